From an optimization exercise on the open Yosys and OpenROAD flow, aimed at small area; shortcuts taken in it are not production practice.
At most, simulation tests tie the RTL to the original design; equivalence was not proved.
Runs are listed by start time; runs that overlapped did not see each other's results, and the first one shown may already differ from the original design.
The series may have gaps, and a smaller design here may also do less where the tests do not look.
For runs 2 and 3, only the layout was checked, not whether the RTL still works.
Power figures rest on the tool's default switching activity, not on a simulated workload.

==> flow/design.v <==
module krv_core (
	input  wire clk,
	input  wire rstn,
	output wire wfi,
	input  wire kplic_int,
	input  wire [63:0] mtime,
	input  wire core_timer_int,
	output wire instr_itcm_access,
	output wire [31:0] instr_itcm_addr,
	input  wire [31:0] instr_itcm_read_data,
	input  wire instr_itcm_read_data_valid,
	output wire data_dtcm_access,
	input  wire data_dtcm_ready,
	output wire data_dtcm_rd0_wr1,
	output wire [3:0] data_dtcm_byte_strobe,
	output wire [31:0] data_dtcm_write_data,
	output wire [31:0] data_dtcm_addr,
	input  wire [31:0] data_dtcm_read_data,
	input  wire data_dtcm_read_data_valid,
	output wire IAXI_access,
	output wire [31:0] IAXI_addr,
	input  wire [31:0] IAXI_read_data,
	input  wire IAXI_read_data_valid,
	output wire DAXI_access,
	output wire DAXI_rd0_wr1,
	output wire [3:0] DAXI_byte_strobe,
	output wire [31:0] DAXI_write_data,
	output wire [31:0] DAXI_addr,
	input  wire DAXI_trans_buffer_full,
	input  wire [31:0] DAXI_read_data,
	input  wire DAXI_read_data_valid
);
core u_core (
	.cpu_clk			(clk),
	.cpu_rstn			(rstn),
	.boot_addr			(32'h0000_0000),
	.pg_resetn			(1'b1),
	.wfi				(wfi),
	.kplic_int			(kplic_int),
	.mtime				(mtime),
	.core_timer_int			(core_timer_int),
	.instr_itcm_access		(instr_itcm_access),
	.instr_itcm_addr		(instr_itcm_addr),
	.instr_itcm_read_data		(instr_itcm_read_data),
	.instr_itcm_read_data_valid	(instr_itcm_read_data_valid),
	.itcm_auto_load			(1'b0),
	.data_dtcm_access		(data_dtcm_access),
	.data_dtcm_ready		(data_dtcm_ready),
	.data_dtcm_rd0_wr1		(data_dtcm_rd0_wr1),
	.data_dtcm_byte_strobe		(data_dtcm_byte_strobe),
	.data_dtcm_write_data		(data_dtcm_write_data),
	.data_dtcm_addr			(data_dtcm_addr),
	.data_dtcm_read_data		(data_dtcm_read_data),
	.data_dtcm_read_data_valid	(data_dtcm_read_data_valid),
	.IAXI_access			(IAXI_access),
	.IAXI_addr			(IAXI_addr),
	.IAXI_read_data			(IAXI_read_data),
	.IAXI_read_data_valid		(IAXI_read_data_valid),
	.DAXI_access			(DAXI_access),
	.DAXI_rd0_wr1			(DAXI_rd0_wr1),
	.DAXI_byte_strobe		(DAXI_byte_strobe),
	.DAXI_write_data		(DAXI_write_data),
	.DAXI_addr			(DAXI_addr),
	.DAXI_trans_buffer_full		(DAXI_trans_buffer_full),
	.DAXI_read_data			(DAXI_read_data),
	.DAXI_read_data_valid		(DAXI_read_data_valid)
);
endmodule
module core (
	input  wire cpu_clk,						 
	input  wire cpu_rstn,						 
	input  wire [32 - 1 : 0] boot_addr,			 
	input  wire pg_resetn,						 
	output wire wfi,						 
	input  wire kplic_int,						 
	input wire [63:0] mtime,
	input wire core_timer_int,					 
	output wire instr_itcm_access,					 
	output wire [32 - 1 : 0] instr_itcm_addr,		 
	input  wire [32 - 1 : 0] instr_itcm_read_data,		 
	input  wire instr_itcm_read_data_valid,				 
	input  wire itcm_auto_load,					 
	output wire data_dtcm_access,	      				 
	input  wire data_dtcm_ready,					 
	output wire data_dtcm_rd0_wr1,					 
	output wire [3:0] data_dtcm_byte_strobe,			 
	output wire [32 - 1 : 0]  data_dtcm_write_data,	 
	output wire [32 - 1 : 0] data_dtcm_addr,		 
	input  wire [32 - 1 : 0] data_dtcm_read_data,		 
	input  wire data_dtcm_read_data_valid,				 
	output wire IAXI_access,					 
	output wire [32 - 1 : 0] IAXI_addr,			 
	input  wire [32 - 1 : 0] IAXI_read_data,		 
	input  wire IAXI_read_data_valid,				 
	output wire DAXI_access,					 
	output wire DAXI_rd0_wr1,					 
	output wire [3:0] DAXI_byte_strobe,				 
	output wire [32 - 1 : 0]  DAXI_write_data,		 
	output wire [32 - 1 : 0] DAXI_addr,			 
	input  wire DAXI_trans_buffer_full,				 
	input  wire [32 - 1 : 0] DAXI_read_data,		 
	input  wire DAXI_read_data_valid				 
);
wire 					jal_dec;
wire 					jalr_dec;
wire [5 - 1 : 0] 		rd_dec;
wire 					ret_ex;
wire 					jalr_ex;
wire 					fence_dec;
wire 					predict_taken_dec;
wire 					predict_taken_ex;
wire 					predict0_taken_dec;
wire 					predict0_taken_ex;
wire 					predict1_taken_dec;
wire 					predict1_taken_ex;
wire 					predict3_taken_dec;
wire 					predict3_taken_ex;
wire 					is_loop_dec;
wire 					is_loop_ex;
wire 					flush_dec;
wire 					ret_stack_pre_rd;
wire 					ret_stack_pre_rd_ex;
wire 					peek_ret_dec;
wire					ret_stack_ren_dec;
wire					ret_stack_ren_ex;
wire[32 - 1 : 0] 		ret_addr_dec;
wire[32 - 1 : 0] 		ret_addr_ex;
wire [32 - 1 : 0] 		pc_dec;
wire [32 - 1 : 0] 		pc_plus4_dec;
wire [5:0] 			rd_ex;
wire signed [32 - 1 : 0]  	src_data1_ex;	
wire signed [32 - 1 : 0]  	src_data2_ex;	
wire signed [32 - 1 : 0] 	imm_ex;
wire signed [32 - 1 : 0] 	imm_dec;
wire					alu_add_ex  ;
wire					alu_sub_ex  ;
wire					alu_com_ex  ;
wire					alu_ucom_ex ;
wire					alu_and_ex  ;
wire					alu_or_ex   ;
wire					alu_xor_ex  ;
wire					alu_sll_ex  ;
wire					alu_srl_ex  ;
wire					alu_sra_ex  ;
wire					alu_mul_ex  ;
wire					alu_mulh_ex  ;
wire					alu_mulhsu_ex  ;
wire					alu_mulhu_ex  ;
wire					alu_rem_ex  ;
wire					alu_remu_ex  ;
wire					alu_div_ex  ;
wire					alu_divu_ex  ;
wire 					beq_ex;
wire 					bne_ex;
wire 					blt_ex;
wire 					bge_ex;
wire 					bltu_ex;
wire 					bgeu_ex;
wire 					branch_taken_ex;
wire 					branch_ex;
wire 					branch_dec;
wire [32 - 1 : 0]		alu_result_ex;				
wire 					load_ex;
wire 					store_ex;
wire 					mem_H_ex;
wire 					mem_B_ex;
wire 					mem_U_ex;
wire [32 - 1 : 0] 		store_data_ex;
wire 					only_src2_used_ex;	
wire [32 - 1 : 0] 		pc_ex;
wire [32 - 1 : 0] 		pc_plus4_ex;
wire [32 - 1 : 0]		mem_addr_ex;
wire [32 - 1 : 0]		data_mem;				
wire [5:0] 			rd_mem;
wire [32 - 1 : 0]		alu_result_mem;		
wire 					load_mem;
wire 					store_mem;
wire 					mem_H_mem;
wire 					mem_B_mem;
wire 					mem_U_mem;
wire [32 - 1 : 0]		store_data_mem;
wire [32 - 1 : 0]		mem_addr_mem;
wire 					mem_wb_data_valid;
wire 					load_wait_data;
wire [5:0] 			rd_wb;
wire signed [32 - 1 : 0]	wr_data_wb;					
wire 					wr_valid_wb;
wire [32 - 1 : 0]		alu_result_wb;				
wire 					alu_result_valid_wb;
wire 					load_wb;	
wire [32 - 1 : 0] 		load_data_wb;
wire 					load_data_valid_wb;
 wire [11:0] 				mcsr_addr;
 wire 					mcsr_rd;
 wire 					mcsr_wr;
 wire 					valid_mcsr_rd;
 wire 					valid_mcsr_wr;
 wire 					mcsr_set;
 wire 					mcsr_clr;
 wire 					meip;		
 wire 					mtip;		
 wire 					meie;		
 wire 					mtie;		
 wire [32 - 1 : 0] 		mepc;		
 wire [32 - 1 : 0] 		dpc;		
 wire [32 - 1 : 0] 		mcause;	
 wire [32 - 1 : 0] 		mtval;	
 wire [32 - 1 : 0] 		mcsr_write_data;
 wire [32 - 1 : 0] 		mcsr_read_data;
 wire 					dtcm_en;
 wire [32 - 1 : 0] 		dtcm_start_addr;
wire 					mis_predict;
wire 					flush_ret_stack;
wire [32 - 1 : 0] 		pc;
wire 					pc_misaligned;
wire 					load_x0;
wire 					csr_illegal_access;
wire [32 - 1 : 0] 		fault_pc;	 
wire 					trap;
wire 					exception_met;
wire 					ecall;
wire 					instr_illegal;
wire 					ebreak;
wire  [32 - 1 : 0] 		vector_addr;
wire 					mret;
wire 					mepc_sel;
wire 					mcause_sel;
wire 					mtval_sel;
wire [32 - 1 : 0] 		illegal_instr;
wire 					valid_interrupt;
wire 					mstatus_mie;
wire [1:0] 				mtvec_mode;
wire [31:0] 				mtvec_base;
wire [32 - 1 : 0] 		instr_dec	;
wire 					instr_read_data_valid;	
wire [32 - 1 : 0] 		instr_read_data;
wire 					if_valid;
wire 					dec_valid;
wire 					ex_valid;
wire 					dec_ready;
wire 					ex_ready;
wire 					mem_ready;
wire 					wb_ready;
wire 					comb_rstn;
reset_comb u_reset_comb (
	.cpu_rstn	(cpu_rstn),
	.pg_resetn	(pg_resetn),
	.comb_rstn	(comb_rstn)
);
imem_ctrl u_imem_ctrl(
.cpu_clk			(cpu_clk),		
.cpu_rstn			(comb_rstn),		
.pc				(pc),	
.instr_read_data		(instr_read_data),
.instr_read_data_valid		(instr_read_data_valid),
.instr_itcm_access		(instr_itcm_access),	
.instr_itcm_addr		(instr_itcm_addr),
.instr_itcm_read_data		(instr_itcm_read_data),
.instr_itcm_read_data_valid	(instr_itcm_read_data_valid),
.itcm_auto_load			(itcm_auto_load),
.IAXI_access			(IAXI_access),	
.IAXI_addr			(IAXI_addr),
.IAXI_read_data			(IAXI_read_data),
.IAXI_read_data_valid		(IAXI_read_data_valid)
);
fetch u_fetch(
.cpu_clk		(cpu_clk),		
.cpu_rstn		(comb_rstn),		
.boot_addr		(boot_addr),
.pc			(pc),	
.instr_read_data	(instr_read_data),
.instr_read_data_valid	(instr_read_data_valid),	
.ret_stack_pre_rd	(ret_stack_pre_rd),
.ret_stack_pre_rd_ex	(ret_stack_pre_rd_ex),
.predict_taken_dec	(predict_taken_dec),
.predict0_taken_dec	(predict0_taken_dec),
.predict1_taken_dec	(predict1_taken_dec),
.predict3_taken_dec	(predict3_taken_dec),
.is_loop_dec		(is_loop_dec),
.peek_ret_dec		(peek_ret_dec),
.ret_stack_ren_dec	(ret_stack_ren_dec),
.ret_addr_dec		(ret_addr_dec),
.flush_dec		(flush_dec),
.pc_dec			(pc_dec),
.pc_plus4_dec		(pc_plus4_dec),
.if_valid		(if_valid ),		
.dec_ready		(dec_ready),		
.instr_dec		(instr_dec ),	
.jal_dec		(jal_dec), 
.jalr_dec		(jalr_dec), 
.rd_dec			(rd_dec), 
.jalr_ex		(jalr_ex), 
.ret_ex			(ret_ex), 
.fence_dec		(fence_dec),
.mis_predict		(mis_predict),
.flush_ret_stack	(flush_ret_stack),
.pc_ex			(pc_ex),
.pc_plus4_ex		(pc_plus4_ex),
.predict_taken_ex	(predict_taken_ex),
.predict0_taken_ex	(predict0_taken_ex),
.predict1_taken_ex	(predict1_taken_ex),
.predict3_taken_ex	(predict3_taken_ex),
.is_loop_ex		(is_loop_ex),
.ret_stack_ren_ex	(ret_stack_ren_ex),
.ret_addr_ex		(ret_addr_ex),
.branch_taken_ex	(branch_taken_ex),
.branch_ex		(branch_ex),
.branch_dec		(branch_dec),
.src_data1_ex		(src_data1_ex ),
.src_data2_ex		(src_data2_ex ),
.imm_ex			(imm_ex),
.imm_dec		(imm_dec),
.mret			(mret),
.pc_misaligned 		(pc_misaligned),
.fault_pc		(fault_pc),
.trap			(trap),
.vector_addr		(vector_addr),
.mepc			(mepc)
);
dec u_dec (
.cpu_clk		(cpu_clk ),	
.cpu_rstn		(comb_rstn ),	
.if_valid		(if_valid ),		
.dec_ready		(dec_ready),		
.instr_dec		(instr_dec ),
.ret_stack_pre_rd	(ret_stack_pre_rd),
.ret_stack_pre_rd_ex	(ret_stack_pre_rd_ex),
.predict_taken_dec	(predict_taken_dec),
.predict0_taken_dec	(predict0_taken_dec),
.predict1_taken_dec	(predict1_taken_dec),
.predict3_taken_dec	(predict3_taken_dec),
.is_loop_dec		(is_loop_dec),
.peek_ret_dec		(peek_ret_dec),
.ret_stack_ren_dec	(ret_stack_ren_dec),
.ret_addr_dec		(ret_addr_dec),
.flush_dec		(flush_dec),
.pc_dec			(pc_dec),
.pc_plus4_dec		(pc_plus4_dec),
.jal_dec		(jal_dec), 
.jalr_dec		(jalr_dec), 
.rd_dec			(rd_dec), 
.jalr_ex		(jalr_ex), 
.ret_ex			(ret_ex), 
.fence_dec		(fence_dec),
.dec_valid		(dec_valid ),		
.ex_ready		(ex_ready),		
.alu_result_ex		(alu_result_ex),
.only_src2_used_ex 	(only_src2_used_ex),
.src_data1_ex		(src_data1_ex ),
.src_data2_ex		(src_data2_ex ),
.alu_add_ex  		(alu_add_ex ),
.alu_sub_ex  		(alu_sub_ex ),
.alu_com_ex  		(alu_com_ex ),
.alu_ucom_ex 		(alu_ucom_ex ),
.alu_and_ex  		(alu_and_ex ),
.alu_or_ex   		(alu_or_ex ),
.alu_xor_ex  		(alu_xor_ex ),
.alu_sll_ex  		(alu_sll_ex ),
.alu_srl_ex  		(alu_srl_ex ),
.alu_sra_ex  		(alu_sra_ex ),
.alu_mul_ex  		(alu_mul_ex ),
.alu_mulh_ex  		(alu_mulh_ex ),
.alu_mulhsu_ex  	(alu_mulhsu_ex ),
.alu_mulhu_ex  		(alu_mulhu_ex ),
.alu_rem_ex  		(alu_rem_ex ),
.alu_remu_ex  		(alu_remu_ex ),
.alu_div_ex  		(alu_div_ex ),
.alu_divu_ex  		(alu_divu_ex ),
.beq_ex			(beq_ex),
.bne_ex			(bne_ex),
.blt_ex			(blt_ex),
.bge_ex			(bge_ex),
.bltu_ex		(bltu_ex),
.bgeu_ex		(bgeu_ex),
.mis_predict		(mis_predict),
.flush_ret_stack	(flush_ret_stack),
.load_ex		(load_ex),
.store_ex		(store_ex),
.mem_H_ex		(mem_H_ex),
.mem_B_ex		(mem_B_ex),
.mem_U_ex		(mem_U_ex),
.store_data_ex		(store_data_ex),
.branch_ex		(branch_ex),
.branch_dec		(branch_dec),
.predict_taken_ex	(predict_taken_ex),
.predict0_taken_ex	(predict0_taken_ex),
.predict1_taken_ex	(predict1_taken_ex),
.predict3_taken_ex	(predict3_taken_ex),
.is_loop_ex		(is_loop_ex),
.ret_stack_ren_ex	(ret_stack_ren_ex),
.ret_addr_ex		(ret_addr_ex),
.pc_ex			(pc_ex),
.pc_plus4_ex		(pc_plus4_ex),
.rd_ex			(rd_ex ), 
.imm_ex			(imm_ex),
.imm_dec		(imm_dec),
.data_mem		(data_mem),
.rd_mem			(rd_mem ),	
.mem_wb_data_valid	(mem_wb_data_valid),
.load_wait_data		(load_wait_data),
.rd_wb			(rd_wb ),	
.wr_valid_wb		(wr_valid_wb ),	
.wr_data_wb		(wr_data_wb),
.mcsr_addr		(mcsr_addr),
.mcsr_rd		(mcsr_rd),
.mcsr_wr		(mcsr_wr),
.valid_mcsr_rd		(valid_mcsr_rd),
.valid_mcsr_wr		(valid_mcsr_wr),
.mcsr_set		(mcsr_set),
.mcsr_clr		(mcsr_clr),
.mcsr_write_data	(mcsr_write_data),
.mcsr_read_data		(mcsr_read_data),
.valid_interrupt	(valid_interrupt),
.exception_met		(exception_met),
.ecall			(ecall),
.ebreak			(ebreak),
.instr_illegal		(instr_illegal),
.load_x0		(load_x0),
.mret			(mret),
.wfi			(wfi)
);
alu u_alu (
.cpu_clk		(cpu_clk ),				
.cpu_rstn		(comb_rstn),				
.alu_result_ex		(alu_result_ex),
.only_src2_used_ex 	(only_src2_used_ex),
.dec_valid		(dec_valid ),		
.ex_ready		(ex_ready),		
.src_data1_ex		(src_data1_ex ),
.src_data2_ex		(src_data2_ex ),	
.alu_add_ex		(alu_add_ex ),				
.alu_sub_ex		(alu_sub_ex ),				
.alu_com_ex		(alu_com_ex ),				
.alu_ucom_ex		(alu_ucom_ex ),				
.alu_and_ex		(alu_and_ex ),				
.alu_or_ex		(alu_or_ex ),				
.alu_xor_ex		(alu_xor_ex ),				
.alu_sll_ex		(alu_sll_ex ),				
.alu_srl_ex		(alu_srl_ex ),				
.alu_sra_ex		(alu_sra_ex ),				
.alu_mul_ex  		(alu_mul_ex ),
.alu_mulh_ex  		(alu_mulh_ex ),
.alu_mulhsu_ex  	(alu_mulhsu_ex ),
.alu_mulhu_ex  		(alu_mulhu_ex ),
.alu_rem_ex  		(alu_rem_ex ),
.alu_remu_ex  		(alu_remu_ex ),
.alu_div_ex  		(alu_div_ex ),
.alu_divu_ex  		(alu_divu_ex ),
.beq_ex			(beq_ex),
.bne_ex			(bne_ex),
.blt_ex			(blt_ex),
.bge_ex			(bge_ex),
.bltu_ex		(bltu_ex),
.bgeu_ex		(bgeu_ex),
.branch_taken_ex	(branch_taken_ex),
.rd_ex			(rd_ex ),			
.load_ex		(load_ex),
.store_ex		(store_ex),
.mem_H_ex		(mem_H_ex),
.mem_B_ex		(mem_B_ex),
.mem_U_ex		(mem_U_ex),
.store_data_ex		(store_data_ex),
.alu_result_mem		(alu_result_mem ),				
.ex_valid		(ex_valid ),				
.mem_ready		(mem_ready),		
.rd_mem			(rd_mem),				
.load_mem		(load_mem),
.store_mem		(store_mem),
.mem_H_mem		(mem_H_mem),
.mem_B_mem		(mem_B_mem),
.mem_U_mem		(mem_U_mem),
.store_data_mem		(store_data_mem),
.mem_addr_mem		(mem_addr_mem)
);
dmem_ctrl u_dmem_ctrl (
.cpu_clk			(cpu_clk ),				
.cpu_rstn			(comb_rstn),				
.load_ex			(load_ex),
.store_ex			(store_ex),
.load_mem			(load_mem),
.store_mem			(store_mem),
.mem_H_mem			(mem_H_mem),
.mem_B_mem			(mem_B_mem),
.mem_U_mem			(mem_U_mem),
.store_data_mem			(store_data_mem),
.mem_addr_mem			(mem_addr_mem),
.alu_result_mem			(alu_result_mem ),		
.ex_valid			(ex_valid ),				
.mem_ready			(mem_ready),		
.data_mem			(data_mem),
.mem_wb_data_valid		(mem_wb_data_valid),
.load_wait_data			(load_wait_data),
.rd_mem				(rd_mem),		
.wb_ready			(wb_ready),		
.load_wb 			(load_wb),			
.alu_result_wb			(alu_result_wb ),				
.alu_result_valid_wb		(alu_result_valid_wb ),				
.load_data_wb			(load_data_wb ),				
.load_data_valid_wb		(load_data_valid_wb ),				
.rd_wb				(rd_wb ),	
.dtcm_en			(dtcm_en),
.dtcm_start_addr		(dtcm_start_addr),
.data_dtcm_access		(data_dtcm_access),
.data_dtcm_ready		(data_dtcm_ready),
.data_dtcm_rd0_wr1		(data_dtcm_rd0_wr1),	
.data_dtcm_byte_strobe		(data_dtcm_byte_strobe),
.data_dtcm_write_data		(data_dtcm_write_data),
.data_dtcm_addr			(data_dtcm_addr),
.data_dtcm_read_data		(data_dtcm_read_data),
.data_dtcm_read_data_valid	(data_dtcm_read_data_valid),
.DAXI_access			(DAXI_access),
.DAXI_rd0_wr1			(DAXI_rd0_wr1),	
.DAXI_byte_strobe		(DAXI_byte_strobe),
.DAXI_write_data		(DAXI_write_data),
.DAXI_addr			(DAXI_addr),
.DAXI_trans_buffer_full		(DAXI_trans_buffer_full),
.DAXI_read_data			(DAXI_read_data),
.DAXI_read_data_valid		(DAXI_read_data_valid)
);
wb_ctrl u_wb_ctrl (
.cpu_clk			(cpu_clk ),				
.cpu_rstn			(comb_rstn),				
.wb_ready			(wb_ready),		
.load_wb 			(load_wb),			
.alu_result_wb			(alu_result_wb ),				
.alu_result_valid_wb		(alu_result_valid_wb ),				
.load_data_wb			(load_data_wb ),				
.load_data_valid_wb		(load_data_valid_wb ),	
.wr_valid_wb			(wr_valid_wb ),	
.wr_data_wb			(wr_data_wb)
);
mcsr u_mcsr(
.cpu_clk		(cpu_clk),		
.cpu_rstn		(comb_rstn),	
.instr_dec		(instr_dec ),	
.csr_addr		(mcsr_addr),
.mcsr_rd		(mcsr_rd),
.mcsr_wr		(mcsr_wr),
.valid_mcsr_rd		(valid_mcsr_rd),
.valid_mcsr_wr		(valid_mcsr_wr),
.mcsr_set		(mcsr_set),
.mcsr_clr		(mcsr_clr),
.write_data		(mcsr_write_data),
.read_data		(mcsr_read_data),
.valid_interrupt	(valid_interrupt),
.mret			(mret),
.meip			(meip),		
.mtip			(mtip),		
.mepc			(mepc),	
.mcause			(mcause),	
.mtval			(mtval),	
.mepc_sel		(mepc_sel),
.mcause_sel		(mcause_sel),
.mtval_sel		(mtval_sel),
.csr_illegal_access	(csr_illegal_access),
.illegal_instr		(illegal_instr ),	
.mstatus_mie		(mstatus_mie),
.meie			(meie),
.mtie			(mtie),
.mtvec_mode		(mtvec_mode),
.mtvec_base		(mtvec_base),
.dtcm_en		(dtcm_en),
.dtcm_start_addr	(dtcm_start_addr),
.mtime			(mtime)
);
trap_ctrl u_trap_ctrl (
.cpu_clk		(cpu_clk),		
.cpu_rstn		(comb_rstn),	
.pc_misaligned 		(pc_misaligned),
.pc			(pc),	
.fault_pc		(fault_pc),
.load_x0		(load_x0),
.csr_illegal_access	(csr_illegal_access),
.illegal_instr		(illegal_instr ),	
.kplic_int		(kplic_int),
.timer_int		(core_timer_int),
.valid_mcsr_rd		(valid_mcsr_rd),
.valid_mcsr_wr		(valid_mcsr_wr),
.mcsr_set		(mcsr_set),
.mcsr_clr		(mcsr_clr),
.write_data		(mcsr_write_data),
.mepc_sel		(mepc_sel),
.mcause_sel		(mcause_sel),
.mtval_sel		(mtval_sel),
.mstatus_mie		(mstatus_mie),
.meie			(meie),
.mtie			(mtie),
.mtvec_mode		(mtvec_mode),
.mtvec_base		(mtvec_base),
.valid_interrupt	(valid_interrupt),
.meip			(meip),				
.mtip			(mtip),		
.mepc			(mepc),
.mcause			(mcause),	
.mtval			(mtval),	
.trap			(trap),
.exception_met		(exception_met),
.ecall			(ecall),
.instr_illegal		(instr_illegal),
.vector_addr		(vector_addr)
);
endmodule
module reset_comb (
input wire cpu_rstn,				 
input wire pg_resetn,				 
output wire comb_rstn				 
);
assign comb_rstn = cpu_rstn && pg_resetn;
endmodule
module imem_ctrl (
input wire cpu_clk,					 
input wire cpu_rstn,					 
input wire [32 - 1 : 0] pc,			 
output wire [32 - 1 : 0] instr_read_data,  	 
output wire instr_read_data_valid,			 
output wire instr_itcm_access,				 
output wire [32 - 1 : 0] instr_itcm_addr,	 
input wire [32 - 1 : 0] instr_itcm_read_data,	 
input wire instr_itcm_read_data_valid,			 
input wire itcm_auto_load,			 
output wire IAXI_access,				 
output wire [32 - 1 : 0] IAXI_addr,		 
input wire [32 - 1 : 0] IAXI_read_data,	 
input wire IAXI_read_data_valid				 
);
wire addr_itcm;
assign addr_itcm =(pc >= 32'h0000_0000) && (pc < 32'h0000_0000 + 32'h0000_4000);
wire addr_AXI;
assign addr_AXI = ~(addr_itcm);
reg addr_AXI_r;
always @ (posedge cpu_clk or negedge cpu_rstn)
begin
	if(!cpu_rstn)
	begin
		addr_AXI_r <= 1'b0;
	end
	else
	begin
		addr_AXI_r <= addr_AXI;
	end
end
assign instr_itcm_access = addr_itcm;
assign instr_itcm_addr = pc;
assign IAXI_access = addr_AXI_r;
assign IAXI_addr = pc;
assign instr_read_data = ({32{(addr_itcm & instr_itcm_read_data_valid)}} & instr_itcm_read_data)
			|({32{(!itcm_auto_load & addr_AXI_r &  IAXI_read_data_valid)}} & IAXI_read_data);
assign instr_read_data_valid = (addr_itcm && instr_itcm_read_data_valid) || (!itcm_auto_load && addr_AXI_r && IAXI_read_data_valid);
endmodule
module fetch (
input wire cpu_clk,					 
input wire cpu_rstn,					 
input wire [32 - 1 : 0] boot_addr,		 
input wire jal_dec, 					 
input wire jalr_dec, 					 
input wire jalr_ex, 					 
input wire [5 - 1 : 0] rd_dec,			 
input wire ret_ex, 					 
input wire fence_dec,					 
input wire flush_dec,					 
output reg predict_taken_dec,				 
output reg predict0_taken_dec,				 
output reg predict1_taken_dec,				 
output reg predict3_taken_dec,				 
output wire ret_stack_pre_rd,				 
output reg ret_stack_ren_dec, 				 
output reg[32 - 1 : 0] ret_addr_dec,		 
output reg peek_ret_dec,				 
output reg is_loop_dec,					 
output reg [32 - 1 : 0] pc_dec,		 
output reg [32 - 1 : 0] pc_plus4_dec,		 
input wire dec_ready, 					 
output reg if_valid,					 
output reg [32 - 1 : 0] instr_dec,		 
input wire signed [32 - 1 : 0] src_data1_ex,	 
input wire signed [32 - 1 : 0] src_data2_ex,	 
input wire signed [32 - 1 : 0] imm_ex,		 
input wire signed [32 - 1 : 0] imm_dec,	 
input wire is_loop_ex,					 
input wire ret_stack_ren_ex,
input wire[32 - 1 : 0] ret_addr_ex,		 
input wire ret_stack_pre_rd_ex,				 
input wire predict_taken_ex,				 
input wire predict0_taken_ex,				 
input wire predict1_taken_ex,				 
input wire predict3_taken_ex,				 
input wire [32 - 1 : 0] pc_ex,			 
input wire [32 - 1 : 0] pc_plus4_ex,		 
output wire mis_predict,				 
output wire flush_ret_stack,				 
input wire branch_dec,
input wire branch_ex,
input wire branch_taken_ex,				 
output reg [32 - 1 : 0] pc,	
input wire instr_read_data_valid,			 
input wire [32 - 1 : 0] instr_read_data, 	 
input wire mret,					 
output wire pc_misaligned,				 
output wire [32 - 1 : 0] fault_pc,		 
input wire trap,					 
input wire  [32 - 1 : 0] vector_addr,		 
input wire [32 - 1 : 0] mepc,			 
);
wire if_bubble;
wire flush_if_r = 1'b0;
wire jal_dec_r = 1'b0;
wire jalr_ex_r = 1'b0;
wire branch_taken_ex_r = 1'b0;
wire predict_taken_ex_r = 1'b0;
wire mret_r = 1'b0;
wire fence_dec_r = 1'b0;
wire [32 - 1 : 0] imm_dec_f = imm_dec;
wire predict_taken;
wire is_loop;
wire [32 - 1 : 0] predict_target_pc;
wire[32 - 1 : 0] branch_target_pc = pc_ex + imm_ex;
wire[32 - 1 : 0] branch_pc_ex = pc_ex; 
wire jump = jal_dec || jalr_ex || ((jal_dec_r || jalr_ex_r) && !instr_read_data_valid);
wire stack_empty;
wire ret_stack_ren = !stack_empty && peek_ret && (!flush_if);
wire [32 - 1 : 0] ret_addr;
wire[32 - 1 : 0] jalr_target_pc = src_data1_ex + imm_ex;
wire[32 - 1 : 0] jal_target_pc = pc_dec + imm_dec_f;
wire [32 - 1 : 0] pc_plus4 = pc + 4;	
reg [32 - 1 : 0] next_pc;
branch_predict u_branch_predict(
.cpu_clk		(cpu_clk		),						
.cpu_rstn		(cpu_rstn		),						
.next_pc		(next_pc		),
.pc			(pc			),
.predict_taken		(predict_taken		),
.predict0_taken		(predict0_taken		),
.predict1_taken		(predict1_taken		),
.predict3_taken		(predict3_taken		),
.is_loop		(is_loop		),
.predict_target_pc	(predict_target_pc	),
.predict0_taken_ex	(predict0_taken_ex	),
.predict1_taken_ex	(predict1_taken_ex	),
.predict3_taken_ex	(predict3_taken_ex	),
.is_loop_dec		(is_loop_dec		),
.is_loop_ex		(is_loop_ex		),
.branch_ex		(branch_ex		),
.jal_dec		(jal_dec		),
.jalr_ex		(jalr_ex		),
.branch_pc_ex		(branch_pc_ex		),
.src_data1_ex		(src_data1_ex		),
.src_data2_ex		(src_data2_ex		),
.branch_target_pc	(branch_target_pc	),
.branch_taken_ex	(branch_taken_ex	)
);
wire mis_predict_taken 	   = (predict_taken_ex && !branch_taken_ex) || (predict_taken_ex_r && !branch_taken_ex_r && !instr_read_data_valid);
wire mis_predict_not_taken = (!predict_taken_ex && branch_taken_ex) || (!predict_taken_ex_r && branch_taken_ex_r && !instr_read_data_valid);
assign mis_predict = mis_predict_taken || mis_predict_not_taken;
wire peek_ret = (instr_read_data == 32'h00008067 );
wire ret_stack_wen = (jal_dec || (!peek_ret_dec && jalr_dec)) && (rd_dec==5'h1) && (!flush_dec);
assign ret_stack_pre_rd =  peek_ret && branch_dec && (!predict_taken_dec);
wire ret_stack_mis_pre_rd = mis_predict_not_taken && ret_stack_pre_rd_ex;
wire peek_ret_err = ret_stack_ren_ex && (!ret_ex);
wire ret_addr_err = (ret_stack_ren_ex && ret_ex) && (ret_addr_ex != jalr_target_pc);
assign flush_ret_stack = ret_addr_err || peek_ret_err;
ret_stack u_ret_stack
(
.cpu_clk		(cpu_clk	),					
.cpu_rstn		(cpu_rstn	),		
.ret_stack_wen		(ret_stack_wen	),
.pc_dec			(pc_dec		),
.ret_stack_mis_pre_rd	(ret_stack_mis_pre_rd),
.ret_stack_ren		(ret_stack_ren	),
.stack_empty		(stack_empty	),
.flush_ret_stack	(flush_ret_stack),
.ret_addr		(ret_addr	)
);
wire keep_pc = fence_dec || (fence_dec_r && !instr_read_data_valid) || !dec_ready || !instr_read_data_valid;
always @*
begin
	if(trap)
	begin
		next_pc = vector_addr;
	end
	else if(mis_predict_taken)
	begin
		next_pc = pc_plus4_ex;
	end
	else if(mis_predict_not_taken)
	begin
		next_pc = branch_target_pc;
	end
	else if(flush_ret_stack || jalr_ex || (jalr_ex_r && !instr_read_data_valid))
	begin
		next_pc = jalr_target_pc;
	end
	else if( jal_dec || (jal_dec_r && !instr_read_data_valid))
	begin
		next_pc = jal_target_pc;
	end
	else if(ret_stack_ren)
	begin
		next_pc = ret_addr;
	end	
	else if(mret || (mret_r))
	begin
		next_pc = mepc;
	end
	else if (keep_pc)
	begin
		next_pc = pc;
	end
	else if(predict_taken)
	begin
		next_pc = predict_target_pc;
	end
	else
	begin
		next_pc = pc_plus4;
	end
end
always @ (posedge cpu_clk or negedge cpu_rstn)
begin
	if (~cpu_rstn)
	begin
		pc <= boot_addr;
	end
	else
	begin
		pc <= next_pc;
	end
end
wire if_stall = 1'b0;
assign if_bubble = !instr_read_data_valid || if_stall;
wire flush_if = fence_dec || fence_dec_r || (jal_dec && dec_ready) || jal_dec_r || jalr_ex || jalr_ex_r || mis_predict || flush_ret_stack || trap | mret || mret_r
;
always @ (posedge cpu_clk or negedge cpu_rstn)
begin
	if (~cpu_rstn)
	begin
		instr_dec <= {32{1'b0}};
		pc_dec <= boot_addr;
		pc_plus4_dec <= boot_addr;
		if_valid <= 1'b0;
		predict_taken_dec <= 1'b0;
		predict0_taken_dec <= 1'b0;
		predict1_taken_dec <= 1'b0;
		predict3_taken_dec <= 1'b0;
		is_loop_dec <= 1'b0;
		peek_ret_dec <= 1'b0;
		ret_stack_ren_dec <= 1'b0;
		ret_addr_dec <= {32{1'b0}};
	end
	else
	begin
		if(flush_if || (flush_if_r && !instr_read_data_valid))
		begin
			instr_dec <= {32{1'b0}};
			if_valid <= 1'b0;
			predict_taken_dec <= 1'b0;
			predict0_taken_dec <= 1'b0;
			predict1_taken_dec <= 1'b0;
			predict3_taken_dec <= 1'b0;
			is_loop_dec <= 1'b0;
			peek_ret_dec <= 1'b0;
			ret_stack_ren_dec <= 1'b0;
			ret_addr_dec <= {32{1'b0}};
		end
		else if(dec_ready)
		begin
			if_valid <= 1'b1;
			if(if_bubble || jump)
			begin
				instr_dec <= {32{1'b0}};
				predict_taken_dec <= 1'b0;
				predict0_taken_dec <= 1'b0;
				predict1_taken_dec <= 1'b0;
				predict3_taken_dec <= 1'b0;
				is_loop_dec <= 1'b0;
				peek_ret_dec <= 1'b0;
				ret_stack_ren_dec <= 1'b0;
				ret_addr_dec <= {32{1'b0}};
			end
			else
			begin
				instr_dec <= instr_read_data;
				pc_dec <= pc;
				pc_plus4_dec <= pc_plus4;
				predict_taken_dec <= predict_taken;
				predict0_taken_dec <= predict0_taken;
				predict1_taken_dec <= predict1_taken;
				predict3_taken_dec <= predict3_taken;
				is_loop_dec <= is_loop;
				peek_ret_dec <= peek_ret;
				ret_addr_dec <= ret_addr;
				ret_stack_ren_dec <= ret_stack_ren;
			end
		end
	end
end
assign pc_misaligned = (|pc[1:0]);
assign fault_pc = pc_misaligned ? pc : {32{1'b0}};
wire [31:0] mis_predict_taken_cnt;
en_cnt u_mis_predict_taken_cnt (.clk(cpu_clk), .rstn(cpu_rstn), .en(mis_predict_taken && dec_ready), .cnt (mis_predict_taken_cnt));
wire [31:0] mis_predict_not_taken_cnt;
en_cnt u_mis_predict_not_taken_cnt (.clk(cpu_clk), .rstn(cpu_rstn), .en(mis_predict_not_taken && dec_ready), .cnt (mis_predict_not_taken_cnt));
wire [31:0] jal_dec_cnt;
en_cnt u_jal_dec_cnt (.clk(cpu_clk), .rstn(cpu_rstn), .en(jal_dec), .cnt (jal_dec_cnt));
wire [31:0] jalr_ex_cnt;
en_cnt u_jalr_ex_cnt (.clk(cpu_clk), .rstn(cpu_rstn), .en(jalr_ex), .cnt (jalr_ex_cnt));
endmodule
module branch_predict (
	input cpu_clk,						
	input cpu_rstn,				
	input [32 - 1 : 0] next_pc,
	input [32 - 1 : 0] pc,
	output predict_taken,
	output predict0_taken,
	output predict1_taken,
	output predict3_taken,
	output is_loop,
	output [32 - 1 : 0] predict_target_pc,
	input predict0_taken_ex,
	input predict1_taken_ex,
	input predict3_taken_ex,
	input [32 - 1 : 0] branch_target_pc,
	input branch_ex,
	input jal_dec,
	input jalr_ex,
	input [32 - 1 : 0] branch_pc_ex,
	input [32 - 1 : 0] src_data1_ex,
	input [32 - 1 : 0] src_data2_ex,
	input is_loop_dec,
	input is_loop_ex,
	input branch_taken_ex
);
parameter ENTRY_NUM = 16;
parameter PR_ADDR_WIDTH = $clog2(ENTRY_NUM);
wire [PR_ADDR_WIDTH - 1 : 0] bht_raddr = next_pc[PR_ADDR_WIDTH + 1 : 2];
wire [PR_ADDR_WIDTH - 1 : 0] bht_waddr = branch_pc_ex[PR_ADDR_WIDTH + 1 : 2];
wire [32 - 1 : 0] bht_w_pc = branch_pc_ex;
wire bht_wen = branch_ex;
reg [ENTRY_NUM - 1 : 0] bht_item_valid;
reg [ENTRY_NUM - 1 : 0] bht_item_is_loop;
reg bht_read_item_valid;
reg is_loop_rec;
reg[15:0] predict0_credit[ENTRY_NUM - 1 : 0];
reg[15:0] predict1_credit[ENTRY_NUM - 1 : 0];
reg[15:0] predict3_credit[ENTRY_NUM - 1 : 0];
reg[15:0] predict0_rd_credit;
reg[15:0] predict1_rd_credit;
reg[15:0] predict3_rd_credit;
always @ (posedge cpu_clk or negedge cpu_rstn)
begin
	if(!cpu_rstn)
	begin
		bht_item_valid <= {ENTRY_NUM{1'b0}};	
		bht_item_is_loop <= {ENTRY_NUM{1'b0}};
		bht_read_item_valid <= 1'b0;
		is_loop_rec <= 1'b0;
		predict0_rd_credit <= 16'h0;
		predict1_rd_credit <= 16'h0;
		predict3_rd_credit <= 16'h0;
	end
	else
	begin
		bht_read_item_valid <= bht_item_valid[bht_raddr];
		is_loop_rec <= bht_item_is_loop[bht_raddr];
		predict0_rd_credit <= predict0_credit[bht_raddr];
		predict1_rd_credit <= predict1_credit[bht_raddr];
		predict3_rd_credit <= predict3_credit[bht_raddr];
		if(bht_wen)
		begin
			bht_item_valid[bht_waddr] <= 1'b1;
			bht_item_is_loop[bht_waddr] <= is_loop_ex;
		end
	end
end
integer i;
wire predict0_credit_full = (predict0_credit[bht_waddr] == 16'hffff);
wire predict1_credit_full = (predict1_credit[bht_waddr] == 16'hffff);
wire predict3_credit_full = (predict3_credit[bht_waddr] == 16'hffff);
wire predict0_score = predict0_taken_ex ~^ branch_taken_ex;
wire predict1_score = predict1_taken_ex ~^ branch_taken_ex;
wire predict3_score = predict3_taken_ex ~^ branch_taken_ex;
always @ (posedge cpu_clk or negedge cpu_rstn)
begin
	if(!cpu_rstn)
	begin
		for(i=0; i<ENTRY_NUM; i=i+1)
		begin
			predict0_credit[i] <= 16'h0;
			predict1_credit[i] <= 16'h0;
			predict3_credit[i] <= 16'h0;
		end
	end
	else
	begin
		if(bht_wen)
		begin
			if(predict0_score && (!predict0_credit_full) && (!is_loop_ex))
			predict0_credit[bht_waddr] <= predict0_credit[bht_waddr] + 16'h1;
			if(predict1_score && (!predict1_credit_full) && (!is_loop_ex))
			predict1_credit[bht_waddr] <= predict1_credit[bht_waddr] + 16'h1;
			if(predict3_score && (!predict3_credit_full) && (!is_loop_ex))
			predict3_credit[bht_waddr] <= predict3_credit[bht_waddr] + 16'h1;
		end
	end
end
reg[32 - 1 : 0] bht [ENTRY_NUM - 1 : 0];
reg[32 - 1 : 0] bht_r_pc;
always @ (posedge cpu_clk)
begin
	bht_r_pc <= bht[bht_raddr];
	if(bht_wen)
	begin
		bht[bht_waddr] <= bht_w_pc;
	end
end
wire hit = bht_read_item_valid ? (pc == bht_r_pc) : 1'b0;
wire predict1_rd_data;
predictor_m2n2 u_predict0(
.cpu_clk		(cpu_clk		),
.cpu_rstn		(cpu_rstn		),
.branch_ex		(branch_ex		),
.is_loop_ex		(is_loop_ex		),
.branch_taken_ex	(branch_taken_ex	),
.next_pc		(next_pc		),
.branch_pc_ex		(branch_pc_ex		),
.predictor		(predict0_rd_data	)
);
wire [PR_ADDR_WIDTH - 1 : 0] predict1_raddr = next_pc[PR_ADDR_WIDTH + 1 : 2];
wire [PR_ADDR_WIDTH - 1 : 0] predict1_waddr = branch_pc_ex[PR_ADDR_WIDTH + 1 : 2];
wire predict1_wen = branch_ex;
basic_predictor_2b #(.entry_num(ENTRY_NUM),.addr_width(PR_ADDR_WIDTH)) u_predict1 (
.cpu_clk		(cpu_clk),
.cpu_rstn		(cpu_rstn),
.predictor_raddr 	(predict1_raddr),
.predictor_waddr 	(predict1_waddr),
.predictor_wen	 	(predict1_wen),
.branch_taken_ex 	(branch_taken_ex),
.predictor_rd_data	(predict1_rd_data)
);
wire predict2_rd_data;
wire is_loop_det;
loop_predictor u_predict2(
.cpu_clk		(cpu_clk),
.cpu_rstn		(cpu_rstn),
.pc_ex			(branch_pc_ex),
.branch_ex		(branch_ex),
.branch_taken_ex	(branch_taken_ex),
.jal_dec		(jal_dec),
.jalr_ex		(jalr_ex),
.pc			(pc),
.is_loop_dec		(is_loop_dec),
.is_loop_ex		(is_loop_ex),
.src_data1_ex		(src_data1_ex),
.src_data2_ex		(src_data2_ex),
.is_loop		(is_loop_det),
.loop_predict_taken	(predict2_rd_data)
);
assign is_loop = is_loop_det;
wire [PR_ADDR_WIDTH - 1 : 0] predict3_raddr = next_pc[PR_ADDR_WIDTH + 1 : 2];
wire [PR_ADDR_WIDTH - 1 : 0] predict3_waddr = branch_pc_ex[PR_ADDR_WIDTH + 1 : 2];
wire predict3_wen = branch_ex;
wire predict3_rd_data;
wire predict3_rd_valid;
predictor_rec #(.entry_num(ENTRY_NUM),.addr_width(PR_ADDR_WIDTH),.rec_num(8)) u_predict3 (
.cpu_clk		(cpu_clk),
.cpu_rstn		(cpu_rstn),
.predictor_raddr 	(predict3_raddr),
.predictor_waddr 	(predict3_waddr),
.predictor_wen	 	(predict3_wen),
.branch_taken_ex 	(branch_taken_ex),
.rec_entry_valid	(predict3_rd_valid),
.predictor_rd_data	(predict3_rd_data)
);
wire predictor;
wire predict0_win = (predict0_rd_credit > predict1_rd_credit) && (predict0_rd_credit > predict3_rd_credit);
wire predict1_win = (predict1_rd_credit >= predict3_rd_credit) && (predict1_rd_credit >= predict0_rd_credit);
wire predict3_win = (predict3_rd_credit > predict0_rd_credit) && (predict3_rd_credit > predict1_rd_credit);
assign predictor = is_loop_det? predict2_rd_data : (predict1_win ? predict1_rd_data : (predict3_win? predict3_rd_data : predict0_rd_data));
assign predict0_taken = hit && predict0_rd_data;
assign predict1_taken = hit && predict1_rd_data;
assign predict3_taken = hit && predict3_rd_data;
assign predict_taken = hit && predictor;
wire [PR_ADDR_WIDTH - 1 : 0] btt_raddr = next_pc[PR_ADDR_WIDTH + 1 : 2];
wire [PR_ADDR_WIDTH - 1 : 0] btt_waddr = branch_pc_ex[PR_ADDR_WIDTH + 1 : 2];
wire [32 - 1 : 0] btt_w_pc = branch_target_pc;
wire btt_wen = branch_ex;
reg[32 - 1 : 0] btt [ENTRY_NUM - 1 : 0];
reg[32 - 1 : 0] btt_r_pc;
always @ (posedge cpu_clk)
begin
	btt_r_pc <= btt[btt_raddr];
	if(btt_wen)
	begin
		btt[btt_waddr] <= btt_w_pc;
	end
end
assign predict_target_pc = btt_r_pc;
endmodule
module predictor_m2n2(
input     			cpu_clk,
input     			cpu_rstn,
input      			branch_ex,
input      			is_loop_ex,
input     			branch_taken_ex,
input [32 - 1 : 0] 	next_pc,
input [32 - 1 : 0] 	branch_pc_ex,
output 				predictor
);
parameter ENTRY_NUM = 16;
parameter PR_ADDR_WIDTH = $clog2(ENTRY_NUM);
wire no_loop_branch_ex = branch_ex && !is_loop_ex;
reg [1 :0] global_history;
always @ (posedge cpu_clk or negedge cpu_rstn)
begin
	if(!cpu_rstn)
	begin
		global_history <= 2'b00;
	end
	else 
	begin
		if(no_loop_branch_ex)
		begin
			global_history <= {global_history[0],branch_taken_ex};
		end
	end
end
wire select_bank0 = (~(|global_history));
wire select_bank1 = ((~global_history[1]) && global_history[0] );
wire select_bank2 = ((global_history[1]) && (~global_history[0]));
wire select_bank3 = (&global_history);
wire [PR_ADDR_WIDTH - 1 : 0] predictor_raddr = next_pc[PR_ADDR_WIDTH + 1 : 2];
wire [PR_ADDR_WIDTH - 1 : 0] predictor_waddr = branch_pc_ex[PR_ADDR_WIDTH + 1 : 2];
wire predictor_bank0_wen = no_loop_branch_ex && select_bank0;
wire predictor_bank0_rd_data;
basic_predictor_2b #(.entry_num(ENTRY_NUM),.addr_width(PR_ADDR_WIDTH)) u_predictor_bank0 (
.cpu_clk		(cpu_clk),
.cpu_rstn		(cpu_rstn),
.predictor_raddr 	(predictor_raddr),
.predictor_waddr 	(predictor_waddr),
.predictor_wen	 	(predictor_bank0_wen),
.branch_taken_ex 	(branch_taken_ex),
.predictor_rd_data	(predictor_bank0_rd_data)
);
wire predictor_bank1_wen = no_loop_branch_ex && select_bank1;
wire predictor_bank1_rd_data;
basic_predictor_2b #(.entry_num(ENTRY_NUM),.addr_width(PR_ADDR_WIDTH)) u_predictor_bank1 (
.cpu_clk		(cpu_clk),
.cpu_rstn		(cpu_rstn),
.predictor_raddr 	(predictor_raddr),
.predictor_waddr 	(predictor_waddr),
.predictor_wen	 	(predictor_bank1_wen),
.branch_taken_ex 	(branch_taken_ex),
.predictor_rd_data	(predictor_bank1_rd_data)
);
wire predictor_bank2_wen = no_loop_branch_ex && select_bank2;
wire predictor_bank2_rd_data;
basic_predictor_2b #(.entry_num(ENTRY_NUM),.addr_width(PR_ADDR_WIDTH)) u_predictor_bank2 (
.cpu_clk		(cpu_clk),
.cpu_rstn		(cpu_rstn),
.predictor_raddr 	(predictor_raddr),
.predictor_waddr 	(predictor_waddr),
.predictor_wen	 	(predictor_bank2_wen),
.branch_taken_ex 	(branch_taken_ex),
.predictor_rd_data	(predictor_bank2_rd_data)
);
wire predictor_bank3_wen = no_loop_branch_ex && select_bank3;
wire predictor_bank3_rd_data;
basic_predictor_2b #(.entry_num(ENTRY_NUM),.addr_width(PR_ADDR_WIDTH)) u_predictor_bank3 (
.cpu_clk		(cpu_clk),
.cpu_rstn		(cpu_rstn),
.predictor_raddr 	(predictor_raddr),
.predictor_waddr 	(predictor_waddr),
.predictor_wen	 	(predictor_bank3_wen),
.branch_taken_ex 	(branch_taken_ex),
.predictor_rd_data	(predictor_bank3_rd_data)
);
assign predictor =  	(select_bank0 & predictor_bank0_rd_data) |
			(select_bank1 & predictor_bank1_rd_data) |
			(select_bank2 & predictor_bank2_rd_data) |
			(select_bank3 & predictor_bank3_rd_data) ;
endmodule
module basic_predictor_2b #
(
parameter entry_num = 256,
parameter addr_width = $clog2(entry_num)
)
(
input cpu_clk,					
input cpu_rstn,		
input wire [addr_width - 1 : 0] predictor_raddr,
input wire [addr_width - 1 : 0] predictor_waddr,
input wire predictor_wen,
input wire branch_taken_ex,
output wire predictor_rd_data
);
reg[1:0] predictor[entry_num - 1 : 0];
reg[1:0] predictor_rd_data_i;
assign predictor_rd_data = predictor_rd_data_i[1];
wire[1:0] predictor_f5 = predictor[245];
integer i;
always @ (posedge cpu_clk or negedge cpu_rstn)
begin
	if(!cpu_rstn)
	begin
		for(i=0; i<entry_num; i=i+1)
		predictor[i] <= 2'b01;	
	end
	else
	begin
		predictor_rd_data_i <= predictor[predictor_raddr];	
		if(predictor_wen)
		begin
			case(predictor[predictor_waddr])
			2'b00: begin
				if(branch_taken_ex)
				predictor[predictor_waddr] <= 2'b01;
				else
				predictor[predictor_waddr] <= 2'b00;
			end
			2'b01: begin
				if(branch_taken_ex)
				predictor[predictor_waddr] <= 2'b10;
				else
				predictor[predictor_waddr] <= 2'b00;
			end
			2'b10: begin
				if(branch_taken_ex)
				predictor[predictor_waddr] <= 2'b11;
				else
				predictor[predictor_waddr] <= 2'b01;
			end
			2'b11: begin
				if(branch_taken_ex)
				predictor[predictor_waddr] <= 2'b11;
				else
				predictor[predictor_waddr] <= 2'b10;
			end
			endcase
		end
	end
end
endmodule
module predictor_rec #
(
parameter entry_num = 256,
parameter addr_width = $clog2(entry_num),
parameter rec_num = 8
)
(
input cpu_clk,					
input cpu_rstn,		
input wire [addr_width - 1 : 0] predictor_raddr,
input wire [addr_width - 1 : 0] predictor_waddr,
input wire predictor_wen,
input wire branch_taken_ex,
output reg rec_entry_valid,
output wire predictor_rd_data
);
reg[3:0] rec_cnt[entry_num - 1 : 0];
reg entry_valid[entry_num - 1 : 0];
integer j;
always @ (posedge cpu_clk or negedge cpu_rstn)
begin
	if(!cpu_rstn)
	begin
		for(j=0; j<entry_num; j=j+1)
		entry_valid[j] <= 1'b0;
	end
	else
	begin
		for(j=0; j<entry_num; j=j+1)
		begin
			if(rec_cnt[j] == (rec_num - 1))
			begin
				entry_valid[j] <= 1'b1;
			end
		end
	end
end
reg [3:0] select_rec;
integer k;
always @ (posedge cpu_clk or negedge cpu_rstn)
begin
	if(!cpu_rstn)
	begin
		select_rec <= 4'h0;
		for(k=0; k<entry_num; k=k+1)
		rec_cnt[k] <= 4'h0;
	end
	else
	begin
		select_rec <= rec_cnt[predictor_raddr];
		if(predictor_wen)
		begin
			if(rec_cnt[predictor_waddr] == (rec_num - 1))
			rec_cnt[predictor_waddr] <= 4'h0;
			else
			rec_cnt[predictor_waddr] <= rec_cnt[predictor_waddr] + 4'h1;
		end
	end
end
reg[rec_num - 1 : 0] rec_rd_data;
reg[rec_num - 1 : 0] rec[entry_num - 1 : 0];
integer i;
wire [rec_num - 1 : 0] rec_wloc_rec = rec[predictor_waddr];
wire [3:0] wr_rec = rec_cnt[predictor_waddr];
always @ (posedge cpu_clk or negedge cpu_rstn)
begin
	if(!cpu_rstn)
	begin
		rec_rd_data <= {rec_num{1'b0}};
		rec_entry_valid <= 1'b0;
		for(i=0; i<entry_num; i=i+1)
		rec[i] <= {rec_num{1'b0}};	
	end
	else
	begin
		rec_entry_valid <= entry_valid[predictor_raddr];
		rec_rd_data <= rec[predictor_raddr];	
		if(predictor_wen)
		begin
			rec[predictor_waddr][wr_rec] <= branch_taken_ex;
		end
	end
end
assign predictor_rd_data = rec_rd_data[select_rec];
endmodule
module loop_predictor(
input wire cpu_clk,
input wire cpu_rstn,
input wire[32 - 1 : 0] pc_ex,
input wire branch_ex,
input wire branch_taken_ex,
input wire jal_dec,
input wire jalr_ex,
input wire[32 - 1 : 0] pc,
input wire is_loop_dec,
input wire is_loop_ex,
input wire[32 - 1 : 0] src_data1_ex,
input wire[32 - 1 : 0] src_data2_ex,
output wire is_loop,
output wire loop_predict_taken
);
reg[32 - 1 : 0] loop_pc;
always @ (posedge cpu_clk or negedge cpu_rstn)
begin
	if(!cpu_rstn)
	begin
		loop_pc <= {32{1'b0}};
	end
	else 
	begin
		if(jal_dec || jalr_ex)
		loop_pc <= {32{1'b0}};
		else if(branch_ex)
		loop_pc <= pc_ex;
	end
end
assign is_loop = (pc == loop_pc);
reg[32 - 1 : 0] loop_src_data1;
reg[32 - 1 : 0] loop_src_data2;
always @ (posedge cpu_clk or negedge cpu_rstn)
begin
	if(!cpu_rstn)
	begin
		loop_src_data1 <= {32{1'b0}};
		loop_src_data2 <= {32{1'b0}};
	end
	else 
	begin
		if(branch_taken_ex)
		begin
			loop_src_data1 <= src_data1_ex;
			loop_src_data2 <= src_data2_ex;
		end
		else if(branch_ex && !is_loop_dec && !is_loop)
		begin
			loop_src_data1 <= src_data1_ex;
			loop_src_data2 <= src_data2_ex;
		end
	end
end
wire [32 - 1 : 0] branch_src_data1_ex = {32{branch_ex & is_loop_ex}} & src_data1_ex;
wire [32 - 1 : 0] branch_src_data2_ex = {32{branch_ex & is_loop_ex}} & src_data2_ex;
wire [32 - 1 : 0] src_data1_incr = is_loop_ex ? ((branch_src_data1_ex > loop_src_data1) ?  (branch_src_data1_ex - loop_src_data1) : (loop_src_data1 - branch_src_data1_ex)) : 0;
wire [32 - 1 : 0] src_data2_incr = is_loop_ex ? ((branch_src_data2_ex > loop_src_data2) ?  (branch_src_data2_ex - loop_src_data2) : (loop_src_data2 - branch_src_data2_ex)) : 0;
wire [32 - 1 : 0] loop_incr_i = src_data1_incr | src_data2_incr;
reg [32 - 1 : 0] loop_incr;
always @ (posedge cpu_clk or negedge cpu_rstn)
begin
	if(!cpu_rstn)
	begin
		loop_incr <= {32{1'b0}};
	end
	else 
	begin
		if(branch_ex && is_loop_ex)
		begin
			loop_incr <= loop_incr_i;
		end
	end
end
wire [32 - 1 : 0] loop_gap = is_loop ? ((loop_src_data1 > loop_src_data2 ) ? (loop_src_data1 - loop_src_data2) : (loop_src_data2 - loop_src_data1)) : {32{1'b0}};
assign loop_predict_taken = (loop_gap > loop_incr);
endmodule
module ret_stack #
(
parameter entry_num = 8,
parameter addr_width = $clog2(entry_num)
)
(
input cpu_clk,					
input cpu_rstn,		
input wire ret_stack_wen,
input wire[32 - 1 : 0] pc_dec,
input wire ret_stack_mis_pre_rd,
input wire ret_stack_ren,
input wire flush_ret_stack,
output wire stack_empty,
output wire[32 - 1 : 0] ret_addr
);
reg [addr_width - 1 : 0] ret_sp;
reg[32 : 0] stack[entry_num - 1 : 0];
assign stack_empty = (ret_sp == 0);
wire stack_full = (ret_sp == entry_num - 1 );
integer i;
always @ (posedge cpu_clk or negedge cpu_rstn)
begin
	if(!cpu_rstn)
	begin
		ret_sp <= {addr_width{1'b0}};
		for(i=0; i<entry_num; i=i+1)
		stack[i] <= {32{1'b0}};	
	end
	else
	begin
		if (flush_ret_stack)
		begin
			ret_sp <= {addr_width{1'b0}};
		end
		else
		begin
			if(ret_stack_wen)
			begin
				stack[ret_sp] <= pc_dec + 32'h4;
				ret_sp <= ret_sp + 1;
			end
			if(ret_stack_mis_pre_rd)
			begin
				ret_sp <= ret_sp + 1;
			end
			if(ret_stack_ren)
			begin
				ret_sp <= ret_sp - 1;
			end
		end
	end
end
assign ret_addr = stack[ret_sp - 1];
endmodule
module dec(
input wire cpu_clk,						 
input wire cpu_rstn,						 
input wire if_valid,						 
output wire dec_ready,						 
input wire predict_taken_dec,					 
input wire predict0_taken_dec,					 
input wire predict1_taken_dec,					 
input wire predict3_taken_dec,					 
input wire is_loop_dec,						 
input wire peek_ret_dec,					 
input wire ret_stack_pre_rd,
input wire ret_stack_ren_dec,
input wire[32 - 1 : 0] ret_addr_dec,
input wire [32 - 1 : 0] instr_dec,			 
input wire [32 - 1 : 0] pc_dec,			 
input wire [32 - 1 : 0] pc_plus4_dec,			 
output wire flush_dec,
output wire fence_dec,						 
output reg ret_stack_pre_rd_ex,
output reg branch_ex,						 
output wire branch_dec,						 
output reg jalr_ex,						 
output reg ret_ex,						 
output wire jal_dec,						 
output wire jalr_dec,						 
output wire [5 - 1 : 0] rd_dec,				 
output reg signed [32 - 1 : 0] imm_ex,			 
output wire signed [32 - 1 : 0] imm_dec,		 
output wire mret,						 
output reg dec_valid,
input wire ex_ready,
input wire[32 - 1 : 0]  alu_result_ex,			 
output reg only_src2_used_ex,					 
output reg signed [32 - 1 : 0]  src_data1_ex,		 
output reg signed [32 - 1 : 0]  src_data2_ex,		 
output reg alu_add_ex  ,					 
output reg alu_sub_ex  ,					 
output reg alu_com_ex  ,					 
output reg alu_ucom_ex ,					 
output reg alu_and_ex  ,					 
output reg alu_or_ex   ,					 
output reg alu_xor_ex  ,					 
output reg alu_sll_ex  ,					 
output reg alu_srl_ex  ,					 
output reg alu_sra_ex  ,					 
output reg alu_mul_ex  ,					 
output reg alu_mulh_ex  ,					 
output reg alu_mulhsu_ex  ,					 
output reg alu_mulhu_ex  ,					 
output reg alu_rem_ex  ,					 
output reg alu_remu_ex  ,					 
output reg alu_div_ex  ,					 
output reg alu_divu_ex  ,					 
output reg beq_ex,						 
output reg bne_ex,  						 
output reg blt_ex,  						 
output reg bge_ex,  						 
output reg bltu_ex, 						 
output reg bgeu_ex, 						 
input wire mis_predict,						 
input wire flush_ret_stack,					
output reg load_ex, 						 
output reg store_ex, 						 
output reg [32 - 1 : 0] store_data_ex,			 
output reg mem_H_ex,						 
output reg mem_B_ex,						 
output reg mem_U_ex,						 
output reg [5:0] rd_ex, 				 
output reg predict_taken_ex,
output reg predict0_taken_ex,
output reg predict1_taken_ex,
output reg predict3_taken_ex,
output reg is_loop_ex,
output reg ret_stack_ren_ex,
output reg [32 - 1 : 0] ret_addr_ex,
output reg [32 - 1 : 0] pc_ex,				 
output reg [32 - 1 : 0] pc_plus4_ex,			 
output reg [32 - 1 : 0] instr_ex,			 
input wire load_wait_data,
input wire [5:0] rd_mem,				 
input wire[32 - 1 : 0]  data_mem,			 
input wire mem_wb_data_valid,
input wire wr_valid_wb,						 
input wire[32 - 1 : 0]  wr_data_wb,			 
input wire [5:0] rd_wb,					 
input wire valid_interrupt,					 
input wire exception_met,					 
output wire load_x0,						 
output wire ecall,						 
output wire ebreak,						 
output wire instr_illegal,					 
output wire mcsr_rd,						 
output wire mcsr_wr,						 
output wire valid_mcsr_rd,					 
output wire valid_mcsr_wr,					 
output wire mcsr_set,						 
output wire mcsr_clr,						 
output wire [11:0] mcsr_addr,					 
output reg [32 - 1 : 0] mcsr_write_data,		 
input wire [32 - 1 : 0] mcsr_read_data,		 
output reg wfi							 
);
wire [32 - 1 : 0]     valid_instr;
wire [7 - 1 : 0]	funct7;
wire [12 - 1 : 0]	funct12;
wire [5 - 1 : 0]	rs2;
wire [5 - 1 : 0] 	rs1;
wire [5 - 1  : 0] 	rd;
assign rd_dec = rd;
wire [3 - 1 : 0]	funct3;
wire [7 - 1 : 0]	opcode;
assign valid_instr = (if_valid) ? instr_dec : {32{1'b0}};
assign opcode 	= valid_instr[6:0] ;
assign funct3 	= valid_instr[14:12] ;
assign funct7 	= valid_instr[31:25] ;
assign funct12 	= valid_instr[31:20] ;
assign rs1 	= valid_instr[19:15] ;
assign rs2 	= valid_instr[24:20] ;
assign rd 	= valid_instr[11:7] ;
wire instruction_is_lui;
wire instruction_is_auipc;
wire instruction_is_jal; 
wire instruction_is_jalr; 
wire instruction_is_branch;
wire instruction_is_alu_rr;
wire instruction_is_alu_ir;
wire instruction_is_load;
wire instruction_is_store;
wire instruction_is_system;
wire instruction_is_fence;
wire instruction_is_ecall_brk;
assign instruction_is_lui	 = (opcode==7'b0110111);
assign instruction_is_auipc	 = (opcode==7'b0010111);
assign instruction_is_jal	 = (opcode==7'b1101111);
assign instruction_is_jalr	 = (opcode==7'b1100111);
assign instruction_is_branch	 = (opcode==7'b1100011);
assign instruction_is_load	 = (opcode==7'b0000011);
assign instruction_is_store	 = (opcode==7'b0100011);
assign instruction_is_alu_ir	 = (opcode==7'b0010011);
assign instruction_is_alu_rr	 = (opcode==7'b0110011);
assign instruction_is_system	 = (opcode==7'b1110011);
assign instruction_is_fence	 = (opcode==7'b0001111);
assign instruction_is_ecall_brk	 = (opcode==7'b1110011);
wire R_type;
wire I_type;
wire S_type;
wire B_type;
wire J_type;
wire U_type;
assign R_type = instruction_is_alu_rr;
assign I_type = instruction_is_load | instruction_is_alu_ir |
			instruction_is_jalr;
assign S_type = instruction_is_store;
assign B_type = instruction_is_branch;
assign J_type = instruction_is_jal;
assign U_type = instruction_is_lui | instruction_is_auipc;
wire funct3_000;
wire funct3_001;
wire funct3_010;
wire funct3_011;
wire funct3_100;
wire funct3_101;
wire funct3_110;
wire funct3_111;
assign funct3_000 = (funct3 == 3'b000);
assign funct3_001 = (funct3 == 3'b001);
assign funct3_010 = (funct3 == 3'b010);
assign funct3_011 = (funct3 == 3'b011);
assign funct3_100 = (funct3 == 3'b100);
assign funct3_101 = (funct3 == 3'b101);
assign funct3_110 = (funct3 == 3'b110);
assign funct3_111 = (funct3 == 3'b111);
wire funct12_mret;
wire funct12_wfi;
wire funct12_ecall;
wire funct12_ebreak;
assign funct12_mret 	= 	(funct12 == 12'b0011_0000_0010);
assign funct12_wfi	= 	(funct12 == 12'b0001_0000_0101);
assign funct12_ecall	= 	(funct12 == 12'b0000_0000_0000);
assign funct12_ebreak	= 	(funct12 == 12'b0000_0000_0001);
wire funct7_000_0000;
wire funct7_000_0001;
wire funct7_010_0000;
assign funct7_000_0000 = (funct7 == 7'b0000000);
assign funct7_000_0001 = (funct7 == 7'b0000001);
assign funct7_010_0000 = (funct7 == 7'b0100000);
wire alu_add_dec;
wire alu_sub_dec;
wire alu_com_dec;
wire alu_ucom_dec;
wire alu_and_dec;
wire alu_or_dec;
wire alu_xor_dec;
wire alu_sll_dec;
wire alu_srl_dec;
wire alu_sra_dec;
wire alu_mul_dec;
wire alu_mulh_dec;
wire alu_mulhsu_dec;
wire alu_mulhu_dec;
wire alu_div_dec;
wire alu_divu_dec;
wire alu_rem_dec;
wire alu_remu_dec;
assign alu_add_dec = instruction_is_auipc || instruction_is_load || instruction_is_store ||
		   ((instruction_is_alu_ir || (instruction_is_alu_rr && funct7_000_0000)) && funct3_000 );
assign alu_sub_dec = (((instruction_is_alu_rr ) &&
		   funct3_000 && funct7_010_0000)) || (instruction_is_branch && (funct3_000 || funct3_001));
assign alu_com_dec = (instruction_is_branch && (funct3_100 || funct3_101 )) ||
		   ((instruction_is_alu_ir || (instruction_is_alu_rr && funct7_000_0000)) && funct3_010);
assign alu_ucom_dec = (instruction_is_branch && (funct3_110 || funct3_111)) ||
		   ((instruction_is_alu_ir || (instruction_is_alu_rr && funct7_000_0000)) &&
		    funct3_011);
assign alu_and_dec = (instruction_is_alu_ir || (instruction_is_alu_rr && funct7_000_0000))&&   funct3_111;
assign alu_or_dec  = (instruction_is_alu_ir || (instruction_is_alu_rr && funct7_000_0000)) &&
		   funct3_110;
assign alu_xor_dec = (instruction_is_alu_ir || (instruction_is_alu_rr && funct7_000_0000)) &&
		   funct3_100;
assign alu_sll_dec = (instruction_is_alu_ir || (instruction_is_alu_rr && funct7_000_0000)) &&
		   funct3_001;
assign alu_srl_dec = (instruction_is_alu_ir || instruction_is_alu_rr) &&
		   funct3_101 && funct7_000_0000;
assign alu_sra_dec = (instruction_is_alu_ir || instruction_is_alu_rr) &&
		   funct3_101 && funct7_010_0000;
assign alu_mul_dec = instruction_is_alu_rr &&
		   funct3_000 && funct7_000_0001;
assign alu_mulh_dec = instruction_is_alu_rr &&
		   funct3_001 && funct7_000_0001;
assign alu_mulhsu_dec = instruction_is_alu_rr &&
		   funct3_010 && funct7_000_0001;
assign alu_mulhu_dec = instruction_is_alu_rr &&
		   funct3_011 && funct7_000_0001;
assign alu_div_dec = instruction_is_alu_rr &&
		   funct3_100 && funct7_000_0001;
assign alu_divu_dec = instruction_is_alu_rr &&
		   funct3_101 && funct7_000_0001;
assign alu_rem_dec = instruction_is_alu_rr &&
		   funct3_110 && funct7_000_0001;
assign alu_remu_dec = instruction_is_alu_rr &&
		   funct3_111 && funct7_000_0001;
wire[32 - 1 : 0]  gprs_data1;
wire[32 - 1 : 0]  gprs_data2;
gprs u_gprs(
.cpu_clk		(cpu_clk),		 
.cpu_rstn		(cpu_rstn),		 
.wr_valid		(wr_valid_wb),		 
.wr_data		(wr_data_wb), 		 
.rd_wb			(rd_wb[4:0]),		 
.rs1_dec		(rs1),			 
.rs2_dec		(rs2),			 
.gprs_data1		(gprs_data1),		 
.gprs_data2		(gprs_data2)		 
);
imm_gen imm_gen_inst (
.instr 		(valid_instr),
.imm_is_I_type 	(I_type),
.imm_is_S_type 	(S_type),
.imm_is_B_type 	(B_type),
.imm_is_J_type 	(J_type),
.imm_is_U_type 	(U_type),
.imm		(imm_dec)
);
wire alu_use_rs2;
wire alu_use_imm;
assign alu_use_rs2 = R_type || B_type ;
assign alu_use_imm = I_type || S_type || U_type;
reg signed [32 - 1 : 0]  src_data1_dec;	 
reg signed [32 - 1 : 0]  src_data2_dec;	 
wire [5  : 0] 	rs1_dec;
wire [5  : 0]	rs2_dec;
assign rs1_dec = {1'b0,rs1};
assign rs2_dec = {1'b0,rs2};
wire dec_stall;
assign jal_dec = instruction_is_jal && !dec_stall;
assign jalr_dec = instruction_is_jalr && !dec_stall;
assign ret_dec = (valid_instr == 32'h00008067 ) && !dec_stall;
wire only_src2_used_dec = instruction_is_lui || mcsr_rd || instruction_is_jal || instruction_is_jalr;  
wire src1_not_used_dec = instruction_is_lui || instruction_is_jal;		   
reg pre_instr_is_load;
reg pre_instr_is_load_r;
always @ *
begin
	if(instruction_is_auipc)
	begin
		src_data1_dec = pc_dec ;
	end
	else
	begin
	  if(!src1_not_used_dec)
		begin
			if(rs1_dec == 0)
			begin
				src_data1_dec = 0;
			end
			else if((!(pre_instr_is_load || pre_instr_is_load_r)) &(rs1_dec == rd_ex))
			begin
				src_data1_dec = alu_result_ex;
			end
			else if (rs1_dec == rd_mem) 
			begin
				src_data1_dec = data_mem;
			end
			else if (rs1_dec == rd_wb)
			begin
				src_data1_dec = wr_data_wb;
			end
			else
			begin
				src_data1_dec = gprs_data1;
			end
		end
	  else  
		begin
			src_data1_dec = 0;
		end
	end
end
reg [32 - 1 : 0]  gprs_data2_mux;	 
always @ *
	begin
		if(rs2_dec == 0)
		begin
			gprs_data2_mux = 0;
		end
		else if(!(pre_instr_is_load || pre_instr_is_load_r) && (rs2_dec == rd_ex))
		begin
			gprs_data2_mux = alu_result_ex;
		end
		else if (rs2_dec == rd_mem)
		begin
			gprs_data2_mux = data_mem;
		end
		else if (rs2_dec == rd_wb)
		begin
			gprs_data2_mux = wr_data_wb;
		end
		else
		begin
			gprs_data2_mux = gprs_data2;
		end
	end
always @ *
begin
	if(instruction_is_jal || instruction_is_jalr)
	begin
		src_data2_dec = pc_dec + 4;
	end
	else if(mcsr_rd)
	begin
		src_data2_dec = (mcsr_read_data
);
	end
	else if (alu_use_rs2)
	begin
		src_data2_dec = gprs_data2_mux;
	end
	else if(alu_use_imm)
	begin
		src_data2_dec = imm_dec;
	end
	else
	begin
		src_data2_dec = 32'h0;
	end
end
wire dec_bubble = !if_valid || dec_stall;
assign flush_dec = mis_predict || flush_ret_stack || jalr_ex || exception_met
;
always @ (posedge cpu_clk or negedge cpu_rstn)
begin
	if (!cpu_rstn)
	begin
		dec_valid    <= 1'b0;
	end
	else
	begin
		if (flush_dec)
		begin
			dec_valid    <= 1'b0;
		end
		else if(ex_ready)
		begin
			dec_valid <= 1'b1;
		end
	end
end
always @ (posedge cpu_clk or negedge cpu_rstn)
begin
	if (!cpu_rstn)
	begin
		src_data1_ex <= {32{1'b0}}; 
		src_data2_ex <= {32{1'b0}}; 
		alu_add_ex <= 1'b0;
		alu_sub_ex <= 1'b0;
		alu_com_ex <= 1'b0;
		alu_ucom_ex <= 1'b0;
		alu_and_ex <= 1'b0;
		alu_or_ex <= 1'b0;
		alu_xor_ex <= 1'b0;
		alu_sll_ex <= 1'b0;
		alu_srl_ex <= 1'b0;
		alu_sra_ex <= 1'b0;
		alu_mul_ex <= 1'b0;
		alu_mulh_ex <= 1'b0;
		alu_mulhsu_ex <= 1'b0;
		alu_mulhu_ex <= 1'b0;
		alu_div_ex <= 1'b0;
		alu_divu_ex <= 1'b0;
		alu_rem_ex <= 1'b0;
		alu_remu_ex <= 1'b0;
	end
	else
	begin
		if (flush_dec)
		begin
			alu_add_ex <= 1'b0;
			alu_sub_ex <= 1'b0;
			alu_com_ex <= 1'b0;
			alu_ucom_ex <= 1'b0;
			alu_and_ex <= 1'b0;
			alu_or_ex <= 1'b0;
			alu_xor_ex <= 1'b0;
			alu_sll_ex <= 1'b0;
			alu_srl_ex <= 1'b0;
			alu_sra_ex <= 1'b0;
			alu_mul_ex <= 1'b0;
			alu_mulh_ex <= 1'b0;
			alu_mulhsu_ex <= 1'b0;
			alu_mulhu_ex <= 1'b0;
			alu_div_ex <= 1'b0;
			alu_divu_ex <= 1'b0;
			alu_rem_ex <= 1'b0;
			alu_remu_ex <= 1'b0;
		end
		else if(ex_ready)
		begin
			if(dec_bubble)
			begin
				src_data1_ex <= {32{1'b0}}; 
				src_data2_ex <= {32{1'b0}}; 
				alu_add_ex <= 1'b0;
				alu_sub_ex <= 1'b0;
				alu_com_ex <= 1'b0;
				alu_ucom_ex <= 1'b0;
				alu_and_ex <= 1'b0;
				alu_or_ex <= 1'b0;
				alu_xor_ex <= 1'b0;
				alu_sll_ex <= 1'b0;
				alu_srl_ex <= 1'b0;
				alu_sra_ex <= 1'b0;
				alu_mul_ex <= 1'b0;
				alu_mulh_ex <= 1'b0;
				alu_mulhsu_ex <= 1'b0;
				alu_mulhu_ex <= 1'b0;
				alu_div_ex <= 1'b0;
				alu_divu_ex <= 1'b0;
				alu_rem_ex <= 1'b0;
				alu_remu_ex <= 1'b0;
			end
			else
			begin
				src_data1_ex <= src_data1_dec; 
				src_data2_ex <= src_data2_dec; 
				alu_add_ex <= alu_add_dec;
				alu_sub_ex <= alu_sub_dec;
				alu_com_ex <= alu_com_dec;
				alu_ucom_ex<= alu_ucom_dec;
				alu_and_ex <= alu_and_dec;
				alu_or_ex  <= alu_or_dec;
				alu_xor_ex <= alu_xor_dec;
				alu_sll_ex <= alu_sll_dec;
				alu_srl_ex <= alu_srl_dec;
				alu_sra_ex <= alu_sra_dec;
				alu_mul_ex <= alu_mul_dec;
				alu_mulh_ex <= alu_mulh_dec;
				alu_mulhsu_ex <= alu_mulhsu_dec;
				alu_mulhu_ex <= alu_mulhu_dec;
				alu_div_ex <= alu_div_dec;
				alu_divu_ex<= alu_divu_dec;
				alu_rem_ex <= alu_rem_dec;
				alu_remu_ex <= alu_remu_dec;
			end
		end
	end
end
assign branch_dec = instruction_is_branch;
always @ (posedge cpu_clk or negedge cpu_rstn)
begin
	if (!cpu_rstn)
	begin
		beq_ex <= 1'b0;
		bne_ex <= 1'b0;
		blt_ex <= 1'b0;
		bge_ex <= 1'b0;
		bltu_ex <= 1'b0;
		bgeu_ex <= 1'b0;
	end
	else
	begin
		if (jalr_ex || exception_met)
			begin
				beq_ex <= 1'b0;
				bne_ex <= 1'b0;
				blt_ex <= 1'b0;
				bge_ex <= 1'b0;
				bltu_ex <= 1'b0;
				bgeu_ex <= 1'b0;
			end
			else if(ex_ready)
			begin
				if(dec_bubble || flush_dec)
				begin
					beq_ex <= 1'b0;
					bne_ex <= 1'b0;
					blt_ex <= 1'b0;
					bge_ex <= 1'b0;
					bltu_ex <= 1'b0;
					bgeu_ex <= 1'b0;
				end
				else
				begin
					beq_ex <= instruction_is_branch && funct3_000;
					bne_ex <= instruction_is_branch && funct3_001;
					blt_ex <= instruction_is_branch && funct3_100;
					bge_ex <= instruction_is_branch && funct3_101;
					bltu_ex <=instruction_is_branch && funct3_110;
					bgeu_ex <=instruction_is_branch && funct3_111;
				end
			end
	end
end
always @ (posedge cpu_clk or negedge cpu_rstn)
begin
	if(!cpu_rstn)
	begin
		branch_ex <= 1'b0;
	end
	else
	begin
		if (flush_dec)
		begin
			branch_ex <= 1'b0;
		end
		else if(ex_ready)
		begin
			if(dec_bubble)
			begin
				branch_ex <= 1'b0;
			end
			else
			begin
				branch_ex <= instruction_is_branch;
			end
		end
		else
		begin
			branch_ex <= 1'b0;
		end
	end
end
wire use_rd;
assign use_rd = R_type || I_type || U_type || J_type || mcsr_rd;
always @ (posedge cpu_clk or negedge cpu_rstn)
begin
	if(!cpu_rstn)
	begin
		rd_ex <= 32;
	end
	else
	begin
		if(flush_dec)
		begin
			rd_ex <= 32;
		end
		else if(ex_ready)
		begin
			if(dec_bubble || !use_rd)
				rd_ex <= 32;
			else
				rd_ex <= {1'b0,rd};
		end
	end
end
always @ (posedge cpu_clk or negedge cpu_rstn)
begin
	if(!cpu_rstn)
	begin
		store_ex <= 1'b0;
		load_ex <= 1'b0;
		mem_H_ex <= 1'b0;
		mem_B_ex <= 1'b0;
		mem_U_ex <= 1'b0;
		predict_taken_ex <= 1'b0;
		ret_stack_pre_rd_ex <= 1'b0;
		predict0_taken_ex <= 1'b0;
		predict1_taken_ex <= 1'b0;
		predict3_taken_ex <= 1'b0;
		is_loop_ex <= 1'b0;
		ret_stack_ren_ex <= 1'b0;
		ret_addr_ex <= {32{1'b0}};
		pc_ex <= 0;
		pc_plus4_ex <= 0;
		instr_ex <= 0;
		imm_ex <= {32{1'b0}};
		pre_instr_is_load <= 1'b0;
	end
	else
	begin
		if (flush_dec)
		begin
			store_ex <= 1'b0;
			load_ex <= 1'b0;
			pre_instr_is_load <= 1'b0;
			predict_taken_ex <= 1'b0;
			ret_stack_pre_rd_ex <= 1'b0;
			predict0_taken_ex <= 1'b0;
			predict1_taken_ex <= 1'b0;
			predict3_taken_ex <= 1'b0;
			is_loop_ex <= 1'b0;
			ret_stack_ren_ex <= 1'b0;
			ret_addr_ex <= {32{1'b0}};
			mem_H_ex <= 1'b0;
			mem_B_ex <= 1'b0;
			mem_U_ex <= 1'b0;
		end
		else if(ex_ready)
		begin
			if(dec_bubble)
			begin
				store_ex <= 1'b0;
				load_ex <= 1'b0;
				pre_instr_is_load <= 1'b0;
				mem_H_ex <= 1'b0;
				mem_B_ex <= 1'b0;
				mem_U_ex <= 1'b0;
				pc_ex <= pc_ex;
				pc_plus4_ex <= pc_plus4_ex;
				instr_ex <= instr_ex;
			end
			else
			begin
				store_ex <= instruction_is_store;
				load_ex <= instruction_is_load;
				pre_instr_is_load <= instruction_is_load;
				mem_H_ex <= (instruction_is_load || instruction_is_store) && (funct3_001 || funct3_101); 
				mem_B_ex <= (instruction_is_load || instruction_is_store) && (funct3_000 || funct3_100); 
				mem_U_ex <= (instruction_is_load || instruction_is_store) && (funct3_101 || funct3_100); 
				predict_taken_ex <= predict_taken_dec;
				ret_stack_pre_rd_ex <= ret_stack_pre_rd;
				predict0_taken_ex <= predict0_taken_dec;
				predict1_taken_ex <= predict1_taken_dec;
				predict3_taken_ex <= predict3_taken_dec;
				is_loop_ex <= is_loop_dec;
				ret_stack_ren_ex <= ret_stack_ren_dec;
				ret_addr_ex <= ret_addr_dec;
				pc_ex <= pc_dec;
				pc_plus4_ex <= pc_plus4_dec;
				instr_ex <= instr_dec;
				imm_ex <= imm_dec;
			end
		end
	end
end
always@(posedge cpu_clk or negedge cpu_rstn)
begin
if(!cpu_rstn)
	begin
		store_data_ex<= {32{1'b0}};
		only_src2_used_ex <= 1'b0;
	end
	else
	begin
		if (flush_dec)
		begin
			store_data_ex<= 0;
			only_src2_used_ex <= 1'b0;
		end
		else if(ex_ready)
		begin
			if(dec_bubble)
			begin
				store_data_ex<= 0;
				only_src2_used_ex <= 1'b0;
			end
			else
			begin
				store_data_ex<= gprs_data2_mux;
				only_src2_used_ex <= only_src2_used_dec || instruction_is_jalr;
			end
		end
	end
end
always@(posedge cpu_clk or negedge cpu_rstn)
begin
if(!cpu_rstn)
	begin
		jalr_ex <= 1'b0;
		ret_ex <= 1'b0;
	end
	else 
	begin
		if(exception_met || mis_predict)
		begin
			jalr_ex <= 1'b0;
			ret_ex <= 1'b0;
		end
		else if(ex_ready)
		begin
			if(dec_bubble)
			begin
				jalr_ex <= 1'b0;
				ret_ex <= 1'b0;
			end
			else
			begin
				jalr_ex <= (jalr_dec && !ret_stack_ren_dec);
				ret_ex <= ret_dec;
			end
		end
	end
end
assign mret = (instruction_is_system && funct12_mret && funct3_000) && !mis_predict;
wire illegal_dret = 1'b0;
assign instr_illegal = illegal_dret;
assign  ecall = (instruction_is_ecall_brk && funct3_000 && funct12_ecall)
;
assign  ebreak = instruction_is_ecall_brk && funct3_000 && funct12_ebreak;
reg wfi_delay1;
reg wfi_delay2;
reg wfi_stall_delay;
wire wfi_i;
assign wfi_i =  ((instruction_is_system && funct12_wfi && funct3_000) && !mis_predict)
;
always @ (posedge cpu_clk or negedge cpu_rstn)
begin
	if(!cpu_rstn)
	begin
		wfi_delay1 <= 1'b0;
		wfi_delay2 <= 1'b0;
		wfi <= 1'b0;
		wfi_stall_delay <= 1'b0;
	end
	else
	begin
		if(ex_ready)
		begin
			wfi_delay1 <= wfi_i;
			wfi_delay2 <= wfi_delay1;
			wfi <= wfi_delay2;
			wfi_stall_delay <= wfi;
		end
	end
end
assign mcsr_addr = valid_instr [31:20];
assign mcsr_rd = instruction_is_system && (((funct3_001 || funct3_101)&&(rd!=0)) || funct3_010 || funct3_011 || funct3_110 || funct3_111 );
assign mcsr_wr = instruction_is_system && (funct3_001 || funct3_101 || ((funct3_010 || funct3_011 || funct3_110 || funct3_111) && (rs1!=0)));
assign valid_mcsr_rd = (!flush_dec) && (ex_ready) && !dec_bubble && mcsr_rd;
assign valid_mcsr_wr = (!flush_dec) && (ex_ready) && !dec_bubble && mcsr_wr;
always @ *
begin
	if (funct3_001 || funct3_010 || funct3_011)
	begin
 		mcsr_write_data =src_data1_dec;
	end
	else if(funct3_101 || funct3_110 || funct3_111)
	begin
		mcsr_write_data = {27'h0, rs1};
	end
	else
	begin
		mcsr_write_data = 32'h0;
	end
end
assign mcsr_set = funct3_010 || funct3_110;
assign mcsr_clr = funct3_011 || funct3_111;
assign load_x0 = instruction_is_load && (!(|rd));
wire load_hazard_1st;  
wire load_hazard_2nd;  
wire rs1_wait_load_1st = ((!src1_not_used_dec) && (rs1_dec == rd_ex)) && load_ex;
wire rs2_wait_load_1st = (rs2_dec == rd_ex) && load_ex;
wire rs1_wait_load_2nd = ((!src1_not_used_dec) && (rs1_dec == rd_mem)) && load_wait_data;
wire rs2_wait_load_2nd = (rs2_dec == rd_mem) && load_wait_data;
reg load_hazard_1st_r;
reg load_hazard_2nd_r;
wire [5:0] hazard_rd_1st =  (rs1_wait_load_1st ? rs1_dec : (rs2_wait_load_1st ? rs2_dec : 6'h32));
wire [5:0] hazard_rd_2nd =  (rs1_wait_load_2nd ? rs1_dec : (rs2_wait_load_2nd ? rs2_dec : 6'h32));
wire [5:0] hazard_rd = load_hazard_2nd ? hazard_rd_2nd : hazard_rd_1st;
reg [5:0] hazard_rd_1st_r;
reg [5:0] hazard_rd_2nd_r;
wire load_hazard_1st_clr = mem_wb_data_valid && ((rd_mem == hazard_rd_1st_r) || (rd_mem == hazard_rd_1st));
wire load_hazard_2nd_clr = mem_wb_data_valid && ((rd_mem == hazard_rd_2nd_r) || (rd_mem == hazard_rd_2nd));
assign load_hazard_1st =(((rs1_wait_load_1st || rs2_wait_load_1st )) ) && (!mret) && !load_hazard_1st_r && !load_hazard_1st_clr;
assign load_hazard_2nd =(((rs1_wait_load_2nd || rs2_wait_load_2nd )) ) && (!mret) && !load_hazard_2nd_r && !load_hazard_1st_r && !load_hazard_2nd_clr && !load_hazard_1st_clr;
wire load_hazard_stall_1st = (load_hazard_1st || load_hazard_1st_r) && (!load_hazard_1st_clr);
wire load_hazard_stall_2nd = (load_hazard_2nd || load_hazard_2nd_r) && (!load_hazard_2nd_clr);
wire load_hazard_stall;
assign load_hazard_stall = load_hazard_stall_1st; 
always@(posedge cpu_clk or negedge cpu_rstn)
begin
	if(!cpu_rstn)
	begin
		load_hazard_1st_r <= 1'b0;
		hazard_rd_1st_r <= 6'h32;
	end
	else if(load_hazard_1st_clr)
	begin
		load_hazard_1st_r <= 1'b0;
		hazard_rd_1st_r <= 6'h32;
	end
	else if(load_hazard_1st)
	begin
		load_hazard_1st_r <= 1'b1;
		hazard_rd_1st_r <= hazard_rd_1st;
	end
end
always@(posedge cpu_clk or negedge cpu_rstn)
begin
	if(!cpu_rstn)
	begin
		load_hazard_2nd_r <= 1'b0;
		hazard_rd_2nd_r <= 6'h32;
	end
	else if(load_hazard_2nd_clr)
	begin
		load_hazard_2nd_r <= 1'b0;
		hazard_rd_2nd_r <= 6'h32;
	end
	else if(load_hazard_2nd)
	begin
		load_hazard_2nd_r <= 1'b1;
		hazard_rd_2nd_r <= hazard_rd_2nd;
	end
end
always@(posedge cpu_clk or negedge cpu_rstn)
begin
	if(!cpu_rstn)
	begin
		pre_instr_is_load_r <= 1'b0;
	end
	else if(load_hazard_1st_clr)
	begin
		pre_instr_is_load_r <= 1'b0;
	end
	else if(load_hazard_1st && pre_instr_is_load)
	begin
		pre_instr_is_load_r <= 1'b1;
	end
end
wire wfi_stall;
assign wfi_stall = wfi_i && !valid_interrupt;
wire fence_stall;
assign fence_dec = (instruction_is_fence && (funct3_000 || funct3_001)) && !fence_stall && !fence_d2 && !fence_d3 && !flush_dec;
reg fence_d1;
reg fence_d2;
reg fence_d3;
reg fence_d4;
reg fence_d5;
reg fence_d6;
always@(posedge cpu_clk or negedge cpu_rstn)
begin
	if(!cpu_rstn)
	begin
		fence_d1 <= 1'b0;
		fence_d2 <= 1'b0;
		fence_d3 <= 1'b0;
		fence_d4 <= 1'b0;
		fence_d5 <= 1'b0;
		fence_d6 <= 1'b0;
	end
	else
	begin
		fence_d1 <= fence_dec;
		fence_d2 <= fence_d1;
		fence_d3 <= fence_d2;
		fence_d4 <= fence_d3;
		fence_d5 <= fence_d4;
		fence_d6 <= fence_d5;
	end
end
assign fence_stall = fence_d1 || fence_d2 || fence_d3 || fence_d4 || fence_d5 ;
assign dec_stall = wfi_stall || load_hazard_stall || fence_stall
;
assign dec_ready = !dec_stall && (ex_ready);
wire [31:0] wfi_stall_cnt;
en_cnt u_wfi_stall_cnt (.clk(cpu_clk), .rstn(cpu_rstn), .en(wfi_stall), .cnt (wfi_stall_cnt));
wire [31:0] load_hazard_stall_cnt;
en_cnt u_load_hazard_stall_cnt (.clk(cpu_clk), .rstn(cpu_rstn), .en(load_hazard_stall), .cnt (load_hazard_stall_cnt));
wire [31:0] fence_stall_cnt;
en_cnt u_fence_stall_cnt (.clk(cpu_clk), .rstn(cpu_rstn), .en(fence_stall), .cnt (fence_stall_cnt));
wire [31:0] branch_cnt;
wire branch = instruction_is_branch && (!flush_dec) && (dec_ready);
en_cnt u_branch_cnt (.clk(cpu_clk), .rstn(cpu_rstn), .en(branch), .cnt (branch_cnt));
wire [31:0] mis_predict_cnt;
wire valid_mis_predict = mis_predict && dec_ready;
en_cnt u_mis_predict_cnt (.clk(cpu_clk), .rstn(cpu_rstn), .en(valid_mis_predict), .cnt (mis_predict_cnt));
endmodule
module gprs (
input cpu_clk,					 
input cpu_rstn,					 
input wr_valid,					 
input [32 - 1 : 0] wr_data, 		 
input [5 - 1 : 0] rd_wb,		 
input [5 - 1 : 0] rs1_dec,		 
output [32 - 1 : 0] gprs_data1,	 
input [5 - 1 : 0] rs2_dec,		 
output [32 - 1 : 0] gprs_data2 	 
);
wire dbg_wr = 1'b0;
wire [16 - 1 : 0]	dbg_regno = 16'h0;
wire [32 - 1 : 0]	dbg_write_data = 32'h0;
wire [32 - 1 : 0] gprs_X [31:0];
reg wr_en [31:1];
integer i;
always @ *
begin
	for(i=1; i<32; i=i+1)
	begin
		wr_en[i] = (wr_valid && (i==rd_wb)) || (dbg_wr && (i==dbg_regno[4:0]));
	end
end
wire [32 - 1 : 0] gprs_wr_data = dbg_wr ? dbg_write_data : wr_data; 		 
genvar gprs_index;
generate 
	for (gprs_index = 0; gprs_index <32; gprs_index = gprs_index + 1)
	begin : GPRS_X
		if (gprs_index == 0)
		begin
		gpr0 u_gpr0 (
			     .rd_data 	(gprs_X[gprs_index])
		);
		end
		else
		begin
		gpr u_gpr (.clk		(cpu_clk),
			   .rstn	(cpu_rstn),
			   .wr_en 	(wr_en[gprs_index]),
			   .wr_data	(gprs_wr_data),
			   .rd_data	(gprs_X[gprs_index])
				);
		end
	end
endgenerate
assign gprs_data1 = gprs_X[rs1_dec];
assign gprs_data2 = gprs_X[rs2_dec];
endmodule
module gpr0 (
output wire [32 - 1 : 0] rd_data
);
assign rd_data = {32 {1'b0}};
endmodule
module gpr (
input clk,
input rstn,
input wr_en,
input [32 - 1 : 0]wr_data,
output reg [32 - 1 : 0] rd_data
);
always @ (posedge clk or negedge rstn)
begin
	if (!rstn)
	begin
		rd_data <= {32 {1'b0}};
	end
	else
	begin
		if (wr_en)
		begin
			rd_data <= wr_data;
		end
	end
end
endmodule
module imm_gen (
input wire [32 - 1 : 0] instr,	 
input wire imm_is_I_type,			 
input wire imm_is_S_type,			 
input wire imm_is_B_type,			 
input wire imm_is_J_type,			 
input wire imm_is_U_type,			 
output reg [32 - 1 : 0] imm		 
);
wire [4:0] imm_type;
assign imm_type = {imm_is_I_type,imm_is_S_type,imm_is_B_type,imm_is_J_type,imm_is_U_type};
always @ *
begin
	case (imm_type)
	5'b00001: imm = {instr[31:12],12'b0};								 
	5'b00010: imm =	{{12{instr[31]}},instr[19:12],instr[20],instr[30:21],1'b0};	 		 
	5'b00100: imm = {{20{instr[31]}},instr[7],instr[30:25],instr[11:8],1'b0};	 		 
	5'b01000: imm = {{21{instr[31]}},instr[30:25],instr[11:7]};				 	 
	5'b10000: imm = {{21{instr[31]}},instr[30:20]}; 						 
	default : imm = 32'b0;
	endcase
end
endmodule
module alu (
input wire cpu_clk,					 
input wire cpu_rstn,					 
input wire dec_valid,
output wire ex_ready,
input wire signed [32 - 1 : 0] src_data1_ex,	 
input wire signed [32 - 1 : 0] src_data2_ex,	 
input wire only_src2_used_ex,				 
input wire alu_add_ex,					 
input wire alu_sub_ex,					 
input wire alu_com_ex,					 
input wire alu_ucom_ex,					 
input wire alu_and_ex,					 
input wire alu_or_ex,					 
input wire alu_xor_ex,					 
input wire alu_sll_ex,					 
input wire alu_srl_ex,					 
input wire alu_sra_ex,					 
input wire alu_mul_ex,					 
input wire alu_mulh_ex,					 
input wire alu_mulhsu_ex,				 
input wire alu_mulhu_ex,				 
input wire alu_rem_ex,					 
input wire alu_remu_ex,					 
input wire alu_div_ex,					 
input wire alu_divu_ex,					 
output wire [32 - 1 : 0] alu_result_ex,	 
input wire beq_ex,					 
input wire bne_ex,					 
input wire blt_ex,					 
input wire bge_ex,					 
input wire bltu_ex,					 
input wire bgeu_ex,					 
output wire branch_taken_ex,				 
input wire load_ex, 	  				 
input wire store_ex, 	    				 
input wire mem_H_ex,					 
input wire mem_B_ex,					 
input wire mem_U_ex,					 
input wire [32 - 1 : 0] store_data_ex, 	 
input wire [5 : 0] rd_ex,			 
output reg ex_valid,					 
input wire mem_ready,					 
output reg [32 - 1 : 0] alu_result_mem,	 
output reg [5:0] rd_mem,			 
output reg load_mem, 					 
output reg store_mem,         				 
output reg mem_H_mem,					 
output reg mem_B_mem,					 
output reg mem_U_mem,					 
output reg [32 - 1 : 0] store_data_mem,	 
output wire [32 - 1 : 0] mem_addr_mem		 
);
wire signed [32 - 1 : 0] adder_src_data1;	 
wire signed [32 - 1 : 0] adder_src_data2;	 
wire signed [32 - 1 : 0] adder_result;		 
assign adder_src_data1 = (alu_add_ex | alu_sub_ex )? src_data1_ex : {32 {1'b0}};
assign adder_src_data2 = alu_add_ex ? src_data2_ex : (alu_sub_ex ? (~src_data2_ex + 32'h1) : {32 {1'b0}});
assign adder_result = adder_src_data1 + adder_src_data2;
wire signed [32 - 1 : 0] com_src_data1;	 
wire signed [32 - 1 : 0] com_src_data2;	 
wire signed [32 - 1 : 0] com_result;		 
assign com_src_data1 = alu_com_ex ? src_data1_ex : {32 {1'b0}};
assign com_src_data2 = alu_com_ex ? src_data2_ex : {32 {1'b0}};
assign com_result = (com_src_data1 < com_src_data2);
wire [32 - 1 : 0] ucom_src_data1;		 
wire [32 - 1 : 0] ucom_src_data2;		 
wire [32 - 1 : 0] ucom_result;			 
assign ucom_src_data1 = alu_ucom_ex ? src_data1_ex : {32 {1'b0}};
assign ucom_src_data2 = alu_ucom_ex ? src_data2_ex : {32 {1'b0}};
assign ucom_result = (ucom_src_data1 < ucom_src_data2);
wire signed [32 - 1 : 0] and_result;		 
assign and_result = alu_and_ex ? src_data1_ex & src_data2_ex : {32{1'b0}};
wire signed [32 - 1 : 0] or_result;		 
assign or_result = alu_or_ex ? src_data1_ex | src_data2_ex : {32{1'b0}};
wire signed [32 - 1 : 0] xor_result;		 
assign xor_result = alu_xor_ex ? src_data1_ex ^ src_data2_ex : {32{1'b0}};
wire [5 - 1 : 0] shamt;
assign shamt = src_data2_ex[5 - 1 : 0];
wire signed [32 - 1 : 0] sll_result;		 
assign sll_result = alu_sll_ex ? src_data1_ex << shamt : {32{1'b0}};
wire signed [32 - 1 : 0] srl_result;		 
assign srl_result = alu_srl_ex ? src_data1_ex >> shamt : {32{1'b0}};
reg signed [32 - 1 : 0] sra_result;		 
always @*
begin
	if(alu_sra_ex)
	begin
		case(shamt)
		5'd0: sra_result = {src_data1_ex};
		5'd1: sra_result = {src_data1_ex[31],src_data1_ex[31:1]};
		5'd2: sra_result = {{2{src_data1_ex[31]}},src_data1_ex[31:2]};
		5'd3: sra_result = {{3{src_data1_ex[31]}},src_data1_ex[31:3]};
		5'd4: sra_result = {{4{src_data1_ex[31]}},src_data1_ex[31:4]};
		5'd5: sra_result = {{5{src_data1_ex[31]}},src_data1_ex[31:5]};
		5'd6: sra_result = {{6{src_data1_ex[31]}},src_data1_ex[31:6]};
		5'd7: sra_result = {{7{src_data1_ex[31]}},src_data1_ex[31:7]};
		5'd8: sra_result = {{8{src_data1_ex[31]}},src_data1_ex[31:8]};
		5'd9: sra_result = {{9{src_data1_ex[31]}},src_data1_ex[31:9]};
		5'd10: sra_result = {{10{src_data1_ex[31]}},src_data1_ex[31:10]};
		5'd11: sra_result = {{11{src_data1_ex[31]}},src_data1_ex[31:11]};
		5'd12: sra_result = {{12{src_data1_ex[31]}},src_data1_ex[31:12]};
		5'd13: sra_result = {{13{src_data1_ex[31]}},src_data1_ex[31:13]};
		5'd14: sra_result = {{14{src_data1_ex[31]}},src_data1_ex[31:14]};
		5'd15: sra_result = {{15{src_data1_ex[31]}},src_data1_ex[31:15]};
		5'd16: sra_result = {{16{src_data1_ex[31]}},src_data1_ex[31:16]};
		5'd17: sra_result = {{17{src_data1_ex[31]}},src_data1_ex[31:17]};
		5'd18: sra_result = {{18{src_data1_ex[31]}},src_data1_ex[31:18]};
		5'd19: sra_result = {{19{src_data1_ex[31]}},src_data1_ex[31:19]};
		5'd20: sra_result = {{20{src_data1_ex[31]}},src_data1_ex[31:20]};
		5'd21: sra_result = {{21{src_data1_ex[31]}},src_data1_ex[31:21]};
		5'd22: sra_result = {{22{src_data1_ex[31]}},src_data1_ex[31:22]};
		5'd23: sra_result = {{23{src_data1_ex[31]}},src_data1_ex[31:23]};
		5'd24: sra_result = {{24{src_data1_ex[31]}},src_data1_ex[31:24]};
		5'd25: sra_result = {{25{src_data1_ex[31]}},src_data1_ex[31:25]};
		5'd26: sra_result = {{26{src_data1_ex[31]}},src_data1_ex[31:26]};
		5'd27: sra_result = {{27{src_data1_ex[31]}},src_data1_ex[31:27]};
		5'd28: sra_result = {{28{src_data1_ex[31]}},src_data1_ex[31:28]};
		5'd29: sra_result = {{29{src_data1_ex[31]}},src_data1_ex[31:29]};
		5'd30: sra_result = {{30{src_data1_ex[31]}},src_data1_ex[31:30]};
		5'd31: sra_result = {{31{src_data1_ex[31]}},src_data1_ex[31:31]};
		endcase
	end
	else
	begin
		sra_result = {32{1'b0}};
	end
end
parameter D_DATA_WIDTH = 2*32;
wire alu_use_mulh = alu_mulh_ex | alu_mulhsu_ex | alu_mulhu_ex;
wire mul_data1_u = alu_mulhu_ex;
wire mul_data2_u = alu_mulhu_ex | alu_mulhsu_ex;
wire mul_data1_s = alu_mul_ex | alu_mulh_ex | alu_mulhsu_ex;
wire mul_data2_s = alu_mul_ex | alu_mulh_ex;
wire [32 - 1 : 0] mul_src_data1_s = mul_data1_s ? (src_data1_ex[31] ? ~(src_data1_ex - 32'h1) : src_data1_ex) : {32 {1'b0}};	 
wire [32 - 1 : 0] mul_src_data2_s = mul_data2_s ? (src_data2_ex[31] ? ~(src_data2_ex - 32'h1) : src_data2_ex) : {32 {1'b0}};	 
wire [32 - 1 : 0] mul_src_data1_u = mul_data1_u ? src_data1_ex : {32 {1'b0}};	 
wire [32 - 1 : 0] mul_src_data2_u = mul_data2_u ? src_data2_ex : {32 {1'b0}};	 
wire [32 - 1 : 0] mul_src_data1 = mul_data1_u ? mul_src_data1_u : mul_src_data1_s;	 
wire [32 - 1 : 0] mul_src_data2 = mul_data2_u ? mul_src_data2_u : mul_src_data2_s;	 
wire [32 - 1 : 0] mul_result_h;	
wire [32 - 1 : 0] mul_result_l;	
assign {mul_result_h,mul_result_l} = (mul_src_data1) * (mul_src_data2);
wire [32 - 1 : 0] mul_result_h_s_i;	
wire [32 - 1 : 0] mul_result_l_s_i;	
assign {mul_result_h_s_i,mul_result_l_s_i} =  ((|src_data1_ex) & (|src_data2_ex) & (src_data1_ex[31] ^ src_data2_ex[31])) ? (~({mul_result_h,mul_result_l}) + 32'h1) : {mul_result_h,mul_result_l};
wire [32 - 1 : 0] mul_result_h_s = alu_mulh_ex ? mul_result_h_s_i : {D_DATA_WIDTH {1'b0}};	
wire [32 - 1 : 0] mul_result_l_s = alu_mul_ex ? mul_result_l_s_i : {D_DATA_WIDTH {1'b0}};	
wire [32 - 1 : 0] mul_result_h_u;	
wire [32 - 1 : 0] mul_result_l_u;	
assign {mul_result_h_u,mul_result_l_u} = alu_mulhu_ex ? {mul_result_h,mul_result_l} : {D_DATA_WIDTH {1'b0}};
wire signed[32 - 1 : 0] mul_result_h_su;	
wire signed[32 - 1 : 0] mul_result_l_su;	
assign {mul_result_h_su,mul_result_l_su} = alu_mulhsu_ex ?  (((|src_data1_ex) & (|src_data2_ex) & (src_data1_ex[31])) ? (~({mul_result_h,mul_result_l}) + 32'h1) : {mul_result_h,mul_result_l}): {D_DATA_WIDTH {1'b0}};
wire alu_use_div_u = alu_divu_ex | alu_remu_ex;
wire [32 - 1 : 0] div_src_data1_u;	 
wire [32 - 1 : 0] div_src_data2_u;	 
assign div_src_data1_u = alu_use_div_u ? src_data1_ex : {32 {1'b0}};
assign div_src_data2_u = alu_use_div_u ? src_data2_ex : 32'h1; 
wire alu_use_div_s = alu_div_ex | alu_rem_ex ;
wire [32 - 1 : 0] div_src_data1_s;	 
wire [32 - 1 : 0] div_src_data2_s;	 
assign div_src_data1_s = alu_use_div_s ? (src_data1_ex[31] ? ~(src_data1_ex - 32'h1) : src_data1_ex) : {32 {1'b0}};
assign div_src_data2_s = alu_use_div_s ? (src_data2_ex[31] ? ~(src_data2_ex - 32'h1) : src_data2_ex) : 32'h1; 
wire [32 - 1 : 0] div_src_data1;	 
wire [32 - 1 : 0] div_src_data2;	 
assign div_src_data1 = alu_use_div_u ? div_src_data1_u : div_src_data1_s;
assign div_src_data2 = alu_use_div_u ? div_src_data2_u : div_src_data2_s;
wire [32 - 1 : 0] div_result;		 
wire [32 - 1 : 0] rem_result;		 
wire div_start = alu_use_div_u | alu_use_div_s;
wire div_done;
div_u u_div_u (
.cpu_clk	(cpu_clk),
.cpu_rstn	(cpu_rstn),
.start		(div_start),
.done		(div_done),
.div_src_data1	(div_src_data1),	
.div_src_data2	(div_src_data2),	
.rem_result	(rem_result),
.div_result	(div_result)
);
wire [32 - 1 : 0] div_result_s_i =  ((|src_data2_ex) && (src_data1_ex[31] ^ src_data2_ex[31])) ? (~div_result + 32'h1) : div_result;
wire [32 - 1 : 0] div_result_s = alu_div_ex ? div_result_s_i : {32 {1'b0}};		
wire [32 - 1 : 0] div_result_u_i =  div_result;
wire [32 - 1 : 0] div_result_u = alu_divu_ex ? div_result_u_i : {32 {1'b0}};		
wire [32 - 1 : 0] rem_result_s_i = src_data1_ex[31] ? (~rem_result + 32'h1) : rem_result;
wire [32 - 1 : 0] rem_result_s = (alu_rem_ex) ? rem_result_s_i : {32 {1'b0}};		 
wire [32 - 1 : 0] rem_result_u_i = rem_result;
wire [32 - 1 : 0] rem_result_u = (alu_remu_ex) ? rem_result_u_i : {32 {1'b0}};		 
wire signed [32 - 1 : 0] alu_result;
assign alu_result = adder_result | com_result | ucom_result | and_result | or_result |
xor_result | sll_result | srl_result | sra_result | mul_result_h_s | mul_result_l_s | mul_result_h_u |  mul_result_h_su |  div_result_u |rem_result_u | div_result_s | rem_result_s; 
assign alu_result_ex = (only_src2_used_ex ? src_data2_ex : alu_result);
wire flush_ex = 1'b0;
wire ex_bubble = !dec_valid || ex_stall;
always@(posedge cpu_clk or negedge cpu_rstn)
begin
	if(!cpu_rstn)
	begin
		alu_result_mem <= {32{1'b0}};
		ex_valid <= 1'b0;
	end
	else
	begin
		if(flush_ex)
		begin
			ex_valid <= 1'b0;
			alu_result_mem <= {32{1'b0}};
		end
	   	else if(mem_ready)
	   	begin
	   	     	ex_valid <= 1'b1;           
			if(ex_bubble)
			begin
				alu_result_mem <= {32{1'b0}};
			end
			else
			begin
	   	     		alu_result_mem <= alu_result_ex;
			end
	   	end
	end
end
assign mem_addr_mem = (load_mem || store_mem ) ? alu_result_mem : {32{1'b0}};
always@(posedge cpu_clk or negedge cpu_rstn)
begin
	if(!cpu_rstn)
	begin
		rd_mem <= 32;
		load_mem <= 1'b0;
		store_mem <= 1'b0;
		mem_H_mem <= 1'b0;
		mem_B_mem <= 1'b0;
		mem_U_mem <= 1'b0;
		store_data_mem <= {32{1'b0}};
	end
	else
	begin
		if(flush_ex)
		begin
			rd_mem <= 32;
			load_mem <= 1'b0;
			store_mem <= 1'b0;
			mem_H_mem <= 1'b0;
			mem_B_mem <= 1'b0;
			mem_U_mem <= 1'b0;
			store_data_mem <= {32{1'b0}};
		end
	   	else if(mem_ready)
	   	begin
	   	     if(ex_bubble)
	   	     begin
	   	     	rd_mem <= 32;
	   	     	load_mem <= 1'b0;
	   	     	store_mem <= 1'b0;
	   	     	mem_H_mem <= 1'b0;
	   	     	mem_B_mem <= 1'b0;
	   	     	mem_U_mem <= 1'b0;
	   	     	store_data_mem <= {32{1'b0}};
	   	     end
	   	     else
	   	     begin
	   	     	rd_mem <= rd_ex;
	   	     	load_mem <= load_ex;
	   	     	store_mem <= store_ex;
	   	     	mem_H_mem <= mem_H_ex;
	   	     	mem_B_mem <= mem_B_ex;
	   	     	mem_U_mem <= mem_U_ex;
	   	     	store_data_mem <= store_data_ex;
	   	     end
	   	end
	end
end
wire adder_res_neq0;
assign adder_res_neq0 = alu_sub_ex && (|adder_result);
wire adder_res_equ0;
assign adder_res_equ0 = ~adder_res_neq0;
wire branch_beq_taken;
wire branch_bne_taken;
wire branch_blt_taken;
wire branch_bge_taken;
wire branch_bltu_taken;
wire branch_bgeu_taken;
assign branch_beq_taken = beq_ex & (adder_res_equ0);
assign branch_bne_taken = bne_ex & (adder_res_neq0);
assign branch_blt_taken = blt_ex & (com_result);
assign branch_bge_taken = bge_ex & (!com_result);
assign branch_bltu_taken = bltu_ex & (ucom_result);
assign branch_bgeu_taken = bgeu_ex & (!ucom_result);
assign branch_taken_ex = branch_beq_taken | branch_bne_taken | branch_blt_taken | branch_bge_taken | branch_bltu_taken | branch_bgeu_taken;
wire ex_stall = (div_start && !div_done) 
;
assign ex_ready = !ex_stall && mem_ready;
wire [31:0] ex_stall_cnt;
en_cnt u_ex_stall_cnt (.clk(cpu_clk), .rstn(cpu_rstn), .en(ex_stall), .cnt (ex_stall_cnt));
endmodule
module div_u (
input wire cpu_clk,				 
input wire cpu_rstn,				 
input wire start,				 
output wire done,				 
input wire [32 - 1 : 0] div_src_data1,	 
input wire [32 - 1 : 0] div_src_data2,	 
output wire [32 - 1 : 0] rem_result,	 
output wire [32 - 1 : 0] div_result	 
);
parameter D_DATA_WIDTH = 32 * 2;
reg [D_DATA_WIDTH - 1 : 0] hold_r;
wire data1ltdata2 = div_src_data1 < div_src_data2;
wire data2equ1 = (div_src_data2 == 1);
wire data2equ0 = (div_src_data2 == 0);
wire single_cycle_div =  data1ltdata2 | data2equ1 | data2equ0;
reg start_r;
always @ (posedge cpu_clk or negedge cpu_rstn)
begin
	if(!cpu_rstn)
	begin
		start_r <= 1'b0;
	end
	else
	begin
		start_r <= start;
	end
end
assign start_rising = start && !start_r;
reg [5:0] div_cycle_cnt;
always @ (posedge cpu_clk or negedge cpu_rstn)
begin
	if(!cpu_rstn)
	begin
		div_cycle_cnt <= 5'h0;
	end
	else
	begin
		if(start_rising && (!single_cycle_div))
		begin
			div_cycle_cnt <= 5'h0;
		end
		else if(start)
		begin
			if(div_cycle_cnt == 32)
			begin
				div_cycle_cnt <= 5'h0;
			end
			else
			begin
				div_cycle_cnt <= div_cycle_cnt + 5'h1;
			end
		end
		else
		begin
			div_cycle_cnt <= 5'h0;
		end
	end
end
always @ (posedge cpu_clk or negedge cpu_rstn)
begin
	if(!cpu_rstn)
	begin
		hold_r <= {D_DATA_WIDTH{1'b0}};
	end
	else 
	begin
		if(start_rising && (!single_cycle_div))
		begin
			hold_r[32 : 1] <= div_src_data1[32 - 1 : 0];
		end
		else if(start)
		begin
			if(div_cycle_cnt < 32)
			begin
				if(hold_r[D_DATA_WIDTH - 1 : 32] >= div_src_data2)	
				begin	
					hold_r[0] <= 1'b1;
					hold_r[D_DATA_WIDTH - 1 : 32 + 1] <= hold_r[D_DATA_WIDTH - 1 : 32] - div_src_data2 ;
					hold_r[32 : 1] <= hold_r[32 - 1 : 0];
				end
				else
				begin
					hold_r[0] <= 1'b0;
					hold_r[D_DATA_WIDTH - 1 : 1] <= hold_r[D_DATA_WIDTH - 2 : 0];
				end
			end
		end
		else 
		begin
			hold_r <= 0;
		end
	end
end
assign done = single_cycle_div | (div_cycle_cnt == 32);
assign div_result = data2equ0 ? {32{1'b1}} : (div_src_data1 / div_src_data2);
assign rem_result = data2equ0 ? div_src_data1 : (div_src_data1 % div_src_data2);
endmodule
module dmem_ctrl (
input wire cpu_clk,						 
input wire cpu_rstn,						 
input load_ex,							 
input store_ex,							 
input load_mem,							 
input store_mem,						 
input wire mem_H_mem,						 
input wire mem_B_mem,						 
input wire mem_U_mem,						 
input wire [32 - 1 : 0]  store_data_mem,		 
input wire [32 - 1 : 0] mem_addr_mem,   		 
input wire [5:0] rd_mem,				 
input wire [32 - 1 : 0] alu_result_mem,		 
input wire ex_valid,						 
output wire mem_ready,
output reg [5:0] rd_wb,					 
output reg [32 - 1 : 0] alu_result_wb,			 
output reg alu_result_valid_wb,		       			 
output reg load_wb,						 
output reg [32 - 1 : 0] load_data_wb,			 
output reg load_data_valid_wb,					 
input wire wb_ready,
output wire mem_wb_data_valid,			 		 
output wire [32 - 1 : 0] data_mem,			 
output wire load_wait_data,					 
input wire dtcm_en,						 
input wire [32 - 1 : 0] dtcm_start_addr,		 
output wire data_dtcm_access,					 
input wire data_dtcm_ready,					 
output wire data_dtcm_rd0_wr1,					 
output wire [3:0] data_dtcm_byte_strobe,			 
output wire [32 - 1 : 0]  data_dtcm_write_data,	 
output wire [32 - 1 : 0] data_dtcm_addr,		 
input wire [32 - 1 : 0] data_dtcm_read_data,		 
input wire data_dtcm_read_data_valid,				 
output wire DAXI_access,					 
output wire DAXI_rd0_wr1,					 
output wire [3:0] DAXI_byte_strobe,				 
output wire [32 - 1 : 0] DAXI_write_data,		 
output wire [32 - 1 : 0] DAXI_addr,			 
input wire DAXI_trans_buffer_full,				 
input wire [32 - 1 : 0] DAXI_read_data,		 
input wire DAXI_read_data_valid					 
);
wire mem_bubble = !ex_valid || dmem_stall;
reg load_mem_r;
always @ (posedge cpu_clk or negedge cpu_rstn)
begin
	if(!cpu_rstn)
	begin
		load_mem_r <= 1'b0;
	end
	else
	begin
		if(!load_stall)
		load_mem_r <= 1'b0;
		else if(load_mem)
		load_mem_r <= 1'b1;
	end
end
wire mem_access;
assign mem_access = (load_mem || store_mem) && (!load_wait_data_r);
wire addr_dtcm;
wire addr_AXI;
assign addr_dtcm = dtcm_en && (mem_addr_mem >= dtcm_start_addr) && (mem_addr_mem < (dtcm_start_addr + 32'h0000_4000));
assign addr_AXI = ~(addr_dtcm );
reg addr_dtcm_r;
reg addr_AXI_r;
always @ (posedge cpu_clk or negedge cpu_rstn)
begin
	if(!cpu_rstn)
	begin
		addr_dtcm_r <= 1'b0;
		addr_AXI_r <= 1'b0;
	end
	else
	begin
		addr_dtcm_r <= addr_dtcm;
		addr_AXI_r <= addr_AXI;
	end
end
wire rd0_wr1;								 
reg [32 - 1 : 0]  mem_write_data;
wire [3:0] mem_byte_strobe;
assign mem_byte_strobe = mem_B_mem ? (4'b0001<<mem_addr_mem[1:0]) : 		 
			(mem_H_mem ? (4'b0011<<{mem_addr_mem[1],1'b0}) : 	 
			4'b1111);				   		 
reg mem_U_mem_r;
reg mem_B_mem_r;
reg mem_H_mem_r;
reg [3:0] mem_byte_strobe_r;
always @ (posedge cpu_clk or negedge cpu_rstn)
begin
	if(!cpu_rstn)
	begin
		mem_byte_strobe_r <= 4'h0;
		mem_U_mem_r <= 1'b0;
		mem_H_mem_r <= 1'b0;
		mem_B_mem_r <= 1'b0;
	end
	else
	begin
		mem_byte_strobe_r <= mem_byte_strobe;
		mem_U_mem_r <= mem_U_mem;
		mem_H_mem_r <= mem_H_mem;
		mem_B_mem_r <= mem_B_mem;
	end
end
assign rd0_wr1 = store_mem;
reg [32 - 1 : 0]  store_data_for_sb;
reg [32 - 1 : 0]  store_data_for_sh;
always @ *
begin
	case (mem_byte_strobe)
		4'b0001:  store_data_for_sb = {24'h0,store_data_mem[7:0]};
		4'b0010:  store_data_for_sb = {16'h0,store_data_mem[7:0], 8'h0};
		4'b0100:  store_data_for_sb = {8'h0,store_data_mem[7:0], 16'h0};
		4'b1000:  store_data_for_sb = {store_data_mem[7:0], 24'h0};
		default:  store_data_for_sb = 32'h0;
	endcase
end
always @ *
begin
	case (mem_byte_strobe)
		4'b0011:  store_data_for_sh = {16'h0,store_data_mem[15:0]};
		4'b1100:  store_data_for_sh = {store_data_mem[15:0], 16'h0};
		default:  store_data_for_sh = 32'h0;
	endcase
end
always @ *
begin
	case ({mem_H_mem,mem_B_mem})
	2'b00: mem_write_data = store_data_mem;	 	  
	2'b01: mem_write_data = store_data_for_sb;	  
	2'b10: mem_write_data = store_data_for_sh;	  
	default: mem_write_data = {32{1'b0}};
	endcase
end			
assign data_dtcm_access 	= mem_access && addr_dtcm; 
assign data_dtcm_rd0_wr1 	= rd0_wr1;
assign data_dtcm_write_data 	= mem_write_data;
assign data_dtcm_addr 		= mem_addr_mem - dtcm_start_addr;
assign data_dtcm_byte_strobe 	= mem_byte_strobe;
assign DAXI_access 		= mem_access && addr_AXI; 
assign DAXI_rd0_wr1 		= rd0_wr1;
assign DAXI_write_data 		= mem_write_data;
assign DAXI_addr 		= mem_addr_mem;
assign DAXI_size 		= mem_B_mem ? 3'b000 : (mem_H_mem ? 3'b001 : 3'b010);
assign DAXI_byte_strobe 	= mem_byte_strobe;
wire [32 - 1 : 0] mem_read_data;
assign mem_read_data = data_dtcm_read_data_valid ? data_dtcm_read_data : (DAXI_read_data_valid ? DAXI_read_data : (  {32{1'b0}}));
wire load_data_sign_bit;
assign load_data_sign_bit = mem_byte_strobe[3]? mem_read_data[31] : 
			   (mem_byte_strobe[2]? mem_read_data[23] : 
			   (mem_byte_strobe[1]? mem_read_data[15] :
			    			mem_read_data[7]));
reg [32 - 1 : 0] mem_wb_data;
reg [32 - 1 : 0] mem_wb_data_for_lb;
reg [32 - 1 : 0] mem_wb_data_for_lh;
reg [32 - 1 : 0] mem_wb_data_for_lbu;
reg [32 - 1 : 0] mem_wb_data_for_lhu;
always @ *
begin
	case(mem_byte_strobe)
		4'b0001: mem_wb_data_for_lb = {{24{load_data_sign_bit}}, mem_read_data[7:0]};
		4'b0010: mem_wb_data_for_lb = {{24{load_data_sign_bit}}, mem_read_data[15:8]};
		4'b0100: mem_wb_data_for_lb = {{24{load_data_sign_bit}}, mem_read_data[23:16]};
		4'b1000: mem_wb_data_for_lb = {{24{load_data_sign_bit}}, mem_read_data[31:24]};
		default: mem_wb_data_for_lb = {32{1'b0}};
	endcase
end
always @ *
begin
	case(mem_byte_strobe)
		4'b0001: mem_wb_data_for_lbu = {{24{1'b0}}, mem_read_data[7:0]};
		4'b0010: mem_wb_data_for_lbu = {{24{1'b0}}, mem_read_data[15:8]};
		4'b0100: mem_wb_data_for_lbu = {{24{1'b0}}, mem_read_data[23:16]};
		4'b1000: mem_wb_data_for_lbu = {{24{1'b0}}, mem_read_data[31:24]};
		default: mem_wb_data_for_lbu = {32{1'b0}};
	endcase
end
always @ *
begin
	case(mem_byte_strobe)
		4'b0011: mem_wb_data_for_lh = {{16{load_data_sign_bit}}, mem_read_data[15:0]};
		4'b1100: mem_wb_data_for_lh = {{16{load_data_sign_bit}}, mem_read_data[31:16]};
		default: mem_wb_data_for_lh = {32{1'b0}};
	endcase
end
always @ *
begin
	case(mem_byte_strobe)
		4'b0011: mem_wb_data_for_lhu = {{16{1'b0}}, mem_read_data[15:0]};
		4'b1100: mem_wb_data_for_lhu = {{16{1'b0}}, mem_read_data[31:16]};
		default: mem_wb_data_for_lhu = {32{1'b0}};
	endcase
end
always @ *
begin
	if (mem_U_mem)
	begin
		case ({mem_H_mem,mem_B_mem})
		2'b00: mem_wb_data = mem_read_data;		  
		2'b01: mem_wb_data = mem_wb_data_for_lbu;	  
		2'b10: mem_wb_data = mem_wb_data_for_lhu;	  
		default: mem_wb_data = {32{1'b0}};
		endcase
	end
	else
	begin
		case ({mem_H_mem,mem_B_mem})
		2'b00: mem_wb_data = mem_read_data;		  
		2'b01: mem_wb_data = mem_wb_data_for_lb;	  
		2'b10: mem_wb_data = mem_wb_data_for_lh;	  
		default: mem_wb_data = {32{1'b0}};
		endcase
	end
end
assign mem_wb_data_valid = (addr_dtcm && data_dtcm_read_data_valid) | (addr_AXI_r && DAXI_read_data_valid) ;
always@(posedge cpu_clk or negedge cpu_rstn)
begin
	if(~cpu_rstn)
	begin
		alu_result_wb <= {32{1'b0}};
		alu_result_valid_wb <= 1'b0;
		load_data_wb <= {32{1'b0}};
		load_data_valid_wb <= 1'b0;
	end
	else
	begin
		if(mem_bubble)
		begin
			alu_result_wb <= {32{1'b0}};
			alu_result_valid_wb <= 1'b0;
			load_data_wb <= {32{1'b0}};
			load_data_valid_wb <= 1'b0;
		end
		else
		begin
			alu_result_wb <= alu_result_mem;
			alu_result_valid_wb <= !(load_mem || store_mem);
			load_data_wb <= mem_wb_data;
			load_data_valid_wb <= mem_wb_data_valid;
		end
	end
end
always@(posedge cpu_clk or negedge cpu_rstn)
begin
	if(~cpu_rstn)
	begin
		rd_wb <= {1'b1,{5{1'b0}}};
	end
	else
	begin
		if(mem_bubble)
		begin
			rd_wb <= {1'b1,{5{1'b0}}};
		end
		else
		begin
			rd_wb <= rd_mem;
		end
	end
end
always@(posedge cpu_clk or negedge cpu_rstn)
begin
	if(~cpu_rstn)
	begin
		load_wb <= 1'b0;
	end
	else
	begin
		if(mem_bubble)
		begin
			load_wb <= 1'b0;
		end
		else
		begin
			load_wb <= load_mem;
		end
	end
end
assign data_mem = (load_mem || load_mem_r)? mem_wb_data : alu_result_mem;
reg load_wait_data_r;
assign load_wait_data = load_mem || load_wait_data_r;
always@(posedge cpu_clk or negedge cpu_rstn)
begin
	if(~cpu_rstn)
	begin
		load_wait_data_r <= 1'b0;
	end
	else 
	begin
		if(mem_wb_data_valid)
		begin
			load_wait_data_r <= 1'b0;
		end
		else if(load_mem)
		begin
			load_wait_data_r <= 1'b1;
		end
	end
end
wire load_stall = (load_mem & (!mem_wb_data_valid));
wire store_stall = (store_mem && ((addr_AXI && DAXI_trans_buffer_full) || (addr_dtcm && !data_dtcm_ready)));
wire dmem_stall =  (load_stall || store_stall);
assign mem_ready = !dmem_stall && wb_ready;
wire [31:0] load_stall_cnt;
en_cnt u_load_stall_cnt (.clk(cpu_clk), .rstn(cpu_rstn), .en(load_stall), .cnt (load_stall_cnt));
wire [31:0] store_stall_cnt;
en_cnt u_store_stall_cnt (.clk(cpu_clk), .rstn(cpu_rstn), .en(store_stall), .cnt (store_stall_cnt));
endmodule
module wb_ctrl (
input wire cpu_clk,				 
input wire cpu_rstn,				 
input wire [32 - 1 : 0] alu_result_wb,	 
input wire alu_result_valid_wb,		       	 
input load_wb,					 
input wire [32 - 1 : 0] load_data_wb,	 
input wire load_data_valid_wb,			 
output wire wb_ready,
output reg [32 - 1 : 0] wr_data_wb,     
output reg wr_valid_wb				 
);
wire wb_type;
assign wb_type = load_wb;
always @ *
begin
	case (wb_type)
	1'b0: begin					 
		wr_data_wb = alu_result_wb;
		wr_valid_wb = alu_result_valid_wb;
	end
	1'b1: begin					 
		wr_data_wb = load_data_wb;
		wr_valid_wb =load_data_valid_wb;
	end
	default: begin
		wr_data_wb = {32{1'b0}};
		wr_valid_wb = 1'b0;
	end
	endcase
end
assign wb_ready = 1;
endmodule
module mcsr (
input wire cpu_clk,					 
input wire cpu_rstn,					 
input  wire [32 - 1 : 0] instr_dec,		 
input wire [11:0] csr_addr,				 
input wire mcsr_rd,					 
input wire mcsr_wr,					 
input wire valid_mcsr_rd,				 
input wire valid_mcsr_wr,				 
input wire mcsr_set,					 
input wire mcsr_clr,					 
input wire [32 - 1 : 0] write_data,		 
output wire [32 - 1 : 0] read_data,		 
input wire meip,					 
input wire mtip,					 
input wire [32 - 1 : 0] mepc,			 
input wire [32 - 1 : 0] mcause,		 
input wire [32 - 1 : 0] mtval,			 
input wire valid_interrupt,				 
input wire mret,					 
output wire mepc_sel,					 
output wire mcause_sel,					 
output wire mtval_sel,					 
output wire csr_illegal_access,				 
output wire [32 - 1 : 0] illegal_instr,	 
output reg meie,					 
output reg mtie,					 
output reg mstatus_mie,					 
output reg [1:0] mtvec_mode,				 
output reg [31:0] mtvec_base,				 
input wire [63:0] mtime,
output reg dtcm_en,					 
output reg [32 - 1 : 0] dtcm_start_addr	 
);
wire dbg_csrs_access = 1'b0;
wire dbg_wr = 1'b0;
wire dbg_rd = 1'b0;
wire [32 - 1 : 0]	dbg_write_data = 32'h0;
wire [11:0] dbg_addr = 12'h0;
wire [11:0] csr_access_addr = dbg_csrs_access ? dbg_addr : csr_addr;
wire mvendorid_sel 	= (csr_access_addr == 12'hF11);
wire marchid_sel 	= (csr_access_addr == 12'hF12);
wire mimpid_sel 	= (csr_access_addr == 12'hF13);
wire mhartid_sel 	= (csr_access_addr == 12'hF14);
wire mstatus_sel 	= (csr_access_addr == 12'h300);
wire misa_sel 		= (csr_access_addr == 12'h301);
wire mie_sel 		= (csr_access_addr == 12'h304);
wire mtvec_sel 		= (csr_access_addr == 12'h305);
assign mepc_sel 		= (csr_access_addr == 12'h341);
assign mcause_sel 	= (csr_access_addr == 12'h342);
assign mtval_sel 		= (csr_access_addr == 12'h343);
wire mip_sel 		= (csr_access_addr == 12'h344);
wire tcm_ctrl_sel	= (csr_access_addr == 12'h500);
wire dtcm_start_addr_sel	= (csr_access_addr == 12'h504);
wire time_sel 		= (csr_access_addr == 12'hc01);
wire timeh_sel 		= (csr_access_addr == 12'hc81);
wire stvec_sel			= (csr_access_addr == 12'h105);
wire satp_sel			= (csr_access_addr == 12'h180);
wire pmpcfg0_sel		= (csr_access_addr == 12'h3a0);
wire pmpaddr0_sel		= (csr_access_addr == 12'h3b0);
wire medeleg_sel		= (csr_access_addr == 12'h302);
wire mideleg_sel		= (csr_access_addr == 12'h303);
wire [22 - 1 : 0] mcsr_sel;
assign mcsr_sel = {mvendorid_sel,marchid_sel,mimpid_sel,mhartid_sel,mstatus_sel,misa_sel,mie_sel,mtvec_sel,mepc_sel,mcause_sel,mtval_sel,mip_sel,tcm_ctrl_sel,dtcm_start_addr_sel,time_sel,timeh_sel,stvec_sel, satp_sel, pmpcfg0_sel, pmpaddr0_sel, medeleg_sel, mideleg_sel};
wire non_exist_csr_access;
assign non_exist_csr_access = (mcsr_rd | mcsr_wr) & (!(|mcsr_sel));
wire wr_ro_csr;
assign wr_ro_csr = (mvendorid_sel | marchid_sel | mimpid_sel | mhartid_sel) & mcsr_wr;
assign csr_illegal_access = non_exist_csr_access | wr_ro_csr;
assign illegal_instr = csr_illegal_access ? instr_dec : {32{1'b0}};
reg [25:0] misa;
always @ (posedge cpu_clk or negedge cpu_rstn)
begin
	if(!cpu_rstn)
	begin
		misa <= 26'h000_0100;
	end
	else
	begin
		if (dbg_wr && misa_sel)
		begin
			misa = dbg_write_data[25:0];
		end
		else if (misa_sel & valid_mcsr_wr)
		begin
			if(mcsr_set)
			begin
				misa <= misa | write_data[25:0];
			end
			else if(mcsr_clr)
			begin
				misa <= misa & (~write_data[25:0]);
			end
			else
			begin
				misa <= write_data[25:0];
			end
		end
		else
		begin
			misa <= misa;
		end
	end
end
wire [32 - 1 : 0] misa_rd_data;
assign misa_rd_data = (misa_sel)? {2'h1,4'h0,misa} : {32{1'b0}};
wire [32 - 1 : 0] mvendorid_rd_data;
assign mvendorid_rd_data = {32{1'b0}};	 
wire [32 - 1 : 0] marchid_rd_data;
assign marchid_rd_data = (marchid_sel) ? {1'h0,31'h0} : {32{1'b0}};  
wire [32 - 1 : 0] mimpid_rd_data;
assign mimpid_rd_data = (mimpid_sel) ? {4'h1,28'h0} : {32{1'b0}};  
wire [32 - 1 : 0] mhartid_rd_data;
assign mhartid_rd_data = {32{1'b0}};
reg is_int;
always @ (posedge cpu_clk or negedge cpu_rstn)
begin
	if(!cpu_rstn)
	begin
		is_int <= 1'b0;
	end
	else
	begin
		if(mret)
		begin
			is_int <= 1'b0;
		end
		else if(valid_interrupt)
		begin
			is_int <= 1'b1;
		end
	end
end
reg mstatus_mpie;
always @ (posedge cpu_clk or negedge cpu_rstn)
begin
	if(!cpu_rstn)
	begin
		mstatus_mpie <= 1'b0;
	end
	else
	begin
		if (dbg_wr && mstatus_sel)
		begin
			mstatus_mpie = dbg_write_data[7];
		end
		else if(mret && is_int)
		begin
			mstatus_mpie <= 1'b1;
		end
		else if(valid_interrupt)
		begin
			mstatus_mpie <= mstatus_mie;
		end
		else if(mstatus_sel & valid_mcsr_wr)
		begin
			if(mcsr_set)
			begin
				mstatus_mpie <= mstatus_mpie | write_data[7];
			end
			else if(mcsr_clr)
			begin
				mstatus_mpie <= mstatus_mpie & (~write_data[7]);
			end
			else
			begin
				mstatus_mpie <= write_data[7];
			end
		end
	end
end
always @ (posedge cpu_clk or negedge cpu_rstn)
begin
	if(!cpu_rstn)
	begin
		mstatus_mie <= 1'b0;
	end
	else
	begin
		if (dbg_wr && mstatus_sel)
		begin
			mstatus_mie = dbg_write_data[3];
		end
		else if(mret && is_int)
		begin
			mstatus_mie <= mstatus_mpie;  
		end
		else if(valid_interrupt)
		begin
			mstatus_mie <= 1'b0;  
		end
		else if(mstatus_sel & valid_mcsr_wr)
		begin
			if(mcsr_set)
			begin
				mstatus_mie <= mstatus_mie | write_data[3];
			end
			else if(mcsr_clr)
			begin
				mstatus_mie <= mstatus_mie & (~write_data[3]);
			end
			else
			begin
				mstatus_mie <= write_data[3];
			end
		end
		else
		begin
			mstatus_mie <= mstatus_mie;
		end
	end
end
wire [32 - 1 : 0] mstatus_rd_data;
assign mstatus_rd_data = (mstatus_sel) ? {24'h0,mstatus_mpie,3'h0,mstatus_mie,3'h0} : {32{1'b0}}; 
always @ (posedge cpu_clk or negedge cpu_rstn)
begin
	if(!cpu_rstn)
	begin
		mtvec_mode <= 2'h0;
		mtvec_base <= 30'h0000_0000;
	end
	else
	begin
		if (dbg_wr && mtvec_sel)
		begin
			mtvec_mode = dbg_write_data[1:0];
			mtvec_base <= {dbg_write_data[31:2],2'h0};
		end
		else if(mtvec_sel & valid_mcsr_wr)
		begin
			if(mcsr_set)
			begin
				mtvec_mode <= mtvec_mode | write_data[1:0];
				mtvec_base <= mtvec_base | write_data[31:2];
			end
			else if(mcsr_clr)
			begin
				mtvec_mode <= mtvec_mode & (~write_data[1:0]);
				mtvec_base <= mtvec_base & (~write_data[31:2]);
			end
			else
			begin
				mtvec_mode <= write_data[1:0];
				mtvec_base <= {write_data[31:2],2'h0};
			end
		end
		else
		begin
			mtvec_mode <= mtvec_mode;
			mtvec_base <= mtvec_base;
		end
	end
end
wire [32 - 1 : 0] mtvec_rd_data;
assign mtvec_rd_data = (mtvec_sel) ? {mtvec_base[31:2], mtvec_mode} : {32{1'b0}}; 
wire [32 - 1 : 0] mip_rd_data;
assign mip_rd_data = (mip_sel) ? {20'h0, meip,3'h0, mtip, 7'h0} : {32{1'b0}}; 
always @ (posedge cpu_clk or negedge cpu_rstn)
begin
	if(!cpu_rstn)
	begin
		meie <= 1'b1;
		mtie <= 1'b1;
	end
	else
	begin
		if (dbg_wr && mie_sel)
		begin
			meie <= dbg_write_data[11];
			mtie <= dbg_write_data[7];
		end
		else if(mie_sel & valid_mcsr_wr)
		begin
			if(mcsr_set)
			begin
				meie <= meie | write_data[11];
				mtie <= mtie | write_data[7];
			end
			else if(mcsr_clr)
			begin
				meie <= meie & (~write_data[11]);
				mtie <= mtie & (~write_data[7]);
			end
			else
			begin
				meie <= write_data[11];
				mtie <= write_data[7];
			end
		end
		else
		begin
			meie <= meie;
			mtie <= mtie;
		end
	end
end
wire [32 - 1 : 0] mie_rd_data;
assign mie_rd_data = (mie_sel) ? {20'h0, meie, 3'h0, mtie, 7'h0} : {32{1'b0}}; 
wire [32 - 1 : 0] mepc_rd_data;
assign mepc_rd_data = (mepc_sel) ? mepc : {32{1'b0}}; 
wire [32 - 1 : 0] mcause_rd_data;
assign mcause_rd_data = (mcause_sel) ? mcause : {32{1'b0}}; 
wire [32 - 1 : 0] mtval_rd_data;
assign mtval_rd_data = (mtval_sel) ? mtval : {32{1'b0}}; 
always @ (posedge cpu_clk or negedge cpu_rstn)
begin
	if(!cpu_rstn)
	begin
		dtcm_start_addr <= 32'h0004_0000;
	end
	else
	begin
		if (dbg_wr && dtcm_start_addr_sel)
		begin
			dtcm_start_addr <= dbg_write_data;
		end
		else if (dtcm_start_addr_sel & valid_mcsr_wr)
		begin
			if(mcsr_set)
			begin
				dtcm_start_addr <= dtcm_start_addr | write_data;
			end
			else if(mcsr_clr)
			begin
				dtcm_start_addr <= dtcm_start_addr & (~write_data);
			end
			else
			begin
				dtcm_start_addr <= write_data;
			end
		end
		else
		begin
			dtcm_start_addr <= dtcm_start_addr;
		end
	end
end
wire [32 - 1 : 0] dtcm_start_addr_rd_data;
assign dtcm_start_addr_rd_data = (dtcm_start_addr_sel)? dtcm_start_addr : {32{1'b0}};
always @ (posedge cpu_clk or negedge cpu_rstn)
begin
	if(!cpu_rstn)
	begin
		dtcm_en <= 1'h1;
	end
	else
	begin
		if (dbg_wr && tcm_ctrl_sel)
		begin
			dtcm_en <= dbg_write_data[0];
		end
		else if (tcm_ctrl_sel & valid_mcsr_wr)
		begin
			if(mcsr_set)
			begin
				dtcm_en <= dtcm_en | write_data[0];
			end
			else if(mcsr_clr)
			begin
				dtcm_en <= dtcm_en & (~write_data[0]);
			end
			else
			begin
				dtcm_en <= write_data[0];
			end
		end
		else
		begin
			dtcm_en <= dtcm_en;
		end
	end
end
wire [32 - 1 : 0] tcm_ctrl_rd_data;
assign tcm_ctrl_rd_data = (tcm_ctrl_sel)? {31'h0, dtcm_en} : {32{1'b0}};
wire [32 - 1 : 0] time_rd_data;
assign time_rd_data = (time_sel) ? mtime[31:0] : {32{1'b0}}; 
wire [32 - 1 : 0] timeh_rd_data;
assign timeh_rd_data = (timeh_sel) ? mtime[63:32] : {32{1'b0}}; 
assign read_data = {32{valid_mcsr_rd || dbg_rd}} & 
		       (misa_rd_data |
			mvendorid_rd_data |
			marchid_rd_data |
			mimpid_rd_data |
			mhartid_rd_data |
			mstatus_rd_data |
			mtvec_rd_data |
			mip_rd_data |
			mie_rd_data |
			mepc_rd_data |
			mcause_rd_data |
			mtval_rd_data |
			dtcm_start_addr_rd_data |
			tcm_ctrl_rd_data |
			time_rd_data |
			timeh_rd_data
	   		);
endmodule
module trap_ctrl (
input wire cpu_clk,					 
input wire cpu_rstn,					 
input wire kplic_int,					 
input wire timer_int,					 
input wire pc_misaligned,				 
input wire [32 - 1 : 0] pc,			 
input wire [32 - 1 : 0] fault_pc,		 
output wire exception_met,				 
output wire trap,					 
output reg  [32 - 1 : 0] vector_addr,		 
input wire load_x0,					 
input wire ecall,
input wire instr_illegal,
input wire valid_mcsr_rd,				 
input wire valid_mcsr_wr,				 
input wire mcsr_set,					 
input wire mcsr_clr,					 
input wire [32 - 1 : 0] write_data,		 
input wire csr_illegal_access,				 
input wire [32 - 1 : 0] illegal_instr,	 
input wire mepc_sel,					 
input wire mcause_sel,					 
input wire mtval_sel,					 
input wire mstatus_mie,					 
input wire meie,					 
input wire mtie,					 
input wire [1:0] mtvec_mode,				 
input wire [31:0] mtvec_base,				 
output wire valid_interrupt,				 
output reg meip,					 
output reg mtip,					 
output reg [32 - 1 : 0] mepc,			 
output reg [32 - 1 : 0] mcause,		 
output reg [32 - 1 : 0] mtval			 
);
wire [32 - 1 : 0]	dbg_write_data = {32{1'b0}};
wire 				dbg_mode = 1'b0;
wire 				dbg_wr = 1'b0;
reg kplic_int_sync1;
reg kplic_int_sync2; 
always @ (posedge cpu_clk or negedge cpu_rstn)
begin
	if (!cpu_rstn)
	begin
		kplic_int_sync1 <= 1'b0;
		kplic_int_sync2 <= 1'b0;
	end
	else
	begin
		kplic_int_sync1 <= kplic_int;
		kplic_int_sync2 <= kplic_int_sync1;
	end
end
always @ (posedge cpu_clk or negedge cpu_rstn)
begin
	if (!cpu_rstn)
	begin
		meip <= 1'b0;
	end
	else
	begin
		meip <= kplic_int_sync2;
	end
end
always @ (posedge cpu_clk or negedge cpu_rstn)
begin
	if (!cpu_rstn)
	begin
		mtip <= 1'b0;
	end
	else
	begin
		mtip <= timer_int;
	end
end
wire valid_wr;
assign valid_wr = valid_mcsr_wr;
wire valid_timer_int;
wire valid_ex_int;
always @ (posedge cpu_clk or negedge cpu_rstn)
begin
	if (!cpu_rstn)
	begin
		mepc <= {32{1'b0}};
	end
	else
	begin
		if (dbg_wr && mepc_sel)
		begin
			mepc = dbg_write_data;
		end
		else if(mepc_sel & valid_wr)	 
		begin
			if(mcsr_set)
			begin
				mepc <= mepc | write_data;
			end
			else if(mcsr_clr)
			begin
				mepc <= mepc & (~write_data);
			end
			else
			begin
				mepc <= write_data;
			end
		end
		else 		 
		begin
			if(exception_met)	 
			begin
				if(ecall)
				begin
					mepc <= pc - 4;
				end
				else
				begin
					mepc <= pc;
				end
			end
			else if (valid_ex_int)
			begin
				mepc <= pc;	 
			end
			else 			 
			begin
				mepc <= mepc;		
			end
		end
	end
end
always @ (posedge cpu_clk or negedge cpu_rstn)
begin
	if (!cpu_rstn)
	begin
		mcause <= {32{1'b1}}; 
	end
	else
	begin
		if (dbg_wr && mcause_sel)
		begin
			mcause = dbg_write_data;
		end
		else if(mcause_sel & valid_wr)	 
		begin
			if(mcsr_set)
			begin
				mcause <= mcause | write_data;
			end
			else if(mcsr_clr)
			begin
				mcause <= mcause & (~write_data);
			end
			else
			begin
				mcause <= write_data;
			end
		end
		else
		begin
			if(exception_met)	 
			begin
				if(pc_misaligned)
				begin
					mcause <= 32'h0;
				end
				else if(load_x0)
				begin
					mcause <= 32'h5;
				end
				else if(csr_illegal_access)
				begin
					mcause <= 32'h2;
				end
				else if(ecall)
				begin
					mcause <= 32'hb;
				end
			end
			else if(valid_timer_int)
			begin
				mcause <= 32'h8000_0007;
			end
			else if(valid_ex_int)
			begin
				mcause <= 32'h8000_000B;
			end
			else
			begin
				mcause <= mcause;
			end
		end
	end
end
always @ (posedge cpu_clk or negedge cpu_rstn)
begin
	if (!cpu_rstn)
	begin
		mtval <= {32{1'b0}}; 
	end
	else
	begin
		if (dbg_wr && mtval_sel)
		begin
			mtval = dbg_write_data;
		end
		else if(mtval_sel & valid_wr)	 
		begin
			if(mcsr_set)
			begin
				mtval <= mtval | write_data;
			end
			else if(mcsr_clr)
			begin
				mtval <= mtval & (~write_data);
			end
			else
			begin
				mtval <= write_data;
			end
		end
		else
		begin
			if(exception_met)	 
			begin
				if(pc_misaligned)
				begin
					mtval <= fault_pc;
				end
				else if(csr_illegal_access)
				begin
					mtval <= illegal_instr;
				end
			end
			else 
			begin
				mtval <= mtval;
			end
		end
	end
end
always @ *
begin
	case (mtvec_mode)
		2'b00: begin
			vector_addr = mtvec_base;
		end
		2'b01: begin
			if(exception_met)						 
			begin
				vector_addr = mtvec_base;
			end
			else								 
			begin
				vector_addr = mtvec_base + (mcause << 2);
			end
		end
		default: begin
			vector_addr = mtvec_base;
		end
	endcase
end
assign valid_interrupt = valid_ex_int || valid_timer_int;
assign valid_ex_int = mstatus_mie && meie && meip;
assign valid_timer_int = mstatus_mie && mtie && mtip;
assign exception_met = pc_misaligned | load_x0 | csr_illegal_access | ecall | instr_illegal;
assign trap = (exception_met | valid_interrupt)
;
endmodule
module en_cnt (
input wire clk,
input wire rstn,
input wire en,
output reg [31:0] cnt
);
always @ (posedge clk or negedge rstn)
begin
	if(!rstn)
	begin
		cnt <= 0;
	end
	else
	begin 
		if(en)
		begin
			cnt <= cnt + 1;
		end
	end
end
endmodule
==> flow/run.sh <==
#!/bin/bash
# synth_recipe.tcl (not shown) runs the flow's synth.tcl, then flattens the netlist and writes it again
# the make line also repeats each setting of config.mk as NAME=value (left out here)
make -C /OpenROAD-flow-scripts/flow DESIGN_CONFIG=/design/flow/config.mk WORK_HOME=/design/flow/orfs CLKGATE_MAP_FILE= SYNTH_SCRIPT=/design/flow/synth_recipe.tcl finish
==> flow/config.mk <==
export PLATFORM = sky130hd
export DESIGN_NAME = krv_core
export DESIGN_NICKNAME = krv_core
export VERILOG_FILES = /design/flow/design.v
export SDC_FILE = /design/flow/constraint.sdc
export NUM_CORES = 8
export LEC_CHECK = 0
export CAP_MARGIN = 20
export CORE_MARGIN = 2
export CORE_UTILIZATION = 30
export SLEW_MARGIN = 20
==> flow/constraint.sdc <==
create_clock -name core_clock -period 100.0 [get_ports {clk}]
set_input_delay 20.0000 -clock core_clock [delete_from_list [all_inputs] [get_ports {clk}]]
set_output_delay 20.0000 -clock core_clock [all_outputs]
set_load 0.01 [all_outputs]
==> results of run 1 <==
through the flow:
stage	utilization [%]	setup slack [ns]	std cells	hold WS (ns)	cell area, um^2
after global routing	35.49	1.260	51090	0.3607	370200
after detailed placement	33.91	7.837	50170	0.3544	353700
final	35.51	6.227	51180	0.3609	370400
after floorplan	-	14.38	35130	0.3312	313900
after CTS	35.44	7.468	51040	0.3619	369700
after global placement	33.89	5.351	50160	0.3425	353400
area by class of cell:
type	count	area share (%)
multi-input combinational	26300	49.42
sequential	4479	31.62
timing repair buffer	3748	8.098
tap	13950	4.712
clock buffer	673	3.674
inverter	1702	1.740
clock inverter	195	0.6452
antenna	134	0.09053
placed cells by master, fill, tap and decap left out, types with 135 or more instances in the layout:
cell type / synthesis / final
nand2_1: 4961 / 4927
buf_4: 73 / 3269
dfrtp_1: 3263 / 3213
o21ai_0: 2585 / 2534
nor2_1: 2578 / 2447
a21oi_1: 2220 / 2211
inv_1: 1684 / 1665
ha_1: 1460 / 1456
edfxtp_1: 1029 / 1029
a22oi_1: 982 / 977
fa_1: 909 / 909
mux2_2: 879 / 879
a22o_1: 601 / 600
and2_1: 608 / 589
a211oi_1: 594 / 584
nand3_1: 591 / 581
xnor2_1: 580 / 547
a221oi_1: 520 / 516
nor3_1: 530 / 499
clkbuf_16: 0 / 481
a21o_1: 444 / 444
nand4_1: 431 / 431
clkdlybuf4s50_1: 0 / 406
xor2_1: 404 / 390
a31oi_1: 345 / 338
mux2i_1: 335 / 302
a222oi_1: 278 / 278
o21a_1: 222 / 220
o211ai_1: 202 / 202
and3_1: 197 / 190
nand2b_1: 192 / 190
or3_1: 179 / 178
nor2b_1: 160 / 159
o31ai_1: 176 / 151
a311o_1: 150 / 150
nor4_1: 158 / 146
o22ai_1: 140 / 135
metal layers:
layer	global-route usage [%]	vias to the layer above	routed length (um)
li1	-	130400	-
met1	42.34	158000	713400
met2	49.81	21360	779400
met3	10.07	5626	202900
met4	21.79	106	146000
met5	0.5550	-	1560
critical path: cells and delay by family, from the launching register on:
kind                       cells  cell delay (ns)
and+or+nand+nor              105            27.26
AOI/OAI and AO/OA            164            40.71
muxes                          5             1.47
xor gates and xnor gates       1             0.52
adders and majority gates     33            10.81
buffers and inverters         62            12.24
DFF                            1             0.40
cells by family after synthesis:
kind of cell	after synthesis	share of synthesized area (%)
and+or+nand+nor	10970	15.59
muxes	1249	4.473
adders and majority gates	2380	11.65
xor gates and xnor gates	995	2.825
AOI/OAI and AO/OA	10710	22.87
DFF	4479	37.30
buffers and inverters	4347	5.299
sequential cells by signal, indices dropped and copies added (netlist names), 64 cells and up, named ones only:
register                                            flops
u_core.u_fetch.u_branch_predict.btt                   512
u_core.u_dec.u_gprs.GPRS_X.genblk1.u_gpr.rd_data      992
u_core.u_fetch.u_branch_predict.predict3_credit       256
u_core.u_fetch.u_ret_stack.stack                      256
u_core.u_fetch.u_branch_predict.u_predict3.rec_cnt     64
u_core.u_fetch.u_branch_predict.bht                   512
u_core.u_fetch.u_branch_predict.predict1_credit       256
u_core.u_fetch.u_branch_predict.predict0_credit       256
u_core.u_fetch.u_branch_predict.u_predict3.rec        128
worst max-delay path by stage:
stage                                            start                            to  cells past startpoint
after floorplan           u_core.u_dec.src_data2_ex[1]   u_core.u_trap_ctrl.mepc[16]                    375
after global placement    u_core.u_dec.src_data2_ex[1]  u_core.u_dec.src_data2_ex[1]                    370
after detailed placement  u_core.u_dec.src_data2_ex[1]  u_core.u_trap_ctrl.mcause[1]                    364
after CTS                 u_core.u_dec.src_data2_ex[1]  u_core.u_trap_ctrl.mcause[1]                    363
after global routing      u_core.u_dec.src_data2_ex[1]  u_core.u_trap_ctrl.mcause[1]                    369
final                     u_core.u_dec.src_data2_ex[1]  u_core.u_trap_ctrl.mcause[1]                    370
==> flow_metrics.env, run 1 <==
export IMPL_routabilityCongestion=1.032
export IMPL_clock_sinks=4479
export IMPL_grt_pass1_vias=300600
export IMPL_clock_skew_ns=0.1979
export IMPL_period_needed_ns=93.77
export IMPL_slowest_delay_ns=1.09
export IMPL_hold_end="u_core.u_trap_ctrl.meip"
export IMPL_first_pass_iters=13
export IMPL_synth_area_top_cells="dfrtp_1 26%, edfxtp_1 9.8%, nand2_1 5.9%"
export IMPL_multi_input_area_um2=183100
export IMPL_worst_pin_slew_ns=1.450
export IMPL_worstPathMaxFanout=29
export IMPL_synth_top_area_share_pct=26.01
export IMPL_critical_path_class="flip-flop to flip-flop"
export IMPL_grt_setup_unrepaired="no"
export IMPL_wirelength_um=1843000
export IMPL_grt_pass1_wl_um=2503000
export IMPL_grt_max_degree=188
export IMPL_drcViolationCount=0
export IMPL_r2r_cells=370
export IMPL_h_tree_depth=5
export IMPL_io_pins=409
export IMPL_avgSynthCellArea_um2=8.936
export IMPL_final_antenna_net_count=0
export IMPL_antenna_found_initial=203
export IMPL_ctsHoldBuffers=0
export IMPL_yosysMostFrequentCell="nand2_1"
export IMPL_reg2reg_to="u_core.u_trap_ctrl.mcause[1]"
export IMPL_fin_crit_sh_pct=93.77
export IMPL_cp_required_ns=100.90
export IMPL_ys_top_cells_by_count="4,961 x nand2_1, 3,263 x dfrtp_1, 2,585 x o21ai_0, 2,578 x nor2_1, 2,288 x clkbuf_1"
export IMPL_die_area_um2=1054000
export IMPL_seqCellArea_um2=117100
export IMPL_ys_seq_area_share_pct=37.30
export IMPL_syn_inst=35130
export IMPL_status="finished clean"
export IMPL_root_buffer="clkbuf_16"
export IMPL_hold_depth=0
export IMPL_timing_fmax_mhz=10.66
export IMPL_die_h_um=1027
export IMPL_drt_initial_drc_count=48890
export IMPL_hold_viol_final=0
export IMPL_rrSetupSlack_ns=6.23
export IMPL_synth_area_leader_cell="dfrtp_1"
export IMPL_ys_ff_latch=4479
export IMPL_cts_tree="yes"
export IMPL_cts_clk_slew_worst_paths_ns=0.07
export IMPL_area_growth_pct=18.01
export IMPL_grt_use_total_pct=33.55
export IMPL_postCtsResizedCells=0
export IMPL_hold_path_class="flip-flop to flip-flop"
export IMPL_maxSlewHeadroom_pct=2.646
export IMPL_cap_violations=0
export IMPL_synth_ff_type="dfrtp_1"
export IMPL_yosys_warnings=39
export IMPL_fill_cells=105900
export IMPL_grt_ovfl_total=0
export IMPL_fp_dieW_um=1027
export IMPL_dr_total_vias=315500
export IMPL_clockBufferDepth=5
export IMPL_via_per_inst=6.164
export IMPL_clk_latency_ns=1.18
export IMPL_final_setup_tns_ns=0
export IMPL_hpwl_um=1323000
export IMPL_timing_rr_start="u_core.u_dec.src_data2_ex[1]"
export IMPL_slowest_stage="nand4_1"
export IMPL_synth_nets=37700
export IMPL_nNetsFinal=39280
export IMPL_synth_cell_area_um2=313900
export IMPL_start_util_pct=30.09
export IMPL_synth_distinct_cells=116
export IMPL_worstHoldStart="u_core.u_trap_ctrl.kplic_int_sync2"
export IMPL_async_flop_share_pct=75.60
export IMPL_drive_above_1_share_pct=15.94
export IMPL_worstSetupEndpointType="flip-flop"
export IMPL_synth_enable_flop_cells=1029
export IMPL_startpoint_type="flip-flop"
export IMPL_crit_top_cell="buf_4"
export IMPL_critPathArrivalTime_ns=94.68
export IMPL_cts_made_buffers=478
export IMPL_postCtsSetupBuffers=0
export IMPL_setup_viol=0
export IMPL_slew_violations=0
export IMPL_core_area_um2=1043000
export IMPL_port_buffer_count=408
export IMPL_wire_per_inst_um=36.01
export IMPL_core_rowCount=375
Power of run 1 is not shown: the default activity estimate is doubtful for this run.
==> run 2: too many edits to list; what changed since run 1 <==
flow/design.v: 3883 -> 5667 lines; modules unchanged: 10
  core: edited, 534 -> 533 lines
  fetch: edited, 257 -> 270 lines
  branch_predict: edited, 191 -> 165 lines
  loop_predictor: edited, 78 -> 81 lines
  ret_stack: edited, 55 -> 61 lines
  dec: edited, 897 -> 893 lines
  gprs: edited, 49 -> 39 lines
  alu: edited, 297 -> 244 lines
  mul33: new, 1835 lines, shown in part
  div_u: edited, 98 -> 91 lines
  dmem_ctrl: edited, 313 -> 316 lines
  trap_ctrl: edited, 269 -> 278 lines
  rca: new, 22 lines
  rinc: new, 21 lines
  removed: gpr0, gpr
==> module core, changes in run 2 <==
@@ -59,4 +59,5 @@
 wire[32 - 1 : 0] 		ret_addr_ex;
 wire [32 - 1 : 0] 		pc_dec;
+wire [32 - 1 : 0] 		pc_dec_plus4;
 wire [32 - 1 : 0] 		pc_plus4_dec;
 wire [5:0] 			rd_ex;
@@ -215,5 +216,5 @@
 .flush_dec		(flush_dec),
 .pc_dec			(pc_dec),
-.pc_plus4_dec		(pc_plus4_dec),
+.pc_dec_plus4		(pc_dec_plus4),
 .if_valid		(if_valid ),		
 .dec_ready		(dec_ready),		
@@ -228,5 +229,4 @@
 .flush_ret_stack	(flush_ret_stack),
 .pc_ex			(pc_ex),
-.pc_plus4_ex		(pc_plus4_ex),
 .predict_taken_ex	(predict_taken_ex),
 .predict0_taken_ex	(predict0_taken_ex),
@@ -268,5 +268,5 @@
 .flush_dec		(flush_dec),
 .pc_dec			(pc_dec),
-.pc_plus4_dec		(pc_plus4_dec),
+.pc_dec_plus4		(pc_dec_plus4),
 .jal_dec		(jal_dec), 
 .jalr_dec		(jalr_dec), 
@@ -323,5 +323,4 @@
 .ret_addr_ex		(ret_addr_ex),
 .pc_ex			(pc_ex),
-.pc_plus4_ex		(pc_plus4_ex),
 .rd_ex			(rd_ex ), 
 .imm_ex			(imm_ex),
==> module fetch, changes in run 2 <==
@@ -20,5 +20,5 @@
 output reg is_loop_dec,					 
 output reg [32 - 1 : 0] pc_dec,		 
-output reg [32 - 1 : 0] pc_plus4_dec,		 
+output wire [32 - 1 : 0] pc_dec_plus4,	 
 input wire dec_ready, 					 
 output reg if_valid,					 
@@ -37,5 +37,4 @@
 input wire predict3_taken_ex,				 
 input wire [32 - 1 : 0] pc_ex,			 
-input wire [32 - 1 : 0] pc_plus4_ex,		 
 output wire mis_predict,				 
 output wire flush_ret_stack,				 
@@ -65,5 +64,7 @@
 wire is_loop;
 wire [32 - 1 : 0] predict_target_pc;
-wire[32 - 1 : 0] branch_target_pc = pc_ex + imm_ex;
+wire[32 - 1 : 0] branch_target_pc;
+wire branch_target_co;
+rca #(.W(32)) u_branch_target (.a(pc_ex), .b({{19{imm_ex[12]}}, imm_ex[12:0]}), .ci(1'b0), .s(branch_target_pc), .co(branch_target_co));
 wire[32 - 1 : 0] branch_pc_ex = pc_ex; 
 wire jump = jal_dec || jalr_ex || ((jal_dec_r || jalr_ex_r) && !instr_read_data_valid);
@@ -71,7 +72,21 @@
 wire ret_stack_ren = !stack_empty && peek_ret && (!flush_if);
 wire [32 - 1 : 0] ret_addr;
-wire[32 - 1 : 0] jalr_target_pc = src_data1_ex + imm_ex;
-wire[32 - 1 : 0] jal_target_pc = pc_dec + imm_dec_f;
-wire [32 - 1 : 0] pc_plus4 = pc + 4;	
+wire[32 - 1 : 0] jalr_target_pc;
+wire jalr_target_co;
+rca #(.W(32)) u_jalr_target (.a(src_data1_ex), .b(imm_ex), .ci(1'b0), .s(jalr_target_pc), .co(jalr_target_co));
+wire[32 - 1 : 0] jal_target_pc;
+wire jal_target_co;
+rca #(.W(32)) u_jal_target (.a(pc_dec), .b({{11{imm_dec_f[20]}}, imm_dec_f[20:0]}), .ci(1'b0), .s(jal_target_pc), .co(jal_target_co));
+wire [32 - 1 : 0] pc_plus4;
+wire pc_plus4_co;
+rinc #(.W(32 - 2)) u_pc_plus4 (.a(pc[32 - 1 : 2]), .ci(1'b1), .s(pc_plus4[32 - 1 : 2]), .co(pc_plus4_co));
+assign pc_plus4[1:0] = pc[1:0];
+wire [32 - 1 : 0] pc_ex_plus4;
+wire pc_ex_plus4_co;
+rinc #(.W(32 - 2)) u_pc_ex_plus4 (.a(pc_ex[32 - 1 : 2]), .ci(1'b1), .s(pc_ex_plus4[32 - 1 : 2]), .co(pc_ex_plus4_co));
+assign pc_ex_plus4[1:0] = pc_ex[1:0];
+wire pc_dec_plus4_co;
+rinc #(.W(32 - 2)) u_pc_dec_plus4 (.a(pc_dec[32 - 1 : 2]), .ci(1'b1), .s(pc_dec_plus4[32 - 1 : 2]), .co(pc_dec_plus4_co));
+assign pc_dec_plus4[1:0] = pc_dec[1:0];
 reg [32 - 1 : 0] next_pc;
 branch_predict u_branch_predict(
@@ -97,5 +112,5 @@
 .src_data1_ex		(src_data1_ex		),
 .src_data2_ex		(src_data2_ex		),
-.branch_target_pc	(branch_target_pc	),
+.imm_ex		(imm_ex			),
 .branch_taken_ex	(branch_taken_ex	)
 );
@@ -115,5 +130,5 @@
 .cpu_rstn		(cpu_rstn	),		
 .ret_stack_wen		(ret_stack_wen	),
-.pc_dec			(pc_dec		),
+.pc_dec_plus4		(pc_dec_plus4	),
 .ret_stack_mis_pre_rd	(ret_stack_mis_pre_rd),
 .ret_stack_ren		(ret_stack_ren	),
@@ -131,5 +146,5 @@
 	else if(mis_predict_taken)
 	begin
-		next_pc = pc_plus4_ex;
+		next_pc = pc_ex_plus4;
 	end
 	else if(mis_predict_not_taken)
@@ -187,5 +202,4 @@
 		instr_dec <= {32{1'b0}};
 		pc_dec <= boot_addr;
-		pc_plus4_dec <= boot_addr;
 		if_valid <= 1'b0;
 		predict_taken_dec <= 1'b0;
@@ -232,5 +246,4 @@
 				instr_dec <= instr_read_data;
 				pc_dec <= pc;
-				pc_plus4_dec <= pc_plus4;
 				predict_taken_dec <= predict_taken;
 				predict0_taken_dec <= predict0_taken;
==> module branch_predict as of run 2 <==
module branch_predict (
	input cpu_clk,						
	input cpu_rstn,				
	input [32 - 1 : 0] next_pc,
	input [32 - 1 : 0] pc,
	output predict_taken,
	output predict0_taken,
	output predict1_taken,
	output predict3_taken,
	output is_loop,
	output [32 - 1 : 0] predict_target_pc,
	input predict0_taken_ex,
	input predict1_taken_ex,
	input predict3_taken_ex,
	input [32 - 1 : 0] imm_ex,
	input branch_ex,
	input jal_dec,
	input jalr_ex,
	input [32 - 1 : 0] branch_pc_ex,
	input [32 - 1 : 0] src_data1_ex,
	input [32 - 1 : 0] src_data2_ex,
	input is_loop_dec,
	input is_loop_ex,
	input branch_taken_ex
);
parameter ENTRY_NUM = 16;
parameter PR_ADDR_WIDTH = $clog2(ENTRY_NUM);
wire [PR_ADDR_WIDTH - 1 : 0] raddr = next_pc[PR_ADDR_WIDTH + 1 : 2];
wire [PR_ADDR_WIDTH - 1 : 0] waddr = branch_pc_ex[PR_ADDR_WIDTH + 1 : 2];
wire wen = branch_ex;
reg [ENTRY_NUM - 1 : 0] item_valid;
reg [25:0] tag [ENTRY_NUM - 1 : 0];
reg [11:0] offs [ENTRY_NUM - 1 : 0];
reg [15:0] credit0 [ENTRY_NUM - 1 : 0];
reg [15:0] credit1 [ENTRY_NUM - 1 : 0];
reg [15:0] credit3 [ENTRY_NUM - 1 : 0];
reg [1:0] bp2b [ENTRY_NUM - 1 : 0];
reg [2:0] rec_cnt [ENTRY_NUM - 1 : 0];
reg [7:0] rec [ENTRY_NUM - 1 : 0];
wire [15:0] rc0 = credit0[raddr];
wire [15:0] rc1 = credit1[raddr];
wire [15:0] rc3 = credit3[raddr];
wire [7:0] rrec = rec[raddr];
wire hit_i = item_valid[raddr] && (tag[raddr] == next_pc[32 - 1 : 6]) && (next_pc[1:0] == 2'b00);
wire [15:0] cmp_s0, cmp_s1, cmp_s2;
wire c1_ge_c3, c1_ge_c0, c0_ge_c3;
rca #(.W(16)) u_c1_ge_c3 (.a(rc1), .b(~rc3), .ci(1'b1), .s(cmp_s0), .co(c1_ge_c3));
rca #(.W(16)) u_c1_ge_c0 (.a(rc1), .b(~rc0), .ci(1'b1), .s(cmp_s1), .co(c1_ge_c0));
rca #(.W(16)) u_c0_ge_c3 (.a(rc0), .b(~rc3), .ci(1'b1), .s(cmp_s2), .co(c0_ge_c3));
wire c3_gt_c0 = !c0_ge_c3;
reg hit;
always @ (posedge cpu_clk or negedge cpu_rstn)
begin
	if(!cpu_rstn)
		hit <= 1'b0;
	else
		hit <= hit_i;
end
reg [11:0] offs_r;
reg predict1_win;
reg predict3_win;
reg predict1_rd_data;
reg predict3_rd_data;
always @ (posedge cpu_clk)
begin
	offs_r <= offs[raddr];
	predict1_win <= c1_ge_c3 && c1_ge_c0;
	predict3_win <= c3_gt_c0 && !c1_ge_c3;
	predict1_rd_data <= bp2b[raddr][1];
	predict3_rd_data <= rrec[rec_cnt[raddr]];
end
wire wvalid = item_valid[waddr];
wire [15:0] wc0 = wvalid ? credit0[waddr] : 16'h0;
wire [15:0] wc1 = wvalid ? credit1[waddr] : 16'h0;
wire [15:0] wc3 = wvalid ? credit3[waddr] : 16'h0;
wire [1:0] wbp = wvalid ? bp2b[waddr] : 2'b01;
wire [2:0] wcnt = wvalid ? rec_cnt[waddr] : 3'h0;
wire [7:0] wrec = wvalid ? rec[waddr] : 8'h0;
wire predict0_score = predict0_taken_ex ~^ branch_taken_ex;
wire predict1_score = predict1_taken_ex ~^ branch_taken_ex;
wire predict3_score = predict3_taken_ex ~^ branch_taken_ex;
wire inc0 = predict0_score && (wc0 != 16'hffff) && (!is_loop_ex);
wire inc1 = predict1_score && (wc1 != 16'hffff) && (!is_loop_ex);
wire inc3 = predict3_score && (wc3 != 16'hffff) && (!is_loop_ex);
wire [15:0] nc0, nc1, nc3;
wire nc0_co, nc1_co, nc3_co;
rinc #(.W(16)) u_nc0 (.a(wc0), .ci(inc0), .s(nc0), .co(nc0_co));
rinc #(.W(16)) u_nc1 (.a(wc1), .ci(inc1), .s(nc1), .co(nc1_co));
rinc #(.W(16)) u_nc3 (.a(wc3), .ci(inc3), .s(nc3), .co(nc3_co));
reg [1:0] nbp;
always @*
begin
	case(wbp)
	2'b00: nbp = branch_taken_ex ? 2'b01 : 2'b00;
	2'b01: nbp = branch_taken_ex ? 2'b10 : 2'b00;
	2'b10: nbp = branch_taken_ex ? 2'b11 : 2'b01;
	default: nbp = branch_taken_ex ? 2'b11 : 2'b10;
	endcase
end
reg [7:0] nrec;
always @*
begin
	nrec = wrec;
	nrec[wcnt] = branch_taken_ex;
end
always @ (posedge cpu_clk or negedge cpu_rstn)
begin
	if(!cpu_rstn)
		item_valid <= {ENTRY_NUM{1'b0}};
	else if(wen)
		item_valid[waddr] <= 1'b1;
end
always @ (posedge cpu_clk)
begin
	if(wen)
	begin
		tag[waddr] <= branch_pc_ex[32 - 1 : 6];
		offs[waddr] <= imm_ex[12:1];
		credit0[waddr] <= nc0;
		credit1[waddr] <= nc1;
		credit3[waddr] <= nc3;
		bp2b[waddr] <= nbp;
		rec_cnt[waddr] <= wcnt + 3'h1;
		rec[waddr] <= nrec;
	end
end
wire predict0_rd_data;
predictor_m2n2 u_predict0(
.cpu_clk		(cpu_clk		),
.cpu_rstn		(cpu_rstn		),
.branch_ex		(branch_ex		),
.is_loop_ex		(is_loop_ex		),
.branch_taken_ex	(branch_taken_ex	),
.next_pc		(next_pc		),
.branch_pc_ex		(branch_pc_ex		),
.predictor		(predict0_rd_data	)
);
wire predict2_rd_data;
wire is_loop_det;
loop_predictor u_predict2(
.cpu_clk		(cpu_clk),
.cpu_rstn		(cpu_rstn),
.pc_ex			(branch_pc_ex),
.branch_ex		(branch_ex),
.branch_taken_ex	(branch_taken_ex),
.jal_dec		(jal_dec),
.jalr_ex		(jalr_ex),
.pc			(pc),
.is_loop_dec		(is_loop_dec),
.is_loop_ex		(is_loop_ex),
.src_data1_ex		(src_data1_ex),
.src_data2_ex		(src_data2_ex),
.is_loop		(is_loop_det),
.loop_predict_taken	(predict2_rd_data)
);
assign is_loop = is_loop_det;
wire predictor = is_loop_det? predict2_rd_data : (predict1_win ? predict1_rd_data : (predict3_win? predict3_rd_data : predict0_rd_data));
assign predict0_taken = hit && predict0_rd_data;
assign predict1_taken = hit && predict1_rd_data;
assign predict3_taken = hit && predict3_rd_data;
assign predict_taken = hit && predictor;
wire predict_target_co;
rca #(.W(32 - 1)) u_predict_target (.a(pc[32 - 1 : 1]), .b({{19{offs_r[11]}}, offs_r}), .ci(1'b0), .s(predict_target_pc[32 - 1 : 1]), .co(predict_target_co));
assign predict_target_pc[0] = pc[0];
endmodule
==> module loop_predictor as of run 2 <==
module loop_predictor(
input wire cpu_clk,
input wire cpu_rstn,
input wire[32 - 1 : 0] pc_ex,
input wire branch_ex,
input wire branch_taken_ex,
input wire jal_dec,
input wire jalr_ex,
input wire[32 - 1 : 0] pc,
input wire is_loop_dec,
input wire is_loop_ex,
input wire[32 - 1 : 0] src_data1_ex,
input wire[32 - 1 : 0] src_data2_ex,
output wire is_loop,
output wire loop_predict_taken
);
reg[32 - 1 : 2] loop_pc;
always @ (posedge cpu_clk or negedge cpu_rstn)
begin
	if(!cpu_rstn)
	begin
		loop_pc <= {(32 - 2){1'b0}};
	end
	else 
	begin
		if(jal_dec || jalr_ex)
		loop_pc <= {(32 - 2){1'b0}};
		else if(branch_ex)
		loop_pc <= pc_ex[32 - 1 : 2];
	end
end
assign is_loop = (pc[32 - 1 : 2] == loop_pc) && (pc[1:0] == 2'b00);
reg[32 - 1 : 0] loop_src_data1;
reg[32 - 1 : 0] loop_src_data2;
always @ (posedge cpu_clk or negedge cpu_rstn)
begin
	if(!cpu_rstn)
	begin
		loop_src_data1 <= {32{1'b0}};
		loop_src_data2 <= {32{1'b0}};
	end
	else 
	begin
		if(branch_taken_ex || (branch_ex && !is_loop_dec && !is_loop))
		begin
			loop_src_data1 <= src_data1_ex;
			loop_src_data2 <= src_data2_ex;
		end
	end
end
wire [32 - 1 : 0] d1, d2, dg;
wire nb1, nb2, nbg;
rca #(.W(32)) u_d1 (.a(src_data1_ex), .b(~loop_src_data1), .ci(1'b1), .s(d1), .co(nb1));
rca #(.W(32)) u_d2 (.a(src_data2_ex), .b(~loop_src_data2), .ci(1'b1), .s(d2), .co(nb2));
rca #(.W(32)) u_dg (.a(loop_src_data1), .b(~loop_src_data2), .ci(1'b1), .s(dg), .co(nbg));
wire [32 - 1 : 0] a1, a2, ag;
wire a1_co, a2_co, ag_co;
rinc #(.W(32)) u_a1 (.a(d1 ^ {32{!nb1}}), .ci(!nb1), .s(a1), .co(a1_co));
rinc #(.W(32)) u_a2 (.a(d2 ^ {32{!nb2}}), .ci(!nb2), .s(a2), .co(a2_co));
rinc #(.W(32)) u_ag (.a(dg ^ {32{!nbg}}), .ci(!nbg), .s(ag), .co(ag_co));
wire [32 - 1 : 0] loop_incr_i = a1 | a2;
reg [32 - 1 : 0] loop_incr;
always @ (posedge cpu_clk or negedge cpu_rstn)
begin
	if(!cpu_rstn)
	begin
		loop_incr <= {32{1'b0}};
	end
	else 
	begin
		if(branch_ex && is_loop_ex)
		begin
			loop_incr <= loop_incr_i;
		end
	end
end
wire [32 - 1 : 0] gap_cmp_s;
wire incr_ge_gap;
rca #(.W(32)) u_gap_cmp (.a(loop_incr), .b(~ag), .ci(1'b1), .s(gap_cmp_s), .co(incr_ge_gap));
assign loop_predict_taken = !incr_ge_gap;
endmodule
==> module ret_stack as of run 2 <==
module ret_stack #
(
parameter entry_num = 8,
parameter addr_width = $clog2(entry_num)
)
(
input cpu_clk,					
input cpu_rstn,		
input wire ret_stack_wen,
input wire[32 - 1 : 0] pc_dec_plus4,
input wire ret_stack_mis_pre_rd,
input wire ret_stack_ren,
input wire flush_ret_stack,
output wire stack_empty,
output wire[32 - 1 : 0] ret_addr
);
reg [addr_width - 1 : 0] ret_sp;
reg [32 - 1 : 2] stack [entry_num - 1 : 0];
reg [entry_num - 1 : 0] stack_valid;
assign stack_empty = (ret_sp == 0);
always @ (posedge cpu_clk or negedge cpu_rstn)
begin
	if(!cpu_rstn)
	begin
		ret_sp <= {addr_width{1'b0}};
		stack_valid <= {entry_num{1'b0}};
	end
	else
	begin
		if (flush_ret_stack)
		begin
			ret_sp <= {addr_width{1'b0}};
		end
		else
		begin
			if(ret_stack_wen)
			begin
				stack_valid[ret_sp] <= 1'b1;
				ret_sp <= ret_sp + 1;
			end
			if(ret_stack_mis_pre_rd)
			begin
				ret_sp <= ret_sp + 1;
			end
			if(ret_stack_ren)
			begin
				ret_sp <= ret_sp - 1;
			end
		end
	end
end
always @ (posedge cpu_clk)
begin
	if(!flush_ret_stack && ret_stack_wen)
	begin
		stack[ret_sp] <= pc_dec_plus4[32 - 1 : 2];
	end
end
wire [addr_width - 1 : 0] top = ret_sp - 1'b1;
assign ret_addr = stack_valid[top] ? {stack[top], 2'b00} : {32{1'b0}};
endmodule
==> module dec, changes in run 2 <==
@@ -15,5 +15,5 @@
 input wire [32 - 1 : 0] instr_dec,			 
 input wire [32 - 1 : 0] pc_dec,			 
-input wire [32 - 1 : 0] pc_plus4_dec,			 
+input wire [32 - 1 : 0] pc_dec_plus4,			 
 output wire flush_dec,
 output wire fence_dec,						 
@@ -76,5 +76,4 @@
 output reg [32 - 1 : 0] ret_addr_ex,
 output reg [32 - 1 : 0] pc_ex,				 
-output reg [32 - 1 : 0] pc_plus4_ex,			 
 output reg [32 - 1 : 0] instr_ex,			 
 input wire load_wait_data,
@@ -345,5 +344,5 @@
 	if(instruction_is_jal || instruction_is_jalr)
 	begin
-		src_data2_dec = pc_dec + 4;
+		src_data2_dec = pc_dec_plus4;
 	end
 	else if(mcsr_rd)
@@ -601,5 +600,4 @@
 		ret_addr_ex <= {32{1'b0}};
 		pc_ex <= 0;
-		pc_plus4_ex <= 0;
 		instr_ex <= 0;
 		imm_ex <= {32{1'b0}};
@@ -636,5 +634,4 @@
 				mem_U_ex <= 1'b0;
 				pc_ex <= pc_ex;
-				pc_plus4_ex <= pc_plus4_ex;
 				instr_ex <= instr_ex;
 			end
@@ -656,5 +653,4 @@
 				ret_addr_ex <= ret_addr_dec;
 				pc_ex <= pc_dec;
-				pc_plus4_ex <= pc_plus4_dec;
 				instr_ex <= instr_dec;
 				imm_ex <= imm_dec;
==> module gprs as of run 2 <==
module gprs (
input cpu_clk,					 
input cpu_rstn,					 
input wr_valid,					 
input [32 - 1 : 0] wr_data, 		 
input [5 - 1 : 0] rd_wb,		 
input [5 - 1 : 0] rs1_dec,		 
output [32 - 1 : 0] gprs_data1,	 
input [5 - 1 : 0] rs2_dec,		 
output [32 - 1 : 0] gprs_data2 	 
);
reg [32 - 1 : 0] rf [31:1];
reg [31:1] rf_valid;
wire wr_en = wr_valid && (rd_wb != 5'h0);
always @ (posedge cpu_clk or negedge cpu_rstn)
begin
	if (!cpu_rstn)
	begin
		rf_valid <= 31'h0;
	end
	else
	begin
		if (wr_en)
		begin
			rf_valid[rd_wb] <= 1'b1;
		end
	end
end
always @ (posedge cpu_clk)
begin
	if (wr_en)
	begin
		rf[rd_wb] <= wr_data;
	end
end
wire [31:0] rf_valid_0 = {rf_valid, 1'b0};
assign gprs_data1 = rf_valid_0[rs1_dec] ? rf[rs1_dec] : {32 {1'b0}};
assign gprs_data2 = rf_valid_0[rs2_dec] ? rf[rs2_dec] : {32 {1'b0}};
endmodule
==> module alu as of run 2 <==
module alu (
input wire cpu_clk,					 
input wire cpu_rstn,					 
input wire dec_valid,
output wire ex_ready,
input wire signed [32 - 1 : 0] src_data1_ex,	 
input wire signed [32 - 1 : 0] src_data2_ex,	 
input wire only_src2_used_ex,				 
input wire alu_add_ex,					 
input wire alu_sub_ex,					 
input wire alu_com_ex,					 
input wire alu_ucom_ex,					 
input wire alu_and_ex,					 
input wire alu_or_ex,					 
input wire alu_xor_ex,					 
input wire alu_sll_ex,					 
input wire alu_srl_ex,					 
input wire alu_sra_ex,					 
input wire alu_mul_ex,					 
input wire alu_mulh_ex,					 
input wire alu_mulhsu_ex,				 
input wire alu_mulhu_ex,				 
input wire alu_rem_ex,					 
input wire alu_remu_ex,					 
input wire alu_div_ex,					 
input wire alu_divu_ex,					 
output wire [32 - 1 : 0] alu_result_ex,	 
input wire beq_ex,					 
input wire bne_ex,					 
input wire blt_ex,					 
input wire bge_ex,					 
input wire bltu_ex,					 
input wire bgeu_ex,					 
output wire branch_taken_ex,				 
input wire load_ex, 	  				 
input wire store_ex, 	    				 
input wire mem_H_ex,					 
input wire mem_B_ex,					 
input wire mem_U_ex,					 
input wire [32 - 1 : 0] store_data_ex, 	 
input wire [5 : 0] rd_ex,			 
output reg ex_valid,					 
input wire mem_ready,					 
output reg [32 - 1 : 0] alu_result_mem,	 
output reg [5:0] rd_mem,			 
output reg load_mem, 					 
output reg store_mem,         				 
output reg mem_H_mem,					 
output reg mem_B_mem,					 
output reg mem_U_mem,					 
output reg [32 - 1 : 0] store_data_mem,	 
output wire [32 - 1 : 0] mem_addr_mem		 
);
wire adder_sub = alu_sub_ex | alu_com_ex | alu_ucom_ex;
wire adder_used = alu_add_ex | adder_sub;
wire [32 - 1 : 0] adder_a = adder_used ? src_data1_ex : {32 {1'b0}};
wire [32 - 1 : 0] adder_b = alu_add_ex ? src_data2_ex : (adder_sub ? ~src_data2_ex : {32 {1'b0}});
wire [32 - 1 : 0] adder_sum;
wire adder_co;
rca #(.W(32)) u_adder (.a(adder_a), .b(adder_b), .ci(adder_sub), .s(adder_sum), .co(adder_co));
wire [32 - 1 : 0] adder_result = (alu_add_ex | alu_sub_ex) ? adder_sum : {32 {1'b0}};
wire com_result = alu_com_ex & ((src_data1_ex[31] ^ src_data2_ex[31]) ? src_data1_ex[31] : !adder_co);
wire ucom_result = alu_ucom_ex & !adder_co;
wire [32 - 1 : 0] and_result = alu_and_ex ? src_data1_ex & src_data2_ex : {32{1'b0}};
wire [32 - 1 : 0] or_result = alu_or_ex ? src_data1_ex | src_data2_ex : {32{1'b0}};
wire [32 - 1 : 0] xor_result = alu_xor_ex ? src_data1_ex ^ src_data2_ex : {32{1'b0}};
wire [5 - 1 : 0] shamt = src_data2_ex[5 - 1 : 0];
wire shift_used = alu_sll_ex | alu_srl_ex | alu_sra_ex;
wire [32 - 1 : 0] src1_rev;
genvar gi;
generate
	for (gi = 0; gi < 32; gi = gi + 1)
	begin : rev_src1
		assign src1_rev[gi] = src_data1_ex[32 - 1 - gi];
	end
endgenerate
wire [32 - 1 : 0] sh_in = alu_sll_ex ? src1_rev : src_data1_ex;
wire sh_fill = alu_sra_ex & src_data1_ex[32 - 1];
wire [32 - 1 : 0] sh_out = $signed({sh_fill, sh_in}) >>> shamt;
wire [32 - 1 : 0] sh_out_rev;
generate
	for (gi = 0; gi < 32; gi = gi + 1)
	begin : rev_out
		assign sh_out_rev[gi] = sh_out[32 - 1 - gi];
	end
endgenerate
wire [32 - 1 : 0] shift_result = shift_used ? (alu_sll_ex ? sh_out_rev : sh_out) : {32{1'b0}};
wire mul_used = alu_mul_ex | alu_mulh_ex | alu_mulhsu_ex | alu_mulhu_ex;
wire mul_a_signed = alu_mul_ex | alu_mulh_ex | alu_mulhsu_ex;
wire mul_b_signed = alu_mul_ex | alu_mulh_ex;
wire [32:0] mul_a = mul_used ? {mul_a_signed & src_data1_ex[31], src_data1_ex} : 33'h0;
wire [32:0] mul_b = mul_used ? {mul_b_signed & src_data2_ex[31], src_data2_ex} : 33'h0;
wire [63:0] mul_p;
mul33 u_mul33 (.a(mul_a), .b(mul_b), .p(mul_p));
wire [32 - 1 : 0] mul_result = mul_used ? (alu_mul_ex ? mul_p[31:0] : mul_p[63:32]) : {32{1'b0}};
wire alu_use_div_u = alu_divu_ex | alu_remu_ex;
wire alu_use_div_s = alu_div_ex | alu_rem_ex ;
wire [32 - 1 : 0] src1_neg;
wire [32 - 1 : 0] src2_neg;
wire src1_neg_co, src2_neg_co;
rinc #(.W(32)) u_src1_neg (.a(~src_data1_ex), .ci(1'b1), .s(src1_neg), .co(src1_neg_co));
rinc #(.W(32)) u_src2_neg (.a(~src_data2_ex), .ci(1'b1), .s(src2_neg), .co(src2_neg_co));
wire [32 - 1 : 0] div_src_data1;	 
wire [32 - 1 : 0] div_src_data2;	 
assign div_src_data1 = alu_use_div_u ? src_data1_ex : (alu_use_div_s ? (src_data1_ex[31] ? src1_neg : src_data1_ex) : {32 {1'b0}});
assign div_src_data2 = alu_use_div_u ? src_data2_ex : (alu_use_div_s ? (src_data2_ex[31] ? src2_neg : src_data2_ex) : 32'h1);
wire [32 - 1 : 0] div_result;		 
wire [32 - 1 : 0] rem_result;		 
wire div_start = alu_use_div_u | alu_use_div_s;
wire div_done;
reg ex_ready_r;
always@(posedge cpu_clk or negedge cpu_rstn)
begin
	if(!cpu_rstn)
		ex_ready_r <= 1'b0;
	else
		ex_ready_r <= ex_ready;
end
div_u u_div_u (
.cpu_clk	(cpu_clk),
.cpu_rstn	(cpu_rstn),
.start		(div_start),
.first		(ex_ready_r),
.done		(div_done),
.div_src_data1	(div_src_data1),	
.div_src_data2	(div_src_data2),	
.rem_result	(rem_result),
.div_result	(div_result)
);
wire div_res_neg = alu_div_ex & (|src_data2_ex) & (src_data1_ex[31] ^ src_data2_ex[31]);
wire rem_res_neg = alu_rem_ex & src_data1_ex[31];
wire [32 - 1 : 0] div_rem_sel = (alu_div_ex | alu_divu_ex) ? div_result : rem_result;
wire div_res_negate = div_res_neg | rem_res_neg;
wire [32 - 1 : 0] div_rem_signed;
wire div_rem_co;
rinc #(.W(32)) u_res_neg (.a(div_rem_sel ^ {32{div_res_negate}}), .ci(div_res_negate), .s(div_rem_signed), .co(div_rem_co));
wire [32 - 1 : 0] div_rem_result = div_start ? div_rem_signed : {32{1'b0}};
wire [32 - 1 : 0] alu_result;
assign alu_result = adder_result | {31'h0, com_result} | {31'h0, ucom_result} | and_result | or_result |
xor_result | shift_result | mul_result | div_rem_result; 
assign alu_result_ex = (only_src2_used_ex ? src_data2_ex : alu_result);
wire flush_ex = 1'b0;
wire ex_bubble = !dec_valid || ex_stall;
always@(posedge cpu_clk or negedge cpu_rstn)
begin
	if(!cpu_rstn)
	begin
		alu_result_mem <= {32{1'b0}};
		ex_valid <= 1'b0;
	end
	else
	begin
		if(flush_ex)
		begin
			ex_valid <= 1'b0;
			alu_result_mem <= {32{1'b0}};
		end
	   	else if(mem_ready)
	   	begin
	   	     	ex_valid <= 1'b1;           
			if(ex_bubble)
			begin
				alu_result_mem <= {32{1'b0}};
			end
			else
			begin
	   	     		alu_result_mem <= alu_result_ex;
			end
	   	end
	end
end
assign mem_addr_mem = (load_mem || store_mem ) ? alu_result_mem : {32{1'b0}};
always@(posedge cpu_clk or negedge cpu_rstn)
begin
	if(!cpu_rstn)
	begin
		rd_mem <= 32;
		load_mem <= 1'b0;
		store_mem <= 1'b0;
		mem_H_mem <= 1'b0;
		mem_B_mem <= 1'b0;
		mem_U_mem <= 1'b0;
		store_data_mem <= {32{1'b0}};
	end
	else
	begin
		if(flush_ex)
		begin
			rd_mem <= 32;
			load_mem <= 1'b0;
			store_mem <= 1'b0;
			mem_H_mem <= 1'b0;
			mem_B_mem <= 1'b0;
			mem_U_mem <= 1'b0;
			store_data_mem <= {32{1'b0}};
		end
	   	else if(mem_ready)
	   	begin
	   	     if(ex_bubble)
	   	     begin
	   	     	rd_mem <= 32;
	   	     	load_mem <= 1'b0;
	   	     	store_mem <= 1'b0;
	   	     	mem_H_mem <= 1'b0;
	   	     	mem_B_mem <= 1'b0;
	   	     	mem_U_mem <= 1'b0;
	   	     	store_data_mem <= {32{1'b0}};
	   	     end
	   	     else
	   	     begin
	   	     	rd_mem <= rd_ex;
	   	     	load_mem <= load_ex;
	   	     	store_mem <= store_ex;
	   	     	mem_H_mem <= mem_H_ex;
	   	     	mem_B_mem <= mem_B_ex;
	   	     	mem_U_mem <= mem_U_ex;
	   	     	store_data_mem <= store_data_ex;
	   	     end
	   	end
	end
end
wire adder_res_neq0;
assign adder_res_neq0 = alu_sub_ex && (|adder_result);
wire adder_res_equ0;
assign adder_res_equ0 = ~adder_res_neq0;
wire branch_beq_taken;
wire branch_bne_taken;
wire branch_blt_taken;
wire branch_bge_taken;
wire branch_bltu_taken;
wire branch_bgeu_taken;
assign branch_beq_taken = beq_ex & (adder_res_equ0);
assign branch_bne_taken = bne_ex & (adder_res_neq0);
assign branch_blt_taken = blt_ex & (com_result);
assign branch_bge_taken = bge_ex & (!com_result);
assign branch_bltu_taken = bltu_ex & (ucom_result);
assign branch_bgeu_taken = bgeu_ex & (!ucom_result);
assign branch_taken_ex = branch_beq_taken | branch_bne_taken | branch_blt_taken | branch_bge_taken | branch_bltu_taken | branch_bgeu_taken;
wire ex_stall = (div_start && !div_done) 
;
assign ex_ready = !ex_stall && mem_ready;
wire [31:0] ex_stall_cnt;
en_cnt u_ex_stall_cnt (.clk(cpu_clk), .rstn(cpu_rstn), .en(ex_stall), .cnt (ex_stall_cnt));
endmodule
==> module mul33 as of run 2, first 36 of 1835 lines <==
module mul33 (
	input wire [32:0] a,
	input wire [32:0] b,
	output wire [63:0] p
);
wire [33:0] bb = {b[32], b};
wire [33:0] ax = {a[32], a};
wire one0 = bb[0] ^ 1'b0;
wire two0 = (bb[1] & ~bb[0] & ~1'b0) | (~bb[1] & bb[0] & 1'b0);
wire neg0 = bb[1] & ~(bb[0] & 1'b0);
wire [33:0] pp0;
assign pp0[0] = ((one0 & ax[0]) | (two0 & 1'b0)) ^ neg0;
assign pp0[1] = ((one0 & ax[1]) | (two0 & ax[0])) ^ neg0;
assign pp0[2] = ((one0 & ax[2]) | (two0 & ax[1])) ^ neg0;
assign pp0[3] = ((one0 & ax[3]) | (two0 & ax[2])) ^ neg0;
assign pp0[4] = ((one0 & ax[4]) | (two0 & ax[3])) ^ neg0;
assign pp0[5] = ((one0 & ax[5]) | (two0 & ax[4])) ^ neg0;
assign pp0[6] = ((one0 & ax[6]) | (two0 & ax[5])) ^ neg0;
assign pp0[7] = ((one0 & ax[7]) | (two0 & ax[6])) ^ neg0;
assign pp0[8] = ((one0 & ax[8]) | (two0 & ax[7])) ^ neg0;
assign pp0[9] = ((one0 & ax[9]) | (two0 & ax[8])) ^ neg0;
assign pp0[10] = ((one0 & ax[10]) | (two0 & ax[9])) ^ neg0;
assign pp0[11] = ((one0 & ax[11]) | (two0 & ax[10])) ^ neg0;
assign pp0[12] = ((one0 & ax[12]) | (two0 & ax[11])) ^ neg0;
assign pp0[13] = ((one0 & ax[13]) | (two0 & ax[12])) ^ neg0;
assign pp0[14] = ((one0 & ax[14]) | (two0 & ax[13])) ^ neg0;
assign pp0[15] = ((one0 & ax[15]) | (two0 & ax[14])) ^ neg0;
assign pp0[16] = ((one0 & ax[16]) | (two0 & ax[15])) ^ neg0;
assign pp0[17] = ((one0 & ax[17]) | (two0 & ax[16])) ^ neg0;
assign pp0[18] = ((one0 & ax[18]) | (two0 & ax[17])) ^ neg0;
assign pp0[19] = ((one0 & ax[19]) | (two0 & ax[18])) ^ neg0;
assign pp0[20] = ((one0 & ax[20]) | (two0 & ax[19])) ^ neg0;
assign pp0[21] = ((one0 & ax[21]) | (two0 & ax[20])) ^ neg0;
assign pp0[22] = ((one0 & ax[22]) | (two0 & ax[21])) ^ neg0;
assign pp0[23] = ((one0 & ax[23]) | (two0 & ax[22])) ^ neg0;
assign pp0[24] = ((one0 & ax[24]) | (two0 & ax[23])) ^ neg0;
==> module div_u as of run 2 <==
module div_u (
input wire cpu_clk,				 
input wire cpu_rstn,				 
input wire start,				 
input wire first,				 
output wire done,				 
input wire [32 - 1 : 0] div_src_data1,	 
input wire [32 - 1 : 0] div_src_data2,	 
output wire [32 - 1 : 0] rem_result,	 
output wire [32 - 1 : 0] div_result	 
);
wire [32 - 1 : 0] lt_s;
wire data1gedata2;
rca #(.W(32)) u_lt (.a(div_src_data1), .b(~div_src_data2), .ci(1'b1), .s(lt_s), .co(data1gedata2));
wire data1ltdata2 = !data1gedata2;
wire data2equ1 = (div_src_data2 == 1);
wire data2equ0 = (div_src_data2 == 0);
wire single_cycle_div =  data1ltdata2 | data2equ1 | data2equ0;
reg start_r;
always @ (posedge cpu_clk or negedge cpu_rstn)
begin
	if(!cpu_rstn)
	begin
		start_r <= 1'b0;
	end
	else
	begin
		start_r <= start;
	end
end
wire start_rising = start && !start_r;
reg [5:0] div_cycle_cnt;
always @ (posedge cpu_clk or negedge cpu_rstn)
begin
	if(!cpu_rstn)
	begin
		div_cycle_cnt <= 6'h0;
	end
	else
	begin
		if(start_rising && (!single_cycle_div))
		begin
			div_cycle_cnt <= 6'h0;
		end
		else if(start)
		begin
			if(div_cycle_cnt == 32)
			begin
				div_cycle_cnt <= 6'h0;
			end
			else
			begin
				div_cycle_cnt <= div_cycle_cnt + 6'h1;
			end
		end
		else
		begin
			div_cycle_cnt <= 6'h0;
		end
	end
end
assign done = single_cycle_div | (div_cycle_cnt == 32);
reg [32 - 1 : 0] rem_r;
reg [32 - 1 : 0] quo_r;
reg [3:0] it;
wire [32 - 1 : 0] r0 = first ? {32{1'b0}} : rem_r;
wire [32 - 1 : 0] q0 = first ? div_src_data1 : quo_r;
wire [32 : 0] t1 = {r0, q0[32 - 1]};
wire [32 : 0] d1;
wire ge1;
rca #(.W(32 + 1)) u_d1 (.a(t1), .b({1'b1, ~div_src_data2}), .ci(1'b1), .s(d1), .co(ge1));
wire [32 - 1 : 0] r1 = ge1 ? d1[32 - 1 : 0] : t1[32 - 1 : 0];
wire [32 - 1 : 0] q1 = {q0[32 - 2 : 0], ge1};
wire [32 : 0] t2 = {r1, q1[32 - 1]};
wire [32 : 0] d2;
wire ge2;
rca #(.W(32 + 1)) u_d2 (.a(t2), .b({1'b1, ~div_src_data2}), .ci(1'b1), .s(d2), .co(ge2));
wire [32 - 1 : 0] r2 = ge2 ? d2[32 - 1 : 0] : t2[32 - 1 : 0];
wire [32 - 1 : 0] q2 = {q1[32 - 2 : 0], ge2};
always @ (posedge cpu_clk)
begin
	if(first || (it != 4'h0))
	begin
		rem_r <= r2;
		quo_r <= q2;
		it <= first ? 4'hf : it - 4'h1;
	end
end
assign div_result = data2equ0 ? {32{1'b1}} : (data2equ1 ? div_src_data1 : (data1ltdata2 ? {32{1'b0}} : quo_r));
assign rem_result = data2equ1 ? {32{1'b0}} : ((data1ltdata2 | data2equ0) ? div_src_data1 : rem_r);
endmodule
==> module dmem_ctrl, changes in run 2 <==
@@ -64,5 +64,8 @@
 wire addr_dtcm;
 wire addr_AXI;
-assign addr_dtcm = dtcm_en && (mem_addr_mem >= dtcm_start_addr) && (mem_addr_mem < (dtcm_start_addr + 32'h0000_4000));
+wire [32 - 1 : 0] dtcm_offset;
+wire dtcm_no_borrow;
+rca #(.W(32)) u_dtcm_offset (.a(mem_addr_mem), .b(~dtcm_start_addr), .ci(1'b1), .s(dtcm_offset), .co(dtcm_no_borrow));
+assign addr_dtcm = dtcm_en && dtcm_no_borrow && (dtcm_offset[32 - 1 : 14] == 18'h0) && !(&dtcm_start_addr[32 - 1 : 14]);
 assign addr_AXI = ~(addr_dtcm );
 reg addr_dtcm_r;
@@ -141,5 +144,5 @@
 assign data_dtcm_rd0_wr1 	= rd0_wr1;
 assign data_dtcm_write_data 	= mem_write_data;
-assign data_dtcm_addr 		= mem_addr_mem - dtcm_start_addr;
+assign data_dtcm_addr 		= dtcm_offset;
 assign data_dtcm_byte_strobe 	= mem_byte_strobe;
 assign DAXI_access 		= mem_access && addr_AXI; 
==> module trap_ctrl, changes in run 2 <==
@@ -75,4 +75,9 @@
 	end
 end
+wire [32 - 1 : 0] pc_minus4_n;
+wire pc_minus4_co;
+rinc #(.W(32 - 2)) u_pc_minus4 (.a(~pc[32 - 1 : 2]), .ci(1'b1), .s(pc_minus4_n[32 - 1 : 2]), .co(pc_minus4_co));
+assign pc_minus4_n[1:0] = ~pc[1:0];
+wire [32 - 1 : 0] pc_minus4 = ~pc_minus4_n;
 wire valid_wr;
 assign valid_wr = valid_mcsr_wr;
@@ -112,5 +117,5 @@
 				if(ecall)
 				begin
-					mepc <= pc - 4;
+					mepc <= pc_minus4;
 				end
 				else
@@ -240,4 +245,8 @@
 	end
 end
+wire [32 - 1 : 0] vector_addr_int;
+wire vector_addr_int_co;
+rca #(.W(32 - 2)) u_vector_addr (.a(mtvec_base[32 - 1 : 2]), .b(mcause[32 - 3 : 0]), .ci(1'b0), .s(vector_addr_int[32 - 1 : 2]), .co(vector_addr_int_co));
+assign vector_addr_int[1:0] = mtvec_base[1:0];
 always @ *
 begin
@@ -253,5 +262,5 @@
 			else								 
 			begin
-				vector_addr = mtvec_base + (mcause << 2);
+				vector_addr = vector_addr_int;
 			end
 		end
==> module rca as of run 2 <==
module rca #(
parameter W = 32
)
(
input wire [W - 1 : 0] a,
input wire [W - 1 : 0] b,
input wire ci,
output wire [W - 1 : 0] s,
output wire co
);
wire [W : 0] c;
assign c[0] = ci;
genvar i;
generate
	for (i = 0; i < W; i = i + 1)
	begin : bit_i
		assign s[i] = a[i] ^ b[i] ^ c[i];
		assign c[i + 1] = (a[i] & b[i]) | (c[i] & (a[i] ^ b[i]));
	end
endgenerate
assign co = c[W];
endmodule
==> module rinc as of run 2 <==
module rinc #(
parameter W = 32
)
(
input wire [W - 1 : 0] a,
input wire ci,
output wire [W - 1 : 0] s,
output wire co
);
wire [W : 0] c;
assign c[0] = ci;
genvar i;
generate
	for (i = 0; i < W; i = i + 1)
	begin : bit_i
		assign s[i] = a[i] ^ c[i];
		assign c[i + 1] = a[i] & c[i];
	end
endgenerate
assign co = c[W];
endmodule
--- a/flow/config.mk
+++ b/flow/config.mk
@@ -6,6 +6,11 @@
 export NUM_CORES = 8
 export LEC_CHECK = 0
-export CAP_MARGIN = 20
+export CAP_MARGIN = 10
 export CORE_MARGIN = 2
-export CORE_UTILIZATION = 30
-export SLEW_MARGIN = 20
+export CORE_UTILIZATION = 55
+export CTS_BUF_LIST = sky130_fd_sc_hd__clkbuf_4 sky130_fd_sc_hd__clkbuf_8
+export CTS_CLUSTER_DIAMETER = 100
+export CTS_CLUSTER_SIZE = 30
+export GPL_TIMING_DRIVEN = 0
+export PLACE_DENSITY = 0.65
+export SLEW_MARGIN = 10
==> run 2 against run 1 <==
  * The run now fails in global routing (5_1_grt)
  * Synthesized cell count decreased by 40%
  * Synthesized area decreased by 25%
==> flow_metrics.env, run 2 <==
export IMPL_ys_ff_latch=3965
export IMPL_syn_inst=21110
export IMPL_stop_error="[ERROR GRT-0116] Global routing finished with congestion. Check the congestion regions in the DRC Viewer."
export IMPL_synth_nets=22820
export IMPL_failed_stage="global routing (5_1_grt)"
export IMPL_cts_made_buffers=168
export IMPL_yosysMostFrequentCell="edfxtp_1"
export IMPL_synth_enable_flop_cells=2888
export IMPL_dp_cells=27360
export IMPL_io_pins=409
export IMPL_die_h_um=657.2
export IMPL_synth_top_area_share_pct=36.96
export IMPL_ys_top_cells_by_count="2,888 x edfxtp_1, 2,686 x nand2_1, 1,327 x clkbuf_1, 1,175 x o21ai_0, 1,151 x nor2_1"
export IMPL_postCtsSetupBuffers=0
export IMPL_root_buffer="clkbuf_8"
export IMPL_ys_seq_area_share_pct=48.46
export IMPL_synth_area_leader_cell="edfxtp_1"
export IMPL_clock_sinks=3965
export IMPL_postCtsResizedCells=0
export IMPL_start_util_pct=55.30
export IMPL_synth_ff_type="edfxtp_1"
export IMPL_h_tree_depth=4
export IMPL_status="stopped before the end"
export IMPL_synth_cell_area_um2=234700
export IMPL_async_flop_share_pct=26.76
export IMPL_postPlaceCellArea_um2=250100
export IMPL_yosys_warnings=25
export IMPL_clockBufferDepth=4
export IMPL_grt_max_degree=163
export IMPL_core_rowCount=239
export IMPL_avgSynthCellArea_um2=11.12
export IMPL_synth_area_top_cells="edfxtp_1 37%, dfrtp_1 10%, fa_1 7.5%"
export IMPL_hpwl_um=974400
export IMPL_fp_dieW_um=657.2
export IMPL_ctsHoldBuffers=0
export IMPL_routabilityCongestion=1.197
export IMPL_synth_distinct_cells=107
export IMPL_port_buffer_count=407
## run 2: cell families after synthesis
logic type               count (synthesis)  synth area share (%)
AND/OR/NAND/NOR                       5691                 10.64
AO/OA/AOI/OAI                         5015                 14.32
flip-flops                            3965                 48.46
buffers and inverters                 2761                 4.628
adder cells (fa/ha/maj)               1517                 10.90
multiplexers                          1281                 7.770
XOR/XNOR                               879                 3.281
## run 2: power groups by stage
stage / clock network, mW / registers, mW / logic [mW]
floorplan: 0 / 1.88 / 0.794
CTS: 0.733 / 1.92 / 1.59
global placement: 0 / 1.95 / 1.55
detailed placement: 0 / 1.95 / 1.58
## run 2: how the worst max path moves through the flow
stage | depth (start not counted) | startpoint | slack [ns] | to
after detailed placement | 41 | u_core.u_alu.load_mem | 61.47 | data_dtcm_access
after floorplan | 40 | u_core.u_alu.load_mem | 64.91 | data_dtcm_access
after global placement | 1 | rstn | 27.85 | u_core.u_dmem_ctrl.alu_result_wb[25]
after CTS | 41 | u_core.u_alu.load_mem | 60.09 | data_dtcm_access
## run 2: metrics by stage
step                      worst slack (ns)  hold slack, ns  util [%]
after CTS                            60.09          0.3898     59.79
after floorplan                      64.91          0.3312         -
after global placement               27.85          0.3453     57.93
after detailed placement             61.47          0.3529     58.95
==> run 3, diff against run 2 <==
==> flow/config.mk (replaced) <==
export PLATFORM = sky130hd
export DESIGN_NAME = krv_core
export DESIGN_NICKNAME = krv_core
export VERILOG_FILES = /design/flow/design.v
export SDC_FILE = /design/flow/constraint.sdc
export NUM_CORES = 8
export LEC_CHECK = 0
export CAP_MARGIN = 0
export CORE_MARGIN = 2
export CORE_UTILIZATION = 70
export CTS_BUF_LIST = sky130_fd_sc_hd__clkbuf_8
export CTS_CLUSTER_DIAMETER = 150
export CTS_CLUSTER_SIZE = 40
export GPL_TIMING_DRIVEN = 0
export PLACE_DENSITY = 0.78
export SLEW_MARGIN = 0
==> run 3 against run 2 <==
  * The flow again stops in global routing (5_1_grt)
  * Synthesized cell count is the same
  * Synthesized area unchanged
==> flow_metrics.env, run 3 <==
export IMPL_ys_ff_latch=3965
export IMPL_clockBufferDepth=4
export IMPL_postCtsResizedCells=0
export IMPL_io_pins=409
export IMPL_core_rowCount=212
export IMPL_start_util_pct=70.32
export IMPL_yosys_warnings=25
export IMPL_synth_area_top_cells="edfxtp_1 37%, dfrtp_1 10%, fa_1 7.5%"
export IMPL_stop_error="[ERROR GRT-0116] Global routing finished with congestion. Check the congestion regions in the DRC Viewer."
export IMPL_avgSynthCellArea_um2=11.12
export IMPL_synth_enable_flop_cells=2888
export IMPL_synth_top_area_share_pct=36.96
export IMPL_die_h_um=583.0
export IMPL_async_flop_share_pct=26.76
export IMPL_root_buffer="clkbuf_8"
export IMPL_routabilityCongestion=1.242
export IMPL_syn_inst=21110
export IMPL_status="stopped before the end"
export IMPL_h_tree_depth=3
export IMPL_cts_made_buffers=114
export IMPL_synth_area_leader_cell="edfxtp_1"
export IMPL_postCtsSetupBuffers=0
export IMPL_synth_ff_type="edfxtp_1"
export IMPL_port_buffer_count=407
export IMPL_ctsHoldBuffers=0
export IMPL_hpwl_um=910400
export IMPL_synth_nets=22820
export IMPL_fp_dieW_um=583.0
export IMPL_ys_seq_area_share_pct=48.46
export IMPL_grt_max_degree=186
export IMPL_failed_stage="global routing (5_1_grt)"
export IMPL_yosysMostFrequentCell="edfxtp_1"
export IMPL_synth_distinct_cells=107
export IMPL_ys_top_cells_by_count="2,888 x edfxtp_1, 2,686 x nand2_1, 1,327 x clkbuf_1, 1,175 x o21ai_0, 1,151 x nor2_1"
export IMPL_synth_cell_area_um2=234700
export IMPL_clock_sinks=3965
-- run 3: how the worst min path moves through the flow --
stage / to / slack (ns) / cells past startpoint / start
3_5_place_dp: u_core.u_trap_ctrl.kplic_int_sync2 / 0.34 / 0 / u_core.u_trap_ctrl.kplic_int_sync1
2_1_floorplan: u_core.u_trap_ctrl.kplic_int_sync2 / 0.33 / 0 / u_core.u_trap_ctrl.kplic_int_sync1
3_3_place_gp: u_core.u_trap_ctrl.kplic_int_sync2 / 0.34 / 0 / u_core.u_trap_ctrl.kplic_int_sync1
4_1_cts: u_core.u_trap_ctrl.meip / 0.39 / 0 / u_core.u_trap_ctrl.kplic_int_sync2
-- run 3: cell families after synthesis --
kind of cell               Yosys count  synth area share, %
muxes                             1281                7.770
and+or+nand+nor                   5691                10.64
AOI/OAI and AO/OA                 5015                14.32
DFF                               3965                48.46
adders and majority gates         1517                10.90
xor gates and xnor gates           879                3.281
buffers and inverters             2761                4.628
-- run 3: power by group through the flow --
stage | Sequential, mW | Combinational [mW] | Clock (mW)
after detailed placement | 1.94 | 1.54 | 0
after global placement | 1.94 | 1.48 | 0
after CTS | 1.91 | 1.56 | 0.571
after floorplan | 1.88 | 0.794 | 0
-- run 3: metrics by stage --
step | hold slack [ns] | power, mW | setup slack [ns] | cell area, um^2 | cells
after CTS | 0.3884 | 4.036 | 61.09 | 249000 | 26210
after detailed placement | 0.3419 | 3.486 | 62.35 | 247000 | 26010
after floorplan | 0.3312 | 2.672 | 64.91 | 234700 | 21110
after global placement | 0.3353 | 3.421 | 28.90 | 244200 | 25900
## Run 4: large edit since run 3, in outline
flow/design.v: 5667 -> 5495 lines; modules unchanged: 16
  core: edited, 533 -> 534 lines
  fetch: edited, 270 -> 273 lines
  branch_predict: edited, 165 -> 165 lines
  predictor_m2n2: edited, 83 -> 92 lines
  dec: edited, 893 -> 904 lines
  alu: edited, 244 -> 259 lines
  mul33: edited, 1835 -> 1618 lines, shown in part
  dmem_ctrl: edited, 316 -> 322 lines
==> module core, changes in run 4 <==
@@ -391,4 +391,5 @@
 .mem_B_ex		(mem_B_ex),
 .mem_U_ex		(mem_U_ex),
+.imm_ex			(imm_ex),
 .store_data_ex		(store_data_ex),
 .alu_result_mem		(alu_result_mem ),				
==> module fetch, changes in run 4 <==
@@ -210,5 +210,4 @@
 		peek_ret_dec <= 1'b0;
 		ret_stack_ren_dec <= 1'b0;
-		ret_addr_dec <= {32{1'b0}};
 	end
 	else
@@ -225,5 +224,4 @@
 			peek_ret_dec <= 1'b0;
 			ret_stack_ren_dec <= 1'b0;
-			ret_addr_dec <= {32{1'b0}};
 		end
 		else if(dec_ready)
@@ -240,5 +238,4 @@
 				peek_ret_dec <= 1'b0;
 				ret_stack_ren_dec <= 1'b0;
-				ret_addr_dec <= {32{1'b0}};
 			end
 			else
@@ -252,9 +249,15 @@
 				is_loop_dec <= is_loop;
 				peek_ret_dec <= peek_ret;
-				ret_addr_dec <= ret_addr;
 				ret_stack_ren_dec <= ret_stack_ren;
 			end
 		end
 	end
+end
+always @ (posedge cpu_clk)
+begin
+	if(flush_if || (flush_if_r && !instr_read_data_valid))
+		ret_addr_dec <= {32{1'b0}};
+	else if(dec_ready)
+		ret_addr_dec <= (if_bubble || jump) ? {32{1'b0}} : ret_addr;
 end
 assign pc_misaligned = (|pc[1:0]);
==> module branch_predict, changes in run 4 <==
@@ -38,15 +38,7 @@
 reg [2:0] rec_cnt [ENTRY_NUM - 1 : 0];
 reg [7:0] rec [ENTRY_NUM - 1 : 0];
-wire [15:0] rc0 = credit0[raddr];
-wire [15:0] rc1 = credit1[raddr];
-wire [15:0] rc3 = credit3[raddr];
+reg [1:0] win [ENTRY_NUM - 1 : 0];
 wire [7:0] rrec = rec[raddr];
 wire hit_i = item_valid[raddr] && (tag[raddr] == next_pc[32 - 1 : 6]) && (next_pc[1:0] == 2'b00);
-wire [15:0] cmp_s0, cmp_s1, cmp_s2;
-wire c1_ge_c3, c1_ge_c0, c0_ge_c3;
-rca #(.W(16)) u_c1_ge_c3 (.a(rc1), .b(~rc3), .ci(1'b1), .s(cmp_s0), .co(c1_ge_c3));
-rca #(.W(16)) u_c1_ge_c0 (.a(rc1), .b(~rc0), .ci(1'b1), .s(cmp_s1), .co(c1_ge_c0));
-rca #(.W(16)) u_c0_ge_c3 (.a(rc0), .b(~rc3), .ci(1'b1), .s(cmp_s2), .co(c0_ge_c3));
-wire c3_gt_c0 = !c0_ge_c3;
 reg hit;
 always @ (posedge cpu_clk or negedge cpu_rstn)
@@ -65,6 +57,6 @@
 begin
 	offs_r <= offs[raddr];
-	predict1_win <= c1_ge_c3 && c1_ge_c0;
-	predict3_win <= c3_gt_c0 && !c1_ge_c3;
+	predict1_win <= win[raddr][0];
+	predict3_win <= win[raddr][1];
 	predict1_rd_data <= bp2b[raddr][1];
 	predict3_rd_data <= rrec[rec_cnt[raddr]];
@@ -88,4 +80,11 @@
 rinc #(.W(16)) u_nc1 (.a(wc1), .ci(inc1), .s(nc1), .co(nc1_co));
 rinc #(.W(16)) u_nc3 (.a(wc3), .ci(inc3), .s(nc3), .co(nc3_co));
+wire [15:0] cmp_s0, cmp_s1, cmp_s2;
+wire c1_ge_c3, c1_ge_c0, c0_ge_c3;
+rca #(.W(16)) u_c1_ge_c3 (.a(nc1), .b(~nc3), .ci(1'b1), .s(cmp_s0), .co(c1_ge_c3));
+rca #(.W(16)) u_c1_ge_c0 (.a(nc1), .b(~nc0), .ci(1'b1), .s(cmp_s1), .co(c1_ge_c0));
+rca #(.W(16)) u_c0_ge_c3 (.a(nc0), .b(~nc3), .ci(1'b1), .s(cmp_s2), .co(c0_ge_c3));
+wire nwin1 = c1_ge_c3 && c1_ge_c0;
+wire nwin3 = !c0_ge_c3 && !c1_ge_c3;
 reg [1:0] nbp;
 always @*
@@ -120,4 +119,5 @@
 		credit1[waddr] <= nc1;
 		credit3[waddr] <= nc3;
+		win[waddr] <= {nwin3, nwin1};
 		bp2b[waddr] <= nbp;
 		rec_cnt[waddr] <= wcnt + 3'h1;
==> module predictor_m2n2 as of run 4 <==
module predictor_m2n2(
input     			cpu_clk,
input     			cpu_rstn,
input      			branch_ex,
input      			is_loop_ex,
input     			branch_taken_ex,
input [32 - 1 : 0] 	next_pc,
input [32 - 1 : 0] 	branch_pc_ex,
output 				predictor
);
parameter ENTRY_NUM = 16;
parameter PR_ADDR_WIDTH = $clog2(ENTRY_NUM);
wire no_loop_branch_ex = branch_ex && !is_loop_ex;
reg [1 :0] global_history;
always @ (posedge cpu_clk or negedge cpu_rstn)
begin
	if(!cpu_rstn)
	begin
		global_history <= 2'b00;
	end
	else 
	begin
		if(no_loop_branch_ex)
		begin
			global_history <= {global_history[0],branch_taken_ex};
		end
	end
end
wire [1:0] sel = global_history;
wire select_bank0 = (sel == 2'b00);
wire select_bank1 = (sel == 2'b01);
wire select_bank2 = (sel == 2'b10);
wire select_bank3 = (sel == 2'b11);
wire [PR_ADDR_WIDTH - 1 : 0] predictor_raddr = next_pc[PR_ADDR_WIDTH + 1 : 2];
wire [PR_ADDR_WIDTH - 1 : 0] predictor_waddr = branch_pc_ex[PR_ADDR_WIDTH + 1 : 2];
reg [1:0] bank0 [ENTRY_NUM - 1 : 0];
reg [1:0] bank1 [ENTRY_NUM - 1 : 0];
reg [1:0] bank2 [ENTRY_NUM - 1 : 0];
reg [1:0] bank3 [ENTRY_NUM - 1 : 0];
reg [3:0] rd_data;		 
always @ (posedge cpu_clk)
begin
	rd_data <= {bank3[predictor_raddr][1], bank2[predictor_raddr][1], bank1[predictor_raddr][1], bank0[predictor_raddr][1]};
end
reg [1:0] old_cnt;
always @*
begin
	case (sel)
	2'b00: old_cnt = bank0[predictor_waddr];
	2'b01: old_cnt = bank1[predictor_waddr];
	2'b10: old_cnt = bank2[predictor_waddr];
	default: old_cnt = bank3[predictor_waddr];
	endcase
end
reg [1:0] new_cnt;
always @*
begin
	case (old_cnt)
	2'b00: new_cnt = branch_taken_ex ? 2'b01 : 2'b00;
	2'b01: new_cnt = branch_taken_ex ? 2'b10 : 2'b00;
	2'b10: new_cnt = branch_taken_ex ? 2'b11 : 2'b01;
	default: new_cnt = branch_taken_ex ? 2'b11 : 2'b10;
	endcase
end
integer i;
always @ (posedge cpu_clk or negedge cpu_rstn)
begin
	if(!cpu_rstn)
	begin
		for(i=0; i<ENTRY_NUM; i=i+1)
		begin
			bank0[i] <= 2'b01;
			bank1[i] <= 2'b01;
			bank2[i] <= 2'b01;
			bank3[i] <= 2'b01;
		end
	end
	else if(no_loop_branch_ex)
	begin
		case (sel)
		2'b00: bank0[predictor_waddr] <= new_cnt;
		2'b01: bank1[predictor_waddr] <= new_cnt;
		2'b10: bank2[predictor_waddr] <= new_cnt;
		default: bank3[predictor_waddr] <= new_cnt;
		endcase
	end
end
assign predictor =  	(select_bank0 & rd_data[0]) |
			(select_bank1 & rd_data[1]) |
			(select_bank2 & rd_data[2]) |
			(select_bank3 & rd_data[3]) ;
endmodule
==> module dec, changes in run 4 <==
@@ -63,5 +63,5 @@
 output reg load_ex, 						 
 output reg store_ex, 						 
-output reg [32 - 1 : 0] store_data_ex,			 
+output wire [32 - 1 : 0] store_data_ex,			 
 output reg mem_H_ex,						 
 output reg mem_B_ex,						 
@@ -351,5 +351,5 @@
 );
 	end
-	else if (alu_use_rs2)
+	else if (alu_use_rs2 || instruction_is_store)
 	begin
 		src_data2_dec = gprs_data2_mux;
@@ -389,6 +389,4 @@
 	if (!cpu_rstn)
 	begin
-		src_data1_ex <= {32{1'b0}}; 
-		src_data2_ex <= {32{1'b0}}; 
 		alu_add_ex <= 1'b0;
 		alu_sub_ex <= 1'b0;
@@ -437,6 +435,4 @@
 			if(dec_bubble)
 			begin
-				src_data1_ex <= {32{1'b0}}; 
-				src_data2_ex <= {32{1'b0}}; 
 				alu_add_ex <= 1'b0;
 				alu_sub_ex <= 1'b0;
@@ -460,6 +456,4 @@
 			else
 			begin
-				src_data1_ex <= src_data1_dec; 
-				src_data2_ex <= src_data2_dec; 
 				alu_add_ex <= alu_add_dec;
 				alu_sub_ex <= alu_sub_dec;
@@ -484,4 +478,28 @@
 	end
 end
+always @ (posedge cpu_clk)
+begin
+	if (!flush_dec && ex_ready)
+	begin
+		if (dec_bubble)
+		begin
+			src_data1_ex <= {32{1'b0}};
+			src_data2_ex <= {32{1'b0}};
+		end
+		else
+		begin
+			src_data1_ex <= src_data1_dec;
+			src_data2_ex <= src_data2_dec;
+		end
+	end
+end
+always @ (posedge cpu_clk)
+begin
+	if (flush_dec)
+		ret_addr_ex <= {32{1'b0}};
+	else if (ex_ready && !dec_bubble)
+		ret_addr_ex <= ret_addr_dec;
+end
+assign store_data_ex = src_data2_ex;
 assign branch_dec = instruction_is_branch;
 always @ (posedge cpu_clk or negedge cpu_rstn)
@@ -598,5 +616,4 @@
 		is_loop_ex <= 1'b0;
 		ret_stack_ren_ex <= 1'b0;
-		ret_addr_ex <= {32{1'b0}};
 		pc_ex <= 0;
 		instr_ex <= 0;
@@ -618,5 +635,4 @@
 			is_loop_ex <= 1'b0;
 			ret_stack_ren_ex <= 1'b0;
-			ret_addr_ex <= {32{1'b0}};
 			mem_H_ex <= 1'b0;
 			mem_B_ex <= 1'b0;
@@ -651,5 +667,4 @@
 				is_loop_ex <= is_loop_dec;
 				ret_stack_ren_ex <= ret_stack_ren_dec;
-				ret_addr_ex <= ret_addr_dec;
 				pc_ex <= pc_dec;
 				instr_ex <= instr_dec;
@@ -663,5 +678,4 @@
 if(!cpu_rstn)
 	begin
-		store_data_ex<= {32{1'b0}};
 		only_src2_used_ex <= 1'b0;
 	end
@@ -670,5 +684,4 @@
 		if (flush_dec)
 		begin
-			store_data_ex<= 0;
 			only_src2_used_ex <= 1'b0;
 		end
@@ -677,10 +690,8 @@
 			if(dec_bubble)
 			begin
-				store_data_ex<= 0;
 				only_src2_used_ex <= 1'b0;
 			end
 			else
 			begin
-				store_data_ex<= gprs_data2_mux;
 				only_src2_used_ex <= only_src2_used_dec || instruction_is_jalr;
 			end
==> module alu, changes in run 4 <==
@@ -39,4 +39,5 @@
 input wire mem_U_ex,					 
 input wire [32 - 1 : 0] store_data_ex, 	 
+input wire [32 - 1 : 0] imm_ex, 		 
 input wire [5 : 0] rd_ex,			 
 output reg ex_valid,					 
@@ -55,5 +56,5 @@
 wire adder_used = alu_add_ex | adder_sub;
 wire [32 - 1 : 0] adder_a = adder_used ? src_data1_ex : {32 {1'b0}};
-wire [32 - 1 : 0] adder_b = alu_add_ex ? src_data2_ex : (adder_sub ? ~src_data2_ex : {32 {1'b0}});
+wire [32 - 1 : 0] adder_b = alu_add_ex ? (store_ex ? imm_ex : src_data2_ex) : (adder_sub ? ~src_data2_ex : {32 {1'b0}});
 wire [32 - 1 : 0] adder_sum;
 wire adder_co;
@@ -77,5 +78,6 @@
 wire [32 - 1 : 0] sh_in = alu_sll_ex ? src1_rev : src_data1_ex;
 wire sh_fill = alu_sra_ex & src_data1_ex[32 - 1];
-wire [32 - 1 : 0] sh_out = $signed({sh_fill, sh_in}) >>> shamt;
+wire [2 * 32 - 1 : 0] sh_wide = {{32{sh_fill}}, sh_in} >> shamt;
+wire [32 - 1 : 0] sh_out = sh_wide[32 - 1 : 0];
 wire [32 - 1 : 0] sh_out_rev;
 generate
@@ -146,5 +148,4 @@
 	if(!cpu_rstn)
 	begin
-		alu_result_mem <= {32{1'b0}};
 		ex_valid <= 1'b0;
 	end
@@ -154,5 +155,4 @@
 		begin
 			ex_valid <= 1'b0;
-			alu_result_mem <= {32{1'b0}};
 		end
 	   	else if(mem_ready)
@@ -161,11 +161,30 @@
 			if(ex_bubble)
 			begin
-				alu_result_mem <= {32{1'b0}};
 			end
 			else
 			begin
-	   	     		alu_result_mem <= alu_result_ex;
 			end
 	   	end
+	end
+end
+always@(posedge cpu_clk)
+begin
+	if(flush_ex)
+	begin
+		alu_result_mem <= {32{1'b0}};
+		store_data_mem <= {32{1'b0}};
+	end
+	else if(mem_ready)
+	begin
+		if(ex_bubble)
+		begin
+			alu_result_mem <= {32{1'b0}};
+			store_data_mem <= {32{1'b0}};
+		end
+		else
+		begin
+			alu_result_mem <= alu_result_ex;
+			store_data_mem <= store_data_ex;
+		end
 	end
 end
@@ -181,5 +200,4 @@
 		mem_B_mem <= 1'b0;
 		mem_U_mem <= 1'b0;
-		store_data_mem <= {32{1'b0}};
 	end
 	else
@@ -193,5 +211,4 @@
 			mem_B_mem <= 1'b0;
 			mem_U_mem <= 1'b0;
-			store_data_mem <= {32{1'b0}};
 		end
 	   	else if(mem_ready)
@@ -205,5 +222,4 @@
 	   	     	mem_B_mem <= 1'b0;
 	   	     	mem_U_mem <= 1'b0;
-	   	     	store_data_mem <= {32{1'b0}};
 	   	     end
 	   	     else
@@ -215,5 +231,4 @@
 	   	     	mem_B_mem <= mem_B_ex;
 	   	     	mem_U_mem <= mem_U_ex;
-	   	     	store_data_mem <= store_data_ex;
 	   	     end
 	   	end
==> module mul33 as of run 4, first 44 of 1618 lines <==
module mul33 (
	input wire [32:0] a,
	input wire [32:0] b,
	output wire [63:0] p
);
wire [35:0] bb = {{3{b[32]}}, b};
wire [35:0] ax = {{3{a[32]}}, a};
wire [35:0] a3;
wire a3_co;
rca #(.W(36)) u_a3 (.a(ax), .b({ax[34:0], 1'b0}), .ci(1'b0), .s(a3), .co(a3_co));
wire [3:0] dg0 = {bb[2], bb[1], bb[0], 1'b0};
reg m1_0, m2_0, m3_0, m4_0;
always @* begin
  {m1_0, m2_0, m3_0, m4_0} = 4'b0000;
  case (dg0)
    4'd1: m1_0 = 1'b1;
    4'd2: m1_0 = 1'b1;
    4'd3: m2_0 = 1'b1;
    4'd4: m2_0 = 1'b1;
    4'd5: m3_0 = 1'b1;
    4'd6: m3_0 = 1'b1;
    4'd7: m4_0 = 1'b1;
    4'd8: m4_0 = 1'b1;
    4'd9: m3_0 = 1'b1;
    4'd10: m3_0 = 1'b1;
    4'd11: m2_0 = 1'b1;
    4'd12: m2_0 = 1'b1;
    4'd13: m1_0 = 1'b1;
    4'd14: m1_0 = 1'b1;
    default: ;
  endcase
end
wire neg0 = bb[2] & ~(bb[1] & bb[0] & 1'b0);
wire [35:0] pp0;
assign pp0[0] = ((m1_0 & ax[0]) | (m2_0 & 1'b0) | (m3_0 & a3[0]) | (m4_0 & 1'b0)) ^ neg0;
assign pp0[1] = ((m1_0 & ax[1]) | (m2_0 & ax[0]) | (m3_0 & a3[1]) | (m4_0 & 1'b0)) ^ neg0;
assign pp0[2] = ((m1_0 & ax[2]) | (m2_0 & ax[1]) | (m3_0 & a3[2]) | (m4_0 & ax[0])) ^ neg0;
assign pp0[3] = ((m1_0 & ax[3]) | (m2_0 & ax[2]) | (m3_0 & a3[3]) | (m4_0 & ax[1])) ^ neg0;
assign pp0[4] = ((m1_0 & ax[4]) | (m2_0 & ax[3]) | (m3_0 & a3[4]) | (m4_0 & ax[2])) ^ neg0;
assign pp0[5] = ((m1_0 & ax[5]) | (m2_0 & ax[4]) | (m3_0 & a3[5]) | (m4_0 & ax[3])) ^ neg0;
assign pp0[6] = ((m1_0 & ax[6]) | (m2_0 & ax[5]) | (m3_0 & a3[6]) | (m4_0 & ax[4])) ^ neg0;
assign pp0[7] = ((m1_0 & ax[7]) | (m2_0 & ax[6]) | (m3_0 & a3[7]) | (m4_0 & ax[5])) ^ neg0;
assign pp0[8] = ((m1_0 & ax[8]) | (m2_0 & ax[7]) | (m3_0 & a3[8]) | (m4_0 & ax[6])) ^ neg0;
assign pp0[9] = ((m1_0 & ax[9]) | (m2_0 & ax[8]) | (m3_0 & a3[9]) | (m4_0 & ax[7])) ^ neg0;
==> module dmem_ctrl, changes in run 4 <==
@@ -19,5 +19,5 @@
 output reg alu_result_valid_wb,		       			 
 output reg load_wb,						 
-output reg [32 - 1 : 0] load_data_wb,			 
+output wire [32 - 1 : 0] load_data_wb,			 
 output reg load_data_valid_wb,					 
 input wire wb_ready,
@@ -226,7 +226,5 @@
 	if(~cpu_rstn)
 	begin
-		alu_result_wb <= {32{1'b0}};
 		alu_result_valid_wb <= 1'b0;
-		load_data_wb <= {32{1'b0}};
 		load_data_valid_wb <= 1'b0;
 	end
@@ -235,18 +233,25 @@
 		if(mem_bubble)
 		begin
-			alu_result_wb <= {32{1'b0}};
 			alu_result_valid_wb <= 1'b0;
-			load_data_wb <= {32{1'b0}};
 			load_data_valid_wb <= 1'b0;
 		end
 		else
 		begin
-			alu_result_wb <= alu_result_mem;
 			alu_result_valid_wb <= !(load_mem || store_mem);
-			load_data_wb <= mem_wb_data;
 			load_data_valid_wb <= mem_wb_data_valid;
 		end
 	end
 end
+always@(posedge cpu_clk)
+begin
+	if(mem_bubble)
+	begin
+		alu_result_wb <= {32{1'b0}};
+	end
+	else
+	begin
+		alu_result_wb <= load_mem ? mem_wb_data : alu_result_mem;
+	end
+end
 always@(posedge cpu_clk or negedge cpu_rstn)
 begin
@@ -285,4 +290,5 @@
 	end
 end
+assign load_data_wb = alu_result_wb;
 assign data_mem = (load_mem || load_mem_r)? mem_wb_data : alu_result_mem;
 reg load_wait_data_r;
removed: flow/run.sh
==> flow/flow/run.sh (new file) <==
#!/bin/bash
# Own flow: the standard flow, except that synthesis maps the logic with an
# area-oriented ABC script (delay relaxed: the clock period is far above the
# logic depth). Registers are mapped exactly as in the standard synthesis
# (dfflibmap runs before ABC, and ABC does not touch flip-flops).
set -euo pipefail
HERE=$(pwd)
rm -rf "$HERE/scripts"
cp -r "$FLOW_HOME/scripts" "$HERE/scripts"
cp "$HERE/flow/abc_area.script" "$HERE/scripts/abc_speed.script"
# synthesis with the area ABC script
sed 's#^make -C#SCRIPTS_DIR='"$HERE"'/scripts make -C#' standard.sh > standard_area.sh
bash standard_area.sh synth > synth.log 2>&1
# the rest of the standard flow
bash standard.sh > layout.log 2>&1
==> flow/flow/abc_area.script (new file) <==
&get -n
&st
&dch -f
&nf -R 1000 -p
&st
&syn2
&dch -f
&nf -R 1000 -p
&st
&syn2
&dch -f
&nf -R 1000 -p
&st
&syn2
&dch -f
&nf -R 1000 -p
&put
buffer -c
topo
stime -c
upsize -c
dnsize -c
==> flow/standard.sh (new file) <==
#!/bin/bash
# synth_recipe.tcl (not shown) runs the flow's synth.tcl, then flattens the netlist and writes it again
# the make line also repeats each setting of config.mk as NAME=value (left out here)
make -C /OpenROAD-flow-scripts/flow DESIGN_CONFIG=/design/flow/config.mk WORK_HOME=/design/flow/orfs CLKGATE_MAP_FILE= SYNTH_SCRIPT=/design/flow/synth_recipe.tcl "${@:-finish}"
==> flow/config.mk (replaced) <==
export PLATFORM = sky130hd
export DESIGN_NAME = krv_core
export DESIGN_NICKNAME = krv_core
export VERILOG_FILES = /design/flow/design.v
export SDC_FILE = /design/flow/constraint.sdc
export NUM_CORES = 8
export LEC_CHECK = 0
export CAP_MARGIN = 30
export CORE_MARGIN = 2
export CORE_UTILIZATION = 48
export CTS_BUF_LIST = sky130_fd_sc_hd__clkbuf_8
export CTS_CLUSTER_DIAMETER = 50
export CTS_CLUSTER_SIZE = 15
export GPL_TIMING_DRIVEN = 0
export PLACE_DENSITY = 0.6
export SLEW_MARGIN = 30
==> run 4 against run 3 <==
  * The layout now fails its checks (antenna rules)
  * Synthesized area decreased by 7.4%
  * Synthesized cell count decreased by 9.5%
==> flow_metrics.env, run 4 <==
export IMPL_synth_nets=20690
export IMPL_crit_top_cell="fa_1"
export IMPL_grt_pass1_vias=179400
export IMPL_grt_pass1_wl_um=1620000
export IMPL_fin_crit_sh_pct=39.02
export IMPL_die_area_um2=458100
export IMPL_synth_area_top_cells="edfxtp_1 42%, dfrtp_1 7.7%, fa_1 6.8%"
export IMPL_largestRegisters="u_core.u_dec.u_gprs.rf x992, u_core.u_fetch.u_branch_predict.tag x416"
export IMPL_hold_path_class="flip-flop to flip-flop"
export IMPL_synth_distinct_cells=91
export IMPL_clock_skew_ns=0.1562
export IMPL_postCtsSetupBuffers=0
export IMPL_drive_above_1_share_pct=11.93
export IMPL_final_common_cell="edfxtp_1"
export IMPL_slowest_delay_ns=0.87
export IMPL_root_buffer="clkbuf_8"
export IMPL_cts_made_buffers=415
export IMPL_antenna_found_initial=151
export IMPL_drt_initial_drc_count=39460
export IMPL_async_flop_share_pct=19.76
export IMPL_fp_dieW_um=676.8
export IMPL_clock_sinks=3933
export IMPL_wire_per_inst_um=46.25
export IMPL_synth_area_leader_cell="edfxtp_1"
export IMPL_nNetsFinal=21840
export IMPL_die_h_um=676.8
export IMPL_timing_fmax_mhz=25.63
export IMPL_synth_enable_flop_cells=3044
export IMPL_clockBufferDepth=4
export IMPL_start_util_pct=48.12
export IMPL_mostFrequentLayoutCells="3,044 x edfxtp_1, 1,688 x nor2_1, 1,568 x nand2_1"
export IMPL_ys_seq_area_share_pct=52.11
export IMPL_first_pass_iters=12
export IMPL_synth_ff_type="edfxtp_1"
export IMPL_core_rowCount=247
export IMPL_violations="antenna rules"
export IMPL_worst_pin_slew_ns=1.371
export IMPL_fill_cells=39390
export IMPL_cp_top_family="adder cells"
export IMPL_status="failed layout checks"
export IMPL_grt_setup_unrepaired="no"
export IMPL_h_tree_depth=5
export IMPL_synth_cell_area_um2=217300
export IMPL_largest_register_ffs=992
export IMPL_cp_required_ns=101.14
export IMPL_final_antenna_net_count=2
export IMPL_final_setup_tns_ns=0
export IMPL_avgSynthCellArea_um2=11.38
export IMPL_dr_total_vias=195500
export IMPL_critical_path_class="flip-flop to flip-flop"
export IMPL_syn_inst=19100
export IMPL_routabilityCongestion=1.167
export IMPL_core_area_um2=451500
export IMPL_crit_buf_inv=10
export IMPL_seqCellArea_um2=113300
export IMPL_slew_violations=0
export IMPL_io_pins=409
export IMPL_grt_max_degree=115
export IMPL_wirelength_um=1234000
export IMPL_hpwl_um=933500
export IMPL_regMostFlops="u_core.u_dec.u_gprs.rf"
export IMPL_cap_violations=0
export IMPL_maxSlewHeadroom_pct=8.605
export IMPL_ctsHoldBuffers=0
export IMPL_period_needed_ns=39.02
export IMPL_startpoint_type="flip-flop"
export IMPL_drcViolationCount=0
export IMPL_critPathArrivalTime_ns=40.16
export IMPL_multi_input_area_um2=95620
export IMPL_hold_viol_final=0
export IMPL_cts_tree="yes"
export IMPL_synth_top_area_share_pct=42.07
export IMPL_area_growth_pct=13.40
export IMPL_port_buffer_count=407
export IMPL_cts_clk_slew_worst_paths_ns=0.10
export IMPL_yosysMostFrequentCell="edfxtp_1"
export IMPL_setup_viol=0
export IMPL_grt_use_total_pct=52.39
export IMPL_slowest_stage="a21boi_0"
export IMPL_worstSetupEndpointType="flip-flop"
export IMPL_clk_latency_ns=1.37
export IMPL_via_per_inst=7.324
export IMPL_worstPathMaxFanout=10
export IMPL_grt_ovfl_total=0
export IMPL_postCtsResizedCells=0
export IMPL_ys_ff_latch=3933
export IMPL_ys_top_cells_by_count="3,044 x edfxtp_1, 1,776 x nor2_1, 1,569 x nand2_1, 1,474 x a21oi_1, 1,360 x o21ai_0"
export IMPL_yosys_warnings=28
-- run 4: cell types whose count changed after synthesis, moves of 471 or more --
cell,before,now
nand2_1,2686,1569
a21oi_1,778,1474
nor2_1,1151,1776
o22ai_1,351,833
nand3_1,612,132
a22oi_1,686,215
-- run 4: worst paths after layout --
check                                                        start                             to  slack, ns  cells after the start
max in group asynchronous                                     rstn         u_core.u_dec.pc_ex[30]      79.24                      4
worst min-delay path            u_core.u_trap_ctrl.kplic_int_sync2        u_core.u_trap_ctrl.meip       0.36                      0
worst max-delay path                       u_core.u_dec.alu_mul_ex    u_core.u_trap_ctrl.mepc[30]      60.98                     94
worst max register to register             u_core.u_dec.alu_mul_ex    u_core.u_trap_ctrl.mepc[30]      60.98                     94
worst min register to register  u_core.u_trap_ctrl.kplic_int_sync2        u_core.u_trap_ctrl.meip       0.36                      0
min in group asynchronous                                     rstn  u_core.u_dmem_ctrl.addr_AXI_r      18.63                      1
-- run 4: per-stage QoR --
| stage | cells | hold slack (ns) | cell area [um^2] | utilization, % | setup slack (ns) |
|---|---|---|---|---|---|
| after global routing | 26590 | 0.3644 | 246100 | 54.51 | 61.02 |
| after global placement | 25480 | 0.3330 | 228800 | 50.68 | 39.86 |
| after floorplan | 19100 | 0.3312 | 217300 | - | 64.81 |
| after detailed placement | 25790 | 0.3413 | 236700 | 52.43 | 62.14 |
| final | 26690 | 0.3614 | 246400 | 54.57 | 60.98 |
| after CTS | 26550 | 0.3602 | 245600 | 54.39 | 61.78 |
-- run 4: final cells by class --
cell class / count / share of cell area (%)
Antenna cell: 123 / 0.1249
Buffer: 1596 / 2.801
Clock buffer: 430 / 2.402
Clock inverter: 326 / 1.190
Inverter: 857 / 1.308
Multi-Input combinational cell: 12710 / 38.81
Sequential cell: 3933 / 45.98
Tap cell: 5976 / 3.035
Timing Repair Buffer: 737 / 4.353
-- run 4: worst reg2reg max path: cells and delay by family (launching register included) --
| kind | cells | cell delay, ns |
|---|---|---|
| flops | 1 | 0.33 |
| buf+inv | 10 | 5.08 |
| compound gates | 10 | 3.40 |
| fa+ha+maj | 67 | 27.74 |
| simple gates | 7 | 2.37 |
-- run 4: per-layer routing --
metal,up-vias,GRT usage [%],routed length (um)
li1,73730,-,-
met3,5624,25.22,196400
met1,96760,63.04,418600
met4,97,41.63,129600
met5,-,1.500,1766
met2,19270,71.20,487900
-- run 4: logic make-up after synthesis --
| family | count (synthesis) | synth area share [%] |
|---|---|---|
| compound gates | 5694 | 16.55 |
| simple gates | 4308 | 8.391 |
| flops | 3933 | 52.11 |
| buf+inv | 2453 | 4.423 |
| fa+ha+maj | 1389 | 10.54 |
| mux | 768 | 5.756 |
| xor+xnor | 552 | 2.225 |
Power of run 4 is not shown: the default activity estimate is doubtful for this run.
==> run 5, diff against run 4 <==
==> flow/run.sh (new file) <==
#!/bin/bash
# synth_recipe.tcl (not shown) runs the flow's synth.tcl, then flattens the netlist and writes it again
# the make line also repeats each setting of config.mk as NAME=value (left out here)
make -C /OpenROAD-flow-scripts/flow DESIGN_CONFIG=/design/flow/config.mk WORK_HOME=/design/flow/orfs CLKGATE_MAP_FILE= SYNTH_SCRIPT=/design/flow/synth_recipe.tcl finish
removed: flow/flow/run.sh
removed: flow/flow/abc_area.script
removed: flow/standard.sh
==> run 5 against run 4 <==
  * The run now finishes clean
  * Clock skew rose by 0.035 ns
  * First-iteration DRC count fell by 2.3%
  * Final area rose by 3.2%
  * Setup slack got worse by 1.0 ns
==> flow_metrics.env, run 5 <==
export IMPL_top_usage_layer="met2"
export IMPL_cp_required_ns=80.00
export IMPL_core_rowCount=251
export IMPL_setup_viol=0
export IMPL_ys_top_cells_by_count="3,044 x edfxtp_1, 2,248 x nand2_1, 1,240 x clkbuf_1, 1,210 x nor2_1, 1,135 x o21ai_0"
export IMPL_postCtsResizedCells=0
export IMPL_fill_cells=40140
export IMPL_avgSynthCellArea_um2=11.42
export IMPL_cts_tree="yes"
export IMPL_slew_violations=0
export IMPL_wirelength_um=1268000
export IMPL_final_antenna_net_count=0
export IMPL_crit_top_cell="fa_1"
export IMPL_wire_per_inst_um=46.10
export IMPL_fp_dieW_um=688.4
export IMPL_clock_sinks=3933
export IMPL_synth_area_leader_cell="edfxtp_1"
export IMPL_finalPower_mw=4.120
export IMPL_ys_seq_area_share_pct=50.35
export IMPL_grt_pass1_vias=183500
export IMPL_via_per_inst=7.269
export IMPL_core_area_um2=467000
export IMPL_reg2reg_to="u_core.u_trap_ctrl.mepc[31]"
export IMPL_antenna_found_initial=136
export IMPL_p_leak_nw=89.60
export IMPL_hold_path_class="flip-flop to flip-flop"
export IMPL_largest_register_ffs=992
export IMPL_first_pass_iters=13
export IMPL_rrSetupSlack_ns=60.53
export IMPL_drive_above_1_share_pct=12.52
export IMPL_use_met2_pct=70.50
export IMPL_synth_nets=21280
export IMPL_clockBufferDepth=4
export IMPL_worst_pin_slew_ns=1.221
export IMPL_r2r_cells=95
export IMPL_mostFrequentLayoutCells="3,044 x edfxtp_1, 2,245 x nand2_1, 1,160 x nor2_1"
export IMPL_syn_inst=19690
export IMPL_timing_fmax_mhz=24.98
export IMPL_final_setup_tns_ns=0
export IMPL_cts_made_buffers=426
export IMPL_clk_latency_ns=1.35
export IMPL_critical_path_class="flip-flop to output pin"
export IMPL_io_pins=409
export IMPL_die_h_um=688.4
export IMPL_drt_initial_drc_count=38570
export IMPL_hold_end="u_core.u_trap_ctrl.meip"
export IMPL_cap_violations=0
export IMPL_final_common_cell="edfxtp_1"
export IMPL_use_met1_pct=65.36
export IMPL_die_area_um2=474000
export IMPL_ctsHoldBuffers=0
export IMPL_peakVddDrop_mv=0.01455
export IMPL_h_tree_depth=5
export IMPL_largestRegisters="u_core.u_dec.u_gprs.rf x992, u_core.u_fetch.u_branch_predict.tag x416"
export IMPL_yosysMostFrequentCell="edfxtp_1"
export IMPL_synth_distinct_cells=113
export IMPL_async_flop_share_pct=19.76
export IMPL_grt_pass1_wl_um=1665000
export IMPL_slowest_stage="fa_1"
export IMPL_worstHoldStart="u_core.u_trap_ctrl.kplic_int_sync2"
export IMPL_worstPathMaxFanout=10
export IMPL_hold_viol_final=0
export IMPL_grt_max_degree=118
export IMPL_routabilityCongestion=1.131
export IMPL_dr_total_vias=199800
export IMPL_yosys_warnings=28
export IMPL_hold_depth=0
export IMPL_grt_setup_unrepaired="no"
export IMPL_synth_ff_type="edfxtp_1"
export IMPL_fin_crit_sh_pct=40.04
export IMPL_root_buffer="clkbuf_8"
export IMPL_drcViolationCount=0
export IMPL_maxSlewHeadroom_pct=17.71
export IMPL_start_util_pct=48.15
export IMPL_hpwl_um=962800
export IMPL_synth_enable_flop_cells=3044
export IMPL_ys_ff_latch=3933
export IMPL_clock_skew_ns=0.1916
export IMPL_slowest_delay_ns=0.82
export IMPL_synth_top_area_share_pct=40.65
export IMPL_area_growth_pct=13.04
export IMPL_nNetsFinal=22420
export IMPL_period_needed_ns=40.04
export IMPL_cts_clk_slew_worst_paths_ns=0.09
export IMPL_synth_cell_area_um2=224900
export IMPL_startpoint_type="flip-flop"
export IMPL_status="finished clean"
export IMPL_grt_use_total_pct=52.18
export IMPL_grt_ovfl_total=0
export IMPL_port_buffer_count=407
export IMPL_synth_area_top_cells="edfxtp_1 41%, dfrtp_1 7.5%, fa_1 6.6%"
export IMPL_regMostFlops="u_core.u_dec.u_gprs.rf"
export IMPL_timing_rr_start="u_core.u_dec.alu_mulh_ex"
export IMPL_postCtsSetupBuffers=0
export IMPL_worstSetupEndpointType="output pin"
export IMPL_grt_use_met3_pct=22.71
export IMPL_critPathArrivalTime_ns=20.04
export IMPL_cellPowerDensity_nw_per_um2=16.21
run 5: final cells by class:
| cell class | count | area, um^2 | share of cell area, % |
|---|---|---|---|
| Multi-Input combinational cell | 13180 | 102700 | 40.40 |
| Sequential cell | 3933 | 113300 | 44.57 |
| Timing Repair Buffer | 707 | 9843 | 3.872 |
| Clock inverter | 340 | 3463 | 1.363 |
| Inverter | 885 | 3324 | 1.308 |
| Buffer | 1695 | 7355 | 2.893 |
| Clock buffer | 449 | 6180 | 2.431 |
| Tap cell | 6198 | 7755 | 3.051 |
| Antenna cell | 107 | 267.8 | 0.1053 |
run 5: worst max path at each step:
stage | from | end | slack (ns) | cells past startpoint
floorplan | u_core.u_alu.load_mem | data_dtcm_access | 64.40 | 41
global placement | rstn | u_core.u_trap_ctrl.mtval[10] | 39.01 | 1
detailed placement | u_core.u_alu.load_mem | data_dtcm_access | 61.45 | 42
CTS | u_core.u_alu.load_mem | data_dtcm_access | 60.16 | 42
global route | u_core.u_alu.load_mem | data_dtcm_access | 59.50 | 42
finish | u_core.u_alu.load_mem | data_dtcm_access | 59.96 | 41
run 5: cells by family (layout without fill, tap and decap cells):
logic type	after synthesis	in the layout	synth area share [%]
AOI/OAI and AO/OA	4986	4986	14.95
and+or+nand+nor	4927	4927	9.606
DFF	3933	3933	50.35
buffers and inverters	2580	4076	4.528
adders and majority gates	1390	1390	10.19
muxes	1238	1238	7.892
xor gates and xnor gates	638	638	2.485
other	0	107	0
run 5: metrics by stage:
| step | area [um^2] | hold WS [ns] | utilization [%] | worst slack (ns) | instances |
|---|---|---|---|---|---|
| 6_report | 254200 | 0.3527 | 54.43 | 59.96 | 27490 |
| 5_1_grt | 254000 | 0.3759 | 54.38 | 59.50 | 27410 |
| 4_1_cts | 253600 | 0.3529 | 54.29 | 60.16 | 27380 |
| 3_5_place_dp | 243900 | 0.3347 | 52.23 | 61.45 | 26590 |
| 3_3_place_gp | 236700 | 0.3355 | 50.68 | 39.01 | 26300 |
| 2_1_floorplan | 224900 | 0.3312 | - | 64.40 | 19690 |
run 5: power by group:
group          internal, mW  total (mW)  switching [mW]  leakage [nW]
sequential             1.80        1.89          0.0979          38.0
combinational         0.283       0.982           0.699          46.5
clock                 0.545        1.24           0.699          5.05
total                  2.62        4.12            1.50          89.6
run 5: worst max-delay path: cells and delay by family (launching register included):
kind / cells / cell delay (ns)
compound gates: 1 / 0.46
fa+ha+maj: 30 / 13.87
buf+inv: 5 / 2.45
flops: 1 / 0.33
simple gates: 5 / 1.70
run 5: layer usage:
metal	part of all wire, %	wire length, um
met2	39	498100
met4	9.9	125300
met5	0.081	1028
met3	16	200600
met1	35	442600

static timing again, ports no longer ideal:
How much do the figures lean on ideal ports? The routed layouts below were timed once more, with nothing changed but the port constraints.
Step 1: set_driving_cell puts a clkbuf_16 on clk and a buf_2 on each other input, an assumption about the parent block.
Step 2 times the ports against the registers' clock, not the clock port: input delays grow and output delays shrink by t, the midpoint of the rising clock arrivals with the driver on.
Slacks: ideal / step 1 / step 2; pairs: ideal / step 1.
| run | shift t [ns] | slack for setup (ns) | worst setup path at the end | latest minus earliest clock arrival (ns) | worst data-port slew with drivers (ns) |
|---|---|---|---|---|---|
| run 1 | 1.215 | 6.227 / 6.227 / 6.227 | register to register | 0.199 / 0.198 | 0.11 |
| run 4 | 1.430 | 60.976 / 60.976 / 60.976 | register to register | 0.164 / 0.164 | 0.20 |
| run 5 | 1.395 | 59.962 / 59.818 / 60.528 | register to register | 0.192 / 0.192 | 0.25 |
